Background: an optimization exercise with open tools, aiming at small area. Do not read the settings as production practice. Where RTL was checked, it was by simulation tests only, not by an equivalence proof against the original. Order is by start time. A run may have started before the one above it ended, and the first run may already hold edits. Not every run is shown, and edits may drop behaviour that the tests do not exercise. The RTL of runs 1, 3, 7, 8, 11, 16 and 19 was laid out without a check of its function. No driver is modelled on the clock port, so clocking that relies on it looks cheaper here than on a real chip.

`flow/run.sh`:
```
#!/bin/bash
# synth_recipe.tcl (not shown) runs the flow's synth.tcl, then flattens the netlist and writes it again
# the make line also repeats each setting of config.mk as NAME=value (left out here)
make -C /OpenROAD-flow-scripts/flow DESIGN_CONFIG=/design/flow/config.mk WORK_HOME=/design/flow/orfs CLKGATE_MAP_FILE= SYNTH_SCRIPT=/design/flow/synth_recipe.tcl finish
```
`flow/config.mk`:
```
export PLATFORM = sky130hd
export DESIGN_NAME = stack
export DESIGN_NICKNAME = stack
export VERILOG_FILES = /design/flow/design.v
export SDC_FILE = /design/flow/constraint.sdc
export NUM_CORES = 4
export LEC_CHECK = 0
export CAP_MARGIN = 20
export CORE_MARGIN = 2
export CORE_UTILIZATION = 40
export SLEW_MARGIN = 20
```
`flow/constraint.sdc`:
```
create_clock -name core_clock -period 5.0 [get_ports {clk}]
set_input_delay 1.0000 -clock core_clock [delete_from_list [all_inputs] [get_ports {clk}]]
set_output_delay 1.0000 -clock core_clock [all_outputs]
set_load 0.01 [all_outputs]
```
`flow/design.v`:
```
module invert (input wire i, output wire o);
   assign o = !i;
endmodule
module and2 (input wire i0, i1, output wire o);
  assign o = i0 & i1;
endmodule
module or2 (input wire i0, i1, output wire o);
  assign o = i0 | i1;
endmodule
module xor2 (input wire i0, i1, output wire o);
  assign o = i0 ^ i1;
endmodule
module nand2 (input wire i0, i1, output wire o);
   wire t;
   and2 and2_0 (i0, i1, t);
   invert invert_0 (t, o);
endmodule
module nor2 (input wire i0, i1, output wire o);
   wire t;
   or2 or2_0 (i0, i1, t);
   invert invert_0 (t, o);
endmodule
module xnor2 (input wire i0, i1, output wire o);
   wire t;
   xor2 xor2_0 (i0, i1, t);
   invert invert_0 (t, o);
endmodule
module and3 (input wire i0, i1, i2, output wire o);
   wire t;
   and2 and2_0 (i0, i1, t);
   and2 and2_1 (i2, t, o);
endmodule
module or3 (input wire i0, i1, i2, output wire o);
   wire t;
   or2 or2_0 (i0, i1, t);
   or2 or2_1 (i2, t, o);
endmodule
module nor3 (input wire i0, i1, i2, output wire o);
   wire t;
   or2 or2_0 (i0, i1, t);
   nor2 nor2_0 (i2, t, o);
endmodule
module nand3 (input wire i0, i1, i2, output wire o);
   wire t;
   and2 and2_0 (i0, i1, t);
   nand2 nand2_1 (i2, t, o);
endmodule
module xor3 (input wire i0, i1, i2, output wire o);
   wire t;
   xor2 xor2_0 (i0, i1, t);
   xor2 xor2_1 (i2, t, o);
endmodule
module xnor3 (input wire i0, i1, i2, output wire o);
   wire t;
   xor2 xor2_0 (i0, i1, t);
   xnor2 xnor2_0 (i2, t, o);
endmodule
module mux2 (input wire i0, i1, j, output wire o);
  assign o = (j==0)?i0:i1;
endmodule
module mux4 (input wire [0:3] i, input wire j1, j0, output wire o);
  wire  t0, t1;
  mux2 mux2_0 (i[0], i[1], j1, t0);
  mux2 mux2_1 (i[2], i[3], j1, t1);
  mux2 mux2_2 (t0, t1, j0, o);
endmodule
module mux8 (input wire [0:7] i, input wire j2, j1, j0, output wire o);
  wire  t0, t1;
  mux4 mux4_0 (i[0:3], j2, j1, t0);
  mux4 mux4_1 (i[4:7], j2, j1, t1);
  mux2 mux2_0 (t0, t1, j0, o);
endmodule
module demux2 (input wire i, j, output wire o0, o1);
  assign o0 = (j==0)?i:1'b0;
  assign o1 = (j==1)?i:1'b0;
endmodule
module demux4 (input wire i, j1, j0, output wire [0:3] o);
  wire  t0, t1;
  demux2 demux2_0 (i, j1, t0, t1);
  demux2 demux2_1 (t0, j0, o[0], o[1]);
  demux2 demux2_2 (t1, j0, o[2], o[3]);
endmodule
module demux8 (input wire i, j2, j1, j0, output wire [0:7] o);
  wire  t0, t1;
  demux2 demux2_0 (i, j2, t0, t1);
  demux4 demux4_0 (t0, j1, j0, o[0:3]);
  demux4 demux4_1 (t1, j1, j0, o[4:7]);
endmodule
module df (input wire clk, in, output wire out);
  reg df_out;
  always@(posedge clk) df_out <= in;
  assign out = df_out;
endmodule
module dfr (input wire clk, reset, in, output wire out);
  wire reset_, df_in;
  invert invert_0 (reset, reset_);
  and2 and2_0 (in, reset_, df_in);
  df df_0 (clk, df_in, out);
endmodule
module dfrl (input wire clk, reset, load, in, output wire out);
  wire _in;
  mux2 mux2_0(out, in, load, _in);
  dfr dfr_1(clk, reset, _in, out);
endmodule
module dfs (input wire clk, set, in, output wire out);
  wire dfr_in,dfr_out;
  invert invert_0(in, dfr_in);
  invert invert_1(dfr_out, out);
  dfr dfr_2(clk, set, dfr_in, dfr_out);
endmodule
module dfsl (input wire clk, set, load, in, output wire out);
  wire _in;
  mux2 mux2_0(out, in, load, _in);
  dfs dfs_1(clk, set, _in, out);
endmodule
module addsub (input wire addsub, i0, i1, cin, output wire sumdiff, cout);
  wire t;
  fa _i0 (i0, t, cin, sumdiff, cout);
  xor2 _i1 (i1, addsub, t);
endmodule
module fa(input wire a,b,c, output wire sum, carry);
    wire t0,t1,t2;
    xor3 a0(a,b,c,sum);
    and2 a1(a,b,t0);
    and2 a2(b,c,t1);
    and2 a3(c,a,t2);
    or3 a4(t0,t1,t2,carry);
endmodule
module fas16(input wire [15:0] a,b, input wire cin, output wire [15:0] sum, output wire carry);
    wire [15:0] bxor,t;
    xor2 a0[15:0](b[15:0],cin,bxor[15:0]);
    fa b0(a[0],bxor[0],cin,sum[0],t[0]);
    fa b1(a[1],bxor[1],t[0],sum[1],t[1]);
    fa b2(a[2],bxor[2],t[1],sum[2],t[2]);
    fa b3(a[3],bxor[3],t[2],sum[3],t[3]);
    fa b4(a[4],bxor[4],t[3],sum[4],t[4]);
    fa b5(a[5],bxor[5],t[4],sum[5],t[5]);
    fa b6(a[6],bxor[6],t[5],sum[6],t[6]);
    fa b7(a[7],bxor[7],t[6],sum[7],t[7]);
    fa b8(a[8],bxor[8],t[7],sum[8],t[8]);
    fa b9(a[9],bxor[9],t[8],sum[9],t[9]);
    fa b10(a[10],bxor[10],t[9],sum[10],t[10]);
    fa b11(a[11],bxor[11],t[10],sum[11],t[11]);
    fa b12(a[12],bxor[12],t[11],sum[12],t[12]);
    fa b13(a[13],bxor[13],t[12],sum[13],t[13]);
    fa b14(a[14],bxor[14],t[13],sum[14],t[14]);
    fa b15(a[15],bxor[15],t[14],sum[15],carry);
endmodule
module fas3(input wire [2:0] a,b, input wire cin, output wire [2:0] sum, output wire carry);
    wire [2:0] bxor,t;
    xor2 a0[2:0](b[2:0],cin,bxor[2:0]);
    fa b0(a[0],bxor[0],cin,sum[0],t[0]);
    fa b1(a[1],bxor[1],t[0],sum[1],t[1]);
    fa b2(a[2],bxor[2],t[1],sum[2],carry);
endmodule
module bitand(input wire [15:0] a,b, output wire [15:0] c);
    and2 a0[15:0](a[15:0],b[15:0],c[15:0]);
endmodule
module bitor(input wire [15:0] a,b, output wire [15:0] c);
    or2 a0[15:0](a[15:0],b[15:0],c[15:0]);
endmodule
module alu(input wire [1:0] op, input wire [15:0] i0, i1, output wire [15:0] o, output wire cout);
    wire [15:0] t0, t1, t2, t3;
    wire zero, one;
    assign zero = 1'b0;
    assign one = 1'b1;    
    wire carry0, carry1;
    fas16 b(i0[15:0], i1[15:0], zero, t0[15:0], carry0);
    fas16 c(i0[15:0], i1[15:0], one, t1[15:0], carry1);
    bitand d(i0[15:0], i1[15:0], t2[15:0]);
    bitor e(i0[15:0], i1[15:0], t3[15:0]);
    mux4 a0({t0[0],t1[0],t2[0],t3[0]},op[0],op[1],o[0]);
    mux4 a1({t0[1],t1[1],t2[1],t3[1]},op[0],op[1],o[1]);
    mux4 a2({t0[2],t1[2],t2[2],t3[2]},op[0],op[1],o[2]);
    mux4 a3({t0[3],t1[3],t2[3],t3[3]},op[0],op[1],o[3]);
    mux4 a4({t0[4],t1[4],t2[4],t3[4]},op[0],op[1],o[4]);
    mux4 a5({t0[5],t1[5],t2[5],t3[5]},op[0],op[1],o[5]);
    mux4 a6({t0[6],t1[6],t2[6],t3[6]},op[0],op[1],o[6]);
    mux4 a7({t0[7],t1[7],t2[7],t3[7]},op[0],op[1],o[7]);
    mux4 a8({t0[8],t1[8],t2[8],t3[8]},op[0],op[1],o[8]);
    mux4 a9({t0[9],t1[9],t2[9],t3[9]},op[0],op[1],o[9]);
    mux4 a10({t0[10],t1[10],t2[10],t3[10]},op[0],op[1],o[10]);
    mux4 a11({t0[11],t1[11],t2[11],t3[11]},op[0],op[1],o[11]);
    mux4 a12({t0[12],t1[12],t2[12],t3[12]},op[0],op[1],o[12]);
    mux4 a13({t0[13],t1[13],t2[13],t3[13]},op[0],op[1],o[13]);
    mux4 a14({t0[14],t1[14],t2[14],t3[14]},op[0],op[1],o[14]);
    mux4 a15({t0[15],t1[15],t2[15],t3[15]},op[0],op[1],o[15]);
    mux2 f(carry0,carry1,op[1],cout);
endmodule
module reg16(input wire clk, reset, load, input wire [15:0] in, output wire [15:0] out);
	dfrl dl[15:0](clk, reset, load, in[15:0], out[15:0]);
endmodule
module reg16_8(input wire clk, reset, input wire [0:7] load, input wire [15:0] in, output wire [15:0] out0, out1, out2, out3, out4, out5, out6, out7);
	reg16 rg0(clk, reset, load[0], in, out0);
	reg16 rg1(clk, reset, load[1], in, out1);
	reg16 rg2(clk, reset, load[2], in, out2);
	reg16 rg3(clk, reset, load[3], in, out3);
	reg16 rg4(clk, reset, load[4], in, out4);
	reg16 rg5(clk, reset, load[5], in, out5);
	reg16 rg6(clk, reset, load[6], in, out6);
	reg16 rg7(clk, reset, load[7], in, out7);
endmodule
module out16_8(input wire [15:0] in0, in1, in2, in3, in4, in5, in6, in7, input wire [2:0] addr, output wire [15:0] out);
	mux8 m0({in0[0],in1[0],in2[0],in3[0],in4[0],in5[0],in6[0],in7[0]},addr[0],addr[1],addr[2],out[0]);
	mux8 m1({in0[1],in1[1],in2[1],in3[1],in4[1],in5[1],in6[1],in7[1]},addr[0],addr[1],addr[2],out[1]);
	mux8 m2({in0[2],in1[2],in2[2],in3[2],in4[2],in5[2],in6[2],in7[2]},addr[0],addr[1],addr[2],out[2]);
	mux8 m3({in0[3],in1[3],in2[3],in3[3],in4[3],in5[3],in6[3],in7[3]},addr[0],addr[1],addr[2],out[3]);
	mux8 m4({in0[4],in1[4],in2[4],in3[4],in4[4],in5[4],in6[4],in7[4]},addr[0],addr[1],addr[2],out[4]);
	mux8 m5({in0[5],in1[5],in2[5],in3[5],in4[5],in5[5],in6[5],in7[5]},addr[0],addr[1],addr[2],out[5]);
	mux8 m6({in0[6],in1[6],in2[6],in3[6],in4[6],in5[6],in6[6],in7[6]},addr[0],addr[1],addr[2],out[6]);
	mux8 m7({in0[7],in1[7],in2[7],in3[7],in4[7],in5[7],in6[7],in7[7]},addr[0],addr[1],addr[2],out[7]);
	mux8 m8({in0[8],in1[8],in2[8],in3[8],in4[8],in5[8],in6[8],in7[8]},addr[0],addr[1],addr[2],out[8]);
	mux8 m9({in0[9],in1[9],in2[9],in3[9],in4[9],in5[9],in6[9],in7[9]},addr[0],addr[1],addr[2],out[9]);
	mux8 m10({in0[10],in1[10],in2[10],in3[10],in4[10],in5[10],in6[10],in7[10]},addr[0],addr[1],addr[2],out[10]);
	mux8 m11({in0[11],in1[11],in2[11],in3[11],in4[11],in5[11],in6[11],in7[11]},addr[0],addr[1],addr[2],out[11]);
	mux8 m12({in0[12],in1[12],in2[12],in3[12],in4[12],in5[12],in6[12],in7[12]},addr[0],addr[1],addr[2],out[12]);
	mux8 m13({in0[13],in1[13],in2[13],in3[13],in4[13],in5[13],in6[13],in7[13]},addr[0],addr[1],addr[2],out[13]);
	mux8 m14({in0[14],in1[14],in2[14],in3[14],in4[14],in5[14],in6[14],in7[14]},addr[0],addr[1],addr[2],out[14]);
	mux8 m15({in0[15],in1[15],in2[15],in3[15],in4[15],in5[15],in6[15],in7[15]},addr[0],addr[1],addr[2],out[15]);
endmodule
module in2_16 (input wire op, input wire [15:0] in0, in1, output wire [15:0] out);
	mux2 m0[15:0](in0, in1, op, out);
endmodule
module reg_file (input wire clk, reset, wr, input wire [2:0] rd_addr_a, rd_addr_b, wr_addr, input wire [15:0] d_in, output wire [15:0] d_out_a, d_out_b);
	wire [0:7] load;
	wire [15:0] o0, o1, o2, o3, o4, o5, o6, o7;
	demux8 a(wr,wr_addr[2],wr_addr[1],wr_addr[0],load);
	reg16_8 b(clk, reset, load, d_in, o0, o1, o2, o3, o4, o5, o6, o7);
	out16_8 c(o0, o1, o2, o3, o4, o5, o6, o7, rd_addr_a, d_out_a);
	out16_8 d(o0, o1, o2, o3, o4, o5, o6, o7, rd_addr_b, d_out_b);
endmodule
module reg_3(input wire clk, reset, load, input wire [2:0] d, output wire [2:0] q);
    dfrl dl[2:0](clk, reset, load, d[2:0], q[2:0]);
endmodule
module regr_1(input wire clk, reset, input wire d, output wire q);
    dfr dl(clk, reset, d, q);
endmodule
module regs_1(input wire clk, set, input wire d, output wire q);
    dfs dl(clk, set, d, q);
endmodule
module mux2_3(input wire op, input wire [2:0] i0, i1, output wire [2:0] out);
    mux2 a0(i0[0],i1[0],op,out[0]);
    mux2 a1(i0[1],i1[1],op,out[1]);
    mux2 a2(i0[2],i1[2],op,out[2]);
endmodule
module mux4_3(input wire op2, op1, input wire [2:0] i0, i1, i2, i3, output wire [2:0] out);
    mux4 a0({i0[0],i1[0],i2[0],i3[0]},op2,op1,out[0]);
    mux4 a1({i0[1],i1[1],i2[1],i3[1]},op2,op1,out[1]);
    mux4 a2({i0[2],i1[2],i2[2],i3[2]},op2,op1,out[2]);
endmodule
module stack(input wire clk, reset, push, pop, input wire [15:0] value_in, output wire [15:0] value_out, output wire full, empty);
    wire is_7, is_7_reg, is_0, is_0_reg, write_push, write_pop, top_write_enable, carry_a, carry_s;
    wire [2:0] top, inc, dec, inc_dec;
    wire [15:0] d_care;
    regr_1 reg1(clk, reset, is_7, is_7_reg);
    mux2 push_checker(push, 1'b0, is_7_reg, write_push);
    regs_1 reg2(clk, reset, is_0, is_0_reg);
    mux2 pop_checker(pop, 1'b0, is_0_reg, write_pop);
    or2 top_reg_writer(write_pop, write_push, top_write_enable);
    reg_3 top_reg(clk, reset, top_write_enable, inc_dec, top);
    fas3 a(top, 3'b001, 1'b0, inc, carry_a);
    fas3 b(top, 3'b001, 1'b1, dec, carry_s);
    mux4_3 top_changer(write_pop, write_push, top, dec, inc, top, inc_dec);
    reg_file rf(clk, reset, write_push, top, 3'bxxx, top, value_in, value_out, d_care);
    and3 full_checker(inc_dec[2], inc_dec[1], inc_dec[0], is_7);
    and3 empty_checker((!inc_dec[2]), (!inc_dec[1]), (!inc_dec[0]), is_0);
    assign full = is_7;
    assign empty = is_0;
endmodule
```
==> impl_metrics.toml, run 1 <==
[route]
wirelength_um = 16200
drc = 0
drtIter0Drc = 400
post_drt_wl_per_cell_um = 18.8
drtPass1Iterations = 6
postRouteAntennaNets = 0
vias = 4728
avgViaCountPerCell = 5.48

[worst_setup_path]
cpPeakStageDelay_ns = 0.55
required_ns = 4.00
crit_path_cell_trace = "clkdlybuf4s50_1 -> nor2b_1 -> xnor2_1 -> a211o_1 -> and2_1 -> clkdlybuf4s50_1"
cp_data_arrival_time_ns = 3.17
reg2reg_from = "top_reg.dl[0].dfr_1.df_0.df_out$_DFF_P_"
r2r-end = "rf.b.rg3.dl[9].dfr_1.df_0.df_out$_DFF_P_"
endpoint_kind = "output port"
cp_slowest_cell = "clkdlybuf4s50_1"
rrSetupSlack_ns = 2.38
crit_fanout = 6
cp_common_cell = "clkdlybuf4s50_1"
r2r_cells = 4
path_class = "primary input to output port"
worstSetupStartpointType = "primary input"

[floorplan]
core_um2 = 14600
die_h_um = 127
die_w_um = 127
start_util_pct = 41.3
rows = 44
dieArea_um2 = 16100
io_pins = 38

[timing]
finalWorstSetupSlack_ns = 0.825
worstMarginPinSlew_ns = 1.10
fin_tns_setup_ns = 0
finClkSkew_ns = 0.0110
post-route-period-util_pct = 83.5
setup_viol_count_final = 0
hold_violations = 0
grt_setup_unrepaired = "false"
slew_headroom_pct = 26.3
fmax_ghz = 0.240
fin_crit_ns = 4.17
drv_slew = 0

[place]
numPlacedInstances = 830
place_ws_ns = 0.819
place_hpwl_um = 9170
io_buffers = 37
place_congestion = 0.809
post_dp_cell_area_um2 = 6250

[hold_path]
whs_endpoint = "rf.b.rg1.dl[0].dfr_1.df_0.df_out$_DFF_P_"
hold_path.class = "flip-flop to flip-flop"
hold_path.startpoint = "rf.b.rg1.dl[0].dfr_1.df_0.df_out$_DFF_P_"
min_path_cells = 2

[synth]
ys.warnings.count = 1
avgSynthCellArea_um2 = 8.85
synth-seq-area-share_pct = 44.0
netlist_instances = 683
ys_ff_latch = 133
syn-cell-area_um2 = 6050
synthDistinctLibCells = 38
syn_nets = 705

[global_routing]
grt_pass1_vias = 4698
grt_pass1_wl_um = 25500
track_usage_pct = 20.7
antenna_found_initial = 0
grt_max_degree = 89
gr-total-overflow = 0

[final_layout]
drive_gt1_share_pct = 13.4
fin_area_um2 = 6810
area_delta_synth_final_pct = 12.5
fin_cells = 862
final_nets = 687
antennaDiodeCount = 0

[clock_network]
cts_buffers = 17
clockBufferDepth = 2
postCtsHoldBufs = 0
cts_setup_buffers = 0
path_clk_slew_ns = 0.06
clock_latency_ns = 0.43
cts_max_level = 4
cts_tree = "done"
ctsResizeCount = 0
clockRootBuffer = "clkbuf_16"
clock_sinks = 133

[job]
drv_cap = 0

[run_status]
outcome = "no timing/DRC/antenna violations"
[logic make-up (layout without fill, tap and decap cells)]
| group | Yosys count | after routing | synth area share [%] |
|---|---|---|---|
| AOI/OAI and AO/OA | 119 | 119 | 9.95 |
| adders and majority gates | 2 | 2 | 0.414 |
| xor gates and xnor gates | 2 | 2 | 0.290 |
| and+or+nand+nor | 277 | 277 | 19.0 |
| buffers and inverters | 82 | 77 | 7.53 |
| muxes | 68 | 68 | 18.8 |
| DFF | 133 | 133 | 44.0 |
[metal layers]
layer  track usage, %  wire length (um)
met1             27.3              6940
met2             33.6              7550
met3             4.93              1410
met4             6.66               280
met5                0                 0
[cell usage in the layout (no fill, tap or decap), drive strengths merged, types with 2 or more instances in the layout]
cell type	instances
mux2	18
xnor2	2
ha	2
dfxtp	133
mux4	32
clkinv	4
clkbuf	19
and2	3
nor4	2
nor3	5
nand3b	2
a21oi	116
inv	5
clkinvlp	6
and3	3
or3	2
nand2	227
nor2	21
clkdlybuf4s50	36
nand3	6
buf	7
mux2i	18
[how the worst max path moves through the flow]
stage                                       startpoint  slack, ns      endpoint
3_3_place_gp                                      push       0.92         empty
5_1_grt                                           push       0.70          full
2_1_floorplan                                     push       2.10          full
6_report                                          push       0.83         empty
3_5_place_dp                                      push       0.82         empty
4_1_cts        top_reg.dl[0].dfr_1.df_0.df_out$_DFF_P_       0.83  value_out[5]
[final cells by class]
cell class | instances | area (um2)
clock buffer | 19 | 453
clock inverter | 13 | 98.8
fill | 1360 | 7840
inverter | 2 | 7.51
multi-input combinational | 468 | 2940
sequential | 133 | 2670
tap | 184 | 230
timing repair buffer | 43 | 413
[cells in the mapped netlist]
cell | instances | area, um2
mux2_2 | 18 | 203
xnor2_1 | 2 | 17.5
ha_1 | 2 | 25.0
mux4_2 | 23 | 518
a21oi_1 | 116 | 581
or3_1 | 2 | 12.5
o21ai_0 | 1 | 5.00
buf_4 | 17 | 128
nand2b_1 | 1 | 6.26
nand2_1 | 227 | 852
nor3b_2 | 1 | 12.5
nand3b_1 | 1 | 7.51
nand3_1 | 5 | 25.0
nor3_4 | 1 | 16.3
nor4_1 | 2 | 12.5
dfxtp_1 | 133 | 2660
mux4_1 | 9 | 236
buf_6 | 1 | 11.3
buf_2 | 22 | 110
buf_12 | 3 | 60.1
mux2i_1 | 18 | 180
a21boi_0 | 1 | 7.51
or2_1 | 1 | 6.26
nor2b_1 | 1 | 6.26
and4_1 | 1 | 8.76
nor2_1 | 21 | 78.8
inv_1 | 1 | 3.75
nor4b_1 | 1 | 8.76
nand3b_2 | 1 | 11.3
nor3_1 | 1 | 5.00
and2_1 | 2 | 12.5
a211o_1 | 1 | 8.76
inv_2 | 1 | 3.75
and3_1 | 3 | 18.8
and2_0 | 1 | 6.26
nor3_2 | 3 | 30.0
nand3_2 | 1 | 10.0
clkbuf_1 | 37 | 139
[sequential cells by signal, summed over array words and instances (netlist names)]
| name | flops |
|---|---|
| rf.b.rg5.dl.dfr_1.df_0.df_out | 16 |
| rf.b.rg2.dl.dfr_1.df_0.df_out | 16 |
| reg1.dl.df_0.df_out | 1 |
| rf.b.rg1.dl.dfr_1.df_0.df_out | 16 |
| rf.b.rg6.dl.dfr_1.df_0.df_out | 16 |
| top_reg.dl.dfr_1.df_0.df_out | 3 |
| rf.b.rg7.dl.dfr_1.df_0.df_out | 16 |
| rf.b.rg4.dl.dfr_1.df_0.df_out | 16 |
| rf.b.rg3.dl.dfr_1.df_0.df_out | 16 |
| rf.b.rg0.dl.dfr_1.df_0.df_out | 16 |
| reg2.dl.dfr_2.df_0.df_out | 1 |
[critical path: cells and delay by family]
kind	cells	cell delay, ns
buf+inv	2	1.02
simple gates	2	0.61
compound gates	1	0.34
xor+xnor	1	0.21
[through the flow]
step                util [%]  hold slack [ns]
global route            46.5            0.472
global placement        42.7            0.437
detailed placement      42.7            0.445
finish                  46.5            0.453
CTS                     46.5            0.454
floorplan                  -            0.432
Power of run 1 is not shown: the default activity estimate is doubtful for this run.
==> inputs of run 2 (changes only) <==
==> flow/design.v (replaced) <==
module stack(input wire clk, reset, push, pop, input wire [15:0] value_in,
             output wire [15:0] value_out, output wire full, empty);
    reg [2:0] n;
    reg [15:0] m0, m1, m2, m3, m4, m5, m6;
    wire can_push = push & ~(n[2] & n[1] & n[0]);
    wire can_pop  = pop & (n != 3'd0);
    wire inc = can_push & ~can_pop;
    wire dec = can_pop & ~can_push;
    wire [2:0] n_next = inc ? n + 3'd1 : dec ? n - 3'd1 : n;
    assign full  = (n_next == 3'd7);
    assign empty = (n_next == 3'd0);
    always @(posedge clk) begin
        if (reset) n <= 3'd0;
        else n <= n_next;
    end
    always @(posedge clk) begin
        if (can_push && n == 3'd0) m0 <= value_in;
        if (can_push && n == 3'd1) m1 <= value_in;
        if (can_push && n == 3'd2) m2 <= value_in;
        if (can_push && n == 3'd3) m3 <= value_in;
        if (can_push && n == 3'd4) m4 <= value_in;
        if (can_push && n == 3'd5) m5 <= value_in;
        if (can_push && n == 3'd6) m6 <= value_in;
    end
    assign value_out = n[2] ? (n[1] ? m6 : (n[0] ? m5 : m4))
                            : (n[1] ? (n[0] ? m3 : m2) : (n[0] ? m1 : m0));
endmodule
==> run 2 against run 1 <==
Net effect: still clean on timing, DRC and antenna; final cell count fell by 45%; sequential cell count fell by 18; count of clock-buffer cells in the layout rose by 1; clock skew fell by 0.0038 ns; fmax rose by 3.1%; routed wire length fell by 48%; non-clock buffer count fell by 3; register-to-register slack barely moved; hold slack improved by 0.39 ns; via count fell by 50%; global-route usage fell by 6.1 points; highest routed layer unchanged.
==> impl_metrics.toml, run 2 <==
[synth]
yosys-top-cells-area = "edfxtp_1 (73%), mux4_2 (7.8%), mux2i_1 (3.5%)"
syn_nets = 297
synth_top_cell_area_share_pct = 72.7
yosys_most_used_dff = "edfxtp_1"
yosysMostFrequentCell = "edfxtp_1"
synth.area.mux_share_pct = 11.3
netlist_instances = 271
ys.warnings.count = 1
ys_ff_latch = 115
async_reset_ff_share_pct = 0
synth_xor_area_share_pct = 0.189
yosys.area_share.simple_pct = 5.68
synthAdderAreaFrac_pct = 1.62
synth-seq-area-share_pct = 74.0
syn-cell-area_um2 = 4630
ys_top_cells_by_count = "edfxtp_1 (112), nand2_1 (21), nor2_1 (18)"
avgSynthCellArea_um2 = 17.1
synthDistinctLibCells = 29
synth-compound-area-share_pct = 5.19
synth_top_family_by_area = "multiplexers"
yosys.area.top_type = "edfxtp_1"
synth_edf_count = 112

[final_layout]
final_common_cell = "edfxtp_1"
n_fill_cell = 981
fin_cells = 472
final_nets = 342
area_delta_synth_final_pct = 22.0
antennaDiodeCount = 0
layout_common_cells = "edfxtp_1 (112), clkdlybuf4s50_1 (37), nand2_1 (21), nor2_1 (18), clkbuf_16 (17)"
drive_gt1_share_pct = 14.9

[timing]
drv_slew = 0
post-route-period-util_pct = 81.0
finClkSkew_ns = 0.00725
hold_violations = 0
grt_setup_unrepaired = "false"
setup_viol_count_final = 0
fin_crit_ns = 4.05
worstMarginPinSlew_ns = 1.01
fin_tns_setup_ns = 0
slew_headroom_pct = 32.4
fmax_ghz = 0.247
finalWorstSetupSlack_ns = 0.949

[route]
drtPass1Iterations = 4
post_drt_wl_per_cell_um = 17.8
drtIter0Drc = 119
avgViaCountPerCell = 5.03
postRouteAntennaNets = 0
wirelength_um = 8410
vias = 2372
drc = 0

[worst_setup_path]
crit_path_start = "pop"
endpoint_kind = "output port"
worstSetupStartpointType = "primary input"
cp_slowest_cell = "clkdlybuf4s50_1"
critPathTopFamily = "buffers and inverters"
crit_fanout = 6
required_ns = 4.00
path_class = "primary input to output port"
crit_path_cell_trace = "clkdlybuf4s50_1 -> a21boi_4 -> o22ai_1 -> a221o_1 -> nor3_2 -> clkdlybuf4s50_1"
cp_data_arrival_time_ns = 3.05
reg2reg_from = "n[0]$_SDFF_PP0_"
cpPeakStageDelay_ns = 0.59
cp_common_cell = "clkdlybuf4s50_1"
r2r_cells = 4
crit_buf_inv = 2
rrSetupSlack_ns = 2.38
r2r-end = "m3[8]$_DFFE_PP_"

[floorplan]
die_h_um = 112
start_util_pct = 40.7
rows = 39
core_um2 = 11400
io_pins = 38
dieArea_um2 = 12400
die_w_um = 112

[clock_network]
clockBufferDepth = 2
clockRootBuffer = "clkbuf_16"
clock_sinks = 115
ctsResizeCount = 0
postCtsHoldBufs = 0
clock_latency_ns = 0.40
cts_setup_buffers = 0
path_clk_slew_ns = 0.05
cts_max_level = 4
cts_buffers = 17
cts_tree = "done"

[place]
io_buffers = 37
numPlacedInstances = 440
place_congestion = 0.723
place_ws_ns = 0.963
place_hpwl_um = 4550

[run_status]
outcome = "no timing/DRC/antenna violations"

[hold_path]
whs_endpoint = "n[2]$_SDFF_PP0_"
min_path_cells = 2
hold_path.startpoint = "n[2]$_SDFF_PP0_"
hold_path.class = "flip-flop to flip-flop"

[global_routing]
grt_pass1_wl_um = 13300
grt_max_degree = 36
antenna_found_initial = 0
gr-total-overflow = 0
grt_pass1_vias = 2458
track_usage_pct = 14.6

[job]
drv_cap = 0
## run 2: cell count changes after synthesis, sizes merged, moves of 16 or more
cell	previous run	this run
a21oi	116	16
buf	43	12
clkbuf	37	2
dfxtp	133	3
edfxtp	0	112
mux2	18	0
mux4	32	16
nand2	227	21
o21ai	1	19
## run 2: area by class of cell
class,instances,area [um2],area share (%)
flip-flops and latches,115,3430,60.7
clock buffers,20,437,7.74
well taps,143,179,3.17
multi-input cells,139,1110,19.6
inverters,3,11.3,0.200
repair buffers,40,393,6.96
clock inverters,12,91.3,1.62
## run 2: worst max path at each step
| stage | endpoint | slack [ns] | cells after the start |
|---|---|---|---|
| floorplan | empty | 2.07 | 4 |
| global placement | empty | 1.01 | 6 |
| detailed placement | empty | 0.96 | 6 |
| CTS | full | 0.91 | 8 |
| global route | full | 0.75 | 8 |
| finish | empty | 0.95 | 6 |
## run 2: through the flow
step / utilization [%] / instance area (um2) / hold slack [ns]
2_1_floorplan: - / 4630 / 0.747
3_3_place_gp: 45.0 / 5120 / 0.830
3_5_place_dp: 45.0 / 5120 / 0.841
4_1_cts: 49.6 / 5640 / 0.846
5_1_grt: 49.6 / 5640 / 0.930
6_report: 49.6 / 5640 / 0.848
## run 2: cell families (layout without fill, tap and decap cells)
logic type / count (synthesis) / count (layout)
AO/OA/AOI/OAI: 42 / 42
XOR/XNOR: 1 / 1
adder cells (fa/ha/maj): 6 / 6
buffers and inverters: 17 / 75
flip-flops: 115 / 115
multiplexers: 32 / 32
AND/OR/NAND/NOR: 58 / 58
## run 2: routing by layer
| layer | global-route usage [%] | part of all wire, % | up-vias |
|---|---|---|---|
| met1 | 19.2 | 47 | 1178 |
| met5 | 0 | 0 | - |
| met3 | 4.90 | 3.8 | 5 |
| met2 | 22.8 | 49 | 43 |
| met4 | 5.68 | 0.97 | 0 |
| li1 | - | - | 1146 |
## run 2: worst register-to-register path, stage by stage, from the launching register on
cell     delay (ns)
dfxtp_2        0.58
buf_4          0.52
ha_1           0.26
ha_1           0.13
and3_1         0.74
Power of run 2 is not shown: the default activity estimate is doubtful for this run.
==> inputs of run 3 (changes only) <==
==> flow/design.v (replaced) <==
module stack(input wire clk, reset, push, pop, input wire [15:0] value_in,
             output wire [15:0] value_out, output wire full, empty);
    reg [2:0] n;
    reg [15:0] m0, m1, m2, m3, m4, m5, m6;
    wire [7:0] s;    
    genvar k;
    generate for (k = 0; k < 8; k = k + 1) begin : g_dec
        assign s[k] = (n == k);
    end endgenerate
    wire can_push = push & ~s[7];
    wire can_pop  = pop & ~s[0];
    wire inc = can_push & ~can_pop;
    wire dec = can_pop & ~can_push;
    reg [2:0] n_next;
    always @* begin
        case (n)
            3'd0: n_next = inc ? 3'd1 : 3'd0;
            3'd1: n_next = inc ? 3'd2 : dec ? 3'd0 : 3'd1;
            3'd2: n_next = inc ? 3'd3 : dec ? 3'd1 : 3'd2;
            3'd3: n_next = inc ? 3'd4 : dec ? 3'd2 : 3'd3;
            3'd4: n_next = inc ? 3'd5 : dec ? 3'd3 : 3'd4;
            3'd5: n_next = inc ? 3'd6 : dec ? 3'd4 : 3'd5;
            3'd6: n_next = inc ? 3'd7 : dec ? 3'd5 : 3'd6;
            default: n_next = dec ? 3'd6 : 3'd7;
        endcase
    end
    assign full  = (s[7] & ~pop) | (s[6] & inc);
    assign empty = (s[0] & ~push) | (s[1] & dec);
    always @(posedge clk) begin
        if (reset) n <= 3'd0;
        else n <= n_next;
    end
    always @(posedge clk) begin
        if (can_push & s[0]) m0 <= value_in;
        if (can_push & s[1]) m1 <= value_in;
        if (can_push & s[2]) m2 <= value_in;
        if (can_push & s[3]) m3 <= value_in;
        if (can_push & s[4]) m4 <= value_in;
        if (can_push & s[5]) m5 <= value_in;
        if (can_push & s[6]) m6 <= value_in;
    end
    assign value_out = ({16{s[0]}} & m0) | ({16{s[1]}} & m1) | ({16{s[2]}} & m2)
                     | ({16{s[3]}} & m3) | ({16{s[4]}} & m4) | ({16{s[5]}} & m5)
                     | ({16{s[6]}} & m6);
endmodule
--- a/flow/config.mk
+++ b/flow/config.mk
@@ -10,2 +10,3 @@
 export CORE_UTILIZATION = 40
+export CTS_BUF_LIST = sky130_fd_sc_hd__clkbuf_4
 export SLEW_MARGIN = 20
==> run 3 against run 2 <==
Net effect: clock skew grew 0.0096 ns; fmax shrank 2.4%; count of clock-buffer cells in the layout shrank 1; first-iteration DRC count grew 69%; hold slack gained 0.047 ns; highest routed layer unchanged; sequential cell count is the same; global-route usage grew 0.89 points; non-clock buffer count grew 7; via count grew 5.2%; register-to-register slack gained 0.18 ns; critical path type is now flip-flop to output port; critical path depth shrank 2.
==> impl_metrics.toml, run 3 <==
[timing]
fmax_ghz = 0.241
finClkSkew_ns = 0.0168
post-route-period-util_pct = 83.0
setup_viol_count_final = 0
fin_crit_ns = 4.15
drv_slew = 0
hold_violations = 0
slew_headroom_pct = 36.8
worstMarginPinSlew_ns = 0.949
fin_tns_setup_ns = 0
grt_setup_unrepaired = "false"

[route]
drtIter0Drc = 201
postRouteAntennaNets = 0
drc = 0
avgViaCountPerCell = 5.32
wirelength_um = 9280
post_drt_wl_per_cell_um = 19.8
drtPass1Iterations = 5
vias = 2495

[worst_setup_path]
crit_fanout = 41
cp_slowest_cell = "dfxtp_2"
crit_buf_inv = 1
crit_path_cell_trace = "nor2b_1 -> a22oi_1 -> o221ai_1 -> clkdlybuf4s50_1"
path_class = "flip-flop to output port"
reg2reg_from = "n[0]$_SDFF_PP0_"
endpoint_kind = "output port"
critPathTopFamily = "flip-flops"
required_ns = 4.00
cp_data_arrival_time_ns = 3.15
rrSetupSlack_ns = 2.56
r2r_cells = 3
worstSetupStartpointType = "flip-flop"
r2r-end = "m3[0]$_DFFE_PP_"
cpPeakStageDelay_ns = 0.95

[run_status]
outcome = "no timing/DRC/antenna violations"

[floorplan]
start_util_pct = 40.8
die_h_um = 111
dieArea_um2 = 12400
die_w_um = 111
rows = 39
io_pins = 38
core_um2 = 11300

[clock_network]
clock_latency_ns = 0.50
path_clk_slew_ns = 0.10
cts_tree = "done"
cts_max_level = 4
clock_sinks = 115
cts_setup_buffers = 0
ctsResizeCount = 0
cts_buffers = 17
clockBufferDepth = 2
postCtsHoldBufs = 0
clockRootBuffer = "clkbuf_4"

[synth]
yosys-top-cells-area = "edfxtp_1 (73%), mux4_2 (3.9%), mux2_2 (2.7%)"
ys.warnings.count = 1
async_reset_ff_share_pct = 0
synth-seq-area-share_pct = 74.2
syn-cell-area_um2 = 4610
yosysMostFrequentCell = "edfxtp_1"
ys_top_cells_by_count = "edfxtp_1 (112), a22oi_1 (16), nand2_1 (12)"
yosys.area.top_type = "edfxtp_1"
synth_top_cell_area_share_pct = 72.9
synth.area.mux_share_pct = 8.32
yosys_most_used_dff = "edfxtp_1"
ys_ff_latch = 115
synth-compound-area-share_pct = 9.92
synth_edf_count = 112
netlist_instances = 270
syn_nets = 293
yosys.area_share.simple_pct = 3.69
avgSynthCellArea_um2 = 17.1
synthAdderAreaFrac_pct = 0.813
synthDistinctLibCells = 38
synth_top_family_by_area = "compound AO/OA/AOI/OAI gates"
synth_xor_area_share_pct = 0

[hold_path]
hold_path.startpoint = "n[0]$_SDFF_PP0_"
whs_endpoint = "n[1]$_SDFF_PP0_"
min_path_cells = 1
hold_path.class = "flip-flop to flip-flop"

[place]
place_congestion = 0.702
place_hpwl_um = 5300
io_buffers = 37

[final_layout]
area_delta_synth_final_pct = 15.9
antennaDiodeCount = 0
layout_common_cells = "edfxtp_1 (112), clkdlybuf4s50_1 (37), clkbuf_4 (19), a22oi_1 (16), nand2_1 (12)"
drive_gt1_share_pct = 19.6
n_fill_cell = 974
final_nets = 339
final_common_cell = "edfxtp_1"

[global_routing]
grt_pass1_vias = 2444
track_usage_pct = 15.5
antenna_found_initial = 0
grt_pass1_wl_um = 14300
grt_max_degree = 42
gr-total-overflow = 0

[job]
drv_cap = 0
run 3: routing by layer:
layer,global-route usage (%),share of wire [%],wire (um),up-vias
met1,22.0,46,4250,1238
met2,23.0,47,4410,67
met3,4.63,5.8,538,7
li1,-,-,-,1183
met4,5.60,0.96,89,0
met5,0,0,0,-
run 3: stage by stage:
stage / setup slack (ns) / area, um2 / utilization [%] / cells / hold slack [ns]
4_1_cts: 0.730 / 5350 / 47.2 / 469 / 0.900
5_1_grt: 0.645 / 5350 / 47.2 / 469 / 0.937
3_3_place_gp: 1.28 / 5160 / 45.6 / 440 / 0.886
3_5_place_dp: 1.24 / 5160 / 45.6 / 440 / 0.849
2_1_floorplan: 2.27 / 4610 / - / 270 / 0.698
6_report: 0.851 / 5350 / 47.2 / 469 / 0.895
run 3: cell families after synthesis:
group,count (synthesis)
AO/OA/AOI/OAI,65
adder cells (fa/ha/maj),3
buffers and inverters,26
flip-flops,115
multiplexers,27
AND/OR/NAND/NOR,34
run 3: layout make-up:
cell class                      count  area, um2  share of cell area, %
Sequential cell                   115       3430                   64.1
Clock buffer                       19        143                   2.67
Timing Repair Buffer               47        445                   8.33
Tap cell                          143        179                   3.35
Inverter                            6       22.5                  0.421
Clock inverter                     10       46.3                  0.866
Multi-Input combinational cell    129       1080                   20.3
run 3: worst reg2reg max path, stage by stage, from the launching register on:
cell and delay (ns):
dfxtp_1 0.77, inv_2 0.43, nor3_2 0.60, buf_4 0.33
run 3: how the worst max path moves through the flow:
stage	to	cells after the start	slack [ns]	start
5_1_grt	value_out[0]	4	0.65	n[2]$_SDFF_PP0_
3_5_place_dp	full	8	1.24	pop
4_1_cts	value_out[0]	4	0.73	n[2]$_SDFF_PP0_
3_3_place_gp	full	8	1.28	pop
6_report	value_out[0]	4	0.85	n[2]$_SDFF_PP0_
2_1_floorplan	full	6	2.27	pop
Power of run 3 is not shown: the default activity estimate is doubtful for this run.
==> inputs of run 4 (changes only) <==
==> flow/design.v (replaced) <==
module sel7(input wire [6:0] s, input wire [6:0] d, output wire o);
    assign o = |(s & d);
endmodule
module count_ctl(input wire [3:0] j, input wire push, pop,
                 output wire [3:0] j_next, output wire [6:0] s, output wire [6:0] we,
                 output wire full, empty);
    wire s7 = ~j[2] & j[3];
    assign s[0] = ~j[3] & ~j[0];
    assign s[1] =  j[0] & ~j[1];
    assign s[2] =  j[1] & ~j[2];
    assign s[3] =  j[2] & ~j[3];
    assign s[4] =  j[3] &  j[0];
    assign s[5] = ~j[0] &  j[1];
    assign s[6] = ~j[1] &  j[2];
    wire inc = push & ~s7 & (~pop | s[0]);
    wire dec = pop & ~s[0] & (~push | s7);
    assign j_next = inc ? {j[2:0], ~j[3]} : dec ? {~j[0], j[3:1]} : j;
    assign we = {7{push}} & s;
    assign full  = (s7 & ~pop) | (s[6] & inc);
    assign empty = (s[0] & ~push) | (s[1] & dec);
endmodule
module stack(input wire clk, reset, push, pop, input wire [15:0] value_in,
             output wire [15:0] value_out, output wire full, empty);
    reg [3:0] j;
    reg [15:0] m0, m1, m2, m3, m4, m5, m6;
    wire [3:0] j_next;
    wire [6:0] s, we;
    count_ctl u_ctl(j, push, pop, j_next, s, we, full, empty);
    always @(posedge clk) begin
        if (reset) j <= 4'b0000;
        else j <= j_next;
    end
    always @(posedge clk) begin
        if (we[0]) m0 <= value_in;
        if (we[1]) m1 <= value_in;
        if (we[2]) m2 <= value_in;
        if (we[3]) m3 <= value_in;
        if (we[4]) m4 <= value_in;
        if (we[5]) m5 <= value_in;
        if (we[6]) m6 <= value_in;
    end
    genvar k;
    generate for (k = 0; k < 16; k = k + 1) begin : g_rd
        sel7 u_sel(s, {m6[k], m5[k], m4[k], m3[k], m2[k], m1[k], m0[k]}, value_out[k]);
    end endgenerate
endmodule
--- a/flow/config.mk
+++ b/flow/config.mk
@@ -9,4 +9,7 @@
 export CORE_MARGIN = 2
-export CORE_UTILIZATION = 40
+export CORE_UTILIZATION = 50
 export CTS_BUF_LIST = sky130_fd_sc_hd__clkbuf_4
+export CTS_CLUSTER_DIAMETER = 100
+export CTS_CLUSTER_SIZE = 20
 export SLEW_MARGIN = 20
+export SYNTH_HIERARCHICAL = 1
==> run 4 against run 3 <==
Net effect: routed wire length decreased by 8.7%; sequential share of layout area increased by 4.2 points; final cell count decreased by 14%; largest cell class unchanged; synthesized area decreased by 8.5%; clock skew decreased by 0.0023 ns; utilization increased by 14 points.
==> impl_metrics.toml, run 4 <==
[worst_setup_path]
rrSetupSlack_ns = 2.48
required_ns = 4.00
reg2reg_from = "j[3]$_SDFF_PP0_"
path_class = "flip-flop to output port"
cp_data_arrival_time_ns = 2.70
crit_buf_inv = 1
r2r-end = "m0[2]$_DFFE_PP_"
cpPeakStageDelay_ns = 0.75
crit_fanout = 16
crit_path_cell_trace = "and2b_1 -> a22oi_1 -> nand3_1 -> clkdlybuf4s50_1"
critPathTopFamily = "simple AND/OR/NAND/NOR gates"
r2r_cells = 3
worstSetupStartpointType = "flip-flop"
endpoint_kind = "output port"
cp_slowest_cell = "and2b_1"

[synth]
ys_top_cells_by_count = "edfxtp_1 (112), a22oi_1 (32), a222oi_1 (16), nand3_1 (16)"
syn-cell-area_um2 = 4220
ys.warnings.count = 7
yosysMostFrequentCell = "edfxtp_1"
synthDistinctLibCells = 31
synth_top_cell_area_share_pct = 79.6
yosys-top-cells-area = "edfxtp_1 (80%), a22oi_1 (5.7%), a222oi_1 (3.8%)"
avgSynthCellArea_um2 = 18.4
synth_xor_area_share_pct = 0.207
yosys.area_share.simple_pct = 5.72
yosys.area.top_type = "edfxtp_1"
async_reset_ff_share_pct = 0
synth.area.mux_share_pct = 0
synth_edf_count = 112
synth-seq-area-share_pct = 81.5
syn_nets = 250
ys_ff_latch = 116
netlist_instances = 230
synth_top_family_by_area = "compound AO/OA/AOI/OAI gates"
synthAdderAreaFrac_pct = 0.504
yosys_most_used_dff = "edfxtp_1"
synth-compound-area-share_pct = 11.3

[global_routing]
grt_pass1_vias = 2314
grt_max_degree = 18
track_usage_pct = 20.6
antenna_found_initial = 0
gr-total-overflow = 0
grt_pass1_wl_um = 13000

[floorplan]
io_pins = 38
start_util_pct = 51.4
die_h_um = 95.9
die_w_um = 95.9
rows = 33
dieArea_um2 = 9200
core_um2 = 8220

[timing]
fmax_ghz = 0.271
slew_headroom_pct = 35.7
worstMarginPinSlew_ns = 0.961
post-route-period-util_pct = 73.9
fin_crit_ns = 3.70
fin_tns_setup_ns = 0
hold_violations = 0
finClkSkew_ns = 0.0146
drv_slew = 0
grt_setup_unrepaired = "false"
setup_viol_count_final = 0

[clock_network]
clock_latency_ns = 0.48
path_clk_slew_ns = 0.10
clockBufferDepth = 2
cts_max_level = 4
ctsResizeCount = 0
clock_sinks = 116
postCtsHoldBufs = 0
cts_buffers = 17
clockRootBuffer = "clkbuf_4"
cts_tree = "done"
cts_setup_buffers = 0

[route]
postRouteAntennaNets = 0
drc = 0
vias = 2343
drtPass1Iterations = 5
avgViaCountPerCell = 5.79
wirelength_um = 8480
drtIter0Drc = 192
post_drt_wl_per_cell_um = 20.9

[final_layout]
antennaDiodeCount = 0
final_nets = 309
fin_area_um2 = 5050
final_common_cell = "edfxtp_1"
n_fill_cell = 608
layout_common_cells = "edfxtp_1 (112), clkdlybuf4s50_1 (37), a22oi_1 (32), clkbuf_4 (20)"
area_delta_synth_final_pct = 19.5
drive_gt1_share_pct = 14.7

[place]
io_buffers = 37
place_congestion = 0.778
post_dp_cell_area_um2 = 4760
place_hpwl_um = 4630

[hold_path]
hold_path.startpoint = "j[0]$_SDFF_PP0_"
whs_endpoint = "j[1]$_SDFF_PP0_"
min_path_cells = 3
hold_path.class = "flip-flop to flip-flop"

[run_status]
outcome = "no timing/DRC/antenna violations"

[job]
drv_cap = 0
[run 4: cells by family after synthesis]
family | Yosys count
AOI/OAI and AO/OA | 58
xor gates and xnor gates | 1
adders and majority gates | 2
buffers and inverters | 7
DFF | 116
and+or+nand+nor | 46
[run 4: worst max path at each step]
stage          cells after the start       startpoint      endpoint
2_1_floorplan                      3             push         empty
3_3_place_gp                       4             push          full
3_5_place_dp                       4             push          full
4_1_cts                            4  j[2]$_SDFF_PP0_  value_out[2]
5_1_grt                            4  j[2]$_SDFF_PP0_  value_out[7]
6_report                           4  j[1]$_SDFF_PP0_  value_out[4]
[run 4: layout make-up]
| type | instances | area [um2] | share of cell area (%) |
|---|---|---|---|
| sequential | 116 | 3440 | 68.2 |
| multi-input combinational | 107 | 752 | 14.9 |
| timing repair buffer | 44 | 423 | 8.38 |
| clock buffer | 20 | 150 | 2.98 |
| clock inverter | 10 | 135 | 2.68 |
| tap | 105 | 131 | 2.60 |
| inverter | 3 | 11.3 | 0.223 |
[run 4: worst reg2reg max path, stage by stage (launching register included)]
cell and delay, ns:
dfxtp_1 0.43, or2_2 0.34, inv_1 0.49, and2_1 0.87
[run 4: layer usage]
layer	track usage [%]	share of wire, %	up-vias
li1	-	-	1096
met1	27.3	45	1164
met2	32.1	48	72
met3	7.13	5.6	11
met4	7.38	1.3	0
met5	0	0	-
[run 4: stage by stage]
stage | utilization (%) | setup WS [ns] | instances | hold WS [ns]
after floorplan | - | 2.46 | 230 | 0.633
after global placement | 57.9 | 1.38 | 375 | 0.742
after detailed placement | 57.9 | 1.37 | 375 | 0.732
after CTS | 61.4 | 1.23 | 405 | 0.752
after global routing | 61.4 | 1.08 | 405 | 0.794
final | 61.4 | 1.30 | 405 | 0.747
[run 4: modules after synthesis, one instance, submodules excluded]
module	cell area, um2	cells inside	times used	flops+latches
count_ctl	274	46	1	0
sel7	30.0	4	16	0
stack	3470	120	1	116
Power of run 4 is not shown: the default activity estimate is doubtful for this run.
==> inputs of run 5 (changes only) <==
--- a/flow/config.mk
+++ b/flow/config.mk
@@ -9,6 +9,6 @@
 export CORE_MARGIN = 2
-export CORE_UTILIZATION = 50
-export CTS_BUF_LIST = sky130_fd_sc_hd__clkbuf_4
-export CTS_CLUSTER_DIAMETER = 100
-export CTS_CLUSTER_SIZE = 20
+export CORE_UTILIZATION = 60
+export CTS_BUF_LIST = sky130_fd_sc_hd__clkbuf_8
+export CTS_CLUSTER_DIAMETER = 200
+export CTS_CLUSTER_SIZE = 40
 export SLEW_MARGIN = 20
==> run 5 against run 4 <==
Net effect: hold slack better by 0.0011 ns; final cell count is 2.2% lower; clock skew fell by 0.0085 ns; synthesized cell count did not move; non-clock buffer count down 1; final area increased by 2.1%; critical endpoint is now value_out[3]; critical path type unchanged; die area is 16% lower.
==> impl_metrics.toml, run 5 <==
[timing]
post-route-period-util_pct = 73.6
setup_viol_count_final = 0
grt_setup_unrepaired = "false"
hold_violations = 0
drv_slew = 0
fin_tns_setup_ns = 0
fin_crit_ns = 3.68
worstMarginPinSlew_ns = 1.04
finalWorstSetupSlack_ns = 1.32
slew_headroom_pct = 30.8
fmax_ghz = 0.272
finClkSkew_ns = 0.00609

[synth]
async_reset_ff_share_pct = 0
ys.warnings.count = 7
netlist_instances = 230
yosys-top-cells-area = "edfxtp_1 (80%), a22oi_1 (5.7%), a222oi_1 (3.8%)"
syn_nets = 250
syn-cell-area_um2 = 4220
ys_top_cells_by_count = "edfxtp_1 (112), a22oi_1 (32), a222oi_1 (16), nand3_1 (16)"
yosys.area.top_type = "edfxtp_1"
synthDistinctLibCells = 31
avgSynthCellArea_um2 = 18.4
synth-seq-area-share_pct = 81.5
synth_edf_count = 112
synth_top_cell_area_share_pct = 79.6
yosys_most_used_dff = "edfxtp_1"
yosysMostFrequentCell = "edfxtp_1"
ys_ff_latch = 116

[worst_setup_path]
required_ns = 4.00
path_class = "flip-flop to output port"
cp_data_arrival_time_ns = 2.68
crit_fanout = 17
worstSetupStartpointType = "flip-flop"
endpoint_kind = "output port"
reg2reg_from = "j[3]$_SDFF_PP0_"
cpPeakStageDelay_ns = 0.55
crit_path_cell_trace = "or2_2 -> inv_1 -> a222oi_1 -> nand3_1 -> clkdlybuf4s50_1"
crit_path_start = "j[3]$_SDFF_PP0_"
cp_slowest_cell = "clkdlybuf4s50_1"
crit_buf_inv = 2
critPathTopFamily = "buffers and inverters"

[hold_path]
hold_path.startpoint = "j[0]$_SDFF_PP0_"
hold_path.class = "flip-flop to flip-flop"

[route]
post_drt_wl_per_cell_um = 21.6
drtIter0Drc = 326
vias = 2417
avgViaCountPerCell = 6.10
drc = 0
drtPass1Iterations = 5
postRouteAntennaNets = 0
wirelength_um = 8570

[final_layout]
drive_gt1_share_pct = 13.0
final_nets = 308
antennaDiodeCount = 0
area_delta_synth_final_pct = 22.0
n_fill_cell = 421
final_common_cell = "edfxtp_1"
layout_common_cells = "edfxtp_1 (112), clkdlybuf4s50_1 (37), a22oi_1 (32), clkbuf_8 (17)"
fin_cells = 396

[floorplan]
io_pins = 38
core_um2 = 6790
rows = 30
dieArea_um2 = 7720
die_h_um = 87.9
die_w_um = 87.9
start_util_pct = 62.2

[clock_network]
cts_buffers = 17
postCtsHoldBufs = 0
path_clk_slew_ns = 0.06
clockBufferDepth = 2
cts_tree = "done"
cts_max_level = 4
clock_sinks = 116
clockRootBuffer = "clkbuf_8"
cts_setup_buffers = 0
ctsResizeCount = 0
clock_latency_ns = 0.42

[global_routing]
met2_usage_pct = 38.0
grt_pass1_wl_um = 12800
antenna_found_initial = 0
grt_pass1_vias = 2308
gr-total-overflow = 0
grt.busiest_layer = "met2"
track_usage_pct = 24.7
grtUsageMet1_pct = 34.0
grt_max_degree = 18
gr-usage-met3_pct = 6.50

[place]
numPlacedInstances = 365
place_hpwl_um = 4550
place_congestion = 0.818
io_buffers = 37
place_ws_ns = 1.38

[run_status]
outcome = "no timing/DRC/antenna violations"

[job]
drv_cap = 0
[run 5: cell counts after synthesis]
Identical to the previous run, type by type.
[run 5: stage by stage]
step	utilization (%)	area (um2)	hold slack [ns]
after floorplan	-	4220	0.633
after global placement	69.8	4740	0.739
after detailed placement	69.8	4740	0.745
after CTS	75.8	5150	0.756
after global routing	75.8	5150	0.832
final	75.8	5150	0.748
[run 5: logic make-up (layout without fill, tap and decap cells)]
group | after synthesis | in the layout | share of synthesized area (%)
buf+inv | 7 | 77 | 0.711
simple gates | 46 | 46 | 5.72
xor+xnor | 1 | 1 | 0.207
compound gates | 58 | 58 | 11.3
flops | 116 | 116 | 81.5
fa+ha+maj | 2 | 2 | 0.504
[run 5: worst paths after layout]
check / endpoint / slack (ns) / depth (start not counted)
max: value_out[3] / 1.32 / 5
max reg2reg: m0[3]$_DFFE_PP_ / 2.47 / 3
min: j[1]$_SDFF_PP0_ / 0.75 / 3
min reg2reg: j[1]$_SDFF_PP0_ / 0.75 / 3
[run 5: final cells by class]
type | instances | area [um2] | share of cell area, %
sequential | 116 | 3440 | 66.9
multi-input combinational | 107 | 754 | 14.7
timing repair buffer | 43 | 415 | 8.07
clock buffer | 17 | 234 | 4.54
clock inverter | 14 | 171 | 3.33
tap | 96 | 120 | 2.33
inverter | 3 | 11.3 | 0.219
[run 5: modules after synthesis, one instance, submodules excluded]
| module | cells inside | flip-flops and latches | copies in the design | cell area (um2) |
|---|---|---|---|---|
| count_ctl | 46 | 0 | 1 | 274 |
| stack | 120 | 116 | 1 | 3470 |
| sel7 | 4 | 0 | 16 | 30.0 |
[run 5: worst min-delay path: cells and delay by family, from the launching register on]
family,cells,cell delay (ns)
flops,1,0.39
buf+inv,1,0.12
simple gates,1,0.12
compound gates,1,0.08
[run 5: metal layers]
| layer | vias up | part of all wire (%) |
|---|---|---|
| met1 | 1205 | 41 |
| met4 | 0 | 1.5 |
| li1 | 1095 | - |
| met5 | - | 0 |
| met3 | 15 | 7.4 |
| met2 | 102 | 50 |
Power of run 5 is not shown: the default activity estimate is doubtful for this run.
==> inputs of run 6 (changes only) <==
==> flow/flow/run.sh (new file) <==
#!/bin/bash
# The standard ORFS flow (standard.sh) with two changes:
#  - port buffers are the smallest buffer, sky130_fd_sc_hd__buf_1, rather
#    than the one buffer_ports picks by default;
#  - clock tree synthesis inserts no dummy loads.
# The full make output goes to standard.log in the work folder; ORFS's
# per-step logs stay under orfs/logs/.
set -euo pipefail
cd "$(dirname "$FLOW_CONFIG")"
export BUFFER_PORTS_ARGS="-buffer_cell sky130_fd_sc_hd__buf_1"
export CTS_ARGS="-sink_clustering_enable -repair_clock_nets -dont_use_dummy_load -buf_list sky130_fd_sc_hd__clkbuf_4"
bash standard.sh > standard.log 2>&1
==> flow/standard.sh (new file) <==
#!/bin/bash
# synth_recipe.tcl (not shown) runs the flow's synth.tcl, then flattens the netlist and writes it again
# the make line also repeats each setting of config.mk as NAME=value (left out here)
make -C /OpenROAD-flow-scripts/flow DESIGN_CONFIG=/design/flow/config.mk WORK_HOME=/design/flow/orfs CLKGATE_MAP_FILE= SYNTH_SCRIPT=/design/flow/synth_recipe.tcl "${@:-finish}"
--- a/flow/config.mk
+++ b/flow/config.mk
@@ -9,6 +9,4 @@
 export CORE_MARGIN = 2
-export CORE_UTILIZATION = 60
-export CTS_BUF_LIST = sky130_fd_sc_hd__clkbuf_8
-export CTS_CLUSTER_DIAMETER = 200
-export CTS_CLUSTER_SIZE = 40
+export CORE_UTILIZATION = 50
+export CTS_BUF_LIST = sky130_fd_sc_hd__clkbuf_4
 export SLEW_MARGIN = 20
removed: flow/run.sh
==> run 6 against run 5 <==
Net effect: register-to-register slack gained 0.03 ns; routed wire length shrank 2.7%; die area grew 19%; global-route usage shrank 4.6 points; sequential cell count is the same; largest cell class unchanged; still clean; count of clock-buffer cells in the layout is the same; synthesized area is the same.
==> impl_metrics.toml, run 6 <==
[global_routing]
track_usage_pct = 20.1
grt_max_degree = 18
antenna_found_initial = 0
gr-total-overflow = 0
grt_pass1_vias = 2215
grt_pass1_wl_um = 12500

[timing]
fin_tns_setup_ns = 0
fin_crit_ns = 3.29
grt_setup_unrepaired = "false"
hold_violations = 0
worstMarginPinSlew_ns = 0.978
slew_headroom_pct = 34.8
drv_slew = 0
fmax_ghz = 0.304
finClkSkew_ns = 0.0240
setup_viol_count_final = 0
post-route-period-util_pct = 65.8

[worst_setup_path]
crit_fanout = 17
required_ns = 4.00
path_class = "flip-flop to output port"
worstSetupStartpointType = "flip-flop"
cp_data_arrival_time_ns = 2.29
endpoint_kind = "output port"

[final_layout]
n_fill_cell = 689
antennaDiodeCount = 0
final_nets = 310
final_common_cell = "edfxtp_1"
drive_gt1_share_pct = 10.8
layout_common_cells = "edfxtp_1 (112), buf_1 (37), a22oi_1 (32), clkbuf_4 (17)"
area_delta_synth_final_pct = 10.4

[place]
io_buffers = 37
place_congestion = 0.796
place_hpwl_um = 4650

[synth]
netlist_instances = 230
yosys.area.top_type = "edfxtp_1"
syn_nets = 250
synth_top_cell_area_share_pct = 79.6
ys_top_cells_by_count = "edfxtp_1 (112), a22oi_1 (32), a222oi_1 (16), nand3_1 (16)"
ys_ff_latch = 116
yosys_most_used_dff = "edfxtp_1"
yosys-top-cells-area = "edfxtp_1 (80%), a22oi_1 (5.7%), a222oi_1 (3.8%)"
synth-seq-area-share_pct = 81.5
ys.warnings.count = 7
syn-cell-area_um2 = 4220
avgSynthCellArea_um2 = 18.4
async_reset_ff_share_pct = 0
synthDistinctLibCells = 31
synth_edf_count = 112
yosysMostFrequentCell = "edfxtp_1"

[clock_network]
clock_sinks = 116
cts_setup_buffers = 0
cts_tree = "done"
clock_latency_ns = 0.48
cts_max_level = 4
clockRootBuffer = "clkbuf_4"
ctsResizeCount = 0
clockBufferDepth = 2
path_clk_slew_ns = 0.08
postCtsHoldBufs = 0
cts_buffers = 17

[floorplan]
die_w_um = 95.9
rows = 33
start_util_pct = 51.4
die_h_um = 95.9
dieArea_um2 = 9200
core_um2 = 8220
io_pins = 38

[run_status]
outcome = "no timing/DRC/antenna violations"

[route]
post_drt_wl_per_cell_um = 21.2
postRouteAntennaNets = 0
avgViaCountPerCell = 5.97
vias = 2347
wirelength_um = 8340
drtPass1Iterations = 5
drtIter0Drc = 176
drc = 0

[job]
drv_cap = 0

[hold_path]
hold_path.class = "flip-flop to flip-flop"
[run 6: layer usage]
| layer | wire, um | share of wire (%) | track usage, % |
|---|---|---|---|
| met3 | 586 | 7.0 | 7.36 |
| met2 | 4060 | 49 | 29.3 |
| met5 | 0 | 0 | 0 |
| met4 | 55 | 0.66 | 6.79 |
| met1 | 3640 | 44 | 28.1 |
[run 6: path summary, 6_finish.rpt]
path,startpoint,to,slack [ns],depth (start not counted)
worst max-delay path,j[0]$_SDFF_PP0_,value_out[4],1.71,5
worst max register to register,j[0]$_SDFF_PP0_,m0[3]$_DFFE_PP_,2.50,3
worst min-delay path,j[0]$_SDFF_PP0_,j[1]$_SDFF_PP0_,0.75,3
worst min register to register,j[0]$_SDFF_PP0_,j[1]$_SDFF_PP0_,0.75,3
[run 6: area by class of cell]
cell class | instances | area [um2] | area share [%]
clock buffers | 17 | 128 | 2.74
repair buffers | 45 | 199 | 4.27
flip-flops and latches | 116 | 3440 | 73.9
inverters | 3 | 11.3 | 0.242
well taps | 105 | 131 | 2.82
multi-input cells | 107 | 749 | 16.1
[run 6: stage by stage]
step                      instances  util [%]  instance area [um2]  setup slack, ns  hold WS (ns)
final                           393      56.7                 4660             1.71         0.751
after global routing            393      56.7                 4660             1.49         0.764
after CTS                       393      56.7                 4660             1.65         0.746
after detailed placement        376      55.2                 4530             2.06         0.719
after global placement          376      55.2                 4530             2.08         0.705
after floorplan                 230         -                 4220             2.46         0.633
[run 6: critical path: stages, from the launching register on]
cell      delay (ns)
dfxtp_1         0.40
or2_2           0.35
inv_1           0.52
a222oi_1        0.24
nand3_1         0.12
buf_1           0.17
[run 6: kinds of logic after synthesis]
logic type / share of synthesized area, %
fa+ha+maj: 0.504
xor+xnor: 0.207
simple gates: 5.72
flops: 81.5
compound gates: 11.3
buf+inv: 0.711
[run 6: modules after synthesis, one instance, submodules excluded]
module	flip-flops and latches	cells inside	area, um2
sel7	0	4	30.0
count_ctl	0	46	274
stack	116	120	3470
Power of run 6 is not shown: the default activity estimate is doubtful for this run.
==> inputs of run 7 (changes only) <==
--- a/flow/design.v
+++ b/flow/design.v
@@ -3,6 +3,3 @@
 endmodule
-module count_ctl(input wire [3:0] j, input wire push, pop,
-                 output wire [3:0] j_next, output wire [6:0] s, output wire [6:0] we,
-                 output wire full, empty);
-    wire s7 = ~j[2] & j[3];
+module jdec(input wire [3:0] j, output wire [7:0] s);
     assign s[0] = ~j[3] & ~j[0];
@@ -14,8 +11,20 @@
     assign s[6] = ~j[1] &  j[2];
-    wire inc = push & ~s7 & (~pop | s[0]);
-    wire dec = pop & ~s[0] & (~push | s7);
+    assign s[7] = ~j[2] &  j[3];
+endmodule
+module jnext(input wire [3:0] j, input wire push, pop, s0, s1, s6, s7,
+             output wire [3:0] j_next, output wire full, empty);
+    wire inc = push & ~s7 & (~pop | s0);
+    wire dec = pop & ~s0 & (~push | s7);
     assign j_next = inc ? {j[2:0], ~j[3]} : dec ? {~j[0], j[3:1]} : j;
-    assign we = {7{push}} & s;
-    assign full  = (s7 & ~pop) | (s[6] & inc);
-    assign empty = (s[0] & ~push) | (s[1] & dec);
+    assign full  = (s7 & ~pop) | (s6 & inc);
+    assign empty = (s0 & ~push) | (s1 & dec);
+endmodule
+module count_ctl(input wire [3:0] j, input wire push, pop,
+                 output wire [3:0] j_next, output wire [6:0] s, output wire [6:0] we,
+                 output wire full, empty);
+    wire [7:0] sd;
+    jdec u_dec(j, sd);
+    jnext u_next(j, push, pop, sd[0], sd[1], sd[6], sd[7], j_next, full, empty);
+    assign s = sd[6:0];
+    assign we = {7{push}} & sd[6:0];
 endmodule
--- a/flow/config.mk
+++ b/flow/config.mk
@@ -9,4 +9,5 @@
 export CORE_MARGIN = 2
-export CORE_UTILIZATION = 50
+export CORE_UTILIZATION = 65
 export CTS_BUF_LIST = sky130_fd_sc_hd__clkbuf_4
+export GPL_TIMING_DRIVEN = 0
 export SLEW_MARGIN = 20
==> run 7 against run 6 <==
Net effect: global-route usage rose by 3.3 points; synthesized area decreased by 0.53%; die area decreased by 23%; hold slack worse by 0.043 ns; sequential cell count unchanged; critical endpoint is now value_out[8]; register-to-register slack worse by 0.02 ns; synthesized cell count shrank 4.8%.
==> impl_metrics.toml, run 7 <==
[run_status]
outcome = "no timing/DRC/antenna violations"

[synth]
synth-seq-area-share_pct = 82.0
yosys_most_used_dff = "edfxtp_1"
yosysMostFrequentCell = "edfxtp_1"
synthDistinctLibCells = 19
avgSynthCellArea_um2 = 19.2
syn-cell-area_um2 = 4200
synth_edf_count = 112
async_reset_ff_share_pct = 0
yosys.area.top_type = "edfxtp_1"
yosys-top-cells-area = "edfxtp_1 (80%), a22oi_1 (5.7%), a222oi_1 (3.8%)"
ys_top_cells_by_count = "edfxtp_1 (112), a22oi_1 (32), nand3_1 (17)"
syn_nets = 239
ys.warnings.count = 7
ys_ff_latch = 116
netlist_instances = 219
synth_top_cell_area_share_pct = 80.1

[place]
numPlacedInstances = 337
post_dp_cell_area_um2 = 4500
place_congestion = 0.744
place_hpwl_um = 4470
io_buffers = 37

[final_layout]
final_nets = 299
fin_area_um2 = 4630
final_common_cell = "edfxtp_1"
drive_gt1_share_pct = 11.2
layout_common_cells = "edfxtp_1 (112), buf_1 (37), a22oi_1 (32), nand3_1 (17), clkbuf_4 (17)"
postLayoutCoreUtil_pct = 73.3
n_fill_cell = 410
antennaDiodeCount = 0
fin_cells = 354
area_delta_synth_final_pct = 10.2

[worst_setup_path]
path_class = "flip-flop to output port"
crit_fanout = 17
required_ns = 4.00
endpoint_kind = "output port"
cp_data_arrival_time_ns = 2.16
worstSetupStartpointType = "flip-flop"

[clock_network]
cts_tree = "done"
clock_sinks = 116
cts_max_level = 4
cts_setup_buffers = 0
clock_latency_ns = 0.46
postCtsHoldBufs = 0
path_clk_slew_ns = 0.08
clockBufferDepth = 2
ctsResizeCount = 0
clockRootBuffer = "clkbuf_4"
cts_buffers = 17

[route]
drtPass1Iterations = 5
wirelength_um = 7750
drtIter0Drc = 214
post_drt_wl_per_cell_um = 21.9
vias = 2313
avgViaCountPerCell = 6.53
drc = 0
postRouteAntennaNets = 0

[floorplan]
start_util_pct = 66.5
dieArea_um2 = 7120
die_h_um = 84.4
die_w_um = 84.4
rows = 29
core_um2 = 6310
io_pins = 38

[hold_path]
hold_path.class = "flip-flop to flip-flop"

[global_routing]
antenna_found_initial = 0
grt_max_degree = 18
grt_pass1_vias = 2248
grt_pass1_wl_um = 12000
track_usage_pct = 23.4
gr-total-overflow = 0

[timing]
fin_tns_setup_ns = 0
setup_viol_count_final = 0
grt_setup_unrepaired = "false"
fin_crit_ns = 3.16
fmax_ghz = 0.316
slew_headroom_pct = 32.8
drv_slew = 0
hold_violations = 0
finClkSkew_ns = 0.0290
post-route-period-util_pct = 63.2
worstMarginPinSlew_ns = 1.01

[job]
drv_cap = 0
## run 7: final cells by class
type	count	area, um2	area share, %
clock buffer	17	128	2.76
inverter	1	3.75	0.0811
sequential	116	3440	74.4
timing repair buffer	41	191	4.14
multi-input combinational	102	766	16.5
tap	77	96.3	2.08
## run 7: modules after synthesis, one instance, submodules excluded
module	flops+latches	copies in the design
sel7	0	16
count_ctl	0	1
jdec	0	1
stack	116	1
jnext	0	1
## run 7: through the flow
stage	worst slack, ns	hold WS, ns
floorplan	2.57	0.620
global placement	1.72	0.689
detailed placement	2.33	0.697
CTS	1.79	0.716
global route	1.66	0.773
finish	1.84	0.707
## run 7: layer usage
layer | up-vias | wire length [um] | global-route usage [%]
met1 | 1145 | 3210 | 32.4
li1 | 1057 | - | -
met3 | 10 | 643 | 7.67
met4 | 0 | 80 | 6.49
met5 | - | 0 | 0
met2 | 101 | 3810 | 36.8
## run 7: final timing paths
| check | from | end | slack [ns] | depth (start not counted) |
|---|---|---|---|---|
| hold / removal | j[2]$_SDFF_PP0_ | j[3]$_SDFF_PP0_ | 0.71 | 3 |
| setup reg to reg | j[0]$_SDFF_PP0_ | m4[8]$_DFFE_PP_ | 2.48 | 2 |
| hold reg to reg | j[2]$_SDFF_PP0_ | j[3]$_SDFF_PP0_ | 0.71 | 3 |
| setup / recovery | j[0]$_SDFF_PP0_ | value_out[8] | 1.84 | 4 |
## run 7: cells by family (layout without fill, tap and decap cells)
family | after synthesis | count (layout) | share of synthesized area, %
XOR/XNOR | 1 | 1 | 0.387
buffers and inverters | 1 | 59 | 0.0893
flip-flops | 116 | 116 | 82.0
AND/OR/NAND/NOR | 45 | 45 | 6.55
AO/OA/AOI/OAI | 56 | 56 | 11.0
## run 7: worst max-delay path, stage by stage, from the launching register on
cell and delay, ns:
dfxtp_1 0.46, and2_1 0.75, a22oi_1 0.17, nand3_1 0.14, buf_1 0.16
Power of run 7 is not shown: the default activity estimate is doubtful for this run.
==> inputs of run 8 (changes only) <==
--- a/flow/config.mk
+++ b/flow/config.mk
@@ -7,3 +7,3 @@
 export LEC_CHECK = 0
-export CAP_MARGIN = 20
+export CAP_MARGIN = 0
 export CORE_MARGIN = 2
@@ -12,3 +12,3 @@
 export GPL_TIMING_DRIVEN = 0
-export SLEW_MARGIN = 20
+export SLEW_MARGIN = 0
 export SYNTH_HIERARCHICAL = 1
==> run 8 against run 7 <==
Net effect: utilization is 0.83 points lower; synthesized cell count unchanged; critical path depth is the same; first-iteration DRC count is 1.4% lower; clock skew increased by 0.0032 ns; sequential cell count stayed put; sequential share of layout area increased by 0.85 points; synthesized area stayed put; via count shrank 1.1%; largest cell class unchanged; highest routed layer unchanged.
==> impl_metrics.toml, run 8 <==
[run_status]
outcome = "no timing/DRC/antenna violations"

[clock_network]
cts_buffers = 17
ctsResizeCount = 0
clockBufferDepth = 2
clockRootBuffer = "clkbuf_4"
cts_tree = "done"
clock_sinks = 116
clock_latency_ns = 0.49
cts_setup_buffers = 0
cts_max_level = 4
postCtsHoldBufs = 0
path_clk_slew_ns = 0.06

[synth]
ys.warnings.count = 7
yosys-top-cells-area = "edfxtp_1 (80%), a22oi_1 (5.7%), a222oi_1 (3.8%)"
yosys_most_used_dff = "edfxtp_1"
syn_nets = 239
synth-seq-area-share_pct = 82.0
synth_top_cell_area_share_pct = 80.1
yosysMostFrequentCell = "edfxtp_1"
ys_ff_latch = 116
synth_edf_count = 112
avgSynthCellArea_um2 = 19.2
async_reset_ff_share_pct = 0
yosys.area.top_type = "edfxtp_1"
netlist_instances = 219
synthDistinctLibCells = 19
syn-cell-area_um2 = 4200
ys_top_cells_by_count = "edfxtp_1 (112), a22oi_1 (32), nand3_1 (17)"

[worst_setup_path]
cpPeakStageDelay_ns = 0.79
critPathTopFamily = "simple AND/OR/NAND/NOR gates"
path_class = "flip-flop to output port"
required_ns = 4.00
rrSetupSlack_ns = 2.46
cp_slowest_cell = "nor2b_2"
cp_data_arrival_time_ns = 2.25
r2r-end = "m6[6]$_DFFE_PP_"
r2r_cells = 2
worstSetupStartpointType = "flip-flop"
crit_path_cell_trace = "nor2b_2 -> a22oi_1 -> nand3_1 -> buf_1"
crit_buf_inv = 1
crit_fanout = 17
reg2reg_from = "j[2]$_SDFF_PP0_"
endpoint_kind = "output port"

[global_routing]
gr-total-overflow = 0
grt_pass1_vias = 2289
antenna_found_initial = 0
grt_pass1_wl_um = 12200
grt_max_degree = 22
track_usage_pct = 24.2

[floorplan]
die_h_um = 84.4
core_um2 = 6310
rows = 29
io_pins = 38
dieArea_um2 = 7120
die_w_um = 84.4
start_util_pct = 66.5

[hold_path]
whs_endpoint = "j[3]$_SDFF_PP0_"
min_path_cells = 3
hold_path.startpoint = "j[2]$_SDFF_PP0_"
hold_path.class = "flip-flop to flip-flop"

[final_layout]
antennaDiodeCount = 0
final_nets = 295
layout_common_cells = "edfxtp_1 (112), buf_1 (37), a22oi_1 (32), nand3_1 (17), clkbuf_4 (17)"
drive_gt1_share_pct = 9.89
final_common_cell = "edfxtp_1"
area_delta_synth_final_pct = 8.94

[route]
postRouteAntennaNets = 0
vias = 2287
drc = 0
wirelength_um = 7810
avgViaCountPerCell = 6.53
drtPass1Iterations = 5
drtIter0Drc = 211
post_drt_wl_per_cell_um = 22.3

[timing]
fmax_ghz = 0.308
finClkSkew_ns = 0.0322
post-route-period-util_pct = 64.9
slew_headroom_pct = 31.9
grt_setup_unrepaired = "false"
setup_viol_count_final = 0
worstMarginPinSlew_ns = 1.02
hold_violations = 0
drv_slew = 0
fin_tns_setup_ns = 0
fin_crit_ns = 3.25

[place]
place_congestion = 0.744
io_buffers = 37
place_hpwl_um = 4130

[job]
drv_cap = 0
-- run 8: cell counts after synthesis --
Identical to the previous run, type by type.
-- run 8: tightest hold or removal path: stages (launching register included) --
cell and delay [ns]:
dfxtp_1 0.37, nand3_1 0.09, o211ai_1 0.09, nor2b_1 0.13
-- run 8: cell type report --
cell class                      instances  area, um2
Timing Repair Buffer                   37        139
Fill cell                             415       1740
Tap cell                               77       96.3
Sequential cell                       116       3440
Inverter                                1       3.75
Clock buffer                           17        128
Multi-Input combinational cell        102        766
-- run 8: logic make-up (layout without fill, tap and decap cells) --
logic type	count (synthesis)	count (layout)	share of synthesized area (%)
flip-flops	116	116	82.0
AND/OR/NAND/NOR	45	45	6.55
buffers and inverters	1	55	0.0893
AO/OA/AOI/OAI	56	56	11.0
XOR/XNOR	1	1	0.387
-- run 8: how the worst max path moves through the flow --
| stage | start | end | slack (ns) | cells past startpoint |
|---|---|---|---|---|
| after floorplan | j[0]$_SDFF_PP0_ | empty | 2.57 | 3 |
| final | j[1]$_SDFF_PP0_ | value_out[8] | 1.75 | 4 |
| after global routing | j[2]$_SDFF_PP0_ | value_out[6] | 1.52 | 4 |
| after detailed placement | j[2]$_SDFF_PP0_ | value_out[8] | 1.85 | 4 |
| after CTS | j[2]$_SDFF_PP0_ | value_out[8] | 1.33 | 4 |
| after global placement | j[1]$_SDFF_PP0_ | value_out[3] | 1.72 | 4 |
-- run 8: through the flow --
stage               cell area (um2)  hold slack, ns  util [%]  instances  setup WS (ns)
floorplan                      4200           0.620         -        219           2.57
global placement               4440           0.689      70.3        333           1.72
detailed placement             4450           0.699      70.4        333           1.85
CTS                            4570           0.719      72.4        350           1.33
global route                   4580           0.740      72.5        350           1.52
finish                         4580           0.719      72.5        350           1.75
-- run 8: per-layer routing --
metal / vias to the layer above / GRT usage (%) / wire length [um]
li1: 1043 / - / -
met1: 1152 / 33.0 / 3250
met2: 86 / 37.1 / 3970
met3: 6 / 8.36 / 529
met4: 0 / 9.09 / 57
met5: - / 0 / 0
-- run 8: per-module statistics from Yosys (local to each module, per instance) --
module     cells  copies in the design  flip-flops and latches  area [um2]
count_ctl      7                     1                       0        43.8
jdec           8                     1                       0        52.6
jnext         20                     1                       0         155
sel7           4                    16                       0        30.0
stack        120                     1                     116        3470
Power of run 8 is not shown: the default activity estimate is doubtful for this run.
==> inputs of run 9 (changes only) <==
==> flow/design.v (replaced) <==
module g_aoi222(input wire a0, a1, b0, b1, c0, c1, output wire y);
    assign y = ~((a0 & a1) | (b0 & b1) | (c0 & c1));
endmodule
module g_nand2(input wire a, b, output wire y);
    assign y = ~(a & b);
endmodule
module g_nand3(input wire a, b, c, output wire y);
    assign y = ~(a & b & c);
endmodule
module g_andn(input wire a, bn, output wire y);    
    assign y = a & ~bn;
endmodule
module g_nor2(input wire a, b, output wire y);
    assign y = ~(a | b);
endmodule
module g_and2(input wire a, b, output wire y);
    assign y = a & b;
endmodule
module g_inv(input wire a, output wire y);
    assign y = ~a;
endmodule
module sel7(input wire [6:0] s, input wire [6:0] d, output wire o);
    wire x, y, z;
    g_aoi222 u_x(s[0], d[0], s[1], d[1], s[2], d[2], x);
    g_aoi222 u_y(s[3], d[3], s[4], d[4], s[5], d[5], y);
    g_nand2 u_z(s[6], d[6], z);
    g_nand3 u_o(x, y, z, o);
endmodule
module jbit(input wire reset, inc, dec, hold, l, r, q, output wire d);
    assign d = ~reset & ((inc & l) | (dec & r) | (hold & q));
endmodule
module g_full(input wire pop, inc, s6, s7, output wire full);
    assign full = (s7 & ~pop) | (s6 & inc);
endmodule
module g_empty(input wire push, dec, s0, s1, output wire empty);
    assign empty = (s0 & ~push) | (s1 & dec);
endmodule
module count_ctl(input wire [3:0] j, input wire reset, push, pop,
                 output wire [3:0] j_next, output wire [6:0] s, output wire [6:0] we,
                 output wire full, empty);
    wire s7, can_push, can_pop, inc, dec, hold, nj0, nj3;
    g_nor2 u_s0(j[3], j[0], s[0]);
    g_andn u_s1(j[0], j[1], s[1]);
    g_andn u_s2(j[1], j[2], s[2]);
    g_andn u_s3(j[2], j[3], s[3]);
    g_and2 u_s4(j[3], j[0], s[4]);
    g_andn u_s5(j[1], j[0], s[5]);
    g_andn u_s6(j[2], j[1], s[6]);
    g_andn u_s7(j[3], j[2], s7);
    genvar k;
    generate for (k = 0; k < 7; k = k + 1) begin : g_we
        g_and2 u_we(push, s[k], we[k]);
    end endgenerate
    g_andn u_cpu(push, s7, can_push);
    g_andn u_cpo(pop, s[0], can_pop);
    g_andn u_inc(can_push, can_pop, inc);
    g_andn u_dec(can_pop, can_push, dec);
    g_nor2 u_hold(inc, dec, hold);
    g_inv u_nj0(j[0], nj0);
    g_inv u_nj3(j[3], nj3);
    jbit u_j0(reset, inc, dec, hold, nj3, j[1], j[0], j_next[0]);
    jbit u_j1(reset, inc, dec, hold, j[0], j[2], j[1], j_next[1]);
    jbit u_j2(reset, inc, dec, hold, j[1], j[3], j[2], j_next[2]);
    jbit u_j3(reset, inc, dec, hold, j[2], nj0, j[3], j_next[3]);
    g_full u_full(pop, inc, s[6], s7, full);
    g_empty u_empty(push, dec, s[0], s[1], empty);
endmodule
module stack(input wire clk, reset, push, pop, input wire [15:0] value_in,
             output wire [15:0] value_out, output wire full, empty);
    reg [3:0] j;
    reg [15:0] m0, m1, m2, m3, m4, m5, m6;
    wire [3:0] j_next;
    wire [6:0] s, we;
    count_ctl u_ctl(j, reset, push, pop, j_next, s, we, full, empty);
    always @(posedge clk) j <= j_next;
    always @(posedge clk) begin
        if (we[0]) m0 <= value_in;
        if (we[1]) m1 <= value_in;
        if (we[2]) m2 <= value_in;
        if (we[3]) m3 <= value_in;
        if (we[4]) m4 <= value_in;
        if (we[5]) m5 <= value_in;
        if (we[6]) m6 <= value_in;
    end
    genvar k;
    generate for (k = 0; k < 16; k = k + 1) begin : g_rd
        sel7 u_sel(s, {m6[k], m5[k], m4[k], m3[k], m2[k], m1[k], m0[k]}, value_out[k]);
    end endgenerate
endmodule
--- a/flow/flow/run.sh
+++ b/flow/flow/run.sh
@@ -1,5 +1,9 @@
 #!/bin/bash
-# The standard ORFS flow (standard.sh) with two changes:
+# The standard ORFS flow (standard.sh) with these changes:
 #  - port buffers are the smallest buffer, sky130_fd_sc_hd__buf_1, rather
 #    than the one buffer_ports picks by default;
+#  - the buffers Yosys/ABC inserted are removed at floorplan;
+#  - before the placement's repair_design, every combinational cell is
+#    swapped for the smallest cell of its family (flow/downsize.tcl);
+#    repair_design and the later timing repair size up what needs it;
 #  - clock tree synthesis inserts no dummy loads.
@@ -10,2 +14,4 @@
 export BUFFER_PORTS_ARGS="-buffer_cell sky130_fd_sc_hd__buf_1"
+export REMOVE_ABC_BUFFERS=1
+export PRE_RESIZE_TCL="$PWD/flow/downsize.tcl"
 export CTS_ARGS="-sink_clustering_enable -repair_clock_nets -dont_use_dummy_load -buf_list sky130_fd_sc_hd__clkbuf_4"
==> flow/flow/downsize.tcl (new file) <==
# Area recovery: every combinational cell is swapped for the smallest cell of
# its family (same function, lowest area, e.g. nor2b_4 -> nor2b_1). The
# repair_design that follows fixes any slew or capacitance this causes, and
# the timing repair after CTS any setup violation. Registers, clock cells,
# tap, fill and tie cells are left alone.
proc downsize_family {name} {
  if {![regexp {^(sky130_fd_sc_hd__[a-z0-9]+)_([0-9]+)$} $name -> fam drive]} { return "" }
  return $fam
}
set db [ord::get_db]
set best [dict create]
foreach lib [$db getLibs] {
  foreach m [$lib getMasters] {
    set n [$m getName]
    set fam [downsize_family $n]
    if {$fam eq ""} { continue }
    if {[string match "*lpflow*" $n] || [string match "*probe*" $n]} { continue }
    set a [expr {[$m getWidth] * [$m getHeight]}]
    regexp {_([0-9]+)$} $n -> d
    if {![dict exists $best $fam]} { dict set best $fam [list $a $d $n]; continue }
    lassign [dict get $best $fam] ba bd bn
    if {$a < $ba || ($a == $ba && $d < $bd)} { dict set best $fam [list $a $d $n] }
  }
}
set skip {df edf sdf sedf dl dfx dfr dfs dfb sdl clk tap fill decap conb diode}
set count 0
foreach inst [[ord::get_db_block] getInsts] {
  set m [$inst getMaster]
  if {[$m getType] ne "CORE"} { continue }
  set n [$m getName]
  set fam [downsize_family $n]
  if {$fam eq "" || ![dict exists $best $fam]} { continue }
  set short [string range $fam 16 end]
  set keep 0
  foreach p $skip { if {[string match "${p}*" $short]} { set keep 1 } }
  if {$keep} { continue }
  set target [lindex [dict get $best $fam] 2]
  if {$target ne $n} {
    replace_cell [$inst getName] $target
    incr count
  }
}
puts "downsize: $count cells swapped for their family's smallest"
==> run 9 against run 8 <==
Net effect: first-iteration DRC count grew 70%; routed wire length up 5.1%; register-to-register slack worse by 0.39 ns; critical path type unchanged.
==> impl_metrics.toml, run 9 <==
[route]
post_drt_wl_per_cell_um = 23.2
drc = 0
drtIter0Drc = 359
vias = 2373
wirelength_um = 8210
avgViaCountPerCell = 6.70
drtPass1Iterations = 9
postRouteAntennaNets = 0

[worst_setup_path]
endpoint_kind = "output port"
cpPeakStageDelay_ns = 0.95
crit_buf_inv = 1
worstSetupStartpointType = "flip-flop"
crit_path_cell_trace = "and2_0 -> a222oi_1 -> nand3_1 -> buf_1"
crit_fanout = 17
path_class = "flip-flop to output port"
critPathTopFamily = "simple AND/OR/NAND/NOR gates"
required_ns = 4.00
cp_slowest_cell = "and2_0"
cp_data_arrival_time_ns = 2.41

[synth]
async_reset_ff_share_pct = 0
netlist_instances = 216
synth-seq-area-share_pct = 82.1
syn-cell-area_um2 = 4190
synth_top_cell_area_share_pct = 80.2
yosysMostFrequentCell = "edfxtp_1"
synthDistinctLibCells = 10
avgSynthCellArea_um2 = 19.4
ys.warnings.count = 7
synth_edf_count = 112
yosys-top-cells-area = "edfxtp_1 (80%), a222oi_1 (8.6%), nor2b_4 (3.3%)"
yosys_most_used_dff = "edfxtp_1"
ys_top_cells_by_count = "edfxtp_1 (112), a222oi_1 (36), nand2_1 (18)"
ys_ff_latch = 116
yosys.area.top_type = "edfxtp_1"

[timing]
worstMarginPinSlew_ns = 1.27
post-route-period-util_pct = 68.3
fin_crit_ns = 3.41
drv_slew = 0
fmax_ghz = 0.293
finClkSkew_ns = 0.0335
slew_headroom_pct = 15.4
grt_setup_unrepaired = "false"
fin_tns_setup_ns = 0
setup_viol_count_final = 0
hold_violations = 0

[clock_network]
postCtsHoldBufs = 0
path_clk_slew_ns = 0.09
cts_max_level = 4
cts_tree = "done"
clockRootBuffer = "clkbuf_4"
cts_setup_buffers = 0
cts_buffers = 17
clock_sinks = 116
clockBufferDepth = 2
ctsResizeCount = 0
clock_latency_ns = 0.48

[floorplan]
start_util_pct = 66.8
rows = 29
die_h_um = 84.3
die_w_um = 84.3
core_um2 = 6280
io_pins = 38
dieArea_um2 = 7110

[final_layout]
seq_area_um2 = 3440
multi_input_comb_area_um2 = 668
antennaDiodeCount = 0
area_delta_synth_final_pct = 9.76
n_fill_cell = 410
layout_common_cells = "edfxtp_1 (112), buf_1 (37), a222oi_1 (36), nand2_1 (18), clkbuf_4 (17)"
final_nets = 299
drive_gt1_share_pct = 10.8
final_common_cell = "edfxtp_1"

[hold_path]
hold_path.class = "flip-flop to flip-flop"

[global_routing]
antenna_found_initial = 0
grt_pass1_vias = 2307
grt_max_degree = 18
gr-total-overflow = 0
grt_pass1_wl_um = 12400
track_usage_pct = 24.9

[place]
io_buffers = 37
place_hpwl_um = 4830
place_congestion = 0.783

[job]
drv_cap = 0

[run_status]
outcome = "no timing/DRC/antenna violations"
-- run 9: worst paths after layout --
check	endpoint	from	slack, ns	depth (start not counted)
setup / recovery	value_out[3]	j[0]$_DFF_P_	1.59	4
hold / removal	j[0]$_DFF_P_	j[3]$_DFF_P_	0.63	3
setup reg to reg	m4[13]$_DFFE_PP_	j[0]$_DFF_P_	2.07	2
hold reg to reg	j[0]$_DFF_P_	j[3]$_DFF_P_	0.63	3
-- run 9: cell families after synthesis --
group	Yosys count	synth area share, %
AOI/OAI and AO/OA	38	9.01
and+or+nand+nor	58	8.53
buffers and inverters	4	0.358
DFF	116	82.1
-- run 9: Yosys stat by module, one instance, submodules excluded, excerpt --
module | copies in the design | cells | flops+latches | area, um2
stack | 1 | 116 | 116 | 3440
g_empty | 1 | 3 | 0 | 16.3
g_full | 1 | 3 | 0 | 16.3
g_andn | 10 | 1 | 0 | 13.8
jbit | 4 | 2 | 0 | 13.8
g_aoi222 | 32 | 1 | 0 | 10.0
g_and2 | 8 | 1 | 0 | 6.26
g_nand3 | 16 | 1 | 0 | 5.00
g_inv | 2 | 1 | 0 | 3.75
g_nand2 | 16 | 1 | 0 | 3.75
g_nor2 | 2 | 1 | 0 | 3.75
-- run 9: layout make-up --
cell class                 count  area share (%)
multi-input combinational     96            14.5
timing repair buffer          44            5.49
sequential                   116            74.8
clock buffer                  17            2.77
tap                           77            2.09
inverter                       4           0.326
-- run 9: through the flow --
stage          hold slack (ns)  instances  worst slack, ns  cell area (um2)  util [%]
5_1_grt                  0.693        354             1.43             4600      73.3
2_1_floorplan            0.570        216             2.51             4190         -
3_3_place_gp             0.622        330             1.51             4430      70.6
3_5_place_dp             0.623        337             1.80             4470      71.2
4_1_cts                  0.616        354             1.22             4600      73.3
6_report                 0.632        354             1.59             4600      73.3
-- run 9: routing by layer --
layer	track usage (%)	up-vias	share of wire [%]
met2	38.3	125	50
met1	33.8	1182	40
li1	-	1057	-
met3	8.55	9	8.9
met5	0	-	0
met4	8.80	0	1.0
-- run 9: worst reg2reg max path, delay by kind of cell, from the launching register on --
family	cells	cell delay [ns]
simple gates	2	2.04
flops	1	0.47
Power of run 9 is not shown: the default activity estimate is doubtful for this run.
==> inputs of run 10 (changes only) <==
--- a/flow/config.mk
+++ b/flow/config.mk
@@ -9,3 +9,3 @@
 export CORE_MARGIN = 2
-export CORE_UTILIZATION = 65
+export CORE_UTILIZATION = 55
 export CTS_BUF_LIST = sky130_fd_sc_hd__clkbuf_4
==> run 10 against run 9 <==
Net effect: setup slack worse by 0.034 ns; critical path depth is the same; critical endpoint is now value_out[12]; highest routed layer unchanged; still clean on timing, DRC and antenna; critical path type unchanged; utilization down 11 points.
==> impl_metrics.toml, run 10 <==
[worst_setup_path]
reg2reg_from = "j[1]$_DFF_P_"
rrSetupSlack_ns = 2.19
r2r-end = "m2[1]$_DFFE_PP_"
crit_fanout = 17
cp_data_arrival_time_ns = 2.45
worstSetupStartpointType = "flip-flop"
endpoint_kind = "output port"
required_ns = 4.00
r2r_cells = 2
path_class = "flip-flop to output port"

[hold_path]
min_path_cells = 3
hold_path.startpoint = "j[0]$_DFF_P_"
whs_endpoint = "j[3]$_DFF_P_"
hold_path.class = "flip-flop to flip-flop"

[global_routing]
track_usage_pct = 20.3
antenna_found_initial = 0
grt_max_degree = 20
gr-total-overflow = 0
grt_pass1_wl_um = 12000
grt_pass1_vias = 2175

[floorplan]
rows = 31
dieArea_um2 = 8340
core_um2 = 7330
die_w_um = 91.3
start_util_pct = 57.2
die_h_um = 91.3
io_pins = 38

[final_layout]
final_nets = 296
antennaDiodeCount = 0
drive_gt1_share_pct = 9.85
multi_input_comb_area_um2 = 668
n_fill_cell = 567
final_common_cell = "edfxtp_1"
area_delta_synth_final_pct = 8.95
seq_area_um2 = 3440
layout_common_cells = "edfxtp_1 (112), buf_1 (37), a222oi_1 (36), nand2_1 (18), clkbuf_4 (17)"

[synth]
yosys.area.top_type = "edfxtp_1"
syn-cell-area_um2 = 4190
ys_ff_latch = 116
synth_top_cell_area_share_pct = 80.2
synthDistinctLibCells = 10
ys.warnings.count = 7
yosys_most_used_dff = "edfxtp_1"
synth_edf_count = 112
async_reset_ff_share_pct = 0
yosys-top-cells-area = "edfxtp_1 (80%), a222oi_1 (8.6%), nor2b_4 (3.3%)"
avgSynthCellArea_um2 = 19.4
netlist_instances = 216
ys_top_cells_by_count = "edfxtp_1 (112), a222oi_1 (36), nand2_1 (18)"
synth-seq-area-share_pct = 82.1
yosysMostFrequentCell = "edfxtp_1"

[route]
drc = 0
drtIter0Drc = 263
drt-met1-wl_um = 3410
drtPass1Iterations = 6
avgViaCountPerCell = 6.11
post_drt_wl_per_cell_um = 21.4
wirelength_um = 7980
top_layer = "met4"
vias = 2279
postRouteAntennaNets = 0
met3_length_um = 547
dr_wl_met2_um = 3990

[timing]
fin_tns_setup_ns = 0
hold_violations = 0
drv_slew = 0
grt_setup_unrepaired = "false"
slew_headroom_pct = 12.2
fin_crit_ns = 3.45
post-route-period-util_pct = 69.0
finClkSkew_ns = 0.0230
worstMarginPinSlew_ns = 1.32
setup_viol_count_final = 0
fmax_ghz = 0.290

[clock_network]
cts_max_level = 4
clock_sinks = 116
cts_buffers = 17
clockBufferDepth = 2
clock_latency_ns = 0.48
cts_tree = "done"
cts_setup_buffers = 0
ctsResizeCount = 0
path_clk_slew_ns = 0.08
clockRootBuffer = "clkbuf_4"
postCtsHoldBufs = 0

[place]
place_hpwl_um = 4320
place_congestion = 0.678
io_buffers = 37

[job]
drv_cap = 0

[run_status]
outcome = "no timing/DRC/antenna violations"
[run 10: cell type report]
class	count	area share (%)
flip-flops and latches	116	75.4
clock buffers	17	2.79
inverters	4	0.329
repair buffers	41	4.19
well taps	99	2.71
multi-input cells	96	14.6
[run 10: modules after synthesis (local to each module, per instance), excerpt]
module,copies in the design,cells inside,flip-flops and latches,area [um2]
stack,1,116,116,3440
g_empty,1,3,0,16.3
g_full,1,3,0,16.3
g_andn,10,1,0,13.8
jbit,4,2,0,13.8
g_aoi222,32,1,0,10.0
g_and2,8,1,0,6.26
g_nand3,16,1,0,5.00
g_inv,2,1,0,3.75
g_nand2,16,1,0,3.75
g_nor2,2,1,0,3.75
[run 10: how the worst max path moves through the flow]
stage / from / depth (start not counted) / endpoint / slack, ns
2_1_floorplan: pop / 4 / empty / 2.51
3_3_place_gp: j[0]$_DFF_P_ / 4 / value_out[12] / 1.66
3_5_place_dp: push / 6 / full / 1.91
4_1_cts: j[0]$_DFF_P_ / 4 / value_out[12] / 1.51
5_1_grt: j[0]$_DFF_P_ / 6 / full / 1.35
6_report: j[0]$_DFF_P_ / 4 / value_out[12] / 1.55
[run 10: layer usage]
metal,GRT usage (%),vias up
met5,0,-
met4,7.07,0
met3,5.56,4
met2,32.8,98
met1,27.0,1134
li1,-,1043
[run 10: kinds of logic (layout without fill, tap and decap cells)]
| family | count (synthesis) | count (layout) | share of synthesized area, % |
|---|---|---|---|
| compound gates | 38 | 38 | 9.01 |
| buf+inv | 4 | 62 | 0.358 |
| flops | 116 | 116 | 82.1 |
| simple gates | 58 | 58 | 8.53 |
[run 10: worst max-delay path, stage by stage (launching register included)]
cell and delay, ns:
dfxtp_1 0.46, and2_0 1.01, a222oi_1 0.19, nand3_1 0.17, buf_1 0.16
[run 10: metrics by stage]
stage	hold slack, ns	setup WS, ns	instance area [um2]	utilization [%]	instances
6_report	0.627	1.55	4570	62.3	373
2_1_floorplan	0.570	2.51	4190	-	216
5_1_grt	0.682	1.35	4570	62.3	373
4_1_cts	0.629	1.51	4540	62.0	371
3_5_place_dp	0.614	1.91	4420	60.2	354
3_3_place_gp	0.619	1.66	4460	60.8	352
Power of run 10 is not shown: the default activity estimate is doubtful for this run.
==> inputs of run 11 (changes only) <==
--- a/flow/design.v
+++ b/flow/design.v
@@ -21,2 +21,14 @@
 endmodule
+module g_nor3(input wire a, b, c, output wire y);
+    assign y = ~(a | b | c);
+endmodule
+module g_nor3b(input wire a, b, cn, output wire y);   
+    assign y = ~a & ~b & cn;
+endmodule
+module g_and3b(input wire a, b, cn, output wire y);   
+    assign y = a & b & ~cn;
+endmodule
+module g_and3(input wire a, b, c, output wire y);
+    assign y = a & b & c;
+endmodule
 module sel7(input wire [6:0] s, input wire [6:0] d, output wire o);
@@ -28,4 +40,10 @@
 endmodule
-module jbit(input wire reset, inc, dec, hold, l, r, q, output wire d);
-    assign d = ~reset & ((inc & l) | (dec & r) | (hold & q));
+module nbit(input wire reset, q, t, output wire d);
+    assign d = ~reset & (q ^ t);
+endmodule
+module carry1(input wire inc, dec, n0, output wire t);
+    assign t = n0 ? inc : dec;
+endmodule
+module carry2(input wire inc, dec, n0, n1, output wire t);
+    assign t = (inc & n0 & n1) | (dec & ~n0 & ~n1);
 endmodule
@@ -37,14 +55,14 @@
 endmodule
-module count_ctl(input wire [3:0] j, input wire reset, push, pop,
-                 output wire [3:0] j_next, output wire [6:0] s, output wire [6:0] we,
+module count_ctl(input wire [2:0] n, input wire reset, push, pop,
+                 output wire [2:0] n_next, output wire [6:0] s, output wire [6:0] we,
                  output wire full, empty);
-    wire s7, can_push, can_pop, inc, dec, hold, nj0, nj3;
-    g_nor2 u_s0(j[3], j[0], s[0]);
-    g_andn u_s1(j[0], j[1], s[1]);
-    g_andn u_s2(j[1], j[2], s[2]);
-    g_andn u_s3(j[2], j[3], s[3]);
-    g_and2 u_s4(j[3], j[0], s[4]);
-    g_andn u_s5(j[1], j[0], s[5]);
-    g_andn u_s6(j[2], j[1], s[6]);
-    g_andn u_s7(j[3], j[2], s7);
+    wire s7, can_push, can_pop, inc, dec, hold, move, t1, t2;
+    g_nor3  u_s0(n[2], n[1], n[0], s[0]);
+    g_nor3b u_s1(n[2], n[1], n[0], s[1]);
+    g_nor3b u_s2(n[2], n[0], n[1], s[2]);
+    g_and3b u_s3(n[1], n[0], n[2], s[3]);
+    g_nor3b u_s4(n[1], n[0], n[2], s[4]);
+    g_and3b u_s5(n[2], n[0], n[1], s[5]);
+    g_and3b u_s6(n[2], n[1], n[0], s[6]);
+    g_and3  u_s7(n[2], n[1], n[0], s7);
     genvar k;
@@ -58,8 +76,8 @@
     g_nor2 u_hold(inc, dec, hold);
-    g_inv u_nj0(j[0], nj0);
-    g_inv u_nj3(j[3], nj3);
-    jbit u_j0(reset, inc, dec, hold, nj3, j[1], j[0], j_next[0]);
-    jbit u_j1(reset, inc, dec, hold, j[0], j[2], j[1], j_next[1]);
-    jbit u_j2(reset, inc, dec, hold, j[1], j[3], j[2], j_next[2]);
-    jbit u_j3(reset, inc, dec, hold, j[2], nj0, j[3], j_next[3]);
+    g_inv u_move(hold, move);
+    carry1 u_t1(inc, dec, n[0], t1);
+    carry2 u_t2(inc, dec, n[0], n[1], t2);
+    nbit u_n0(reset, n[0], move, n_next[0]);
+    nbit u_n1(reset, n[1], t1, n_next[1]);
+    nbit u_n2(reset, n[2], t2, n_next[2]);
     g_full u_full(pop, inc, s[6], s7, full);
@@ -69,8 +87,8 @@
              output wire [15:0] value_out, output wire full, empty);
-    reg [3:0] j;
+    reg [2:0] n;
     reg [15:0] m0, m1, m2, m3, m4, m5, m6;
-    wire [3:0] j_next;
+    wire [2:0] n_next;
     wire [6:0] s, we;
-    count_ctl u_ctl(j, reset, push, pop, j_next, s, we, full, empty);
-    always @(posedge clk) j <= j_next;
+    count_ctl u_ctl(n, reset, push, pop, n_next, s, we, full, empty);
+    always @(posedge clk) n <= n_next;
     always @(posedge clk) begin
--- a/flow/flow/downsize.tcl
+++ b/flow/flow/downsize.tcl
@@ -1,3 +1,4 @@
 # Area recovery: every combinational cell is swapped for the smallest cell of
-# its family (same function, lowest area, e.g. nor2b_4 -> nor2b_1). The
+# its family (same function, lowest area, e.g. nor2b_4 -> nor2b_1; of cells
+# with the same area, the strongest, e.g. and2_1 rather than and2_0). The
 # repair_design that follows fixes any slew or capacitance this causes, and
@@ -21,3 +22,3 @@
     lassign [dict get $best $fam] ba bd bn
-    if {$a < $ba || ($a == $ba && $d < $bd)} { dict set best $fam [list $a $d $n] }
+    if {$a < $ba || ($a == $ba && $d > $bd)} { dict set best $fam [list $a $d $n] }
   }
@@ -43 +44,2 @@
 puts "downsize: $count cells swapped for their family's smallest"
+
==> run 11 against run 10 <==
Net effect: still clean on timing, DRC and antenna; fmax is 1.8% lower; final cell count unchanged; non-clock buffer count stayed put; synthesized area shrank 0.45%; synthesized cell count stayed put; routed wire length rose by 5.4%; sequential share of layout area down 0.44 points; critical path type unchanged; largest cell class unchanged.
==> impl_metrics.toml, run 11 <==
[global_routing]
antenna_found_initial = 0
grt_max_degree = 19
grt_pass1_vias = 2121
gr-total-overflow = 0
track_usage_pct = 21.7
grt_pass1_wl_um = 12600

[floorplan]
die_h_um = 91.1
die_w_um = 91.1
core_um2 = 7290
rows = 31
dieArea_um2 = 8300
io_pins = 38
start_util_pct = 57.3

[synth]
syn-cell-area_um2 = 4180
yosysMostFrequentCell = "edfxtp_1"
avgSynthCellArea_um2 = 19.3
synth.area.mux_share_pct = 0.360
synthDistinctLibCells = 17
synth-compound-area-share_pct = 8.30
synth_top_cell_area_share_pct = 80.6
ys_ff_latch = 115
netlist_instances = 216
synth-seq-area-share_pct = 82.0
synth_xor_area_share_pct = 0.629
synth_top_family_by_area = "simple AND/OR/NAND/NOR gates"
yosys.area.top_type = "edfxtp_1"
synth_edf_count = 112
yosys.area_share.simple_pct = 8.45
yosys-top-cells-area = "edfxtp_1 (81%), a222oi_1 (7.7%), nand3_1 (2.0%)"
ys.warnings.count = 7
async_reset_ff_share_pct = 0
yosys_most_used_dff = "edfxtp_1"
ys_top_cells_by_count = "edfxtp_1 (112), a222oi_1 (32), nand2_1 (18)"
synthAdderAreaFrac_pct = 0

[worst_setup_path]
r2r-end = "m5[6]$_DFFE_PP_"
crit_path_cell_trace = "nor3b_2 -> buf_6 -> a222oi_1 -> nand3_1 -> buf_1"
crit_buf_inv = 2
endpoint_kind = "output port"
critPathTopFamily = "simple AND/OR/NAND/NOR gates"
crit_fanout = 12
reg2reg_from = "n[0]$_DFF_P_"
cp_data_arrival_time_ns = 2.51
required_ns = 4.00
rrSetupSlack_ns = 2.26
path_class = "flip-flop to output port"
cpPeakStageDelay_ns = 0.81
cp_slowest_cell = "nor3b_2"
r2r_cells = 2
worstSetupStartpointType = "flip-flop"

[timing]
fmax_ghz = 0.285
slew_headroom_pct = 29.6
drv_slew = 0
setup_viol_count_final = 0
fin_tns_setup_ns = 0
post-route-period-util_pct = 70.2
hold_violations = 0
worstMarginPinSlew_ns = 1.06
finClkSkew_ns = 0.0304
hold_ws_ns = 0.660
grt_setup_unrepaired = "false"
fin_crit_ns = 3.51

[final_layout]
final_common_cell = "edfxtp_1"
n_fill_cell = 579
area_delta_synth_final_pct = 9.44
drive_gt1_share_pct = 10.6
fin_area_um2 = 4570
antennaDiodeCount = 0
final_nets = 296
layout_common_cells = "edfxtp_1 (112), buf_1 (37), a222oi_1 (32), nand2_1 (18)"

[hold_path]
hold_path.startpoint = "n[2]$_DFF_P_"
min_path_cells = 2
whs_endpoint = "n[2]$_DFF_P_"
hold_path.class = "flip-flop to flip-flop"

[route]
drtIter0Drc = 278
vias = 2298
drtPass1Iterations = 6
drc = 0
postRouteAntennaNets = 0
avgViaCountPerCell = 6.16
wirelength_um = 8400
post_drt_wl_per_cell_um = 22.5

[place]
place_hpwl_um = 4640
place_congestion = 0.726
io_buffers = 37
post_dp_cell_area_um2 = 4440

[clock_network]
clock_sinks = 115
clockBufferDepth = 2
cts_buffers = 17
cts_tree = "done"
clockRootBuffer = "clkbuf_4"
postCtsHoldBufs = 0
cts_setup_buffers = 0
cts_max_level = 4
ctsResizeCount = 0
clock_latency_ns = 0.47
path_clk_slew_ns = 0.09

[run_status]
outcome = "no timing/DRC/antenna violations"

[job]
drv_cap = 0
## run 11: changes by cell type after synthesis, sizes merged, moves of 2 or more
cell	change
nor2	-2
a222oi	-4
nor2b	-6
and3b	+3
xnor2	+3
nor3b	+3
## run 11: kinds of logic after synthesis
logic type | after synthesis
flops | 115
simple gates | 59
compound gates | 35
xor+xnor | 3
buf+inv | 3
mux | 1
## run 11: worst register-to-register path: cells and delay by family (launching register included)
| kind | cells | cell delay, ns |
|---|---|---|
| DFF | 1 | 0.61 |
| and+or+nand+nor | 2 | 1.73 |
## run 11: per-layer routing
metal | share of wire [%] | global-route usage, %
met1 | 46 | 31.5
met2 | 46 | 32.0
met3 | 6.8 | 6.31
met4 | 0.83 | 7.20
met5 | 0 | 0
## run 11: worst max path at each step
stage / from / end / cells after the start
2_1_floorplan: n[0]$_DFF_P_ / value_out[0] / 3
3_3_place_gp: n[1]$_DFF_P_ / value_out[9] / 4
3_5_place_dp: push / full / 6
4_1_cts: n[0]$_DFF_P_ / value_out[13] / 5
5_1_grt: n[0]$_DFF_P_ / value_out[13] / 5
6_report: n[0]$_DFF_P_ / value_out[13] / 5
## run 11: Yosys stat by module (local to each module, per instance), excerpt
module | cell area (um2) | cells | copies in the design | flops+latches
stack | 3420 | 115 | 1 | 115
carry2 | 20.0 | 3 | 1 | 0
g_empty | 16.3 | 3 | 1 | 0
carry1 | 15.0 | 1 | 1 | 0
g_andn | 13.8 | 1 | 4 | 0
g_aoi222 | 10.0 | 1 | 32 | 0
g_nor3 | 10.0 | 1 | 1 | 0
g_and3b | 8.76 | 1 | 3 | 0
g_and3 | 6.26 | 1 | 1 | 0
g_and2 | 6.26 | 1 | 7 | 0
g_nand3 | 5.00 | 1 | 16 | 0
g_inv | 3.75 | 1 | 1 | 0
## run 11: final cells by class
class	count	area, um2	share of cell area [%]
clock buffers	17	128	2.79
inverters	3	11.3	0.246
multi-input cells	98	696	15.2
flip-flops and latches	115	3420	74.9
well taps	99	124	2.71
repair buffers	41	188	4.11
## run 11: stage by stage
step	util, %	std cells	setup slack [ns]
after CTS	62.7	373	1.45
after detailed placement	60.9	356	1.93
after global routing	62.7	373	1.30
after floorplan	-	216	2.49
final	62.7	373	1.49
after global placement	60.9	352	1.61
Power of run 11 is not shown: the default activity estimate is doubtful for this run.
==> inputs of run 12 (changes only) <==
==> flow/design.v: back to that of run 9 <==
==> run 12 against run 11 <==
Net effect: still clean on timing, DRC and antenna; global-route usage down 1.3 points; final area down 0.82%; register-to-register slack better by 0.07 ns; via count decreased by 2.3%; largest cell class unchanged.
==> impl_metrics.toml, run 12 <==
[run_status]
outcome = "no timing/DRC/antenna violations"

[floorplan]
rows = 31
die_h_um = 91.3
start_util_pct = 57.2
core_um2 = 7330
io_pins = 38
die_w_um = 91.3
dieArea_um2 = 8340

[synth]
synthDistinctLibCells = 10
yosysMostFrequentCell = "edfxtp_1"
yosys_most_used_dff = "edfxtp_1"
yosys-top-cells-area = "edfxtp_1 (80%), a222oi_1 (8.6%), nor2b_4 (3.3%)"
ys.warnings.count = 7
netlist_instances = 216
async_reset_ff_share_pct = 0
syn-cell-area_um2 = 4190
synth_edf_count = 112
ys_ff_latch = 116
synth-seq-area-share_pct = 82.1
ys_top_cells_by_count = "edfxtp_1 (112), a222oi_1 (36), nand2_1 (18)"
synth_top_cell_area_share_pct = 80.2
avgSynthCellArea_um2 = 19.4
yosys.area.top_type = "edfxtp_1"

[clock_network]
clock_latency_ns = 0.45
cts_buffers = 17
cts_tree = "done"
postCtsHoldBufs = 0
clockRootBuffer = "clkbuf_4"
clock_sinks = 116
cts_setup_buffers = 0
ctsResizeCount = 0
clockBufferDepth = 2
cts_max_level = 4
path_clk_slew_ns = 0.08

[final_layout]
fin_area_um2 = 4530
final_nets = 293
drive_gt1_share_pct = 10.3
layout_common_cells = "edfxtp_1 (112), buf_1 (37), a222oi_1 (36), nand2_1 (18), clkbuf_4 (17)"
area_delta_synth_final_pct = 8.05
antennaDiodeCount = 0
final_common_cell = "edfxtp_1"
fin_cells = 370

[worst_setup_path]
cpPeakStageDelay_ns = 0.77
crit_fanout = 19
cp_slowest_cell = "nor2_2"
path_depth = 6
endpoint_kind = "output port"
r2r_cells = 2
cp_data_arrival_time_ns = 2.44
crit_buf_inv = 1
cp_common_cell = "nor2b_1"
critPathTopFamily = "simple AND/OR/NAND/NOR gates"
path_class = "flip-flop to output port"
crit_path_cell_trace = "nor2_2 -> nor2b_1 -> nor2b_1 -> nand2_1 -> o21ai_1 -> buf_1"
worstSetupStartpointType = "flip-flop"
required_ns = 4.00

[route]
avgViaCountPerCell = 6.07
drtPass1Iterations = 6
post_drt_wl_per_cell_um = 21.3
wirelength_um = 7880
vias = 2246
drtIter0Drc = 274
drc = 0
postRouteAntennaNets = 0

[global_routing]
antenna_found_initial = 0
grt_pass1_wl_um = 12100
grt_max_degree = 20
grt_pass1_vias = 2183
gr-total-overflow = 0
track_usage_pct = 20.4

[place]
numPlacedInstances = 353
post_dp_cell_area_um2 = 4400
place_hpwl_um = 4230
io_buffers = 37
place_congestion = 0.678

[job]
drv_cap = 0

[timing]
finClkSkew_ns = 0.0251
fin_tns_setup_ns = 0
slew_headroom_pct = 30.7
hold_violations = 0
post-route-period-util_pct = 68.8
grt_setup_unrepaired = "false"
setup_viol_count_final = 0
drv_slew = 0
worstMarginPinSlew_ns = 1.04
fmax_ghz = 0.291
fin_crit_ns = 3.44

[hold_path]
min_path_cells = 3
hold_path.class = "flip-flop to flip-flop"
-- run 12: cell families after synthesis --
group | share of synthesized area [%]
AO/OA/AOI/OAI | 9.01
AND/OR/NAND/NOR | 8.53
buffers and inverters | 0.358
flip-flops | 82.1
-- run 12: metal layers --
metal | vias to the layer above | routed length (um) | global-route usage (%)
li1 | 1040 | - | -
met1 | 1136 | 3510 | 27.4
met2 | 66 | 3920 | 32.4
met3 | 4 | 418 | 6.72
met4 | 0 | 32 | 5.68
met5 | - | 0 | 0
-- run 12: final timing paths --
kind,endpoint,slack (ns),startpoint
setup / recovery,full,1.56,j[0]$_DFF_P_
hold / removal,j[3]$_DFF_P_,0.62,j[0]$_DFF_P_
setup reg to reg,m1[1]$_DFFE_PP_,2.33,j[0]$_DFF_P_
hold reg to reg,j[3]$_DFF_P_,0.62,j[0]$_DFF_P_
-- run 12: per-module statistics from Yosys, one instance, submodules excluded, excerpt --
module    cell area, um2  cells inside
g_empty             16.3             3
jbit                13.8             2
g_aoi222            10.0             1
g_inv               3.75             1
g_full              16.3             3
g_and2              6.26             1
g_nor2              3.75             1
-- run 12: tightest hold or removal path, delay by kind of cell (launching register included) --
family,cells,cell delay [ns]
flops,1,0.39
simple gates,1,0.08
compound gates,1,0.05
buf+inv,1,0.07
-- run 12: layout make-up --
cell class	count	area, um2
clock buffers	17	128
fillers	553	2800
inverters	4	15.0
multi-input cells	96	668
flip-flops and latches	116	3440
well taps	99	124
repair buffers	38	154
-- run 12: metrics by stage --
step	worst slack (ns)	hold WS [ns]	utilization, %
2_1_floorplan	2.51	0.570	-
3_3_place_gp	1.66	0.619	60.8
3_5_place_dp	1.93	0.594	60.1
4_1_cts	1.52	0.620	61.8
5_1_grt	1.29	0.674	61.8
6_report	1.56	0.622	61.8
Power of run 12 is not shown: the default activity estimate is doubtful for this run.
==> inputs of run 13 (changes only) <==
--- a/flow/flow/run.sh
+++ b/flow/flow/run.sh
@@ -8,3 +8,7 @@
 #    repair_design and the later timing repair size up what needs it;
-#  - clock tree synthesis inserts no dummy loads.
+#  - the clock tree is built by flow/clocktree.tcl before the CTS step:
+#    eight sky130_fd_sc_hd__clkinv_4 inverters, each at the centre of a group
+#    of flops, driven by one sky130_fd_sc_hd__clkinv_8 from the clock port;
+#    every flop gets the same two inversions. clock_tree_synthesis then finds
+#    the clock already buffered and adds nothing.
 # The full make output goes to standard.log in the work folder; ORFS's
@@ -16,3 +20,7 @@
 export PRE_RESIZE_TCL="$PWD/flow/downsize.tcl"
-export CTS_ARGS="-sink_clustering_enable -repair_clock_nets -dont_use_dummy_load -buf_list sky130_fd_sc_hd__clkbuf_4"
+export PRE_CTS_TCL="$PWD/flow/clocktree.tcl"
+export CLK_LEAVES=8
+export CLK_LEAF_CELL=sky130_fd_sc_hd__clkinv_4
+export CLK_ROOT_CELL=sky130_fd_sc_hd__clkinv_8
+export CTS_ARGS="-clk_nets clk"
 bash standard.sh > standard.log 2>&1
==> flow/flow/clocktree.tcl (new file) <==
# Builds the clock tree by hand from inverters: the flops are split into
# CLK_LEAVES groups by k-means on their placed positions; each group gets a
# CLK_LEAF_CELL inverter at its centre, and one CLK_ROOT_CELL inverter at the
# leaves' centre drives the leaves from the clock port. Every flop sees the
# same two inversions, so the clock reaches it with its polarity unchanged.
set block [ord::get_db_block]
set db [ord::get_db]
set K $::env(CLK_LEAVES)
set leafm [$db findMaster $::env(CLK_LEAF_CELL)]
set rootm [$db findMaster $::env(CLK_ROOT_CELL)]
set clknet [$block findNet clk]
set its {}; set xs {}; set ys {}
foreach it [$clknet getITerms] {
  set i [$it getInst]; set b [$i getBBox]
  lappend its $it
  lappend xs [expr {([$b xMin] + [$b xMax]) / 2.0}]
  lappend ys [expr {([$b yMin] + [$b yMax]) / 2.0}]
}
set n [llength $its]
set order [lsort -indices -real $xs]
set cx {}; set cy {}
for {set k 0} {$k < $K} {incr k} {
  set idx [lindex $order [expr {int(($k + 0.5) * $n / $K)}]]
  lappend cx [lindex $xs $idx]; lappend cy [lindex $ys $idx]
}
for {set iter 0} {$iter < 100} {incr iter} {
  set assign {}
  for {set p 0} {$p < $n} {incr p} {
    set best 0; set bd 1e18
    for {set k 0} {$k < $K} {incr k} {
      set d [expr {abs([lindex $xs $p] - [lindex $cx $k]) + abs([lindex $ys $p] - [lindex $cy $k])}]
      if {$d < $bd} { set bd $d; set best $k }
    }
    lappend assign $best
  }
  set ncx {}; set ncy {}
  for {set k 0} {$k < $K} {incr k} {
    set sx 0; set sy 0; set c 0
    for {set p 0} {$p < $n} {incr p} {
      if {[lindex $assign $p] == $k} { set sx [expr {$sx + [lindex $xs $p]}]; set sy [expr {$sy + [lindex $ys $p]}]; incr c }
    }
    if {$c > 0} { lappend ncx [expr {$sx / $c}]; lappend ncy [expr {$sy / $c}] } else { lappend ncx [lindex $cx $k]; lappend ncy [lindex $cy $k] }
  }
  set cx $ncx; set cy $ncy
}
proc mterm_of {master dir} {
  foreach mt [$master getMTerms] {
    if {[$mt getSigType] eq "SIGNAL" && [$mt getIoType] eq $dir} { return [$mt getName] }
  }
}
set rin [mterm_of $rootm INPUT]; set rout [mterm_of $rootm OUTPUT]
set lin [mterm_of $leafm INPUT]; set lout [mterm_of $leafm OUTPUT]
set rootnet [odb::dbNet_create $block clk_root]
set rx 0; set ry 0
for {set k 0} {$k < $K} {incr k} {
  set lnet [odb::dbNet_create $block clk_leaf_$k]
  set leaf [odb::dbInst_create $block $leafm clkleaf_$k]
  $leaf setLocation [expr {int([lindex $cx $k])}] [expr {int([lindex $cy $k])}]
  $leaf setPlacementStatus PLACED
  [$leaf findITerm $lin] connect $rootnet
  [$leaf findITerm $lout] connect $lnet
  set c 0
  for {set p 0} {$p < $n} {incr p} {
    if {[lindex $assign $p] == $k} { set it [lindex $its $p]; $it disconnect; $it connect $lnet; incr c }
  }
  puts "clock leaf $k: $c flops at [expr {int([lindex $cx $k])/1000.0}] [expr {int([lindex $cy $k])/1000.0}]"
  set rx [expr {$rx + [lindex $cx $k] / $K}]; set ry [expr {$ry + [lindex $cy $k] / $K}]
}
set root [odb::dbInst_create $block $rootm clkroot]
$root setLocation [expr {int($rx)}] [expr {int($ry)}]
$root setPlacementStatus PLACED
[$root findITerm $rin] connect $clknet
[$root findITerm $rout] connect $rootnet
$clknet setSigType CLOCK
$rootnet setSigType CLOCK
==> run 13 against run 12 <==
Net effect: critical endpoint unchanged; die area is the same; register-to-register slack is essentially flat; synthesized area is the same; first-iteration DRC count grew 26%; hold slack lost 0.0034 ns; utilization grew 14 points; critical path depth is the same.
==> impl_metrics.toml, run 13 <==
[run_status]
outcome = "no timing/DRC/antenna violations"

[clock_network]
postCtsHoldBufs = 0
cts_setup_buffers = 0
path_clk_slew_ns = 0.04
cts_tree = "done"
clock_latency_ns = 0.62
ctsResizeCount = 0
cts_buffers = 3

[worst_setup_path]
cpPeakStageDelay_ns = 0.79
cp_slowest_cell = "nor2_2"
cp_data_arrival_time_ns = 2.62
reg2reg_from = "j[0]$_DFF_P_"
cp-endpoint = "full"
endpoint_kind = "output port"
worstSetupStartpointType = "flip-flop"
crit_fanout = 19
path_class = "flip-flop to output port"
required_ns = 4.00
crit_path_start = "j[0]$_DFF_P_"
r2r_cells = 2
r2r-end = "m1[1]$_DFFE_PP_"
cp_common_cell = "nor2b_1"
rrSetupSlack_ns = 2.32
crit_path_cell_trace = "nor2_2 -> nor2b_1 -> nor2b_1 -> nand2_1 -> o21ai_1 -> buf_1"

[route]
vias = 2700
drtPass1Iterations = 5
avgViaCountPerCell = 5.63
drc = 0
drtIter0Drc = 345
post_drt_wl_per_cell_um = 18.6
postRouteAntennaNets = 0
wirelength_um = 8910

[global_routing]
grt_pass1_wl_um = 14400
grt_max_degree = 20
antenna_found_initial = 0
gr-total-overflow = 0
track_usage_pct = 23.0
grt_pass1_vias = 3058

[final_layout]
final_common_cell = "clkinv_4"
antennaDiodeCount = 0
layout_common_cells = "clkinv_4 (116), edfxtp_1 (112), buf_1 (37), a222oi_1 (36), nand2_1 (18)"
drive_gt1_share_pct = 36.2
final_nets = 403
area_delta_synth_final_pct = 33.3

[synth]
synthDistinctLibCells = 10
async_reset_ff_share_pct = 0
avgSynthCellArea_um2 = 19.4
ys_top_cells_by_count = "edfxtp_1 (112), a222oi_1 (36), nand2_1 (18)"
yosys-top-cells-area = "edfxtp_1 (80%), a222oi_1 (8.6%), nor2b_4 (3.3%)"
ys.warnings.count = 7
yosysMostFrequentCell = "edfxtp_1"
netlist_instances = 216
synth_top_cell_area_share_pct = 80.2
yosys.area.top_type = "edfxtp_1"
synth_edf_count = 112
syn-cell-area_um2 = 4190
ys_ff_latch = 116
synth-seq-area-share_pct = 82.1
yosys_most_used_dff = "edfxtp_1"

[timing]
post-route-period-util_pct = 72.5
fin_tns_setup_ns = 0
slew_headroom_pct = 31.3
drv_slew = 0
grt_setup_unrepaired = "false"
fin_crit_ns = 3.62
worstMarginPinSlew_ns = 1.03
finClkSkew_ns = 0.0650
hold_violations = 0
fmax_ghz = 0.276
setup_viol_count_final = 0

[place]
place_hpwl_um = 4230
io_buffers = 37
place_congestion = 0.678

[job]
drv_cap = 0

[hold_path]
hold_path.class = "flip-flop to flip-flop"

[floorplan]
io_pins = 38
dieArea_um2 = 8340
die_h_um = 91.3
rows = 31
die_w_um = 91.3
core_um2 = 7330
start_util_pct = 57.2
## run 13: cell count changes in the layout (fill, tap and decap cells not counted), sizes merged
cell and change:
clkbuf -14, clkinv +124
## run 13: cells by family after synthesis
| group | Yosys count | share of synthesized area, % |
|---|---|---|
| buffers and inverters | 4 | 0.358 |
| flip-flops | 116 | 82.1 |
| AO/OA/AOI/OAI | 38 | 9.01 |
| AND/OR/NAND/NOR | 58 | 8.53 |
## run 13: layout make-up, clock buffers not listed
type / instances / area (um2)
sequential: 116 / 3440
fill: 478 / 1740
clock inverter: 124 / 1150
multi-input combinational: 96 / 668
timing repair buffer: 38 / 154
tap: 99 / 124
inverter: 4 / 15.0
## run 13: worst max-delay path: cells and delay by family (launching register included)
| kind | cells | cell delay, ns |
|---|---|---|
| buf+inv | 1 | 0.16 |
| simple gates | 4 | 1.38 |
| compound gates | 1 | 0.09 |
| flops | 1 | 0.38 |
## run 13: worst min-delay path by stage
| stage | from | end | slack [ns] | cells after the start |
|---|---|---|---|---|
| 2_1_floorplan | j[0]$_DFF_P_ | j[3]$_DFF_P_ | 0.57 | 3 |
| 3_3_place_gp | j[0]$_DFF_P_ | j[3]$_DFF_P_ | 0.62 | 3 |
| 3_5_place_dp | j[0]$_DFF_P_ | j[3]$_DFF_P_ | 0.59 | 3 |
| 4_1_cts | reset | j[2]$_DFF_P_ | 0.61 | 2 |
| 5_1_grt | reset | j[2]$_DFF_P_ | 0.63 | 2 |
| 6_report | j[0]$_DFF_P_ | j[3]$_DFF_P_ | 0.62 | 3 |
## run 13: metrics by stage
stage / setup WS, ns / std cells / instance area, um2 / hold slack, ns / utilization [%]
4_1_cts: 1.39 / 480 / 5590 / 0.613 / 76.3
2_1_floorplan: 2.51 / 216 / 4190 / 0.570 / -
3_3_place_gp: 1.66 / 352 / 4460 / 0.619 / 60.8
5_1_grt: 1.14 / 480 / 5590 / 0.626 / 76.3
6_report: 1.38 / 480 / 5590 / 0.618 / 76.3
3_5_place_dp: 1.93 / 353 / 4400 / 0.594 / 60.1
## run 13: metal layers
metal	track usage (%)	vias up	routed length, um
li1	-	1282	-
met1	28.0	1302	3440
met2	36.4	100	4610
met3	9.21	16	711
met4	10.5	0	149
met5	0	-	0
## run 13: modules after synthesis (local to each module, per instance), excerpt
module / times used / cells inside / cell area (um2)
g_nor2: 2 / 1 / 3.75
g_empty: 1 / 3 / 16.3
g_nand3: 16 / 1 / 5.00
g_inv: 2 / 1 / 3.75
g_nand2: 16 / 1 / 3.75
g_and2: 8 / 1 / 6.26
stack: 1 / 116 / 3440
Power of run 13 is not shown: the default activity estimate is doubtful for this run.
==> inputs of run 14 (changes only) <==
--- a/flow/flow/run.sh
+++ b/flow/flow/run.sh
@@ -8,7 +8,10 @@
 #    repair_design and the later timing repair size up what needs it;
-#  - the clock tree is built by flow/clocktree.tcl before the CTS step:
-#    eight sky130_fd_sc_hd__clkinv_4 inverters, each at the centre of a group
-#    of flops, driven by one sky130_fd_sc_hd__clkinv_8 from the clock port;
-#    every flop gets the same two inversions. clock_tree_synthesis then finds
-#    the clock already buffered and adds nothing.
+#  - the clock tree is built by hand in the CTS step: eight
+#    sky130_fd_sc_hd__clkinv_4 inverters, each at the centre of a group of
+#    flops, driven by one sky130_fd_sc_hd__clkinv_8 from the clock port, so
+#    every flop gets the same two inversions. flow/clocktree_pre.tcl puts a
+#    temporary buffer on the clock before clock_tree_synthesis, so that it
+#    and repair_clock_inverters leave the clock alone; flow/clocktree.tcl
+#    (after the step's own repairs) replaces that buffer with the tree and
+#    legalizes the placement.
 # The full make output goes to standard.log in the work folder; ORFS's
@@ -20,3 +23,4 @@
 export PRE_RESIZE_TCL="$PWD/flow/downsize.tcl"
-export PRE_CTS_TCL="$PWD/flow/clocktree.tcl"
+export PRE_CTS_TCL="$PWD/flow/clocktree_pre.tcl"
+export POST_CTS_TCL="$PWD/flow/clocktree.tcl"
 export CLK_LEAVES=8
--- a/flow/flow/clocktree.tcl
+++ b/flow/flow/clocktree.tcl
@@ -7,2 +7,11 @@
 set db [ord::get_db]
+# undo flow/clocktree_pre.tcl's temporary buffer: the flops go back on clk
+set clknet [$block findNet clk]
+set tmp [$block findInst clktemp]
+set tmpnet [$block findNet clk_temp]
+foreach it [$tmpnet getITerms] {
+  if {[$it getInst] ne $tmp} { $it disconnect; $it connect $clknet }
+}
+odb::dbInst_destroy $tmp
+odb::dbNet_destroy $tmpnet
 set K $::env(CLK_LEAVES)
@@ -75 +84,6 @@
 $rootnet setSigType CLOCK
+
+# place the new cells legally and bring the parasitics up to date
+detailed_placement
+estimate_parasitics -placement
+report_clock_skew
==> flow/flow/clocktree_pre.tcl (new file) <==
# Before CTS: one temporary buffer drives every flop, so that
# clock_tree_synthesis finds the clock already buffered and adds nothing,
# and repair_clock_inverters finds no inverter to clone. The CTS step's
# POST hook (flow/clocktree.tcl) replaces it with the real tree.
set block [ord::get_db_block]
set sx 0; set sy 0; set n 0
foreach it [[$block findNet clk] getITerms] {
  set b [[$it getInst] getBBox]
  set sx [expr {$sx + ([$b xMin] + [$b xMax]) / 2}]; set sy [expr {$sy + ([$b yMin] + [$b yMax]) / 2}]; incr n
}
insert_buffer -buffer_cell sky130_fd_sc_hd__clkbuf_16 -net clk -location [list [expr {$sx / $n / 1000.0}] [expr {$sy / $n / 1000.0}]] -buffer_name clktemp -net_name clk_temp
==> run 14 against run 13 <==
Net effect: the run now fails in 4_1_cts; synthesized cell count unchanged; synthesized area stayed put.
==> impl_metrics.toml, run 14 <==
[run_status]
outcome = "did not finish"
last-stage-reached = "4_1_cts"
toolErrorMsg = "Error: cts.tcl, 90 invalid command name \"NULL\""

[synth]
synth.area.mux_share_pct = 0
yosys-top-cells-area = "edfxtp_1 (80%), a222oi_1 (8.6%), nor2b_4 (3.3%)"
yosys_most_used_dff = "edfxtp_1"
synthAdderAreaFrac_pct = 0
synth_top_cell_area_share_pct = 80.2
synth_xor_area_share_pct = 0
synth_edf_count = 112
ys_ff_latch = 116
synth-compound-area-share_pct = 9.01
ys.warnings.count = 7
synthDistinctLibCells = 10
ys_top_cells_by_count = "edfxtp_1 (112), a222oi_1 (36), nand2_1 (18)"
yosysMostFrequentCell = "edfxtp_1"
netlist_instances = 216
yosys.area_share.simple_pct = 8.53
yosys.area.top_type = "edfxtp_1"
synth_top_family_by_area = "compound AO/OA/AOI/OAI gates"
avgSynthCellArea_um2 = 19.4
synth-seq-area-share_pct = 82.1
async_reset_ff_share_pct = 0
syn-cell-area_um2 = 4190

[floorplan]
start_util_pct = 57.2
rows = 31
die_w_um = 91.3
io_pins = 38
die_h_um = 91.3

[place]
place_hpwl_um = 4230
io_buffers = 37
place_congestion = 0.678
place_ws_ns = 1.93
[run 14: cell counts after synthesis]
Identical to the previous run, type by type.
[run 14: cell families after synthesis]
logic type / after synthesis
DFF: 116
and+or+nand+nor: 58
AOI/OAI and AO/OA: 38
buffers and inverters: 4
[run 14: worst max-delay path by stage]
| stage | to | slack (ns) | cells past startpoint |
|---|---|---|---|
| after detailed placement | full | 1.93 | 6 |
| after global placement | value_out[12] | 1.66 | 4 |
| after floorplan | empty | 2.51 | 4 |
[run 14: stage by stage]
stage	hold WS [ns]	instance area [um2]	std cells	utilization [%]
after floorplan	0.570	4190	216	-
after global placement	0.619	4460	352	60.8
after detailed placement	0.594	4400	353	60.1
[run 14: modules after synthesis (local to each module, per instance), a selection]
module	times used	area, um2
g_and2	8	6.26
g_andn	10	13.8
g_aoi222	32	10.0
g_empty	1	16.3
g_full	1	16.3
g_inv	2	3.75
g_nand2	16	3.75
g_nand3	16	5.00
g_nor2	2	3.75
jbit	4	13.8
stack	1	3440
==> inputs of run 15 (changes only) <==
--- a/flow/flow/clocktree.tcl
+++ b/flow/flow/clocktree.tcl
@@ -9,4 +9,6 @@
 set clknet [$block findNet clk]
-set tmp [$block findInst clktemp]
-set tmpnet [$block findNet clk_temp]
+set tmp [[lindex [$clknet getITerms] 0] getInst]
+set tmpnet ""
+foreach it [$tmp getITerms] { if {[$it isOutputSignal]} { set tmpnet [$it getNet] } }
+puts "removing temporary clock buffer [$tmp getName] on [$tmpnet getName]"
 foreach it [$tmpnet getITerms] {
==> run 15 against run 14 <==
Net effect: now clean on timing, DRC and antenna; synthesized area unchanged; synthesized cell count unchanged.
==> impl_metrics.toml, run 15 <==
[synth]
ys_top_cells_by_count = "edfxtp_1 (112), a222oi_1 (36), nand2_1 (18)"
synth_edf_count = 112
yosys.area.top_type = "edfxtp_1"
ys.warnings.count = 7
synth_top_cell_area_share_pct = 80.2
yosys_most_used_dff = "edfxtp_1"
avgSynthCellArea_um2 = 19.4
async_reset_ff_share_pct = 0
synth-seq-area-share_pct = 82.1
yosysMostFrequentCell = "edfxtp_1"
syn-cell-area_um2 = 4190
ys_ff_latch = 116
synthDistinctLibCells = 10
yosys-top-cells-area = "edfxtp_1 (80%), a222oi_1 (8.6%), nor2b_4 (3.3%)"
netlist_instances = 216

[timing]
setup_viol_count_final = 0
hold_ws_ns = 0.620
drv_slew = 0
fin_tns_setup_ns = 0
finClkSkew_ns = 0.0245
slew_headroom_pct = 31.3
grt_setup_unrepaired = "false"
post-route-period-util_pct = 63.6
hold_violations = 0
fin_crit_ns = 3.18
worstMarginPinSlew_ns = 1.03
fmax_ghz = 0.314

[final_layout]
layout_common_cells = "edfxtp_1 (112), buf_1 (37), a222oi_1 (36), nand2_1 (18), nand3_1 (16)"
final_nets = 285
area_delta_synth_final_pct = 7.07
final_common_cell = "edfxtp_1"
drive_gt1_share_pct = 7.60
fin_area_um2 = 4490
antennaDiodeCount = 0
n_fill_cell = 551

[hold_path]
hold_path.class = "flip-flop to flip-flop"

[route]
post_drt_wl_per_cell_um = 21.5
postRouteAntennaNets = 0
drc = 0
avgViaCountPerCell = 6.10
vias = 2209
wirelength_um = 7780
drtIter0Drc = 256
drtPass1Iterations = 7

[worst_setup_path]
cp_data_arrival_time_ns = 2.18
cp_common_cell = "nor2b_1"
required_ns = 4.00
critPathTopFamily = "simple AND/OR/NAND/NOR gates"
path_class = "flip-flop to output port"
rrSetupSlack_ns = 2.37
crit_buf_inv = 1
worstSetupStartpointType = "flip-flop"
crit_path_cell_trace = "nor2_2 -> nor2b_1 -> nor2b_1 -> nand2_1 -> o21ai_1 -> buf_1"
crit_fanout = 19
cpPeakStageDelay_ns = 0.76
endpoint_kind = "output port"
cp_slowest_cell = "nor2_2"

[clock_network]
clock_latency_ns = 0.23
path_clk_slew_ns = 0.07

[place]
io_buffers = 37
place_hpwl_um = 4230
place_congestion = 0.678
post_dp_cell_area_um2 = 4400

[global_routing]
grt_pass1_wl_um = 11900
grt_pass1_vias = 2129
grt_max_degree = 20
antenna_found_initial = 0
track_usage_pct = 18.8
gr-total-overflow = 0

[floorplan]
rows = 31
core_um2 = 7330
dieArea_um2 = 8340
start_util_pct = 57.2
die_w_um = 91.3
die_h_um = 91.3
io_pins = 38

[job]
drv_cap = 0

[run_status]
outcome = "no timing/DRC/antenna violations"
==> run 15: metrics by stage <==
| step | util (%) | setup slack (ns) | cells |
|---|---|---|---|
| finish | 61.3 | 1.82 | 362 |
| global route | 61.3 | 1.58 | 362 |
| detailed placement | 60.1 | 1.93 | 353 |
| global placement | 60.8 | 1.66 | 352 |
| floorplan | - | 2.51 | 216 |
==> run 15: cell type report <==
type / count / area, um2 / share of cell area (%)
Tap cell: 99 / 124 / 2.76
Sequential cell: 116 / 3440 / 76.7
Inverter: 13 / 101 / 2.26
Multi-Input combinational cell: 96 / 668 / 14.9
Timing Repair Buffer: 38 / 154 / 3.43
==> run 15: path summary, 6_finish.rpt <==
kind | end | from | cells after the start
min | j[3]$_DFF_P_ | j[0]$_DFF_P_ | 3
max | full | j[0]$_DFF_P_ | 6
min reg2reg | j[3]$_DFF_P_ | j[0]$_DFF_P_ | 3
max reg2reg | m1[9]$_DFFE_PP_ | j[0]$_DFF_P_ | 2
==> run 15: metal layers <==
layer	wire [um]	vias up	global-route usage (%)	share of wire (%)
li1	-	1023	-	-
met1	3410	1097	27.1	44
met2	3760	78	32.0	48
met3	461	11	1.41	5.9
met4	138	0	3.66	1.8
met5	0	-	0	0
==> run 15: cell families (layout without fill, tap and decap cells) <==
kind of cell | after synthesis | after routing | share of synthesized area, %
AND/OR/NAND/NOR | 58 | 58 | 8.53
flip-flops | 116 | 116 | 82.1
buffers and inverters | 4 | 51 | 0.358
AO/OA/AOI/OAI | 38 | 38 | 9.01
==> run 15: worst register-to-register path, stage by stage (launching register included) <==
cell and delay [ns]:
dfxtp_1 0.48, nor2b_2 0.89, and2_1 0.89
==> run 15: per-module statistics from Yosys (local to each module, per instance), a selection <==
module,times used,area (um2),cells inside,flops+latches
g_aoi222,32,10.0,1,0
g_empty,1,16.3,3,0
g_full,1,16.3,3,0
g_inv,2,3.75,1,0
g_nand2,16,3.75,1,0
g_nor2,2,3.75,1,0
stack,1,3440,116,116
Power of run 15 is not shown: the default activity estimate is doubtful for this run.
==> inputs of run 16 (changes only) <==
--- a/flow/design.v
+++ b/flow/design.v
@@ -40,12 +40,16 @@
                  output wire full, empty);
-    wire s7, can_push, can_pop, inc, dec, hold, nj0, nj3;
+    wire s7, can_push, can_pop, inc, dec, hold;
+    wire [3:0] nj;
+    genvar k;
+    generate for (k = 0; k < 4; k = k + 1) begin : g_nj
+        g_inv u_nj(j[k], nj[k]);
+    end endgenerate
     g_nor2 u_s0(j[3], j[0], s[0]);
-    g_andn u_s1(j[0], j[1], s[1]);
-    g_andn u_s2(j[1], j[2], s[2]);
-    g_andn u_s3(j[2], j[3], s[3]);
-    g_and2 u_s4(j[3], j[0], s[4]);
-    g_andn u_s5(j[1], j[0], s[5]);
-    g_andn u_s6(j[2], j[1], s[6]);
-    g_andn u_s7(j[3], j[2], s7);
-    genvar k;
+    g_nor2 u_s1(nj[0], j[1], s[1]);
+    g_nor2 u_s2(nj[1], j[2], s[2]);
+    g_nor2 u_s3(nj[2], j[3], s[3]);
+    g_nor2 u_s4(nj[3], nj[0], s[4]);
+    g_nor2 u_s5(j[0], nj[1], s[5]);
+    g_nor2 u_s6(j[1], nj[2], s[6]);
+    g_nor2 u_s7(j[2], nj[3], s7);
     generate for (k = 0; k < 7; k = k + 1) begin : g_we
@@ -58,8 +62,6 @@
     g_nor2 u_hold(inc, dec, hold);
-    g_inv u_nj0(j[0], nj0);
-    g_inv u_nj3(j[3], nj3);
-    jbit u_j0(reset, inc, dec, hold, nj3, j[1], j[0], j_next[0]);
+    jbit u_j0(reset, inc, dec, hold, nj[3], j[1], j[0], j_next[0]);
     jbit u_j1(reset, inc, dec, hold, j[0], j[2], j[1], j_next[1]);
     jbit u_j2(reset, inc, dec, hold, j[1], j[3], j[2], j_next[2]);
-    jbit u_j3(reset, inc, dec, hold, j[2], nj0, j[3], j_next[3]);
+    jbit u_j3(reset, inc, dec, hold, j[2], nj[0], j[3], j_next[3]);
     g_full u_full(pop, inc, s[6], s7, full);
==> run 16 against run 15 <==
Net effect: hold slack better by 0.029 ns; final area increased by 0.95%; global-route usage grew 1.8 points; sequential cell count stayed put; critical path depth stayed put; first-iteration DRC count is 3.9% higher; register-to-register slack improved by 0.10 ns; via count rose by 4.2%; synthesized cell count rose by 0.93%; final cell count increased by 1.7%; die area is 1.3% lower; setup slack gained 0.096 ns.
==> impl_metrics.toml, run 16 <==
[run_status]
outcome = "no timing/DRC/antenna violations"

[global_routing]
grt_max_degree = 19
gr-total-overflow = 0
antenna_found_initial = 0
grt_pass1_vias = 2225
grt_pass1_wl_um = 12800
track_usage_pct = 20.6

[final_layout]
n_fill_cell = 576
final_nets = 291
drive_gt1_share_pct = 9.67
fin_area_um2 = 4530
final_common_cell = "edfxtp_1"
area_delta_synth_final_pct = 9.52
antennaDiodeCount = 0
layout_common_cells = "edfxtp_1 (112), buf_1 (37), a222oi_1 (36), nand2_1 (18), nand3_1 (16)"

[worst_setup_path]
cp_data_arrival_time_ns = 2.09
required_ns = 4.00
worstSetupStartpointType = "primary input"
path_class = "primary input to output port"
endpoint_kind = "output port"
crit_fanout = 9

[route]
vias = 2302
postRouteAntennaNets = 0
post_drt_wl_per_cell_um = 22.6
wirelength_um = 8300
drtIter0Drc = 266
drtPass1Iterations = 6
avgViaCountPerCell = 6.26
drc = 0

[timing]
drv_slew = 0
grt_setup_unrepaired = "false"
fmax_ghz = 0.324
finClkSkew_ns = 0.0247
fin_tns_setup_ns = 0
slew_headroom_pct = 29.0
setup_viol_count_final = 0
hold_ws_ns = 0.649
worstMarginPinSlew_ns = 1.06
post-route-period-util_pct = 61.7
hold_violations = 0
finalWorstSetupSlack_ns = 1.91
fin_crit_ns = 3.09

[synth]
avgSynthCellArea_um2 = 19.0
async_reset_ff_share_pct = 0
yosys.area.top_type = "edfxtp_1"
ys.warnings.count = 7
synth_top_cell_area_share_pct = 81.3
yosys-top-cells-area = "edfxtp_1 (81%), a222oi_1 (8.7%), dfxtp_1 (1.9%)"
ys_top_cells_by_count = "edfxtp_1 (112), a222oi_1 (36), nand2_1 (18)"
synth_edf_count = 112
netlist_instances = 218
synthDistinctLibCells = 10
synth-seq-area-share_pct = 83.2
ys_ff_latch = 116
yosysMostFrequentCell = "edfxtp_1"
syn-cell-area_um2 = 4140
yosys_most_used_dff = "edfxtp_1"

[floorplan]
die_w_um = 90.8
rows = 31
start_util_pct = 57.1
die_h_um = 90.8
dieArea_um2 = 8240
io_pins = 38
core_um2 = 7250

[place]
post_dp_cell_area_um2 = 4440
io_buffers = 37
place_hpwl_um = 4680
place_ws_ns = 1.78
place_congestion = 0.741

[clock_network]
clock_latency_ns = 0.24
path_clk_slew_ns = 0.10

[job]
drv_cap = 0

[hold_path]
hold_path.class = "flip-flop to flip-flop"
==> run 16: changes by cell type after synthesis, sizes merged <==
cell	delta
and2	-1
inv	+2
nor2	+7
nor2b	-6
==> run 16: cell type report <==
| type | count | area [um2] | area share [%] |
|---|---|---|---|
| Tap cell | 99 | 124 | 2.73 |
| Sequential cell | 116 | 3440 | 76.0 |
| Timing Repair Buffer | 42 | 206 | 4.55 |
| Inverter | 15 | 109 | 2.40 |
| Multi-Input combinational cell | 96 | 651 | 14.4 |
==> run 16: worst paths after layout <==
| kind | from | endpoint | cells after the start | slack (ns) |
|---|---|---|---|---|
| max | push | full | 6 | 1.91 |
| min | j[0]$_DFF_P_ | j[3]$_DFF_P_ | 3 | 0.65 |
| max reg2reg | j[1]$_DFF_P_ | m5[14]$_DFFE_PP_ | 4 | 2.47 |
| min reg2reg | j[0]$_DFF_P_ | j[3]$_DFF_P_ | 3 | 0.65 |
==> run 16: worst max-delay path: stages <==
cell and delay, ns:
buf_1 0.21, nor2b_1 0.19, nor2b_1 0.35, nand2_1 0.09, o21ai_1 0.09, buf_1 0.16
==> run 16: cells by family (layout without fill, tap and decap cells) <==
logic type | after synthesis | count (layout) | share of synthesized area, %
DFF | 116 | 116 | 83.2
AOI/OAI and AO/OA | 38 | 38 | 9.13
buffers and inverters | 6 | 57 | 0.544
and+or+nand+nor | 58 | 58 | 7.13
==> run 16: layer usage <==
layer	share of wire [%]	vias to the layer above	track usage [%]
li1	-	1034	-
met1	43	1152	30.2
met2	47	101	33.5
met3	7.7	15	2.50
met4	2.1	0	5.00
met5	0	-	0
==> run 16: modules after synthesis, one instance, submodules excluded, a selection <==
module	flip-flops and latches	cells inside
g_nand2	0	1
g_nor2	0	1
stack	116	116
g_empty	0	3
g_and2	0	1
g_inv	0	1
g_nand3	0	1
jbit	0	2
g_aoi222	0	1
g_andn	0	1
g_full	0	3
==> run 16: per-stage QoR <==
stage	std cells	util [%]
after floorplan	218	-
after global placement	354	60.7
after detailed placement	359	61.2
after global routing	368	62.5
final	368	62.5
Power of run 16 is not shown: the default activity estimate is doubtful for this run.
==> inputs of run 17 (changes only) <==
--- a/flow/design.v
+++ b/flow/design.v
@@ -40,16 +40,12 @@
                  output wire full, empty);
-    wire s7, can_push, can_pop, inc, dec, hold;
-    wire [3:0] nj;
+    wire s7, can_push, can_pop, inc, dec, hold, nj0, nj3;
+    g_nor2 u_s0(j[3], j[0], s[0]);
+    g_andn u_s1(j[0], j[1], s[1]);
+    g_andn u_s2(j[1], j[2], s[2]);
+    g_andn u_s3(j[2], j[3], s[3]);
+    g_and2 u_s4(j[3], j[0], s[4]);
+    g_andn u_s5(j[1], j[0], s[5]);
+    g_andn u_s6(j[2], j[1], s[6]);
+    g_andn u_s7(j[3], j[2], s7);
     genvar k;
-    generate for (k = 0; k < 4; k = k + 1) begin : g_nj
-        g_inv u_nj(j[k], nj[k]);
-    end endgenerate
-    g_nor2 u_s0(j[3], j[0], s[0]);
-    g_nor2 u_s1(nj[0], j[1], s[1]);
-    g_nor2 u_s2(nj[1], j[2], s[2]);
-    g_nor2 u_s3(nj[2], j[3], s[3]);
-    g_nor2 u_s4(nj[3], nj[0], s[4]);
-    g_nor2 u_s5(j[0], nj[1], s[5]);
-    g_nor2 u_s6(j[1], nj[2], s[6]);
-    g_nor2 u_s7(j[2], nj[3], s7);
     generate for (k = 0; k < 7; k = k + 1) begin : g_we
@@ -62,6 +58,8 @@
     g_nor2 u_hold(inc, dec, hold);
-    jbit u_j0(reset, inc, dec, hold, nj[3], j[1], j[0], j_next[0]);
+    g_inv u_nj0(j[0], nj0);
+    g_inv u_nj3(j[3], nj3);
+    jbit u_j0(reset, inc, dec, hold, nj3, j[1], j[0], j_next[0]);
     jbit u_j1(reset, inc, dec, hold, j[0], j[2], j[1], j_next[1]);
     jbit u_j2(reset, inc, dec, hold, j[1], j[3], j[2], j_next[2]);
-    jbit u_j3(reset, inc, dec, hold, j[2], nj[0], j[3], j_next[3]);
+    jbit u_j3(reset, inc, dec, hold, j[2], nj0, j[3], j_next[3]);
     g_full u_full(pop, inc, s[6], s7, full);
--- a/flow/config.mk
+++ b/flow/config.mk
@@ -9,5 +9,6 @@
 export CORE_MARGIN = 2
-export CORE_UTILIZATION = 55
+export CORE_UTILIZATION = 62
 export CTS_BUF_LIST = sky130_fd_sc_hd__clkbuf_4
 export GPL_TIMING_DRIVEN = 0
+export PLACE_DENSITY = 0.85
 export SLEW_MARGIN = 0
==> run 17 against run 16 <==
Net effect: utilization is 6.4 points higher; final cell count is 7.9% lower; global-route usage is 0.84 points higher; setup slack worse by 0.16 ns; critical path type is now flip-flop to output port; largest cell class unchanged; highest routed layer unchanged.
==> impl_metrics.toml, run 17 <==
[route]
avgViaCountPerCell = 6.84
vias = 2320
post_drt_wl_per_cell_um = 23.4
wirelength_um = 7940
drtIter0Drc = 374
drc = 0
postRouteAntennaNets = 0
drtPass1Iterations = 8

[timing]
finClkSkew_ns = 0.0181
grt_setup_unrepaired = "false"
fin_tns_setup_ns = 0
drv_slew = 0
worstMarginPinSlew_ns = 1.00
fmax_ghz = 0.308
slew_headroom_pct = 32.8
fin_crit_ns = 3.25
setup_viol_count_final = 0
post-route-period-util_pct = 65.0
hold_violations = 0

[floorplan]
die_h_um = 86.2
rows = 29
io_pins = 38
die_w_um = 86.2
core_um2 = 6460
dieArea_um2 = 7440
start_util_pct = 64.9

[synth]
yosys_most_used_dff = "edfxtp_1"
ys_top_cells_by_count = "edfxtp_1 (112), a222oi_1 (36), nand2_1 (18)"
synth_top_cell_area_share_pct = 80.2
avgSynthCellArea_um2 = 19.4
synthDistinctLibCells = 10
synth_edf_count = 112
netlist_instances = 216
syn-cell-area_um2 = 4190
yosysMostFrequentCell = "edfxtp_1"
yosys.area.top_type = "edfxtp_1"
ys.warnings.count = 7
async_reset_ff_share_pct = 0
ys_ff_latch = 116
yosys-top-cells-area = "edfxtp_1 (80%), a222oi_1 (8.6%), nor2b_4 (3.3%)"
synth-seq-area-share_pct = 82.1

[global_routing]
track_usage_pct = 21.4
grt_pass1_wl_um = 12000
gr-total-overflow = 0
antenna_found_initial = 0
grt_pass1_vias = 2253
grt_max_degree = 20

[final_layout]
final_nets = 284
seq_area_um2 = 3440
n_fill_cell = 420
drive_gt1_share_pct = 7.25
layout_common_cells = "edfxtp_1 (112), buf_1 (37), a222oi_1 (36), nand2_1 (18), nand3_1 (16)"
antennaDiodeCount = 0
final_common_cell = "edfxtp_1"
area_delta_synth_final_pct = 6.06
multi_input_comb_area_um2 = 668

[worst_setup_path]
endpoint_kind = "output port"
crit_buf_inv = 1
cp_common_cell = "nor2b_1"
critPathTopFamily = "simple AND/OR/NAND/NOR gates"
cpPeakStageDelay_ns = 0.80
path_class = "flip-flop to output port"
required_ns = 4.00
cp_slowest_cell = "nor2_2"
cp_data_arrival_time_ns = 2.25
crit_path_cell_trace = "nor2_2 -> nor2b_1 -> nor2b_1 -> nand2_1 -> o21ai_1 -> buf_1"
worstSetupStartpointType = "flip-flop"
crit_fanout = 19

[run_status]
outcome = "no timing/DRC/antenna violations"

[job]
drv_cap = 0

[place]
io_buffers = 37
place_hpwl_um = 4340
place_congestion = 0.754

[hold_path]
hold_path.class = "flip-flop to flip-flop"

[clock_network]
clock_latency_ns = 0.23
path_clk_slew_ns = 0.09
==> run 17: changes by cell type after synthesis <==
cell | before | now
nor2b_4 | 4 | 10
and2_1 | 7 | 8
inv_1 | 6 | 4
nor2_1 | 13 | 6
==> run 17: cell families after synthesis <==
logic type | count (synthesis) | synth area share [%]
buffers and inverters | 4 | 0.358
AO/OA/AOI/OAI | 38 | 9.01
AND/OR/NAND/NOR | 58 | 8.53
flip-flops | 116 | 82.1
==> run 17: cell type report <==
type / instances / area share [%]
Sequential cell: 116 / 77.4
Multi-Input combinational cell: 96 / 15.0
Timing Repair Buffer: 37 / 3.12
Inverter: 13 / 2.28
Tap cell: 77 / 2.17
==> run 17: metrics by stage <==
stage | instances | instance area [um2] | hold slack [ns] | setup WS (ns) | util (%)
6_report | 339 | 4450 | 0.625 | 1.75 | 68.9
5_1_grt | 339 | 4450 | 0.679 | 1.47 | 68.9
3_5_place_dp | 330 | 4360 | 0.604 | 1.80 | 67.5
3_3_place_gp | 330 | 4430 | 0.601 | 1.66 | 68.6
2_1_floorplan | 216 | 4190 | 0.570 | 2.51 | -
==> run 17: Yosys stat by module, one instance, submodules excluded, a selection <==
module	cell area, um2	flops+latches	cells	times used
g_inv	3.75	0	1	2
g_full	16.3	0	3	1
jbit	13.8	0	2	4
stack	3440	116	116	1
g_nand2	3.75	0	1	16
g_and2	6.26	0	1	8
g_empty	16.3	0	3	1
g_aoi222	10.0	0	1	32
g_nand3	5.00	0	1	16
g_andn	13.8	0	1	10
g_nor2	3.75	0	1	2
==> run 17: final timing paths <==
check,from,endpoint,slack (ns),cells after the start
max reg2reg,j[0]$_DFF_P_,m1[11]$_DFFE_PP_,2.36,2
min reg2reg,j[0]$_DFF_P_,j[3]$_DFF_P_,0.62,3
max,j[0]$_DFF_P_,full,1.75,6
min,j[0]$_DFF_P_,j[3]$_DFF_P_,0.62,3
==> run 17: metal layers <==
| layer | part of all wire (%) | up-vias | global-route usage [%] |
|---|---|---|---|
| li1 | - | 1020 | - |
| met1 | 39 | 1168 | 31.1 |
| met2 | 50 | 120 | 35.5 |
| met3 | 9.3 | 12 | 3.33 |
| met4 | 1.5 | 0 | 4.69 |
| met5 | 0 | - | 0 |
==> run 17: worst min-delay path, delay by kind of cell (launching register included) <==
family / cells / cell delay, ns
compound gates: 1 / 0.05
buf+inv: 1 / 0.07
flops: 1 / 0.39
simple gates: 1 / 0.08
Power of run 17 is not shown: the default activity estimate is doubtful for this run.
==> inputs of run 18 (changes only) <==
--- a/flow/config.mk
+++ b/flow/config.mk
@@ -9,6 +9,6 @@
 export CORE_MARGIN = 2
-export CORE_UTILIZATION = 62
+export CORE_UTILIZATION = 55
 export CTS_BUF_LIST = sky130_fd_sc_hd__clkbuf_4
 export GPL_TIMING_DRIVEN = 0
-export PLACE_DENSITY = 0.85
+export PLACE_DENSITY = 0.8
 export SLEW_MARGIN = 0
==> run 18 against run 17 <==
Net effect: hold slack improved by 0.021 ns; fmax decreased by 0.16%; sequential cell count unchanged; largest cell class unchanged; highest routed layer unchanged.
==> impl_metrics.toml, run 18 <==
[route]
postRouteAntennaNets = 0
avgViaCountPerCell = 6.20
post_drt_wl_per_cell_um = 21.4
wirelength_um = 7710
drtIter0Drc = 254
drtPass1Iterations = 5
vias = 2240
drc = 0

[floorplan]
dieArea_um2 = 8340
io_pins = 38
core_um2 = 7330
die_w_um = 91.3
die_h_um = 91.3
rows = 31
start_util_pct = 57.2

[timing]
post-route-period-util_pct = 65.1
fin_tns_setup_ns = 0
fmax_ghz = 0.307
drv_slew = 0
slew_headroom_pct = 33.0
hold_violations = 0
setup_viol_count_final = 0
fin_crit_ns = 3.26
worstMarginPinSlew_ns = 1.00
finClkSkew_ns = 0.0198
grt_setup_unrepaired = "false"

[synth]
syn-cell-area_um2 = 4190
ys_ff_latch = 116
avgSynthCellArea_um2 = 19.4
ys_top_cells_by_count = "edfxtp_1 (112), a222oi_1 (36), nand2_1 (18)"
netlist_instances = 216
yosys.area.top_type = "edfxtp_1"
synth-seq-area-share_pct = 82.1
yosys-top-cells-area = "edfxtp_1 (80%), a222oi_1 (8.6%), nor2b_4 (3.3%)"
ys.warnings.count = 7
synth_edf_count = 112
yosysMostFrequentCell = "edfxtp_1"
yosys_most_used_dff = "edfxtp_1"
async_reset_ff_share_pct = 0
synth_top_cell_area_share_pct = 80.2
synthDistinctLibCells = 10

[final_layout]
area_delta_synth_final_pct = 6.71
final_nets = 284
antennaDiodeCount = 0
final_common_cell = "edfxtp_1"
n_fill_cell = 532
multi_input_comb_area_um2 = 668
seq_area_um2 = 3440
drive_gt1_share_pct = 7.25
layout_common_cells = "edfxtp_1 (112), buf_1 (37), a222oi_1 (36), nand2_1 (18), nand3_1 (16)"
fin_cells = 361

[worst_setup_path]
worstSetupStartpointType = "flip-flop"
path_class = "flip-flop to output port"
cp_data_arrival_time_ns = 2.26
crit_fanout = 19
required_ns = 4.00
endpoint_kind = "output port"

[place]
place_congestion = 0.689
io_buffers = 37
place_hpwl_um = 4230
numPlacedInstances = 352

[job]
drv_cap = 0

[clock_network]
path_clk_slew_ns = 0.08
clock_latency_ns = 0.24

[global_routing]
grt_max_degree = 20
grt_pass1_vias = 2266
grt_pass1_wl_um = 11800
track_usage_pct = 18.3
antenna_found_initial = 0
gr-total-overflow = 0

[run_status]
outcome = "no timing/DRC/antenna violations"

[hold_path]
hold_path.class = "flip-flop to flip-flop"
## run 18: cell counts after synthesis
Identical to the previous run, type by type.
## run 18: routing by layer
metal / vias up / wire length, um / track usage, %
met2: 117 / 3850 / 31.7
li1: 1021 / - / -
met5: - / 0 / 0
met3: 10 / 688 / 2.49
met4: 0 / 104 / 3.41
met1: 1092 / 3070 / 25.5
## run 18: final cells by class
type                            instances  area share, %
Inverter                               13           2.26
Sequential cell                       116           76.9
Tap cell                               99           2.77
Multi-Input combinational cell         96           14.9
Timing Repair Buffer                   37           3.10
## run 18: through the flow
step | setup WS [ns] | hold WS [ns] | utilization [%] | area [um2]
final | 1.74 | 0.646 | 61.1 | 4480
after global routing | 1.49 | 0.688 | 61.1 | 4480
after detailed placement | 1.71 | 0.606 | 59.8 | 4380
after global placement | 1.71 | 0.627 | 60.8 | 4460
after floorplan | 2.51 | 0.570 | - | 4190
## run 18: critical path, cell delays in order, from the launching register on
cell and delay [ns]:
dfxtp_1 0.40, nor2_2 0.81, nor2b_1 0.12, nor2b_1 0.37
nand2_1 0.09, o21ai_1 0.10, buf_1 0.15
## run 18: cells by family after synthesis
kind of cell           count (synthesis)  share of synthesized area [%]
flip-flops                           116                           82.1
AO/OA/AOI/OAI                         38                           9.01
AND/OR/NAND/NOR                       58                           8.53
buffers and inverters                  4                          0.358
## run 18: per-module statistics from Yosys, one instance, submodules excluded, excerpt
module / cells / flops+latches
g_inv: 1 / 0
g_nand3: 1 / 0
g_nand2: 1 / 0
g_nor2: 1 / 0
g_full: 3 / 0
g_empty: 3 / 0
g_and2: 1 / 0
g_andn: 1 / 0
stack: 116 / 116
g_aoi222: 1 / 0
jbit: 2 / 0
## run 18: worst paths after layout
| kind | start | endpoint | slack (ns) | depth (start not counted) |
|---|---|---|---|---|
| worst max register to register | j[0]$_DFF_P_ | m1[12]$_DFFE_PP_ | 2.36 | 2 |
| worst min register to register | j[0]$_DFF_P_ | j[3]$_DFF_P_ | 0.65 | 3 |
| worst min-delay path | j[0]$_DFF_P_ | j[3]$_DFF_P_ | 0.65 | 3 |
| worst max-delay path | j[0]$_DFF_P_ | full | 1.74 | 6 |
Power of run 18 is not shown: the default activity estimate is doubtful for this run.
==> inputs of run 19 (changes only) <==
==> flow/design.v (replaced) <==
module g_oai22(input wire a0, a1, b0, b1, output wire y);
    assign y = ~((a0 | a1) & (b0 | b1));
endmodule
module g_nor4(input wire a, b, c, d, output wire y);
    assign y = ~(a | b | c | d);
endmodule
module g_nand2(input wire a, b, output wire y);
    assign y = ~(a & b);
endmodule
module g_nor2(input wire a, b, output wire y);
    assign y = ~(a | b);
endmodule
module g_and2(input wire a, b, output wire y);
    assign y = a & b;
endmodule
module g_andn(input wire a, bn, output wire y);    
    assign y = a & ~bn;
endmodule
module g_inv(input wire a, output wire y);
    assign y = ~a;
endmodule
module sel7(input wire [6:0] sn, input wire [6:0] d, output wire o);
    wire x, y, z, w;
    g_oai22 u_x(sn[0], d[0], sn[1], d[1], x);
    g_oai22 u_y(sn[2], d[2], sn[3], d[3], y);
    g_oai22 u_z(sn[4], d[4], sn[5], d[5], z);
    g_nor2 u_w(sn[6], d[6], w);
    g_nor4 u_o(x, y, z, w, o);
endmodule
module jbit(input wire reset, inc, dec, hold, l, r, q, output wire d);
    assign d = ~reset & ((inc & l) | (dec & r) | (hold & q));
endmodule
module g_full(input wire pop, inc, sn6, sn7, output wire full);
    assign full = (~sn7 & ~pop) | (~sn6 & inc);
endmodule
module g_empty(input wire push, dec, sn0, sn1, output wire empty);
    assign empty = (~sn0 & ~push) | (~sn1 & dec);
endmodule
module count_ctl(input wire [3:0] j, input wire reset, push, pop,
                 output wire [3:0] j_next, output wire [6:0] sn, output wire [6:0] we,
                 output wire full, empty);
    wire sn7, pushn, can_push, can_pop, inc, dec, hold;
    wire [3:0] nj;
    genvar k;
    generate for (k = 0; k < 4; k = k + 1) begin : g_nj
        g_inv u_nj(j[k], nj[k]);
    end endgenerate
    g_nand2 u_s0(nj[3], nj[0], sn[0]);
    g_nand2 u_s1(j[0], nj[1], sn[1]);
    g_nand2 u_s2(j[1], nj[2], sn[2]);
    g_nand2 u_s3(j[2], nj[3], sn[3]);
    g_nand2 u_s4(j[3], j[0], sn[4]);
    g_nand2 u_s5(nj[0], j[1], sn[5]);
    g_nand2 u_s6(nj[1], j[2], sn[6]);
    g_nand2 u_s7(nj[2], j[3], sn7);
    g_inv u_pushn(push, pushn);
    generate for (k = 0; k < 7; k = k + 1) begin : g_we
        g_nor2 u_we(pushn, sn[k], we[k]);
    end endgenerate
    g_and2 u_cpu(push, sn7, can_push);
    g_and2 u_cpo(pop, sn[0], can_pop);
    g_andn u_inc(can_push, can_pop, inc);
    g_andn u_dec(can_pop, can_push, dec);
    g_nor2 u_hold(inc, dec, hold);
    jbit u_j0(reset, inc, dec, hold, nj[3], j[1], j[0], j_next[0]);
    jbit u_j1(reset, inc, dec, hold, j[0], j[2], j[1], j_next[1]);
    jbit u_j2(reset, inc, dec, hold, j[1], j[3], j[2], j_next[2]);
    jbit u_j3(reset, inc, dec, hold, j[2], nj[0], j[3], j_next[3]);
    g_full u_full(pop, inc, sn[6], sn7, full);
    g_empty u_empty(push, dec, sn[0], sn[1], empty);
endmodule
module stack(input wire clk, reset, push, pop, input wire [15:0] value_in,
             output wire [15:0] value_out, output wire full, empty);
    reg [3:0] j;
    reg [15:0] m0, m1, m2, m3, m4, m5, m6;
    wire [3:0] j_next;
    wire [6:0] sn, we;
    count_ctl u_ctl(j, reset, push, pop, j_next, sn, we, full, empty);
    always @(posedge clk) j <= j_next;
    always @(posedge clk) begin
        if (we[0]) m0 <= value_in;
        if (we[1]) m1 <= value_in;
        if (we[2]) m2 <= value_in;
        if (we[3]) m3 <= value_in;
        if (we[4]) m4 <= value_in;
        if (we[5]) m5 <= value_in;
        if (we[6]) m6 <= value_in;
    end
    genvar k;
    generate for (k = 0; k < 16; k = k + 1) begin : g_rd
        sel7 u_sel(sn, {m6[k], m5[k], m4[k], m3[k], m2[k], m1[k], m0[k]}, value_out[k]);
    end endgenerate
endmodule
==> run 19 against run 18 <==
Net effect: still clean on timing, DRC and antenna; fmax fell by 4.3%; die area rose by 0.37%; hold slack got worse by 0.021 ns; register-to-register slack improved by 0.11 ns; sequential share of layout area fell by 0.32 points; final cell count rose by 5.5%; synthesized cell count rose by 7.9%; first-iteration DRC count fell by 3.1%; final area rose by 0.42%; synthesized area rose by 0.39%; routed wire length rose by 2.0%; largest cell class unchanged.
==> impl_metrics.toml, run 19 <==
[synth]
yosys.area.top_type = "edfxtp_1"
ys_ff_latch = 116
async_reset_ff_share_pct = 0
yosysMostFrequentCell = "edfxtp_1"
synth_top_cell_area_share_pct = 79.9
avgSynthCellArea_um2 = 18.1
synth_edf_count = 112
syn-cell-area_um2 = 4210
synth-seq-area-share_pct = 81.8
netlist_instances = 233
yosys_most_used_dff = "edfxtp_1"
yosys-top-cells-area = "edfxtp_1 (80%), o22ai_1 (7.1%), nor4_2 (4.8%)"
synthDistinctLibCells = 11
ys.warnings.count = 7
ys_top_cells_by_count = "edfxtp_1 (112), o22ai_1 (48), nor2_1 (28)"

[global_routing]
gr-total-overflow = 0
grt_pass1_wl_um = 12000
antenna_found_initial = 0
track_usage_pct = 18.5
grt_pass1_vias = 2284
grt_max_degree = 21

[route]
drc = 0
avgViaCountPerCell = 6.17
drtIter0Drc = 246
post_drt_wl_per_cell_um = 20.7
vias = 2352
wirelength_um = 7870
drtPass1Iterations = 5
postRouteAntennaNets = 0

[timing]
drv_slew = 0
finClkSkew_ns = 0.0360
slew_headroom_pct = 31.8
hold_violations = 0
setup_viol_count_final = 0
worstMarginPinSlew_ns = 1.02
fin_crit_ns = 3.40
fin_tns_setup_ns = 0
finalWorstSetupSlack_ns = 1.60
post-route-period-util_pct = 68.0
fmax_ghz = 0.294
grt_setup_unrepaired = "false"

[worst_setup_path]
crit_buf_inv = 3
r2r_cells = 7
endpoint_kind = "output port"
critPathTopFamily = "simple AND/OR/NAND/NOR gates"
cp_data_arrival_time_ns = 2.40
cp_common_cell = "inv_2"
cpPeakStageDelay_ns = 0.67
crit_path_cell_trace = "inv_2 -> nand2_1 -> and2_1 -> nor2b_1 -> inv_2 -> o22ai_1 -> buf_1"
path_class = "flip-flop to output port"
required_ns = 4.00
crit_fanout = 19
worstSetupStartpointType = "flip-flop"
cp_slowest_cell = "nand2_1"
path_depth = 7

[final_layout]
drive_gt1_share_pct = 9.22
n_fill_cell = 548
area_delta_synth_final_pct = 6.75
antennaDiodeCount = 0
final_common_cell = "edfxtp_1"
fin_cells = 381
final_nets = 304
layout_common_cells = "edfxtp_1 (112), o22ai_1 (50), buf_1 (37), nor2_1 (21), nor4_1 (16)"
fin_area_um2 = 4490

[place]
place_congestion = 0.709
numPlacedInstances = 372
io_buffers = 37
post_dp_cell_area_um2 = 4410
place_hpwl_um = 4530
place_ws_ns = 1.87

[run_status]
outcome = "no timing/DRC/antenna violations"

[floorplan]
io_pins = 38
dieArea_um2 = 8370
rows = 31
die_h_um = 91.5
start_util_pct = 57.4
die_w_um = 91.5
core_um2 = 7330

[clock_network]
path_clk_slew_ns = 0.07
clock_latency_ns = 0.25

[job]
drv_cap = 0

[hold_path]
hold_path.class = "flip-flop to flip-flop"
min_path_cells = 3
-- run 19: changes by cell type in the layout (fill, tap and decap cells not counted), sizes merged --
cell / before / now
nand2: 18 / 8
a222oi: 36 / 4
nor2: 6 / 28
nand3: 16 / 0
nor4: 0 / 16
o21ai: 2 / 0
buf: 37 / 40
and2: 8 / 2
nor2b: 10 / 2
inv: 4 / 7
o22ai: 0 / 50
-- run 19: logic make-up after synthesis --
group / after synthesis / synth area share, %
buffers and inverters: 7 / 0.624
flip-flops: 116 / 81.8
AND/OR/NAND/NOR: 56 / 8.92
AO/OA/AOI/OAI: 54 / 8.68
-- run 19: area by class of cell --
| class | instances | area, um2 | area share, % |
|---|---|---|---|
| inverters | 16 | 113 | 2.51 |
| multi-input cells | 110 | 631 | 14.0 |
| flip-flops and latches | 116 | 3440 | 76.6 |
| well taps | 99 | 124 | 2.76 |
| repair buffers | 40 | 184 | 4.09 |
-- run 19: routing by layer --
| layer | up-vias | wire (um) | track usage [%] | share of wire (%) |
|---|---|---|---|---|
| met4 | 0 | 235 | 5.81 | 3.0 |
| met5 | - | 0 | 0 | 0 |
| met2 | 113 | 3780 | 31.1 | 48 |
| met1 | 1149 | 3240 | 25.6 | 41 |
| li1 | 1067 | - | - | - |
| met3 | 23 | 611 | 2.32 | 7.8 |
-- run 19: stage by stage --
step | hold slack [ns] | util (%)
6_report | 0.624 | 61.3
3_3_place_gp | 0.570 | 61.0
3_5_place_dp | 0.607 | 60.1
2_1_floorplan | 0.533 | -
5_1_grt | 0.668 | 61.3
-- run 19: path summary, 6_finish.rpt --
kind,to,slack (ns),from
worst min-delay path,j[3]$_DFF_P_,0.62,j[0]$_DFF_P_
worst max-delay path,empty,1.60,j[0]$_DFF_P_
worst max register to register,j[1]$_DFF_P_,2.47,j[0]$_DFF_P_
worst min register to register,j[3]$_DFF_P_,0.62,j[0]$_DFF_P_
-- run 19: worst reg2reg max path: stages, from the launching register on --
cell      delay (ns)
dfxtp_1         0.42
inv_2           0.07
nand2_1         0.67
and2_1          0.26
nor2b_1         0.41
nor2_1          0.17
a222oi_1        0.36
nor2_1          0.07
-- run 19: per-module statistics from Yosys, one instance, submodules excluded, a selection --
| module | copies in the design | cells inside |
|---|---|---|
| g_andn | 2 | 1 |
| stack | 1 | 116 |
| g_oai22 | 48 | 1 |
| g_empty | 1 | 2 |
| g_nor2 | 24 | 1 |
| g_inv | 5 | 1 |
| g_full | 1 | 2 |
| g_nand2 | 8 | 1 |
| g_and2 | 2 | 1 |
| jbit | 4 | 2 |
| g_nor4 | 16 | 1 |
Power of run 19 is not shown: the default activity estimate is doubtful for this run.
==> inputs of run 20 (changes only) <==
--- a/flow/design.v
+++ b/flow/design.v
@@ -14,2 +14,5 @@
     assign y = a & b;
+endmodule
+module g_and3(input wire a, b, c, output wire y);
+    assign y = a & b & c;
 endmodule
@@ -41,3 +44,3 @@
                  output wire full, empty);
-    wire sn7, pushn, can_push, can_pop, inc, dec, hold;
+    wire sn7, can_push, can_pop, inc, dec, hold;
     wire [3:0] nj;
@@ -55,6 +58,9 @@
     g_nand2 u_s7(nj[2], j[3], sn7);
-    g_inv u_pushn(push, pushn);
-    generate for (k = 0; k < 7; k = k + 1) begin : g_we
-        g_nor2 u_we(pushn, sn[k], we[k]);
-    end endgenerate
+    g_and3 u_we0(push, nj[3], nj[0], we[0]);
+    g_and3 u_we1(push, j[0], nj[1], we[1]);
+    g_and3 u_we2(push, j[1], nj[2], we[2]);
+    g_and3 u_we3(push, j[2], nj[3], we[3]);
+    g_and3 u_we4(push, j[3], j[0], we[4]);
+    g_and3 u_we5(push, nj[0], j[1], we[5]);
+    g_and3 u_we6(push, nj[1], j[2], we[6]);
     g_and2 u_cpu(push, sn7, can_push);
==> run 20 against run 19 <==
Net effect: global-route usage fell by 0.45 points; still clean on timing, DRC and antenna; first-iteration DRC count fell by 31%; die area rose by 0.31%; routed wire length fell by 1.3%; clock skew fell by 0.025 ns; fmax rose by 1.7%; register-to-register slack improved by 0.06 ns; via count fell by 2.7%; hold slack improved by 0.036 ns; final area fell by 1.1%.
==> impl_metrics.toml, run 20 <==
[worst_setup_path]
cp_data_arrival_time_ns = 2.34
crit_fanout = 18
endpoint_kind = "output port"
worstSetupStartpointType = "flip-flop"
path_class = "flip-flop to output port"
required_ns = 4.00

[timing]
drv_slew = 0
fmax_ghz = 0.299
fin_tns_setup_ns = 0
setup_viol_count_final = 0
hold_violations = 0
post-route-period-util_pct = 66.9
finClkSkew_ns = 0.0112
worstMarginPinSlew_ns = 0.956
slew_headroom_pct = 36.3
fin_crit_ns = 3.34
grt_setup_unrepaired = "false"

[final_layout]
antennaDiodeCount = 0
drive_gt1_share_pct = 5.40
area_delta_synth_final_pct = 5.24
n_fill_cell = 549
layout_common_cells = "edfxtp_1 (112), o22ai_1 (50), buf_1 (37), nor2_1 (21), nor4_1 (16)"
final_nets = 300
final_common_cell = "edfxtp_1"

[synth]
ys.warnings.count = 7
synthDistinctLibCells = 12
yosys-top-cells-area = "edfxtp_1 (80%), o22ai_1 (7.1%), nor4_2 (4.7%)"
avgSynthCellArea_um2 = 18.2
synth_top_cell_area_share_pct = 79.6
ys_top_cells_by_count = "edfxtp_1 (112), o22ai_1 (48), nor2_1 (21)"
yosys_most_used_dff = "edfxtp_1"
yosys.area.top_type = "edfxtp_1"
ys_ff_latch = 116
netlist_instances = 232
synth_edf_count = 112
yosysMostFrequentCell = "edfxtp_1"
synth-seq-area-share_pct = 81.5
async_reset_ff_share_pct = 0
syn-cell-area_um2 = 4220

[run_status]
outcome = "no timing/DRC/antenna violations"

[global_routing]
gr-usage-met3_pct = 2.30
gr-total-overflow = 0
grt.busiest_layer = "met2"
track_usage_pct = 18.1
grtUsageMet1_pct = 25.3
grt_pass1_vias = 2233
met2_usage_pct = 30.5
grt_pass1_wl_um = 11800
antenna_found_initial = 0
grt_max_degree = 19

[route]
drc = 0
vias = 2288
drtPass1Iterations = 4
avgViaCountPerCell = 6.07
drtIter0Drc = 170
post_drt_wl_per_cell_um = 20.6
postRouteAntennaNets = 0
wirelength_um = 7770

[job]
drv_cap = 0

[floorplan]
core_um2 = 7330
io_pins = 38
start_util_pct = 57.6
dieArea_um2 = 8400
die_h_um = 91.6
rows = 31
die_w_um = 91.6

[place]
place_hpwl_um = 4250
place_congestion = 0.694
io_buffers = 37

[hold_path]
hold_path.class = "flip-flop to flip-flop"

[clock_network]
clock_latency_ns = 0.23
path_clk_slew_ns = 0.08
[run 20: cell type report]
class	instances	area, um2	area share (%)
sequential	116	3440	77.5
multi-input combinational	110	631	14.2
timing repair buffer	37	139	3.12
tap	99	124	2.79
inverter	15	109	2.45
[run 20: modules after synthesis, one instance, submodules excluded, a selection]
| module | cells inside | cell area (um2) | flops+latches | copies in the design |
|---|---|---|---|---|
| g_nor2 | 1 | 3.75 | 0 | 17 |
| g_empty | 2 | 16.3 | 0 | 1 |
| jbit | 2 | 13.8 | 0 | 4 |
| g_oai22 | 1 | 6.26 | 0 | 48 |
| g_inv | 1 | 3.75 | 0 | 4 |
| g_andn | 1 | 13.8 | 0 | 2 |
| g_nand2 | 1 | 3.75 | 0 | 8 |
| stack | 116 | 3440 | 116 | 1 |
| g_nor4 | 1 | 12.5 | 0 | 16 |
| g_and2 | 1 | 6.26 | 0 | 2 |
[run 20: per-stage QoR]
| stage | area, um2 | utilization [%] | cells | worst slack (ns) | hold WS, ns |
|---|---|---|---|---|---|
| after detailed placement | 4360 | 59.5 | 368 | 1.89 | 0.647 |
| after floorplan | 4220 | - | 232 | 2.42 | 0.545 |
| after global routing | 4450 | 60.6 | 377 | 1.41 | 0.694 |
| final | 4450 | 60.6 | 377 | 1.66 | 0.660 |
| after global placement | 4490 | 61.2 | 368 | 1.99 | 0.591 |
[run 20: worst max-delay path, stage by stage, from the launching register on]
cell     delay [ns]
dfxtp_1        0.46
inv_2          0.09
nand2_1        0.61
and2_1         0.24
nor2b_1        0.37
inv_2          0.04
o22ai_1        0.13
buf_1          0.18
[run 20: path summary, 6_finish.rpt]
path | start | end | slack [ns] | depth (start not counted)
max | j[0]$_DFF_P_ | empty | 1.66 | 7
min | j[3]$_DFF_P_ | j[2]$_DFF_P_ | 0.66 | 2
max reg2reg | j[0]$_DFF_P_ | j[3]$_DFF_P_ | 2.53 | 7
min reg2reg | j[3]$_DFF_P_ | j[2]$_DFF_P_ | 0.66 | 2
[run 20: metal layers]
layer | routed length [um] | share of wire (%) | vias up
li1 | - | - | 1062
met1 | 3130 | 40 | 1109
met2 | 3890 | 50 | 98
met3 | 580 | 7.5 | 19
met4 | 175 | 2.3 | 0
met5 | 0 | 0 | -
[run 20: cells by family after synthesis]
family	count (synthesis)	synth area share [%]
flip-flops	116	81.5
AND/OR/NAND/NOR	56	9.30
buffers and inverters	6	0.533
AO/OA/AOI/OAI	54	8.65
Power of run 20 is not shown: the default activity estimate is doubtful for this run.
==> inputs of run 21 (changes only) <==
--- a/flow/design.v
+++ b/flow/design.v
@@ -18,5 +18,2 @@
 endmodule
-module g_andn(input wire a, bn, output wire y);    
-    assign y = a & ~bn;
-endmodule
 module g_inv(input wire a, output wire y);
@@ -32,4 +29,10 @@
 endmodule
-module jbit(input wire reset, inc, dec, hold, l, r, q, output wire d);
-    assign d = ~reset & ((inc & l) | (dec & r) | (hold & q));
+module jbit_n(input wire inc, dec, hold, l, r, q, output wire dn);
+    assign dn = ~((inc & l) | (dec & r) | (hold & q));
+endmodule
+module g_step(input wire a, bn, reset, output wire y);    
+    assign y = a & ~bn & ~reset;
+endmodule
+module g_nor3(input wire a, b, c, output wire y);
+    assign y = ~(a | b | c);
 endmodule
@@ -41,11 +44,12 @@
 endmodule
-module count_ctl(input wire [3:0] j, input wire reset, push, pop,
-                 output wire [3:0] j_next, output wire [6:0] sn, output wire [6:0] we,
+module count_ctl(input wire [3:0] jn, input wire reset, push, pop,
+                 output wire [3:0] jn_next, output wire [6:0] sn, output wire [6:0] we,
                  output wire full, empty);
     wire sn7, can_push, can_pop, inc, dec, hold;
-    wire [3:0] nj;
+    wire [3:0] j, nj;
     genvar k;
     generate for (k = 0; k < 4; k = k + 1) begin : g_nj
-        g_inv u_nj(j[k], nj[k]);
+        g_inv u_j(jn[k], j[k]);
     end endgenerate
+    assign nj = jn;
     g_nand2 u_s0(nj[3], nj[0], sn[0]);
@@ -67,9 +71,9 @@
     g_and2 u_cpo(pop, sn[0], can_pop);
-    g_andn u_inc(can_push, can_pop, inc);
-    g_andn u_dec(can_pop, can_push, dec);
-    g_nor2 u_hold(inc, dec, hold);
-    jbit u_j0(reset, inc, dec, hold, nj[3], j[1], j[0], j_next[0]);
-    jbit u_j1(reset, inc, dec, hold, j[0], j[2], j[1], j_next[1]);
-    jbit u_j2(reset, inc, dec, hold, j[1], j[3], j[2], j_next[2]);
-    jbit u_j3(reset, inc, dec, hold, j[2], nj[0], j[3], j_next[3]);
+    g_step u_inc(can_push, can_pop, reset, inc);
+    g_step u_dec(can_pop, can_push, reset, dec);
+    g_nor3 u_hold(inc, dec, reset, hold);
+    jbit_n u_j0(inc, dec, hold, nj[3], j[1], j[0], jn_next[0]);
+    jbit_n u_j1(inc, dec, hold, j[0], j[2], j[1], jn_next[1]);
+    jbit_n u_j2(inc, dec, hold, j[1], j[3], j[2], jn_next[2]);
+    jbit_n u_j3(inc, dec, hold, j[2], nj[0], j[3], jn_next[3]);
     g_full u_full(pop, inc, sn[6], sn7, full);
@@ -79,8 +83,8 @@
              output wire [15:0] value_out, output wire full, empty);
-    reg [3:0] j;
+    reg [3:0] jn;    
     reg [15:0] m0, m1, m2, m3, m4, m5, m6;
-    wire [3:0] j_next;
+    wire [3:0] jn_next;
     wire [6:0] sn, we;
-    count_ctl u_ctl(j, reset, push, pop, j_next, sn, we, full, empty);
-    always @(posedge clk) j <= j_next;
+    count_ctl u_ctl(jn, reset, push, pop, jn_next, sn, we, full, empty);
+    always @(posedge clk) jn <= jn_next;
     always @(posedge clk) begin
==> run 21 against run 20 <==
Net effect: register-to-register slack got worse by 0.09 ns; utilization fell by 0.15 points; clock skew increased by 0.018 ns; synthesized area down 0.27%; die area down 0.25%; sequential cell count unchanged; critical path type unchanged; critical endpoint is now full; largest cell class unchanged.
==> impl_metrics.toml, run 21 <==
[run_status]
outcome = "no timing/DRC/antenna violations"

[synth]
ys_ff_latch = 116
ys.warnings.count = 7
synth_top_cell_area_share_pct = 79.8
async_reset_ff_share_pct = 0
syn-cell-area_um2 = 4210
avgSynthCellArea_um2 = 18.5
synth_xor_area_share_pct = 0
synth-seq-area-share_pct = 81.7
synth.area.mux_share_pct = 0
synthDistinctLibCells = 13
synthAdderAreaFrac_pct = 0
synth_top_family_by_area = "simple AND/OR/NAND/NOR gates"
synth-compound-area-share_pct = 8.67
yosys.area_share.simple_pct = 9.06
yosys-top-cells-area = "edfxtp_1 (80%), o22ai_1 (7.1%), nor4_2 (4.8%)"
netlist_instances = 228
ys_top_cells_by_count = "edfxtp_1 (112), o22ai_1 (48), nor2_1 (16), nor4_2 (16), nand2_1 (8)"
yosysMostFrequentCell = "edfxtp_1"
yosys_most_used_dff = "edfxtp_1"
synth_edf_count = 112
yosys.area.top_type = "edfxtp_1"

[route]
postRouteAntennaNets = 0
post_drt_wl_per_cell_um = 22.4
drtPass1Iterations = 4
drtIter0Drc = 191
vias = 2279
wirelength_um = 8340
drc = 0
avgViaCountPerCell = 6.11

[timing]
hold_violations = 0
slew_headroom_pct = 34.3
fin_crit_ns = 3.52
setup_viol_count_final = 0
grt_setup_unrepaired = "false"
finClkSkew_ns = 0.0294
worstMarginPinSlew_ns = 0.986
fmax_ghz = 0.284
fin_tns_setup_ns = 0
post-route-period-util_pct = 70.3
drv_slew = 0

[final_layout]
seq_area_um2 = 3440
n_fill_cell = 562
postLayoutCoreUtil_pct = 60.5
final_nets = 296
layout_common_cells = "edfxtp_1 (112), o22ai_1 (50), buf_1 (37), nor4_1 (16), nor2_1 (16)"
multi_input_comb_area_um2 = 619
area_delta_synth_final_pct = 5.26
drive_gt1_share_pct = 5.47
antennaDiodeCount = 0
final_common_cell = "edfxtp_1"
fin_area_um2 = 4430

[worst_setup_path]
critPathTopFamily = "simple AND/OR/NAND/NOR gates"
required_ns = 4.00
crit_fanout = 18
cp_data_arrival_time_ns = 2.52
worstSetupStartpointType = "flip-flop"
crit_path_cell_trace = "nand2_1 -> and2_1 -> nor3b_1 -> inv_2 -> o22ai_1 -> buf_1"
cpPeakStageDelay_ns = 0.59
cp_slowest_cell = "nor3b_1"
crit_buf_inv = 2
path_class = "flip-flop to output port"
endpoint_kind = "output port"

[hold_path]
hold_path.class = "flip-flop to flip-flop"

[global_routing]
track_usage_pct = 19.8
antenna_found_initial = 0
gr-total-overflow = 0
grt_pass1_vias = 2242
grt_max_degree = 20
grt_pass1_wl_um = 12800

[floorplan]
die_w_um = 91.5
dieArea_um2 = 8380
die_h_um = 91.5
start_util_pct = 57.5
core_um2 = 7330
rows = 31
io_pins = 38

[clock_network]
path_clk_slew_ns = 0.10
clock_latency_ns = 0.23

[place]
place_hpwl_um = 4600
place_congestion = 0.761
io_buffers = 37
post_dp_cell_area_um2 = 4350

[job]
drv_cap = 0
run 21: layout make-up:
cell class / count / share of cell area [%]
multi-input cells: 106 / 14.0
flip-flops and latches: 116 / 77.7
repair buffers: 37 / 3.13
inverters: 15 / 2.45
well taps: 99 / 2.79
run 21: metal layers:
metal	vias to the layer above	GRT usage, %	routed length (um)
li1	1047	-	-
met3	7	2.74	575
met1	1142	28.3	3530
met2	83	33.8	4140
met4	0	2.15	96
met5	-	0	0
run 21: worst paths after layout:
kind	cells after the start	end	start	slack, ns
hold reg to reg	1	jn[3]$_DFF_P_	jn[0]$_DFF_P_	0.56
setup / recovery	6	full	jn[3]$_DFF_P_	1.48
setup reg to reg	5	jn[2]$_DFF_P_	jn[3]$_DFF_P_	2.44
hold / removal	1	jn[3]$_DFF_P_	jn[0]$_DFF_P_	0.56
run 21: modules after synthesis (local to each module, per instance), excerpt:
module,cells,copies in the design
g_nor3,1,1
g_oai22,1,48
g_and2,1,2
g_nand2,1,8
g_nor2,1,16
g_empty,2,1
g_and3,1,7
jbit_n,1,4
stack,116,1
g_step,1,2
g_nor4,1,16
g_inv,1,4
g_full,2,1
run 21: kinds of logic after synthesis:
family          Yosys count
buf+inv                   6
flops                   116
compound gates           54
simple gates             52
run 21: per-stage QoR:
stage	std cells	setup slack, ns	hold slack (ns)
2_1_floorplan	228	2.28	0.492
3_3_place_gp	364	1.85	0.523
3_5_place_dp	364	1.68	0.543
5_1_grt	373	1.24	0.597
6_report	373	1.48	0.559
Power of run 21 is not shown: the default activity estimate is doubtful for this run.
==> inputs of run 22 (changes only) <==
--- a/flow/flow/clocktree.tcl
+++ b/flow/flow/clocktree.tcl
@@ -1,3 +1,4 @@
 # Builds the clock tree by hand from inverters: the flops are split into
-# CLK_LEAVES groups by k-means on their placed positions; each group gets a
+# CLK_LEAVES groups of at most ceil(flops / CLK_LEAVES) by balanced k-means
+# on their placed positions; each group gets a
 # CLK_LEAF_CELL inverter at its centre, and one CLK_ROOT_CELL inverter at the
@@ -36,11 +37,19 @@
 }
-for {set iter 0} {$iter < 100} {incr iter} {
-  set assign {}
+# balanced k-means: each group takes at most ceil(n / K) flops; points are
+# handed out nearest pair first
+set cap [expr {($n + $K - 1) / $K}]
+for {set iter 0} {$iter < 30} {incr iter} {
+  set pairs {}
   for {set p 0} {$p < $n} {incr p} {
-    set best 0; set bd 1e18
     for {set k 0} {$k < $K} {incr k} {
-      set d [expr {abs([lindex $xs $p] - [lindex $cx $k]) + abs([lindex $ys $p] - [lindex $cy $k])}]
-      if {$d < $bd} { set bd $d; set best $k }
+      lappend pairs [list [expr {abs([lindex $xs $p] - [lindex $cx $k]) + abs([lindex $ys $p] - [lindex $cy $k])}] $p $k]
     }
-    lappend assign $best
+  }
+  set assign [lrepeat $n -1]
+  set fill [lrepeat $K 0]
+  foreach pr [lsort -real -index 0 $pairs] {
+    lassign $pr d p k
+    if {[lindex $assign $p] >= 0 || [lindex $fill $k] >= $cap} { continue }
+    lset assign $p $k
+    lset fill $k [expr {[lindex $fill $k] + 1}]
   }
==> run 22 against run 21 <==
Net effect: sequential cell count unchanged; synthesized cell count unchanged; register-to-register slack better by 0.05 ns; synthesized area did not move; first-iteration DRC count down 12%.
==> impl_metrics.toml, run 22 <==
[run_status]
outcome = "no timing/DRC/antenna violations"

[timing]
fmax_ghz = 0.289
grt_setup_unrepaired = "false"
hold_violations = 0
drv_slew = 0
fin_tns_setup_ns = 0
setup_viol_count_final = 0
post-route-period-util_pct = 69.2
finalWorstSetupSlack_ns = 1.54
fin_crit_ns = 3.46
slew_headroom_pct = 32.5
worstMarginPinSlew_ns = 1.01
finClkSkew_ns = 0.0215

[synth]
syn-cell-area_um2 = 4210
yosys_most_used_dff = "edfxtp_1"
yosysMostFrequentCell = "edfxtp_1"
ys.warnings.count = 7
synthAdderAreaFrac_pct = 0
yosys.area.top_type = "edfxtp_1"
async_reset_ff_share_pct = 0
netlist_instances = 228
synth.area.mux_share_pct = 0
synthDistinctLibCells = 13
synth-compound-area-share_pct = 8.67
yosys-top-cells-area = "edfxtp_1 (80%), o22ai_1 (7.1%), nor4_2 (4.8%)"
synth_top_cell_area_share_pct = 79.8
synth-seq-area-share_pct = 81.7
ys_top_cells_by_count = "edfxtp_1 (112), o22ai_1 (48), nor2_1 (16), nor4_2 (16), nand2_1 (8)"
synth_edf_count = 112
synth_xor_area_share_pct = 0
synth_top_family_by_area = "simple AND/OR/NAND/NOR gates"
avgSynthCellArea_um2 = 18.5
ys_ff_latch = 116
yosys.area_share.simple_pct = 9.06

[final_layout]
final_nets = 296
n_fill_cell = 559
postLayoutCoreUtil_pct = 60.5
area_delta_synth_final_pct = 5.26
final_common_cell = "edfxtp_1"
layout_common_cells = "edfxtp_1 (112), o22ai_1 (50), buf_1 (37), nor4_1 (16), nor2_1 (16)"
antennaDiodeCount = 0
drive_gt1_share_pct = 5.47
fin_area_um2 = 4430

[floorplan]
rows = 31
dieArea_um2 = 8380
io_pins = 38
start_util_pct = 57.5
core_um2 = 7330
die_w_um = 91.5
die_h_um = 91.5

[route]
drc = 0
drtPass1Iterations = 4
vias = 2303
avgViaCountPerCell = 6.17
drtIter0Drc = 169
postRouteAntennaNets = 0
post_drt_wl_per_cell_um = 22.5
wirelength_um = 8380

[worst_setup_path]
reg2reg_from = "jn[3]$_DFF_P_"
path_depth = 6
crit_path_cell_trace = "nand2_1 -> and2_1 -> nor3b_1 -> inv_2 -> o22ai_1 -> buf_1"
cp_slowest_cell = "nor3b_1"
cpPeakStageDelay_ns = 0.57
crit_buf_inv = 2
crit_fanout = 18
rrSetupSlack_ns = 2.49
path_class = "flip-flop to output port"
endpoint_kind = "output port"
r2r_cells = 5
critPathTopFamily = "simple AND/OR/NAND/NOR gates"
worstSetupStartpointType = "flip-flop"
crit_path_start = "jn[3]$_DFF_P_"
cp_data_arrival_time_ns = 2.46
required_ns = 4.00
r2r-end = "jn[2]$_DFF_P_"
cp-endpoint = "full"

[global_routing]
antenna_found_initial = 0
grt_pass1_vias = 2229
grt_pass1_wl_um = 12800
track_usage_pct = 19.9
gr-total-overflow = 0
grt_max_degree = 19

[job]
drv_cap = 0

[place]
place_congestion = 0.761
post_dp_cell_area_um2 = 4350
place_ws_ns = 1.68
place_hpwl_um = 4600
io_buffers = 37

[hold_path]
hold_path.class = "flip-flop to flip-flop"

[clock_network]
path_clk_slew_ns = 0.08
clock_latency_ns = 0.24
==> run 22: cell counts after synthesis <==
No cell type changed its count.
==> run 22: metrics by stage <==
stage,hold slack (ns),cells
2_1_floorplan,0.492,228
3_3_place_gp,0.523,364
3_5_place_dp,0.543,364
5_1_grt,0.593,373
6_report,0.559,373
==> run 22: how the worst min path moves through the flow <==
stage / start / depth (start not counted) / slack, ns / endpoint
detailed placement: jn[0]$_DFF_P_ / 1 / 0.54 / jn[3]$_DFF_P_
global route: jn[0]$_DFF_P_ / 1 / 0.59 / jn[3]$_DFF_P_
finish: jn[0]$_DFF_P_ / 1 / 0.56 / jn[3]$_DFF_P_
global placement: jn[0]$_DFF_P_ / 1 / 0.52 / jn[3]$_DFF_P_
floorplan: jn[0]$_DFF_P_ / 1 / 0.49 / jn[3]$_DFF_P_
==> run 22: logic make-up (layout without fill, tap and decap cells) <==
group                  after synthesis  in the layout
flip-flops                         116            116
AO/OA/AOI/OAI                       54             54
AND/OR/NAND/NOR                     52             52
buffers and inverters                6             52
==> run 22: per-module statistics from Yosys, one instance, submodules excluded, a selection <==
module / times used / cell area, um2
g_and3: 7 / 6.26
g_full: 1 / 16.3
g_inv: 4 / 3.75
g_nor2: 16 / 3.75
g_nor3: 1 / 10.0
g_nor4: 16 / 12.5
g_oai22: 48 / 6.26
jbit_n: 4 / 10.0
stack: 1 / 3440
==> run 22: layer usage <==
layer / track usage [%] / vias to the layer above / share of wire [%]
li1: - / 1058 / -
met1: 29.0 / 1135 / 42
met2: 33.3 / 96 / 48
met3: 2.24 / 14 / 7.5
met4: 3.66 / 0 / 2.0
met5: 0 / - / 0
==> run 22: final cells by class <==
cell class | count | area [um2] | area share [%]
Sequential cell | 116 | 3440 | 77.7
Timing Repair Buffer | 37 | 139 | 3.13
Tap cell | 99 | 124 | 2.79
Multi-Input combinational cell | 106 | 619 | 14.0
Inverter | 15 | 109 | 2.45
Power of run 22 is not shown: the default activity estimate is doubtful for this run.

## re-timing with driven ports
No port has a modelled driver above. Below, the same layouts with a new extraction and two added sets of constraints. Step 1 (the two cells are an assumption about what drives the block):
set clk [get_ports {clk}]
set_driving_cell -lib_cell sky130_fd_sc_hd__clkbuf_16 $clk
set_driving_cell -lib_cell sky130_fd_sc_hd__buf_2 [delete_from_list [all_inputs] $clk]
Step 2 also shifts input and output timing later by t, the mid clock arrival at the registers, as if the neighbouring blocks saw the same clock. Three values: ideal, step 1, step 2; two values: the first two.
run	t, ns	slack for setup (ns)	clock arrival spread, ns	worst register clock-pin slew, ns	worst slew at a driven data input, ns
run 1	0.461	0.825 / 0.794 / 0.794	0.013 / 0.013	0.06 / 0.06	0.06
run 2	0.431	0.949 / 0.924 / 0.924	0.012 / 0.012	0.05 / 0.05	0.03
run 3	0.514	0.851 / 0.821 / 1.200	0.021 / 0.022	0.11 / 0.11	0.04
run 4	0.500	1.305 / 1.276 / 1.335	0.016 / 0.016	0.10 / 0.10	0.04
run 5	0.444	1.321 / 1.291 / 1.357	0.008 / 0.008	0.07 / 0.07	0.05
run 6	0.496	1.712 / 1.682 / 2.033	0.031 / 0.032	0.09 / 0.09	0.05
run 7	0.484	1.838 / 1.811 / 2.294	0.046 / 0.047	0.11 / 0.11	0.03
run 8	0.502	1.754 / 1.724 / 2.226	0.037 / 0.037	0.10 / 0.10	0.04
run 9	0.489	1.585 / 1.557 / 1.836	0.041 / 0.040	0.10 / 0.10	0.04
run 10	0.484	1.552 / 1.523 / 1.882	0.045 / 0.046	0.11 / 0.11	0.04
run 11	0.490	1.489 / 1.461 / 1.883	0.045 / 0.045	0.11 / 0.11	0.04
run 12	0.476	1.562 / 1.535 / 1.883	0.044 / 0.045	0.11 / 0.11	0.04
run 13	0.620	1.376 / 1.346 / 1.874	0.072 / 0.072	0.05 / 0.05	0.04
run 15	0.273	1.819 / 1.768 / 1.873	0.024 / 0.024	0.10 / 0.10	0.04
run 16	0.275	1.915 / 1.892 / 1.892	0.025 / 0.024	0.10 / 0.10	0.04
run 17	0.274	1.750 / 1.699 / 1.816	0.030 / 0.030	0.10 / 0.10	0.04
run 18	0.270	1.745 / 1.697 / 1.813	0.028 / 0.028	0.11 / 0.11	0.04
run 19	0.271	1.600 / 1.551 / 1.822	0.049 / 0.049	0.11 / 0.11	0.05
run 20	0.270	1.657 / 1.608 / 1.861	0.012 / 0.012	0.09 / 0.09	0.04
run 21	0.273	1.484 / 1.431 / 1.607	0.037 / 0.038	0.11 / 0.11	0.05
run 22	0.280	1.542 / 1.491 / 1.642	0.022 / 0.022	0.11 / 0.11	0.05
After both steps every run listed still meets setup and hold. The setup slack of run 1, which loses most, moves by -0.031 ns with the drivers and by -0.031 ns with both steps.
